Context: an optimization exercise on an open-source flow, tuned for small area, a short achievable clock period and few clock cycles. The choices shown serve that exercise and are no tape-out recipe. At most, simulation tests tie the RTL to the original design; equivalence was not proved. The runs stand in the order in which they began. Some may have run side by side, so a run need not build on the results above it, and the first need not be the original design. Not every run is shown, and edits may drop behaviour that the tests do not exercise. Function not checked in run 1: the RTL went through the layout flow alone. No activity file was given, so power comes from the tool's default toggle rates.

## flow/run.sh

```bash
#!/bin/bash
# synth_recipe.tcl (not shown) runs the flow's synth.tcl, then flattens the netlist and writes it again
# the make line also repeats each setting of config.mk as NAME=value (left out here)
make -C /OpenROAD-flow-scripts/flow DESIGN_CONFIG=/design/flow/config.mk WORK_HOME=/design/flow/orfs CLKGATE_MAP_FILE= SYNTH_SCRIPT=/design/flow/synth_recipe.tcl finish
```

## flow/config.mk

```make
export PLATFORM = sky130hd
export DESIGN_NAME = PDU_kernel
export DESIGN_NICKNAME = PDU_kernel
export VERILOG_FILES = /design/flow/design.v
export SDC_FILE = /design/flow/constraint.sdc
export NUM_CORES = 4
export LEC_CHECK = 0
export CAP_MARGIN = 20
export CORE_MARGIN = 2
export CORE_UTILIZATION = 40
export SLEW_MARGIN = 20
```

## flow/constraint.sdc

```tcl
create_clock -name core_clock -period 12.0 [get_ports {sys_clk}]
set_input_delay 2.4000 -clock core_clock [delete_from_list [all_inputs] [get_ports {sys_clk}]]
set_output_delay 2.4000 -clock core_clock [all_outputs]
set_load 0.01 [all_outputs]
```

## flow/design.v

```verilog
module PDU_kernel (
    input                   [ 0 : 0]            sys_clk,
    input                   [ 0 : 0]            sys_rst,
    output                  [31 : 0]            imem_addr,
    input                   [31 : 0]            imem_rdata,
    output                  [31 : 0]            dmem_addr,
    output                  [31 : 0]            dmem_wdata,
    output                  [ 0 : 0]            dmem_we,
    input                   [31 : 0]            dmem_rdata
);
    reg  [ 1 : 0]           cur_state       ;
    reg  [ 1 : 0]           next_state      ;
    wire [31 : 0]           pc              ;
    wire [31 : 0]           npc             ;
    wire [31 : 0]           pc_offset       ;
    wire [31 : 0]           inst            ;
    wire [ 0 : 0]           dmem_we_raw     ;
    wire [ 4 : 0]           rf_ra0          ;
    wire [ 4 : 0]           rf_ra1          ;
    wire [ 0 : 0]           rf_we           ;
    wire [ 4 : 0]           rf_wa           ;
    wire [ 1 : 0]           wb_mux_sel      ;
    wire [ 2 : 0]           br_type         ;
    wire [ 0 : 0]           alu_src0_sel    ;
    wire [ 0 : 0]           alu_src1_sel    ;
    wire [31 : 0]           imm             ;
    wire [31 : 0]           rf_rd0          ;
    wire [31 : 0]           rf_rd1          ;
    wire [31 : 0]           rf_wd           ;
    wire [31 : 0]           alu_res         ;
    wire [ 3 : 0]           alu_op          ;
    wire [31 : 0]           alu_src0        ;
    wire [31 : 0]           alu_src1        ;
    wire [ 0 : 0]           npc_sel         ;   
    wire [31 : 0]           pc_add4     =   pc + 32'H4;
    always @(posedge sys_clk) begin
        if (sys_rst)
            cur_state <= 2'D0;
        else
            cur_state <= next_state;
    end
    always @(*) begin
        case (cur_state)
            2'D0:
                next_state = 2'D1;
            2'D1:
                next_state = 2'D2;
            2'D2:
                next_state = 2'D3;
            2'D3:
                next_state = 2'D1;
        endcase
    end
    Pkernel_MUX2 pdu_npc_mux (
        .src0           (pc_add4        ),
        .src1           (pc_offset      ),
        .sel            (npc_sel        ),
        .res            (npc            )
    );
    PKernel_PC pdu_pc (
        .sys_clk        (sys_clk        ),
        .sys_rst        (sys_rst        ),
        .set            (cur_state == 2'D0),
        .we             (cur_state == 2'D3),
        .npc            (npc            ),
        .pc             (pc             )        
    );
    assign  imem_addr   = pc;
    assign  inst        = imem_rdata;
    PKernel_Decoder pdu_decoder (
        .inst           (inst           ),
        .dmem_we        (dmem_we_raw    ),
        .rf_ra0         (rf_ra0         ),
        .rf_ra1         (rf_ra1         ),
        .rf_we          (rf_we          ),
        .rf_wa          (rf_wa          ),
        .wb_mux_sel     (wb_mux_sel     ),
        .br_type        (br_type        ),
        .alu_op         (alu_op         ),
        .alu_src0_sel   (alu_src0_sel   ),
        .alu_src1_sel   (alu_src1_sel   ),
        .imm            (imm            )
    );
    Pkernel_RegFile pdu_rf (
        .sys_clk        (sys_clk        ),
        .en             (cur_state == 2'D3),
        .rf_ra0         (rf_ra0         ),
        .rf_ra1         (rf_ra1         ),
        .rf_rd0         (rf_rd0         ),
        .rf_rd1         (rf_rd1         ),
        .rf_wa          (rf_wa          ),
        .rf_wd          (rf_wd          ),
        .rf_we          (rf_we          )
    );
    Pkernel_MUX2 pdu_alu_src0_mux (
        .src0           (rf_rd0         ),
        .src1           (pc             ),
        .sel            (alu_src0_sel   ),
        .res            (alu_src0       )
    );
    Pkernel_MUX2 pdu_alu_src1_mux (
        .src0           (rf_rd1         ),
        .src1           (imm            ),
        .sel            (alu_src1_sel   ),
        .res            (alu_src1       )
    );
    Pkernel_ALU pdu_alu (
        .src0           (alu_src0       ),
        .src1           (alu_src1       ),
        .alu_op         (alu_op         ),
        .res            (alu_res        )
    );
    assign pc_offset = alu_res;
    Pkernel_Branch pdu_branch (
        .src0           (rf_rd0         ),
        .src1           (rf_rd1         ),
        .br_type        (br_type        ),
        .npc_sel        (npc_sel        )
    );
    assign  dmem_addr   = alu_res;
    assign  dmem_wdata  = rf_rd1;
    assign  dmem_we     = dmem_we_raw && (cur_state == 2'D2);
    Pkernel_MUX4 pdu_wb_mux (
        .src0           (alu_res        ),
        .src1           (dmem_rdata     ),
        .src2           (pc_add4        ),
        .src3           (imm            ),
        .sel            (wb_mux_sel     ),
        .res            (rf_wd          )
    );
endmodule
module PKernel_PC (
    input                   [ 0 : 0]            sys_clk,
    input                   [ 0 : 0]            sys_rst,
    input                   [ 0 : 0]            set,
    input                   [ 0 : 0]            we,
    input                   [31 : 0]            npc,
    output          reg     [31 : 0]            pc
);
    always @(posedge sys_clk) begin
        if (sys_rst)
            pc <= 'B0;
        else if (set)
            pc <= 32'H00000000;
        else if (we)
            pc <= npc;
    end
endmodule
module PKernel_Decoder(
    input                   [31 : 0]            inst,
    output                  [ 0 : 0]            dmem_we,
    output                  [ 4 : 0]            rf_ra0,
    output                  [ 4 : 0]            rf_ra1,
    output                  [ 0 : 0]            rf_we,
    output                  [ 4 : 0]            rf_wa,
    output          reg     [ 1 : 0]            wb_mux_sel,
    output          reg     [ 2 : 0]            br_type,
    output          reg     [ 3 : 0]            alu_op,
    output          reg     [ 0 : 0]            alu_src0_sel,
    output          reg     [ 0 : 0]            alu_src1_sel,
    output          reg     [31 : 0]            imm 
);
    wire [ 0 : 0]  is_OP            ;
    wire [ 0 : 0]  is_OP_IMM        ;
    wire [ 0 : 0]  is_STORE         ;
    wire [ 0 : 0]  is_LOAD          ;
    wire [ 0 : 0]  is_BRANCH        ;
    wire [ 0 : 0]  is_LUI           ; 
    wire [ 0 : 0]  is_AUIPC         ; 
    wire [ 0 : 0]  is_JAL           ; 
    wire [ 0 : 0]  is_JALR          ; 
    wire [ 2 : 0]  func3            ;
    assign is_OP            = ~inst[6] &  inst[5] &  inst[4] & ~inst[3] & ~inst[2];       
    assign is_OP_IMM        = ~inst[6] & ~inst[5] &  inst[4] & ~inst[3] & ~inst[2];       
    assign is_LOAD          = ~inst[6] & ~inst[5] & ~inst[4] & ~inst[3] & ~inst[2];       
    assign is_STORE         = ~inst[6] &  inst[5] & ~inst[4] & ~inst[3] & ~inst[2];       
    assign is_BRANCH        =  inst[6] &  inst[5] & ~inst[4] & ~inst[3] & ~inst[2];       
    assign is_LUI           = ~inst[6] &  inst[5] &  inst[4] & ~inst[3] &  inst[2];       
    assign is_AUIPC         = ~inst[6] & ~inst[5] &  inst[4] & ~inst[3] &  inst[2];       
    assign is_JAL           =  inst[6] &  inst[5] & ~inst[4] &  inst[3] &  inst[2];       
    assign is_JALR          =  inst[6] &  inst[5] & ~inst[4] & ~inst[3] &  inst[2];       
    assign func3            =  inst[14:12];
    assign rf_ra0           = inst[19 : 15];
    assign rf_ra1           = inst[24 : 20];
    assign rf_wa            = inst[11 :  7];
    assign rf_we            = (|{is_OP , is_OP_IMM, is_LOAD, is_LUI, is_AUIPC, is_JAL, is_JALR});
    assign dmem_we          = is_STORE;
    always @(*) begin
        alu_op = 4'D0;
        if (is_OP || is_OP_IMM) begin
            case(func3)
                3'B000:
                    if (inst[30] && is_OP)
                        alu_op = 4'D1;
                    else
                        alu_op = 4'D0;
                3'B001:
                    alu_op = 4'D7;
                3'B010:
                    alu_op = 4'D2;
                3'B011:
                    alu_op = 4'D3;
                3'B100:
                    alu_op = 4'D6;
                3'B101:
                    if (inst[30])
                        alu_op = 4'D9;
                    else
                        alu_op = 4'D8;
                3'B110:
                    alu_op = 4'D5;
                3'B111:
                    alu_op = 4'D4;
                default:
                    alu_op = 4'D0;
            endcase
        end
    end
    always @(*) begin
        if (is_BRANCH || is_AUIPC || is_JAL)
            alu_src0_sel = 1'B1;
        else
            alu_src0_sel = 1'B0;
        if (is_OP_IMM || is_LOAD || is_STORE || is_BRANCH || is_LUI || is_AUIPC || is_JAL || is_JALR)
            alu_src1_sel = 1'B1;
        else
            alu_src1_sel = 1'B0;
    end
    always @(*) begin
        wb_mux_sel = 2'D0;
        if (is_LOAD)
            wb_mux_sel = 2'D1;
        else if (is_JAL || is_JALR)
            wb_mux_sel = 2'D2;
        else if (is_LUI)
            wb_mux_sel = 2'D3;
    end
    always @(*) begin
        if (is_BRANCH)
            case(func3)
                3'B000:
                    br_type = 3'D1;
                3'B001:
                    br_type = 3'D2;
                3'B100:
                    br_type = 3'D3;
                3'B110:
                    br_type = 3'D5;
                3'B101:
                    br_type = 3'D4;
                3'B111:
                    br_type = 3'D6;
                default:
                    br_type = 3'D0;
            endcase
        else if (is_JAL || is_JALR)
            br_type = 3'D7;
        else
            br_type = 3'D0;
    end
    always @(*) begin
        imm = 0;
        if (is_BRANCH) begin
            imm = {{20{inst[31]}}, inst[7], inst[30:25], inst[11:8], 1'B0};
        end
        if (is_LOAD || is_OP_IMM || is_JALR) begin
            imm = {{20{inst[31]}}, inst[31:20]};
        end
        if (is_STORE) begin
            imm = {{20{inst[31]}}, inst[31:25], inst[11:7]};
        end
        if (is_LUI || is_AUIPC) begin
            imm = {inst[31:12], 12'h0};
        end
        if (is_JAL) begin
            imm = {{12{inst[31]}}, inst[19:12], inst[20], inst[30:21], 1'B0};
        end
    end
endmodule
module Pkernel_ALU (
    input                   [31 : 0]            src0,
    input                   [31 : 0]            src1,
    input                   [ 3 : 0]            alu_op,
    output          reg     [31 : 0]            res
);
    always @(*) begin
        case (alu_op)
            4'D0:
                res = src0 + src1;
            4'D1:
                res = src0 - src1;
            4'D2:
                res = ($signed(src0) < $signed(src1)) ? 32'H1 : 32'H0;
            4'D3:
                res = (src0 < src1) ? 32'H1 : 32'H0;
            4'D4:
                res = src0 & src1;
            4'D5:
                res = src0 | src1;
            4'D6:
                res = src0 ^ src1;
            4'D7:
                res = src0 << src1[ 4 : 0];
            4'D8:
                res = src0 >> src1[ 4 : 0];
            4'D9:
                res = $signed(src0) >>> src1[ 4 : 0];
            default:
                res = 32'H0;
        endcase
    end
endmodule
module Pkernel_RegFile (
    input                   [ 0 : 0]            sys_clk,
    input                   [ 0 : 0]            en,
    input                   [ 4 : 0]            rf_ra0,
    input                   [ 4 : 0]            rf_ra1,
    output                  [31 : 0]            rf_rd0,
    output                  [31 : 0]            rf_rd1,
    input                   [ 4 : 0]            rf_wa,
    input                   [31 : 0]            rf_wd,
    input                   [ 0 : 0]            rf_we
);
    reg [31 : 0]    reg_file [0 : 31];
    always @(posedge sys_clk) begin
        if (en && rf_we && (|rf_wa))
            reg_file[rf_wa] <= rf_wd;
    end
    assign rf_rd0 = (|rf_ra0) ? reg_file[rf_ra0] : 32'H0;
    assign rf_rd1 = (|rf_ra1) ? reg_file[rf_ra1] : 32'H0;
endmodule
module Pkernel_Branch (
    input                   [31 : 0]            src0,
    input                   [31 : 0]            src1,
    input                   [ 2 : 0]            br_type,            
    output          reg     [ 0 : 0]            npc_sel
);
    always @(*) begin
        npc_sel = 1'B0;
        case (br_type)
            3'D0:
                npc_sel = 1'B0;
            3'D1:
                if (src0 == src1)
                    npc_sel = 1'B1;
            3'D2:
                if (src0 != src1)
                    npc_sel = 1'B1;
            3'D3:
                if ($signed(src0) < $signed(src1))
                    npc_sel = 1'B1;
            3'D5:
                if (src0 < src1)
                    npc_sel = 1'B1;
            3'D4:
                if ($signed(src0) >= $signed(src1))
                    npc_sel = 1'B1;
            3'D6:
                if (src0 >= src1)
                    npc_sel = 1'B1;
            3'D7:
                npc_sel = 1'B1;
        endcase
    end
endmodule
module Pkernel_MUX2 (
    input                   [31 : 0]            src0,
    input                   [31 : 0]            src1,
    input                   [ 0 : 0]            sel,
    output                  [31 : 0]            res
);
    assign  res = sel ? src1 : src0;
endmodule
module Pkernel_MUX4 (
    input                   [31 : 0]            src0,
    input                   [31 : 0]            src1,
    input                   [31 : 0]            src2,
    input                   [31 : 0]            src3,
    input                   [ 1 : 0]            sel,
    output                  [31 : 0]            res
);
    assign res = sel[1] ? (sel[0] ? src3 : src2) : (sel[0] ? src1 : src0);
endmodule
```

==> run notes, run 1 <==
# fillers -> 13600
global-route wire length before repair -> 382 mm
cell family with most CP delay -> compound AO/OA/AOI/OAI gates
Hold Crit Start -> cur_state[0]$_SDFF_PP0_
drt via density -> 6.75
Starting Density -> 40.2%
Yosys top cell area share -> 49.6%
antenna violations before repair -> 16
Clock Sinks -> 1058
Max Fanout on Critical Path -> 11
Max VDD drop -> 0.172 mV
Worst Hold Margin -> 613 ps
CTS root buffer -> clkbuf_16
WP buf/inv -> 9
static leakage -> 26.0 nW
Synth top cells by count -> edfxtp_1 (1024), mux4_2 (473), nand2_1 (284)
CP dominant cell by count -> buf_4
Crit Path Category -> in2out
Worst-path clk slew -> 60 ps
Post-synth EDFFs -> 1024
htree depth -> 3
violation count after the first detailed-route iteration -> 6987
total gr overflow -> 0
total power -> 11.7 mW
Worst setup EP type -> output pin
status -> timing/DRC/antenna clean
Fin. Hold Viols -> 0
Period minus WS final -> 12000 ps
RSZ-0062 raised after global routing -> no
num rows -> 144
cts bufs inserted -> 112
Max-slew headroom -> 19.2%
Synthesis Warnings -> 6
clk_skew -> 88.7 ps
drt wl/cell -> 38.5 um
Area growth syn-to-layout -> 19.2%
Final period util -> 100%
final WL -> 280 mm
Die Wd -> 398 um
setup bufs post-CTS -> 0
Reg2Reg Setup Slack -> 4280 ps
Hold Path Stages -> 2
Slowest-stage cell, CP -> a22oi_1
vias in the first global route -> 47200
worst path required time -> 9600 ps
R2R cell count -> 25
Seq cells post-synth -> 1058
most frequent cell after synthesis -> edfxtp_1
ys async rst share -> 0%
Worst R2R Start -> pdu_rf.reg_file[14][0]$_DFFE_PP_
Clock Latency Late Sink -> 790 ps
Setup violations, final -> 0
Max-Cap Viols -> 0
Die Ht -> 398 um
largest net degree at the start of global routing -> 76
Post-Syn Instances -> 4593
All-Layer GR Usage -> 34.8%
Pre-antenna DRT Iters -> 8
Hold Path Class -> reg2reg
worst reg2reg endpoint -> pdu_rf.reg_file[25][26]$_DFFE_PP_
Slew Viols, Final -> 0
maximum clock frequency -> 83.3 MHz
GPL Wtd Cong -> 1.09
CTS tree -> built
sequential-to-total area share from yosys stat -> 50.7%
ANT nets after route -> 0
port bufs -> 160
Setup crit start kind -> input port
Top Ports -> 163
dpl hpwl -> 192 mm
Die ar. -> 0.158 mm^2
Power Density -> 158 mW/mm^2
synth top area cells -> edfxtp_1 (50%), mux4_2 (17%), mux2i_1 (4.2%)
hold_buf cts -> 0
Final #Nets -> 5326
Worst EP arrival -> 9600 ps
CP peak stage delay -> 800 ps
Post-Syn Area -> 0.0620 mm^2
residual DRC count -> 0
CTS max path bufs -> 3
layout cells sized above 1 -> 27.2%
Core Area -> 0.154 mm^2
WHS Endpoint -> cur_state[0]$_SDFF_PP0_
Synth area leader -> edfxtp_1
Syn Area/Cell -> 13.5 um^2
Via Count -> 49100
actual slew at the worst max-slew pin -> 1210 ps
Cell variety after synth -> 103
Post-synth top flop -> edfxtp_1
[metrics by stage]
step	setup slack [ps]	instance area [um^2]	utilization (%)	cells	setup TNS (ps)
6_report	0.360	73800	47.9	7274	0
3_5_place_dp	-49.0	70000	45.5	7053	-49.0
2_1_floorplan	1000	62100	-	4624	0
4_1_cts	39.6	73800	47.9	7264	0
3_3_place_gp	-10.8	70000	45.4	7052	-10.8
5_1_grt	14.2	73800	47.9	7264	0
[metal layers]
layer	GRT usage [%]	part of all wire, %	vias to the layer above
met4	23.9	8.3	8
met1	43.3	36	25000
li1	-	-	19800
met5	0	0.013	-
met3	8.44	11	865
met2	53.8	45	3530
[tightest hold or removal path, stage by stage, from the launching register on]
cell and delay (ps):
dfxtp_1 360, ha_1 160, nor2_1 50
[worst max-delay path by stage]
stage | startpoint | end | slack, ps | depth (start not counted)
2_1_floorplan | imem_rdata[20] | dmem_addr[23] | 1000 | 26
3_3_place_gp | imem_rdata[18] | dmem_addr[30] | -10 | 24
3_5_place_dp | imem_rdata[18] | dmem_addr[30] | -50 | 24
4_1_cts | imem_rdata[18] | dmem_addr[30] | 40 | 28
5_1_grt | imem_rdata[15] | dmem_addr[30] | 10 | 26
6_report | imem_rdata[5] | dmem_addr[27] | 0.4 | 25
[power by group]
group | internal (mW) | switching [mW] | total [mW]
combinational | 1.26 | 2.38 | 3.64
clock | 1.98 | 1.54 | 3.52
sequential | 4.52 | 0.0165 | 4.53
total | 7.77 | 3.93 | 11.7
[registers in the layout, summed over array words and instances (netlist names)]
signal / flops
pdu_rf.reg_file: 1024
pdu_pc.pc: 32
cur_state: 2
[cell usage in the layout (no fill, tap or decap), types with 54 or more instances in the layout]
cell and n:
edfxtp_1 1024, buf_4 562, mux4_2 473, nand2_1 284, mux2i_1 260, a21oi_1 243
nor2_1 208, clkdlybuf4s50_1 150, inv_1 148, ha_1 135, o21ai_0 132, clkbuf_16 112
a211oi_1 82, a22oi_1 78, nor3_1 77, o22ai_1 67, nand3_1 58, a22o_1 54
[cells by family (layout without fill, tap and decap cells)]
family,after synthesis,in the layout,share of synthesized area (%)
AO/OA/AOI/OAI,1159,1159,13.4
XOR/XNOR,38,38,0.537
adder cells (fa/ha/maj),137,137,2.79
buffers and inverters,532,1128,3.79
flip-flops,1058,1058,50.7
multiplexers,751,751,21.7
other,1,42,0.00605
AND/OR/NAND/NOR,917,917,7.06
[cell type report]
| class | instances | area [um^2] | share of cell area [%] |
|---|---|---|---|
| sequential | 1058 | 31400 | 42.6 |
| multi-input combinational | 3034 | 28900 | 39.1 |
| timing repair buffer | 761 | 6630 | 8.98 |
| clock buffer | 129 | 2870 | 3.88 |
| tap | 2044 | 2560 | 3.46 |
| clock inverter | 82 | 868 | 1.18 |
| inverter | 156 | 586 | 0.793 |
| antenna | 10 | 25.0 | 0.0339 |
[timing repair]
action                                  CTS  global route
gates resized for setup                   1             9
endpoints found under the hold margin     0             0
endpoints found under the setup margin    1             9
==> run 2, diff against run 1 <==
==> flow/design.v (replaced) <==
module PDU_kernel (
    input                   [ 0 : 0]            sys_clk,
    input                   [ 0 : 0]            sys_rst,
    output                  [31 : 0]            imem_addr,
    input                   [31 : 0]            imem_rdata,
    output                  [31 : 0]            dmem_addr,
    output                  [31 : 0]            dmem_wdata,
    output                  [ 0 : 0]            dmem_we,
    input                   [31 : 0]            dmem_rdata
);
    reg  [31:0] f_pc;
    reg         btb_v;
    reg  [31:0] btb_pc;
    reg  [31:0] btb_tgt;
    reg         d_v;
    reg         d_pred;
    reg  [31:0] d_pc;
    reg         e_v;
    reg         e_pred;
    reg  [31:0] e_pc;
    reg  [31:0] e_rs1;
    reg  [31:0] e_rs2;
    reg  [31:0] e_imm;
    reg         e_src0_pc, e_src0_rs1, e_src1_imm, e_cmp_imm, e_sub;
    reg         e_s_add, e_s_slt, e_s_sltu, e_s_xor, e_s_or, e_s_and, e_s_sh, e_s_link;
    reg         e_sh_left, e_sh_arith;
    reg         e_br, e_jmp;
    reg  [ 2:0] e_f3;
    reg         e_ld, e_st, e_wen;
    reg  [ 4:0] e_rd;
    reg         e_f1m, e_f1w, e_f2m, e_f2w;
    reg         m_we, m_ld, m_wen;
    reg  [ 4:0] m_rd;
    reg  [31:0] m_res;
    reg  [31:0] m_sdata;
    reg         w_ld, w_wen;
    reg  [ 4:0] w_rd;
    reg  [31:0] w_res;
    wire [31:0] w_data = w_ld ? dmem_rdata : w_res;
    reg  [31:0] rf [1:31];
    genvar gi;
    generate
        for (gi = 1; gi < 32; gi = gi + 1) begin : g_rf
            always @(posedge sys_clk)
                if (w_wen && w_rd == gi)
                    rf[gi] <= w_data;
        end
    endgenerate
    wire        btb_hit = btb_v && (btb_pc == f_pc);
    assign imem_addr = f_pc;
    wire [31:0] inst = imem_rdata;
    wire [ 4:0] opc  = inst[6:2];
    wire [ 2:0] f3   = inst[14:12];
    wire [ 4:0] rs1  = inst[19:15];
    wire [ 4:0] rs2  = inst[24:20];
    wire [ 4:0] rd   = inst[11:7];
    wire is_op    = opc == 5'b01100;
    wire is_opi   = opc == 5'b00100;
    wire is_ld    = opc == 5'b00000;
    wire is_st    = opc == 5'b01000;
    wire is_br    = opc == 5'b11000;
    wire is_lui   = opc == 5'b01101;
    wire is_auipc = opc == 5'b00101;
    wire is_jal   = opc == 5'b11011;
    wire is_jalr  = opc == 5'b11001;
    wire use1 = is_op | is_opi | is_ld | is_st | is_br | is_jalr;
    wire use2 = is_op | is_st | is_br;
    wire wen  = (is_op | is_opi | is_ld | is_lui | is_auipc | is_jal | is_jalr) & (|rd);
    wire alu  = is_op | is_opi;
    reg  [31:0] imm;
    always @(*) begin
        imm = {{20{inst[31]}}, inst[31:20]};
        if (is_br)
            imm = {{20{inst[31]}}, inst[7], inst[30:25], inst[11:8], 1'b0};
        if (is_st)
            imm = {{20{inst[31]}}, inst[31:25], inst[11:7]};
        if (is_lui || is_auipc)
            imm = {inst[31:12], 12'h0};
        if (is_jal)
            imm = {{12{inst[31]}}, inst[19:12], inst[20], inst[30:21], 1'b0};
    end
    wire [31:0] rd1 = (w_wen && w_rd == rs1) ? w_data : ((|rs1) ? rf[rs1] : 32'h0);
    wire [31:0] rd2 = (w_wen && w_rd == rs2) ? w_data : ((|rs2) ? rf[rs2] : 32'h0);
    wire haz = d_v && (
        (e_v && e_ld && e_wen && ((use1 && e_rd == rs1) || (use2 && e_rd == rs2))) ||
        (m_ld && m_wen && ((use1 && m_rd == rs1) || (use2 && m_rd == rs2))));
    wire [31:0] a = e_f1m ? m_res : (e_f1w ? w_res : e_rs1);
    wire [31:0] b = e_f2m ? m_res : (e_f2w ? w_res : e_rs2);
    wire [31:0] src0 = ({32{e_src0_pc}} & e_pc) | ({32{e_src0_rs1}} & a);
    wire [31:0] src1 = e_src1_imm ? e_imm : b;
    wire [31:0] sum  = src0 + (src1 ^ {32{e_sub}}) + {31'b0, e_sub};
    wire [31:0] cmp_b = e_cmp_imm ? e_imm : b;
    wire        eq    = a == cmp_b;
    wire        ltu   = a < cmp_b;
    wire        lt    = (a[31] ^ cmp_b[31]) ? a[31] : ltu;
    reg  [31:0] sh_in, sh_res;
    integer k;
    always @(*)
        for (k = 0; k < 32; k = k + 1)
            sh_in[k] = e_sh_left ? a[31-k] : a[k];
    wire [32:0] sh_ext = {e_sh_arith & a[31], sh_in};
    wire [32:0] sh_out = $signed(sh_ext) >>> src1[4:0];
    always @(*)
        for (k = 0; k < 32; k = k + 1)
            sh_res[k] = e_sh_left ? sh_out[31-k] : sh_out[k];
    wire [31:0] link = e_pc + 32'h4;
    wire [31:0] res =
        ({32{e_s_add}}  & sum) |
        ({32{e_s_slt}}  & {31'b0, lt}) |
        ({32{e_s_sltu}} & {31'b0, ltu}) |
        ({32{e_s_xor}}  & (a ^ src1)) |
        ({32{e_s_or}}   & (a | src1)) |
        ({32{e_s_and}}  & (a & src1)) |
        ({32{e_s_sh}}   & sh_res) |
        ({32{e_s_link}} & link);
    wire cond = e_f3[2] ? ((e_f3[1] ? ltu : lt) ^ e_f3[0]) : (~e_f3[1] & (eq ^ e_f3[0]));
    wire taken = e_jmp | (e_br & cond);
    wire redirect = e_v && (taken ? !(e_br && e_pred) : e_pred);
    wire [31:0] redirect_pc = taken ? sum : link;
    wire replay = haz && !redirect;
    always @(posedge sys_clk) begin
        if (sys_rst) begin
            f_pc  <= 32'h0;
            btb_v <= 1'b0;
            d_v   <= 1'b0;
            e_v   <= 1'b0;
            e_wen <= 1'b0;
            e_ld  <= 1'b0;
            m_we  <= 1'b0;
            m_ld  <= 1'b0;
            m_wen <= 1'b0;
            w_wen <= 1'b0;
            w_ld  <= 1'b0;
        end else begin
            if (redirect)
                f_pc <= redirect_pc;
            else if (replay)
                f_pc <= d_pc;
            else if (btb_hit)
                f_pc <= btb_tgt;
            else
                f_pc <= f_pc + 32'h4;
            if (e_v && e_br && taken && !e_pred && e_imm[31]) begin
                btb_v   <= 1'b1;
                btb_pc  <= e_pc;
                btb_tgt <= sum;
            end
            d_v    <= !(redirect || replay);
            d_pred <= btb_hit;
            d_pc   <= f_pc;
            e_v        <= d_v && !redirect && !haz;
            e_wen      <= d_v && !redirect && !haz && wen;
            e_ld       <= is_ld;
            e_st       <= is_st;
            e_br       <= is_br;
            e_jmp      <= is_jal | is_jalr;
            e_pred     <= d_pred;
            e_pc       <= d_pc;
            e_rs1      <= rd1;
            e_rs2      <= rd2;
            e_imm      <= imm;
            e_rd       <= rd;
            e_f3       <= f3;
            e_src0_pc  <= is_auipc | is_jal | is_br;
            e_src0_rs1 <= is_op | is_opi | is_ld | is_st | is_jalr;
            e_src1_imm <= !is_op;
            e_cmp_imm  <= is_opi;
            e_sub      <= is_op && f3 == 3'b000 && inst[30];
            e_s_add    <= alu ? (f3 == 3'b000) : !(is_jal | is_jalr);
            e_s_slt    <= alu && f3 == 3'b010;
            e_s_sltu   <= alu && f3 == 3'b011;
            e_s_xor    <= alu && f3 == 3'b100;
            e_s_or     <= alu && f3 == 3'b110;
            e_s_and    <= alu && f3 == 3'b111;
            e_s_sh     <= alu && (f3 == 3'b001 || f3 == 3'b101);
            e_s_link   <= is_jal | is_jalr;
            e_sh_left  <= f3 == 3'b001;
            e_sh_arith <= inst[30] && !f3[1] && f3[0] && f3[2];
            e_f1m      <= e_wen && e_rd == rs1;
            e_f1w      <= m_wen && m_rd == rs1;
            e_f2m      <= e_wen && e_rd == rs2;
            e_f2w      <= m_wen && m_rd == rs2;
            m_we    <= e_v && e_st;
            m_ld    <= e_v && e_ld;
            m_wen   <= e_wen;
            m_rd    <= e_rd;
            m_res   <= res;
            m_sdata <= b;
            w_ld  <= m_ld;
            w_wen <= m_wen;
            w_rd  <= m_rd;
            w_res <= m_res;
        end
    end
    assign dmem_addr  = m_res;
    assign dmem_wdata = m_sdata;
    assign dmem_we    = m_we;
endmodule
==> run 2 against run 1 <==
  * Still clean
  * Final cell count rose by 5.0%
  * Setup slack gained 4500 ps
  * Global-route usage is 0.60 points higher
==> run notes, run 2 <==
Max VDD drop -> 0.172 mV (+0.13%)
Starting Density -> 40.3% (+0.099 points)
placed cell area -> 0.0724 mm^2 (+3.4%)
port bufs -> 160 (unchanged)
Worst EP arrival -> 7970 ps (-1630 ps)
Final #Nets -> 5517 (+3.6%)
Post-Synth XOR/XNOR Area -> 2.36% (+1.8 points)
Synth top cells by count -> edfxtp_1 (1353), a22oi_1 (336), nand2_1 (334)
worst setup margin -> 4520 ps (+4520 ps)
Power Density -> 158 mW/mm^2 (about the same)
clk_skew -> 58.8 ps (-30.0 ps)
static leakage -> 25.5 nW (-2.0%)
GPL Wtd Cong -> 0.990 (-9.4%)
Post-Syn Area -> 0.0674 mm^2 (+8.8%)
worst slack at placement -> 4790 ps (+4840 ps)
Design Area, Final -> 0.0772 mm^2 (+4.5%)
Max Fanout on Critical Path -> 39 (+28)
status -> timing/DRC/antenna clean
Die Wd -> 415 um (+4.3%)
largest family of logic cells by synthesized area -> compound AO/OA/AOI/OAI gates
TNS Setup -> 0 ps (unchanged)
total power -> 12.2 mW (+4.5%)
Max-slew headroom -> 18.5% (-0.70 points)
Final period util -> 62.3% (-38 points)
Setup crit start kind -> register
CP peak stage delay -> 730 ps (-70 ps)
Synth area leader -> edfxtp_1
# fillers -> 14700 (+8.5%)
dpl hpwl -> 187 mm (-2.5%)
Via Count -> 56400 (+15%)
Post-synth EDFFs -> 1353 (+32%)
Core Area -> 0.167 mm^2 (+8.6%)
worst path required time -> 12500 ps (+2900 ps)
Crit Path Category -> reg2reg
Clock Latency Late Sink -> 830 ps (+40 ps)
layout cells sized above 1 -> 11.3% (-16 points)
Slew Viols, Final -> 0 (unchanged)
Post-Synth Adder-Cell Area -> 2.40% (-0.39 points)
Max-Cap Viols -> 0 (unchanged)
CTS tree -> built
Die Ht -> 415 um (+4.3%)
Slowest-stage cell, CP -> o21ai_0
synth top area cells -> edfxtp_1 (60%), a22oi_1 (3.7%), a221oi_1 (3.6%)
area of the multi-input gates -> 0.0248 mm^2 (-14%)
Largest Register -> rf
Post-Syn Instances -> 5206 (+13%)
ys async rst share -> 0% (unchanged)
Compound-Gate Fraction of Synth Area -> 17.8% (+4.4 points)
actual slew at the worst max-slew pin -> 1210 ps (-4.83 ps)
number of flip-flops in the largest register -> 992 (-3.1%)
antenna violations before repair -> 11 (-5)
commonest non-fill, non-tap cell in the layout -> edfxtp_1
All-Layer GR Usage -> 35.4% (+0.60 points)
Die ar. -> 0.172 mm^2 (+8.7%)
final WL -> 316 mm (+13%)
num rows -> 150 (+4.2%)
CP dominant cell by count -> o21ai_0
ANT nets after route -> 0 (unchanged)
CTS root buffer -> clkbuf_16
Clock Sinks -> 1395 (+32%)
Resized cells post-CTS -> 0 (-1)
crit-path cells -> buf_4 -> mux2_4 -> mux2_4 -> o21ai_4 -> inv_4 -> xor2_1 -> inv_1 -> fa_1 -> nor2b_1 -> o31a_1 -> o21ai_0 -> o21ai_0 -> o21ai_0 -> o31ai_1 -> a21oi_1 -> xnor2_1 -> a221oi_1 -> o21ai_0
setup bufs post-CTS -> 0 (unchanged)
drt wl/cell -> 41.4 um (+7.7%)
utilization after layout -> 46.1% (-1.8 points)
most frequent cells in the layout -> edfxtp_1 (1353), a22oi_1 (336), nand2_1 (333), a221oi_1 (281), a22o_1 (261)
CTS max path bufs -> 3 (unchanged)
Worst Hold Margin -> 449 ps (-163 ps)
residual DRC count -> 0 (unchanged)
FF+latch area -> 0.0415 mm^2 (+32%)
drt via density -> 7.38 (+9.2%)
hold_buf cts -> 0 (unchanged)
Worst-path clk slew -> 60 ps (about the same)
Setup violations, final -> 0 (unchanged)
Worst setup EP type -> register
Period minus WS final -> 7480 ps (-4520 ps)
Pre-antenna DRT Iters -> 12 (+4)
Post-synth top flop -> edfxtp_1
Seq cells post-synth -> 1395 (+32%)
Syn Area/Cell -> 13.0 um^2 (-4.0%)
Synthesis Warnings -> 34 (+28)
Yosys top cell area share -> 60.2% (+11 points)
sequential-to-total area share from yosys stat -> 61.5% (+11 points)
most frequent cell after synthesis -> edfxtp_1
synthesized-area fraction occupied by and/or/nand/nor cells -> 7.58% (+0.52 points)
cts bufs inserted -> 147 (+31%)
htree depth -> 4 (+1)
Hold Path Class -> reg2reg
post-synthesis mux area share -> 5.57% (-16 points)
RSZ-0062 raised after global routing -> no
Cell variety after synth -> 85 (-17%)
maximum clock frequency -> 134 MHz (+61%)
Top Ports -> 163 (unchanged)
largest net degree at the start of global routing -> 119 (+57%)
final std cells w/o fill -> 7640 (+5.0%)
Area growth syn-to-layout -> 14.4%
vias in the first global route -> 52200 (+10%)
global-route wire length before repair -> 426 mm (+12%)
DP Cell Count -> 7377 (+4.6%)
Fin. Hold Viols -> 0 (unchanged)
total gr overflow -> 0 (unchanged)
violation count after the first detailed-route iteration -> 12300 (+75%)
==> run 2: logic make-up after synthesis <==
group	after synthesis
XOR/XNOR	182
AO/OA/AOI/OAI	1625
adder cells (fa/ha/maj)	129
multiplexers	322
AND/OR/NAND/NOR	1069
buffers and inverters	484
flip-flops	1395
==> run 2: cell type report <==
class / count / share of cell area [%]
clock buffers: 173 / 4.95
flip-flops and latches: 1395 / 53.8
multi-input cells: 3327 / 32.2
well taps: 2204 / 3.57
inverters: 122 / 0.610
clock inverters: 89 / 1.19
diodes: 1 / 0.00324
repair buffers: 329 / 3.72
==> run 2: worst max-delay path, delay by kind of cell (launching register included) <==
family          cells  cell delay (ps)
simple gates        1              170
buf+inv             3             1080
flops               1              330
mux                 2              650
fa+ha+maj           1              440
xor+xnor            2              500
compound gates      9             3960
==> run 2: path summary, 6_finish.rpt <==
kind / start / end / slack [ps] / cells past startpoint
worst min-delay path: d_pc[29]$_DFFE_PN_ / e_pc[29]$_DFFE_PN_ / 450 / 0
worst min register to register: d_pc[29]$_DFFE_PN_ / e_pc[29]$_DFFE_PN_ / 450 / 0
worst max-delay path: e_f2w$_DFFE_PN_ / m_res[30]$_DFFE_PN_ / 4520 / 18
worst max register to register: e_f2w$_DFFE_PN_ / m_res[30]$_DFFE_PN_ / 4520 / 18
==> run 2: where the power goes <==
part	leakage, nW	switching [mW]	internal [mW]	total [mW]
Clock	2.27	2.08	2.46	4.54
Combinational	10.5	1.35	0.638	1.99
Sequential	12.6	0.140	5.54	5.68
==> run 2: layer usage <==
layer	global-route usage [%]	routed length, um	vias to the layer above
met2	51.4	131000	5863
met5	1.36	370	-
met4	23.7	27300	14
met1	43.2	107000	27600
met3	14.3	50200	1607
li1	-	-	21300
Testbench counts for the RTL of run 2, summed over its fixed seeds: cycles 103,759.
==> run 3, diff against run 2 <==
--- a/flow/design.v
+++ b/flow/design.v
@@ -88,7 +88,8 @@
     wire [31:0] b = e_f2m ? m_res : (e_f2w ? w_res : e_rs2);
     wire [31:0] src0 = ({32{e_src0_pc}} & e_pc) | ({32{e_src0_rs1}} & a);
     wire [31:0] src1 = e_src1_imm ? e_imm : b;
-    wire [31:0] sum  = src0 + (src1 ^ {32{e_sub}}) + {31'b0, e_sub};
+    wire [32:0] sum_x = {src0, 1'b1} + {src1 ^ {32{e_sub}}, e_sub};
+    wire [31:0] sum   = sum_x[32:1];
     wire [31:0] cmp_b = e_cmp_imm ? e_imm : b;
     wire        eq    = a == cmp_b;
     wire        ltu   = a < cmp_b;
@@ -125,7 +126,6 @@
             d_v   <= 1'b0;
             e_v   <= 1'b0;
             e_wen <= 1'b0;
-            e_ld  <= 1'b0;
             m_we  <= 1'b0;
             m_ld  <= 1'b0;
             m_wen <= 1'b0;
@@ -140,16 +140,26 @@
                 f_pc <= btb_tgt;
             else
                 f_pc <= f_pc + 32'h4;
-            if (e_v && e_br && taken && !e_pred && e_imm[31]) begin
-                btb_v   <= 1'b1;
-                btb_pc  <= e_pc;
-                btb_tgt <= sum;
-            end
-            d_v    <= !(redirect || replay);
+            if (e_v && e_br && taken && !e_pred && e_imm[31])
+                btb_v <= 1'b1;
+            d_v   <= !(redirect || replay);
+            e_v   <= d_v && !redirect && !haz;
+            e_wen <= d_v && !redirect && !haz && wen;
+            m_we  <= e_v && e_st;
+            m_ld  <= e_v && e_ld;
+            m_wen <= e_wen;
+            w_ld  <= m_ld;
+            w_wen <= m_wen;
+        end
+    end
+    always @(posedge sys_clk)
+        if (e_v && e_br && taken && !e_pred && e_imm[31]) begin
+            btb_pc  <= e_pc;
+            btb_tgt <= sum;
+        end
+    always @(posedge sys_clk) begin
             d_pred <= btb_hit;
             d_pc   <= f_pc;
-            e_v        <= d_v && !redirect && !haz;
-            e_wen      <= d_v && !redirect && !haz && wen;
             e_ld       <= is_ld;
             e_st       <= is_st;
             e_br       <= is_br;
@@ -180,17 +190,11 @@
             e_f1w      <= m_wen && m_rd == rs1;
             e_f2m      <= e_wen && e_rd == rs2;
             e_f2w      <= m_wen && m_rd == rs2;
-            m_we    <= e_v && e_st;
-            m_ld    <= e_v && e_ld;
-            m_wen   <= e_wen;
             m_rd    <= e_rd;
             m_res   <= res;
             m_sdata <= b;
-            w_ld  <= m_ld;
-            w_wen <= m_wen;
             w_rd  <= m_rd;
             w_res <= m_res;
-        end
     end
     assign dmem_addr  = m_res;
     assign dmem_wdata = m_sdata;
--- a/flow/config.mk
+++ b/flow/config.mk
@@ -8,4 +8,5 @@
 export CAP_MARGIN = 20
 export CORE_MARGIN = 2
 export CORE_UTILIZATION = 40
+export SETUP_SLACK_MARGIN = 5
 export SLEW_MARGIN = 20
==> run 3 against run 2 <==
  * Clock skew decreased by 19 ps
  * Maximum frequency is 12% higher
  * Global-route usage is 0.13 points higher
  * Core utilization rose by 0.26 points
  * Critical endpoint is now btb_pc[25]$_DFFE_PP_
  * Register-to-register slack better by 790 ps
  * Clock-buffer cell count grew 5
  * Largest cell class unchanged
  * Non-clock buffer count up 2
  * Total power down 2.8%
  * Hold slack got worse by 110 ps
  * Design area shrank 3.6%
  * Sequential share of layout area shrank 2.0 points
==> run notes, run 3 <==
Die Ht -> 406 um (-2.1%)
Crit Path Category -> reg2reg
port bufs -> 160 (unchanged)
Area growth syn-to-layout -> 15.2%
most frequent cells in the layout -> edfxtp_1 (1056), a22oi_1 (361), dfxtp_1 (332), nand2_1 (310), a22o_1 (279)
Slew Viols, Final -> 0 (unchanged)
Die Wd -> 406 um (-2.1%)
Post-synth EDFFs -> 1056 (-22%)
commonest non-fill, non-tap cell in the layout -> edfxtp_1
global-route wire length before repair -> 408 mm (-4.4%)
total gr overflow -> 0 (unchanged)
Top Ports -> 163 (unchanged)
Fin. Hold Viols -> 0 (unchanged)
sequential-to-total area share from yosys stat -> 59.6% (-1.9 points)
Period minus WS final -> 6680 ps (-795 ps)
crit-path cells -> buf_4 -> mux2i_1 -> o21ai_0 -> mux2i_1 -> ha_1 -> nand4_2 -> or4_1 -> or3_1 -> a21oi_2 -> o22ai_1 -> a221oi_4 -> buf_4 -> nor4b_4 -> buf_4
Yosys top cell area share -> 49.1% (-11 points)
utilization after layout -> 46.4% (+0.26 points)
Hold Path Class -> reg2reg
RSZ-0062 raised after global routing -> no
Max VDD drop -> 0.147 mV (-14%)
Die ar. -> 0.165 mm^2 (-4.2%)
Power Density -> 160 mW/mm^2 (+0.78%)
Slowest-stage cell, CP -> o21ai_0
Worst Hold Margin -> 337 ps (-112 ps)
CTS root buffer -> clkbuf_16
Worst-path clk slew -> 60 ps (about the same)
CP peak stage delay -> 850 ps (+120 ps)
TNS Setup -> 0 ps (unchanged)
Synth top cells by count -> edfxtp_1 (1056), a22oi_1 (361), dfxtp_1 (339)
number of flip-flops in the largest register -> 992 (unchanged)
Worst setup EP type -> register
Max-slew headroom -> 12.0% (-6.4 points)
Final period util -> 55.7% (-6.6 points)
Clock Latency Late Sink -> 810 ps (-20 ps)
status -> timing/DRC/antenna clean
final WL -> 301 mm (-4.7%)
drt via density -> 7.13 (-3.4%)
Resized cells post-CTS -> 0 (unchanged)
WHS Endpoint -> e_pred$_DFF_P_
Design Area, Final -> 0.0744 mm^2 (-3.6%)
static leakage -> 24.9 nW (-2.3%)
num rows -> 147 (-2.0%)
clk_skew -> 39.5 ps (-19.3 ps)
residual DRC count -> 0 (unchanged)
violation count after the first detailed-route iteration -> 11900 (-2.7%)
DP Cell Count -> 7329 (-0.65%)
CTS max path bufs -> 3 (unchanged)
Setup crit start kind -> register
Largest Register -> rf
CP dominant cell by count -> buf_4
drt wl/cell -> 39.7 um (-4.2%)
layout cells sized above 1 -> 11.7% (+0.39 points)
Clock Sinks -> 1395 (unchanged)
synth top area cells -> edfxtp_1 (49%), dfxtp_1 (11%), a22oi_1 (4.2%)
# fillers -> 14400 (-2.4%)
actual slew at the worst max-slew pin -> 1310 ps (+98.1 ps)
Seq cells post-synth -> 1395 (unchanged)
vias in the first global route -> 50900 (-2.3%)
Hold Path Stages -> 0 (unchanged)
ys async rst share -> 0% (unchanged)
worst reg2reg endpoint -> btb_pc[25]$_DFFE_PP_
ANT nets after route -> 0 (unchanged)
GPL Wtd Cong -> 1.03 (+4.5%)
Post-Syn Instances -> 5202 (-0.077%)
Starting Density -> 40.3% (-0.061 points)
Synth area leader -> edfxtp_1
Post-synth top flop -> edfxtp_1
most frequent cell after synthesis -> edfxtp_1
Max Fanout on Critical Path -> 65 (+67%)
CTS tree -> built
placed cell area -> 0.0695 mm^2 (-4.0%)
setup bufs post-CTS -> 0 (unchanged)
Worst R2R Start -> e_f2w$_DFF_P_
Pre-antenna DRT Iters -> 10 (-2)
Core Area -> 0.160 mm^2 (-4.1%)
final std cells w/o fill -> 7601 (-0.51%)
Max-Cap Viols -> 0 (unchanged)
htree depth -> 4 (unchanged)
Post-Syn Area -> 0.0646 mm^2 (-4.2%)
Syn Area/Cell -> 12.4 um^2 (-4.2%)
Hold Crit Start -> d_pred$_DFF_P_
maximum clock frequency -> 150 MHz (+12%)
Setup violations, final -> 0 (unchanged)
worst path required time -> 12390 ps (-110 ps)
hold_buf cts -> 0 (unchanged)
cts bufs inserted -> 144 (-2.0%)
Cell variety after synth -> 89 (+4.7%)
Worst EP arrival -> 7070 ps (-900 ps)
Reg2Reg Setup Slack -> 5320 ps (+790 ps)
largest net degree at the start of global routing -> 68 (-43%)
dpl hpwl -> 179 mm (-4.4%)
All-Layer GR Usage -> 35.6% (+0.13 points)
Via Count -> 54200 (-3.9%)
cell family with most CP delay -> simple AND/OR/NAND/NOR gates
WP buf/inv -> 3 (unchanged)
Synthesis Warnings -> 34 (unchanged)
R2R cell count -> 14 (-4)
Final #Nets -> 5514 (-0.054%)
antenna violations before repair -> 14 (+3)
## run 3: final cells by class
cell class	instances	area, um^2	area share, %
tap	2160	2700	3.63
antenna	9	22.5	0.0303
sequential	1395	38500	51.8
clock inverter	81	956	1.28
multi-input combinational	3330	25000	33.7
clock buffer	178	3850	5.18
inverter	117	439	0.590
timing repair buffer	331	2880	3.87
## run 3: cells by family after synthesis
| logic type | Yosys count | synth area share [%] |
|---|---|---|
| buffers and inverters | 477 | 2.88 |
| xor gates and xnor gates | 178 | 2.45 |
| muxes | 288 | 5.28 |
| adders and majority gates | 129 | 2.50 |
| AOI/OAI and AO/OA | 1647 | 19.1 |
| DFF | 1395 | 59.6 |
| and+or+nand+nor | 1088 | 8.17 |
## run 3: worst max-delay path by stage
| stage | from | end | slack, ps | depth (start not counted) |
|---|---|---|---|---|
| after detailed placement | imem_rdata[20] | e_rs2[27]$_DFF_P_ | 5400 | 10 |
| after global placement | imem_rdata[20] | e_rs2[27]$_DFF_P_ | 5430 | 10 |
| after global routing | e_f2w$_DFF_P_ | btb_pc[26]$_DFFE_PP_ | 5200 | 14 |
| after CTS | e_f1w$_DFF_P_ | btb_pc[26]$_DFFE_PP_ | 5460 | 14 |
| after floorplan | e_f2w$_DFF_P_ | btb_pc[0]$_DFFE_PP_ | 5820 | 14 |
| final | e_f2w$_DFF_P_ | btb_pc[25]$_DFFE_PP_ | 5320 | 14 |
## run 3: per-layer routing
metal,wire [um],GRT usage (%),share of wire [%],up-vias
li1,-,-,-,21200
met1,102000,42.4,34,26100
met2,128000,52.8,42,5354
met3,45900,14.2,15,1512
met4,25700,24.0,8.5,14
met5,80,0.178,0.027,-
## run 3: per-stage QoR
| stage | worst slack, ps | power (mW) |
|---|---|---|
| 3_3_place_gp | 5430 | 7.23 |
| 3_5_place_dp | 5400 | 7.25 |
| 4_1_cts | 5460 | 11.8 |
| 6_report | 5320 | 11.9 |
| 2_1_floorplan | 5820 | 6.47 |
| 5_1_grt | 5200 | 12.1 |
## run 3: power breakdown
part	internal (mW)	total [mW]	switching, mW
Combinational	0.493	1.62	1.13
Sequential	5.48	5.62	0.140
Clock	2.60	4.63	2.03
Total	8.57	11.9	3.30
Testbench counts for the RTL of run 3, summed over its fixed seeds: cycles 103,759.
==> run 4, diff against run 3 <==
==> flow/design.v (replaced) <==
module PDU_kernel (
    input                   [ 0 : 0]            sys_clk,
    input                   [ 0 : 0]            sys_rst,
    output                  [31 : 0]            imem_addr,
    input                   [31 : 0]            imem_rdata,
    output                  [31 : 0]            dmem_addr,
    output                  [31 : 0]            dmem_wdata,
    output                  [ 0 : 0]            dmem_we,
    input                   [31 : 0]            dmem_rdata
);
    reg  [31:0] f_pc;
    reg         btb_v;
    reg  [31:0] btb_pc;
    reg  [31:0] btb_tgt;
    reg         d_v;
    reg         d_pred;
    reg  [31:0] d_pc;
    reg         e_v;
    reg         e_pred;
    reg  [31:0] e_pc;
    reg  [31:0] e_rs1;
    reg  [31:0] e_rs2;
    reg  [31:0] e_imm;
    reg         e_a_m, e_a_w, e_a_r;
    reg         e_b_m, e_b_w, e_b_r;
    reg         e_s1_m, e_s1_w, e_s1_r, e_s1_i;
    reg         e_sub;
    reg         e_s_add, e_s_slt, e_s_sltu, e_s_xor, e_s_or, e_s_and, e_s_sh;
    reg         e_s_link, e_s_tgt, e_s_imm;
    reg         e_sh_left, e_sh_arith;
    reg         e_br, e_jal, e_jalr, e_btb_new;
    reg  [ 2:0] e_f3;
    reg         e_ld, e_st, e_wen;
    reg  [ 4:0] e_rd;
    reg         m_we, m_ld, m_wen;
    reg  [ 4:0] m_rd;
    reg  [31:0] m_res;
    reg  [31:0] m_sdata;
    reg         w_ld, w_wen;
    reg  [ 4:0] w_rd;
    reg  [31:0] w_res;
    wire [31:0] w_data = w_ld ? dmem_rdata : w_res;
    reg  [31:0] rf [1:31];
    genvar gi;
    generate
        for (gi = 1; gi < 32; gi = gi + 1) begin : g_rf
            always @(posedge sys_clk)
                if (w_wen && w_rd == gi)
                    rf[gi] <= w_data;
        end
    endgenerate
    wire        btb_hit = btb_v && (btb_pc == f_pc);
    assign imem_addr = f_pc;
    wire [31:0] inst = imem_rdata;
    wire [ 4:0] opc  = inst[6:2];
    wire [ 2:0] f3   = inst[14:12];
    wire [ 4:0] rs1  = inst[19:15];
    wire [ 4:0] rs2  = inst[24:20];
    wire [ 4:0] rd   = inst[11:7];
    wire is_op    = opc == 5'b01100;
    wire is_opi   = opc == 5'b00100;
    wire is_ld    = opc == 5'b00000;
    wire is_st    = opc == 5'b01000;
    wire is_br    = opc == 5'b11000;
    wire is_lui   = opc == 5'b01101;
    wire is_auipc = opc == 5'b00101;
    wire is_jal   = opc == 5'b11011;
    wire is_jalr  = opc == 5'b11001;
    wire use1 = is_op | is_opi | is_ld | is_st | is_br | is_jalr;
    wire use2 = is_op | is_st | is_br;
    wire wen  = (is_op | is_opi | is_ld | is_lui | is_auipc | is_jal | is_jalr) & (|rd);
    wire alu  = is_op | is_opi;
    reg  [31:0] imm;
    always @(*) begin
        imm = {{20{inst[31]}}, inst[31:20]};
        if (is_br)
            imm = {{20{inst[31]}}, inst[7], inst[30:25], inst[11:8], 1'b0};
        if (is_st)
            imm = {{20{inst[31]}}, inst[31:25], inst[11:7]};
        if (is_lui || is_auipc)
            imm = {inst[31:12], 12'h0};
        if (is_jal)
            imm = {{12{inst[31]}}, inst[19:12], inst[20], inst[30:21], 1'b0};
    end
    wire [31:0] rd1 = (w_wen && w_rd == rs1) ? w_data : ((|rs1) ? rf[rs1] : 32'h0);
    wire [31:0] rd2 = (w_wen && w_rd == rs2) ? w_data : ((|rs2) ? rf[rs2] : 32'h0);
    wire f1m = e_wen && e_rd == rs1;
    wire f1w = m_wen && m_rd == rs1 && !f1m;
    wire f2m = e_wen && e_rd == rs2;
    wire f2w = m_wen && m_rd == rs2 && !f2m;
    wire haz = d_v && (
        (e_v && e_ld && e_wen && ((use1 && e_rd == rs1) || (use2 && e_rd == rs2))) ||
        (m_ld && m_wen && ((use1 && m_rd == rs1) || (use2 && m_rd == rs2))));
    wire [31:0] a  = ({32{e_a_m}} & m_res) | ({32{e_a_w}} & w_res) | ({32{e_a_r}} & e_rs1);
    wire [31:0] b  = ({32{e_b_m}} & m_res) | ({32{e_b_w}} & w_res) | ({32{e_b_r}} & e_rs2);
    wire [31:0] s1 = ({32{e_s1_m}} & m_res) | ({32{e_s1_w}} & w_res) | ({32{e_s1_r}} & e_rs2) |
                     ({32{e_s1_i}} & e_imm);
    wire [33:0] sum_x = {1'b0, a, 1'b1} + {1'b0, s1 ^ {32{e_sub}}, e_sub};
    wire [31:0] sum   = sum_x[32:1];
    wire        sltu  = !sum_x[33];
    wire        slt   = (a[31] ^ s1[31]) ? a[31] : sum[31];
    wire        eq    = a == b;
    wire        ltu   = a < b;
    wire        lt    = (a[31] ^ b[31]) ? a[31] : ltu;
    reg  [31:0] sh_in, sh_res;
    integer k;
    always @(*)
        for (k = 0; k < 32; k = k + 1)
            sh_in[k] = e_sh_left ? a[31-k] : a[k];
    wire [32:0] sh_ext = {e_sh_arith & a[31], sh_in};
    wire [32:0] sh_out = $signed(sh_ext) >>> s1[4:0];
    always @(*)
        for (k = 0; k < 32; k = k + 1)
            sh_res[k] = e_sh_left ? sh_out[31-k] : sh_out[k];
    wire [31:0] link = e_pc + 32'h4;
    wire [31:0] tgt  = e_pc + e_imm;
    wire [31:0] res =
        ({32{e_s_add}}  & sum) |
        ({32{e_s_slt}}  & {31'b0, slt}) |
        ({32{e_s_sltu}} & {31'b0, sltu}) |
        ({32{e_s_xor}}  & (a ^ s1)) |
        ({32{e_s_or}}   & (a | s1)) |
        ({32{e_s_and}}  & (a & s1)) |
        ({32{e_s_sh}}   & sh_res) |
        ({32{e_s_link}} & link) |
        ({32{e_s_tgt}}  & tgt) |
        ({32{e_s_imm}}  & e_imm);
    wire cond = e_f3[2] ? ((e_f3[1] ? ltu : lt) ^ e_f3[0]) : (~e_f3[1] & (eq ^ e_f3[0]));
    wire        redir_t  = e_v && !(e_br && e_pred);       
    wire        redir_nt = e_v && e_pred;                  
    wire        taken    = e_jal | e_jalr | (e_br & cond);
    wire        redirect = taken ? redir_t : redir_nt;
    wire [31:0] tgt_t    = e_jalr ? sum : tgt;
    wire replay = haz && !redirect;
    wire [31:0] seq_pc = haz ? d_pc : (btb_hit ? btb_tgt : f_pc + 32'h4);
    wire [31:0] pc_t   = redir_t  ? tgt_t : seq_pc;
    wire [31:0] pc_nt  = redir_nt ? link  : seq_pc;
    wire [31:0] f_next = taken ? pc_t : pc_nt;
    always @(posedge sys_clk) begin
        if (sys_rst) begin
            f_pc  <= 32'h0;
            btb_v <= 1'b0;
            d_v   <= 1'b0;
            e_v   <= 1'b0;
            e_wen <= 1'b0;
            m_we  <= 1'b0;
            m_ld  <= 1'b0;
            m_wen <= 1'b0;
            w_wen <= 1'b0;
            w_ld  <= 1'b0;
        end else begin
            f_pc  <= f_next;
            if (e_v && e_btb_new)
                btb_v <= 1'b1;
            d_v   <= !(redirect || haz);
            e_v   <= d_v && !redirect && !haz;
            e_wen <= d_v && !redirect && !haz && wen;
            m_we  <= e_v && e_st;
            m_ld  <= e_v && e_ld;
            m_wen <= e_wen;
            w_ld  <= m_ld;
            w_wen <= m_wen;
        end
    end
    always @(posedge sys_clk)
        if (e_v && e_btb_new) begin
            btb_pc  <= e_pc;
            btb_tgt <= tgt;
        end
    always @(posedge sys_clk) begin
        d_pred <= btb_hit;
        d_pc   <= f_pc;
        e_ld       <= is_ld;
        e_st       <= is_st;
        e_br       <= is_br;
        e_jal      <= is_jal;
        e_jalr     <= is_jalr;
        e_btb_new  <= is_br && inst[31] && !d_pred;
        e_pred     <= d_pred;
        e_pc       <= d_pc;
        e_rs1      <= rd1;
        e_rs2      <= rd2;
        e_imm      <= imm;
        e_rd       <= rd;
        e_f3       <= f3;
        e_a_m      <= f1m;
        e_a_w      <= f1w;
        e_a_r      <= !f1m && !f1w;
        e_b_m      <= f2m;
        e_b_w      <= f2w;
        e_b_r      <= !f2m && !f2w;
        e_s1_m     <= is_op && f2m;
        e_s1_w     <= is_op && f2w;
        e_s1_r     <= is_op && !f2m && !f2w;
        e_s1_i     <= !is_op;
        e_sub      <= alu && (f3 == 3'b010 || f3 == 3'b011 || (is_op && f3 == 3'b000 && inst[30]));
        e_s_add    <= (alu && f3 == 3'b000) || is_ld || is_st;
        e_s_slt    <= alu && f3 == 3'b010;
        e_s_sltu   <= alu && f3 == 3'b011;
        e_s_xor    <= alu && f3 == 3'b100;
        e_s_or     <= alu && f3 == 3'b110;
        e_s_and    <= alu && f3 == 3'b111;
        e_s_sh     <= alu && (f3 == 3'b001 || f3 == 3'b101);
        e_s_link   <= is_jal | is_jalr;
        e_s_tgt    <= is_auipc;
        e_s_imm    <= is_lui;
        e_sh_left  <= f3 == 3'b001;
        e_sh_arith <= inst[30] && f3 == 3'b101;
        m_rd    <= e_rd;
        m_res   <= res;
        m_sdata <= b;
        w_rd  <= m_rd;
        w_res <= m_res;
    end
    assign dmem_addr  = m_res;
    assign dmem_wdata = m_sdata;
    assign dmem_we    = m_we;
endmodule
==> run 4 against run 3 <==
  * Still clean on timing, DRC and antenna
  * Final cell count rose by 4.7%
  * Core utilization fell by 0.058 points
  * Die area rose by 2.3%
  * Global-route usage rose by 3.1 points
  * Via count rose by 7.8%
  * Clock-buffer cell count rose by 9
  * Clock power rose by 3%
  * Largest power group unchanged
  * Sequential cell count rose by 7
  * Critical path type is now in2reg
  * Wire length rose by 12%
  * First-iteration DRC count rose by 13%
==> run notes, run 4 <==
status -> timing/DRC/antenna clean
Max-slew headroom -> 9.94% (-2.1 points)
Max-Cap Viols -> 0 (unchanged)
Slowest-stage cell, CP -> nor2_4
Cell variety after synth -> 82 (-7.9%)
Post-Syn Area -> 0.0661 mm^2 (+2.3%)
port bufs -> 160 (unchanged)
setup bufs post-CTS -> 0 (unchanged)
Synth top cells by count -> edfxtp_1 (1056), a22oi_1 (417), nand2_1 (361)
Largest Register -> rf
All-Layer GR Usage -> 38.7% (+3.1 points)
final WL -> 337 mm (+12%)
drt wl/cell -> 42.4 um (+6.9%)
Fin. Hold Viols -> 0 (unchanged)
largest net degree at the start of global routing -> 66 (-2.9%)
Top Ports -> 163 (unchanged)
Die Wd -> 410 um (+1.2%)
Slew Viols, Final -> 0 (unchanged)
CP peak stage delay -> 1080 ps (+230 ps)
actual slew at the worst max-slew pin -> 1340 ps (+35.3 ps)
Area growth syn-to-layout -> 15.4%
Setup violations, final -> 0 (unchanged)
Clock Sinks -> 1402 (+0.50%)
Worst EP arrival -> 7050 ps (-20 ps)
antenna violations before repair -> 12 (-2)
Final period util -> 52.6% (-3.1 points)
residual DRC count -> 0 (unchanged)
Worst-path clk slew -> 60 ps (about the same)
ANT nets after route -> 0 (unchanged)
violation count after the first detailed-route iteration -> 13500 (+13%)
Starting Density -> 40.2% (-0.12 points)
Yosys top cell area share -> 48.0% (-1.1 points)
CTS tree -> built
Final #Nets -> 5869 (+6.4%)
dpl hpwl -> 196 mm (+9.3%)
htree depth -> 4 (unchanged)
Die ar. -> 0.169 mm^2 (+2.3%)
GPL Wtd Cong -> 1.04 (+0.57%)
TNS Setup -> 0 ps (unchanged)
Die Ht -> 410 um (+1.2%)
WP buf/inv -> 2 (-1)
Seq cells post-synth -> 1402 (+0.50%)
Resized cells post-CTS -> 0 (unchanged)
drt via density -> 7.33 (+2.9%)
most frequent cell after synthesis -> edfxtp_1
Period minus WS final -> 6310 ps (-374 ps)
Clock Latency Late Sink -> 850 ps (+40 ps)
number of flip-flops in the largest register -> 992 (unchanged)
static leakage -> 26.7 nW (+7.3%)
worst path required time -> 12740 ps (+350 ps)
crit-path cells -> clkdlybuf4s50_1 -> nand2b_1 -> nor2_4 -> buf_4 -> a22o_1 -> a221oi_1 -> nand4_1 -> nor3_1 -> a21oi_1 -> nand2_1 -> o21ai_0
Worst setup EP type -> register
sequential-to-total area share from yosys stat -> 58.5% (-1.2 points)
# fillers -> 14700 (+2.4%)
num rows -> 149 (+1.4%)
utilization after layout -> 46.3% (-0.058 points)
Worst Hold Margin -> 346 ps (+8.99 ps)
Synth area leader -> edfxtp_1
Post-Syn Instances -> 5517 (+6.1%)
vias in the first global route -> 54400 (+6.8%)
Max VDD drop -> 0.134 mV (-8.8%)
Power Density -> 158 mW/mm^2 (-1.1%)
CTS root buffer -> clkbuf_16
Post-synth EDFFs -> 1056 (unchanged)
RSZ-0062 raised after global routing -> no
hold_buf cts -> 0 (unchanged)
ys async rst share -> 0% (unchanged)
synth top area cells -> edfxtp_1 (48%), dfxtp_1 (10%), a22oi_1 (4.7%)
layout cells sized above 1 -> 10.5% (-1.2 points)
Syn Area/Cell -> 12.0 um^2 (-3.5%)
Hold Path Class -> reg2reg
CTS max path bufs -> 3 (unchanged)
Core Area -> 0.165 mm^2 (+2.6%)
commonest non-fill, non-tap cell in the layout -> edfxtp_1
most frequent cells in the layout -> edfxtp_1 (1056), a22oi_1 (417), nand2_1 (361), dfxtp_1 (342), a221oi_1 (278)
Crit Path Category -> in2reg
Via Count -> 58400 (+7.8%)
Synthesis Warnings -> 34 (unchanged)
Setup crit start kind -> input port
clk_skew -> 60.2 ps (+20.8 ps)
Max Fanout on Critical Path -> 20 (-69%)
Post-synth top flop -> edfxtp_1
cts bufs inserted -> 149 (+3.5%)
maximum clock frequency -> 159 MHz (+5.9%)
Pre-antenna DRT Iters -> 13 (+3)
global-route wire length before repair -> 451 mm (+11%)
cell family with most CP delay -> simple AND/OR/NAND/NOR gates
total gr overflow -> 0 (unchanged)
run 4: final timing paths:
check             cells past startpoint  slack (ps)                end             start
hold reg to reg                       0         350   e_pc[25]$_DFF_P_  d_pc[25]$_DFF_P_
setup / recovery                     11        5690  e_rs1[21]$_DFF_P_    imem_rdata[18]
hold / removal                        0         350   e_pc[25]$_DFF_P_  d_pc[25]$_DFF_P_
setup reg to reg                     12        6510  m_res[26]$_DFF_P_     e_a_m$_DFF_P_
run 4: through the flow:
stage	instances	cell area, um^2	setup WS (ps)	total power, mW
2_1_floorplan	5517	66100	7310	6.38
3_3_place_gp	7676	71100	5380	7.22
3_5_place_dp	7678	71200	5360	7.22
4_1_cts	7950	76200	6200	11.9
5_1_grt	7951	76200	5890	12.3
6_report	7962	76300	5690	12.0
run 4: final cells by class:
cell class,count,area [um^2],area share (%)
Antenna cell,11,27.5,0.0361
Timing Repair Buffer,351,3050,3.99
Multi-Input combinational cell,3561,26100,34.3
Tap cell,2189,2740,3.59
Sequential cell,1402,38600,50.7
Clock inverter,85,975,1.28
Inverter,176,661,0.866
Clock buffer,187,4060,5.32
run 4: cells by family (layout without fill, tap and decap cells):
logic type | Yosys count | count (layout) | synth area share [%]
XOR/XNOR | 204 | 204 | 2.70
AO/OA/AOI/OAI | 1822 | 1822 | 20.9
buffers and inverters | 554 | 799 | 3.17
adder cells (fa/ha/maj) | 162 | 162 | 3.08
AND/OR/NAND/NOR | 1211 | 1211 | 8.79
multiplexers | 162 | 162 | 2.95
flip-flops | 1402 | 1402 | 58.5
other | 0 | 11 | 0
run 4: per-layer routing:
metal  GRT usage [%]  part of all wire, %  vias up
li1                -                    -    22500
met1            45.3                   33    28300
met2            56.6                   42     5826
met3            15.8                   15     1739
met4            29.5                  9.9       31
met5           0.431                 0.11        -
run 4: where the power goes:
| group | internal [mW] | switching, mW |
|---|---|---|
| Combinational | 0.530 | 1.23 |
| Sequential | 5.35 | 0.128 |
| Clock | 2.71 | 2.08 |
Testbench counts for the RTL of run 4, summed over its fixed seeds: cycles 103,759.
==> run 5, diff against run 4 <==
--- a/flow/config.mk
+++ b/flow/config.mk
@@ -5,8 +5,8 @@
 export SDC_FILE = /design/flow/constraint.sdc
 export NUM_CORES = 4
 export LEC_CHECK = 0
-export CAP_MARGIN = 20
+export CAP_MARGIN = 50
 export CORE_MARGIN = 2
 export CORE_UTILIZATION = 40
 export SETUP_SLACK_MARGIN = 5
-export SLEW_MARGIN = 20
+export SLEW_MARGIN = 70
==> run 5 against run 4 <==
  * Synthesized area unchanged
  * Setup slack better by 450 ps
  * Hold slack got worse by 2.5 ps
  * Critical path type is now reg2reg
  * Critical endpoint is now f_pc[14]$_SDFF_PP0_
  * Largest power group unchanged
==> run notes, run 5 <==
status -> timing/DRC/antenna clean
Max VDD drop -> 0.144 mV (+7.6%)
sequential-to-total area share from yosys stat -> 58.5% (unchanged)
ys async rst share -> 0% (unchanged)
worst path required time -> 12720 ps (-20 ps)
layout cells sized above 1 -> 17.9% (+7.4 points)
setup bufs post-CTS -> 0 (unchanged)
Area growth syn-to-layout -> 24.5%
actual slew at the worst max-slew pin -> 536 ps (-805 ps)
Post-Syn Area -> 0.0661 mm^2 (unchanged)
most frequent cells in the layout -> edfxtp_1 (1056), a22oi_1 (416), nand2_1 (355), dfxtp_1 (310), a221oi_1 (269)
R2R cell count -> 16 (+4)
placed cell area -> 0.0764 mm^2 (+7.4%)
Design Area, Final -> 0.0823 mm^2 (+7.9%)
htree depth -> 4 (unchanged)
Setup violations, final -> 0 (unchanged)
drt via density -> 7.31 (-0.30%)
num rows -> 149 (unchanged)
Max-slew headroom -> 64.2% (+54 points)
met2 WL -> 143 mm (+1.9%)
Syn Area/Cell -> 12.0 um^2 (unchanged)
maximum clock frequency -> 171 MHz (+7.6%)
Die Ht -> 410 um (unchanged)
global-route wire length before repair -> 462 mm (+2.3%)
largest net degree at the start of global routing -> 65 (-1.5%)
vias in the first global route -> 56300 (+3.5%)
Max Fanout on Critical Path -> 32 (+60%)
number of flip-flops in the largest register -> 992 (unchanged)
Post-synth EDFFs -> 1056 (unchanged)
dpl hpwl -> 228 mm (+16%)
total gr overflow -> 0 (unchanged)
Die Wd -> 410 um (unchanged)
residual DRC count -> 0 (unchanged)
Worst setup EP type -> register
Worst Hold Margin -> 343 ps (-2.51 ps)
worst setup margin -> 6140 ps (+446 ps)
Clock Sinks -> 1402 (unchanged)
Hold Path Class -> reg2reg
hold_buf cts -> 0 (unchanged)
cell depth of the worst setup path -> 16 (+5)
violation count after the first detailed-route iteration -> 14100 (+4.5%)
DP Cell Count -> 7942 (+3.4%)
utilization after layout -> 50.0% (+3.6 points)
clk_skew -> 72.6 ps (+12.4 ps)
Period minus WS final -> 5860 ps (-446 ps)
Max-Cap Viols -> 0 (unchanged)
met1 wire length -> 113 mm (+0.54%)
final std cells w/o fill -> 8256 (+3.7%)
drt wl/cell -> 41.6 um (-1.7%)
crit-path cells -> buf_6 -> a222oi_1 -> clkdlybuf4s50_1 -> clkdlybuf4s50_1 -> inv_1 -> ha_1 -> nand4_1 -> nor3_1 -> and2_1 -> nand4_1 -> xnor2_1 -> a311o_1 -> or2_0 -> buf_4 -> nand2_1 -> o32ai_1
port bufs -> 160 (unchanged)
Cell variety after synth -> 82 (unchanged)
CTS max path bufs -> 3 (unchanged)
Pre-antenna DRT Iters -> 13 (unchanged)
Final #Nets -> 6159 (+4.9%)
Clock Latency Late Sink -> 860 ps (about the same)
most frequent cell after synthesis -> edfxtp_1
Worst-path clk slew -> 60 ps (about the same)
Die ar. -> 0.169 mm^2 (unchanged)
Crit Path Category -> reg2reg
Via Count -> 60400 (+3.4%)
Slowest-stage cell, CP -> clkdlybuf4s50_1
RSZ-0062 raised after global routing -> no
Hold Path Stages -> 0 (unchanged)
All-Layer GR Usage -> 39.5% (+0.83 points)
Synth area leader -> edfxtp_1
cts bufs inserted -> 149 (unchanged)
CTS tree -> built
Power Density -> 150 mW/mm^2 (-4.8%)
Core Area -> 0.165 mm^2 (unchanged)
Worst EP arrival -> 6580 ps (-470 ps)
Setup crit start kind -> register
GPL Wtd Cong -> 1.04 (unchanged)
Resized cells post-CTS -> 0 (unchanged)
CTS root buffer -> clkbuf_16
Post-Syn Instances -> 5517 (unchanged)
Post-synth top flop -> edfxtp_1
cell family with most CP delay -> buffers and inverters
WP buf/inv -> 5 (+3)
Yosys top cell area share -> 48.0% (unchanged)
ANT nets after route -> 0 (unchanged)
worst slack at placement -> 6320 ps (+966 ps)
synth top area cells -> edfxtp_1 (48%), dfxtp_1 (10%), a22oi_1 (4.7%)
met3 wire len -> 50.7 mm (-0.46%)
DR top layer -> met5
commonest non-fill, non-tap cell in the layout -> edfxtp_1
Top Ports -> 163 (unchanged)
Synthesis Warnings -> 34 (unchanged)
CP peak stage delay -> 580 ps (-500 ps)
Seq cells post-synth -> 1402 (unchanged)
final WL -> 344 mm (+1.9%)
Synth top cells by count -> edfxtp_1 (1056), a22oi_1 (417), nand2_1 (361)
Largest Register -> rf
Final period util -> 48.8% (-3.7 points)
total power -> 12.4 mW (+2.6%)
antenna violations before repair -> 7 (-5)
Starting Density -> 40.2% (unchanged)
Slew Viols, Final -> 0 (unchanged)
TNS Setup -> 0 ps (unchanged)
Fin. Hold Viols -> 0 (unchanged)
static leakage -> 28.9 nW (+8.4%)
Reg2Reg Setup Slack -> 6140 ps (-370 ps)
==> run 5: cells by family after synthesis <==
group           Yosys count  synth area share [%]
simple gates           1211                  8.79
mux                     162                  2.95
xor+xnor                204                  2.70
fa+ha+maj               162                  3.08
compound gates         1822                  20.9
buf+inv                 554                  3.17
flops                  1402                  58.5
==> run 5: layer usage <==
layer / track usage [%] / up-vias
li1: - / 23100
met1: 45.5 / 29100
met2: 57.8 / 6165
met3: 16.0 / 1954
met4: 31.8 / 12
met5: 1.49 / -
==> run 5: worst paths after layout <==
| check | from | to |
|---|---|---|
| setup reg to reg | e_a_m$_DFF_P_ | f_pc[14]$_SDFF_PP0_ |
| hold / removal | d_pc[2]$_DFF_P_ | e_pc[2]$_DFF_P_ |
| setup / recovery | e_a_m$_DFF_P_ | f_pc[14]$_SDFF_PP0_ |
| hold reg to reg | d_pc[2]$_DFF_P_ | e_pc[2]$_DFF_P_ |
==> run 5: worst register-to-register path, cell delays in order (launching register included) <==
cell and delay, ps:
dfxtp_1 300, buf_6 210, a222oi_1 430, clkdlybuf4s50_1 580
clkdlybuf4s50_1 540, inv_1 170, ha_1 340, nand4_1 140
nor3_1 420, and2_1 370, nand4_1 260, xnor2_1 310
a311o_1 440, or2_0 160, buf_4 330, nand2_1 340
o32ai_1 440
==> run 5: power breakdown <==
group / switching, mW / internal, mW
logic: 1.33 / 0.690
registers: 0.133 / 5.35
clock network: 2.09 / 2.77
total: 3.54 / 8.81
==> run 5: cell type report <==
type / instances / area [um^2]
clock buffers: 199 / 4140
diodes: 12 / 30.0
well taps: 2189 / 2740
flip-flops and latches: 1402 / 38700
multi-input cells: 3561 / 27800
clock inverters: 76 / 976
repair buffers: 641 / 7120
fillers: 14200 / 82400
inverters: 176 / 722
==> run 6, diff against run 5 <==
==> flow/config.mk (replaced) <==
export PLATFORM = sky130hd
export DESIGN_NAME = PDU_kernel
export DESIGN_NICKNAME = PDU_kernel
export VERILOG_FILES = /design/flow/design.v
export SDC_FILE = /design/flow/constraint.sdc
export NUM_CORES = 4
export LEC_CHECK = 0
export CAP_MARGIN = 20
export CORE_MARGIN = 2
export CORE_UTILIZATION = 55
export CTS_BUF_LIST = sky130_fd_sc_hd__clkbuf_8
export SETUP_SLACK_MARGIN = 5
export SLEW_MARGIN = 20
==> run 6 against run 5 <==
  * Clock power is 15% lower
  * Via count decreased by 1.5%
  * Wire length is 6.1% lower
  * Largest cell class unchanged
  * Sequential power about the same
  * Maximum frequency down 4.4%
  * Highest routed layer unchanged
  * Synthesized area unchanged
  * Hold slack better by 3.1 ps
  * Critical path depth fell by 5
  * Synthesized cell count is the same
==> run notes, run 6 <==
Post-Synth Adder-Cell Area -> 3.08% (unchanged)
Clock Latency Late Sink -> 1000 ps (+140 ps)
Post-Syn Instances -> 5517 (unchanged)
Worst setup EP type -> register
most frequent cells in the layout -> edfxtp_1 (1056), a22oi_1 (417), nand2_1 (361), dfxtp_1 (343), a221oi_1 (278)
Max-Cap Viols -> 0 (unchanged)
drt wl/cell -> 42.9 um (+2.9%)
cts bufs inserted -> 219 (+47%)
Setup crit start kind -> input port
synth top area cells -> edfxtp_1 (48%), dfxtp_1 (10%), a22oi_1 (4.7%)
antenna violations before repair -> 23 (+16)
Seq cells post-synth -> 1402 (unchanged)
vias in the first global route -> 54800 (-2.7%)
Yosys top cell area share -> 48.0% (unchanged)
largest net degree at the start of global routing -> 66 (+1.5%)
layout cells sized above 1 -> 11.3% (-6.6 points)
DP Cell Count -> 7098 (-11%)
Compound-Gate Fraction of Synth Area -> 20.9% (unchanged)
Pre-antenna DRT Iters -> 15 (+2)
final std cells w/o fill -> 7531 (-8.8%)
Final period util -> 51.1% (+2.2 points)
actual slew at the worst max-slew pin -> 1290 ps (+752 ps)
Setup violations, final -> 0 (unchanged)
CP startpoint -> imem_rdata[19]
Worst R2R Start -> e_a_m$_DFF_P_
Worst-path clk slew -> 60 ps (about the same)
All-Layer GR Usage -> 51.3% (+12 points)
ys async rst share -> 0% (unchanged)
Max-slew headroom -> 14.1% (-50 points)
Die Wd -> 351 um (-15%)
Syn Area/Cell -> 12.0 um^2 (unchanged)
# fillers -> 9451 (-33%)
Core Area -> 0.119 mm^2 (-27%)
CTS root buffer -> clkbuf_8
Cell variety after synth -> 82 (unchanged)
Synthesis Warnings -> 34 (unchanged)
Max VDD drop -> 0.119 mV (-18%)
most frequent cell after synthesis -> edfxtp_1
clk_skew -> 66.3 ps (-6.37 ps)
synthesized-area fraction occupied by and/or/nand/nor cells -> 8.79% (unchanged)
TNS Setup -> 0 ps (unchanged)
largest family of logic cells by synthesized area -> compound AO/OA/AOI/OAI gates
Hold Crit Start -> d_pc[4]$_DFF_P_
drt via density -> 7.90 (+8.0%)
num rows -> 127 (-15%)
Slew Viols, Final -> 0 (unchanged)
RSZ-0062 raised after global routing -> no
total power -> 11.4 mW (-8.0%)
CTS max path bufs -> 3 (unchanged)
Post-synth EDFFs -> 1056 (unchanged)
post-synthesis mux area share -> 2.95% (unchanged)
GPL Wtd Cong -> 1.03 (-1.1%)
Max Fanout on Critical Path -> 17 (-47%)
commonest non-fill, non-tap cell in the layout -> edfxtp_1
worst slack at placement -> 5310 ps (-1010 ps)
Largest Register -> rf
Starting Density -> 55.3% (+15 points)
sequential-to-total area share from yosys stat -> 58.5% (unchanged)
residual DRC count -> 0 (unchanged)
maximum clock frequency -> 163 MHz (-4.4%)
ANT nets after route -> 0 (unchanged)
global-route wire length before repair -> 433 mm (-6.3%)
static leakage -> 26.8 nW (-7.5%)
Resized cells post-CTS -> 0 (unchanged)
Synth area leader -> edfxtp_1
FF+latch area -> 0.0386 mm^2 (-0.11%)
final WL -> 323 mm (-6.1%)
worst path required time -> 12900 ps (+180 ps)
Worst EP arrival -> 7030 ps (+450 ps)
setup bufs post-CTS -> 0 (unchanged)
port bufs -> 160 (unchanged)
Post-Syn Area -> 0.0661 mm^2 (unchanged)
Die ar. -> 0.123 mm^2 (-27%)
status -> timing/DRC/antenna clean
Hold Path Class -> reg2reg
dpl hpwl -> 190 mm (-17%)
Area growth syn-to-layout -> 13.3%
htree depth -> 4 (unchanged)
Post-Synth XOR/XNOR Area -> 2.70% (unchanged)
Top Ports -> 163 (unchanged)
number of flip-flops in the largest register -> 992 (unchanged)
Crit Path Category -> in2reg
Fin. Hold Viols -> 0 (unchanged)
area of the multi-input gates -> 0.0261 mm^2 (-6.3%)
CTS tree -> built
Via Count -> 59500 (-1.5%)
Period minus WS final -> 6130 ps (+267 ps)
worst setup margin -> 5870 ps (-267 ps)
hold_buf cts -> 0 (unchanged)
Clock Sinks -> 1402 (unchanged)
Post-synth top flop -> edfxtp_1
total gr overflow -> 0 (unchanged)
Die Ht -> 351 um (-15%)
violation count after the first detailed-route iteration -> 14300 (+1.6%)
Power Density -> 152 mW/mm^2 (+0.98%)
Synth top cells by count -> edfxtp_1 (1056), a22oi_1 (417), nand2_1 (361)
Final #Nets -> 5936 (-3.6%)
-- run 6: cell counts after synthesis --
Identical to the previous run, type by type.
-- run 6: final timing paths --
path	endpoint	slack [ps]	cells past startpoint
setup / recovery	e_rs1[0]$_DFF_P_	5870	11
hold / removal	e_pc[4]$_DFF_P_	350	0
setup reg to reg	f_pc[27]$_SDFF_PP0_	6140	13
hold reg to reg	e_pc[4]$_DFF_P_	350	0
-- run 6: routing by layer --
layer / track usage, % / share of wire [%] / vias to the layer above
met5: 0.510 / 0.025 / -
met4: 41.8 / 11 / 4
met3: 23.1 / 17 / 2048
met2: 72.0 / 40 / 6660
met1: 60.4 / 32 / 28100
li1: - / - / 22700
-- run 6: worst max-delay path: stages --
cell and delay, ps:
clkdlybuf4s50_1 780, nand2_1 620, nor2_4 1090, buf_4 560, a22o_1 200, a221oi_1 50, nand3_1 130, nor3_1 80
a21oi_1 610, nand2_1 340, o21ai_0 140
-- run 6: per-stage QoR --
stage,hold WS (ps),area [um^2],util [%]
2_1_floorplan,326,66100,-
3_3_place_gp,333,70400,58.9
3_5_place_dp,336,70400,58.9
4_1_cts,350,74800,62.6
5_1_grt,351,74900,62.6
6_report,346,74900,62.7
-- run 6: logic make-up after synthesis --
logic type               after synthesis
adder cells (fa/ha/maj)              162
AND/OR/NAND/NOR                     1211
XOR/XNOR                             204
flip-flops                          1402
buffers and inverters                554
AO/OA/AOI/OAI                       1822
multiplexers                         162
-- run 6: final cells by class --
type,instances,area share (%)
clock buffers,237,4.35
diodes,26,0.0869
clock inverters,169,1.55
multi-input cells,3561,34.8
inverters,176,0.882
repair buffers,348,4.03
flip-flops and latches,1402,51.6
well taps,1612,2.69
-- run 6: where the power goes --
part	internal (mW)	switching [mW]	total, mW	leakage (nW)
sequential	5.36	0.136	5.49	12.6
clock	2.13	2.01	4.14	2.54
combinational	0.524	1.20	1.73	11.6
total	8.01	3.35	11.4	26.8
==> run 7, diff against run 6 <==
--- a/flow/design.v
+++ b/flow/design.v
@@ -12,9 +12,13 @@
     reg         btb_v;
     reg  [31:0] btb_pc;
     reg  [31:0] btb_tgt;
+    reg         i_v;
+    reg         i_pred;
+    reg  [31:0] i_pc;
     reg         d_v;
     reg         d_pred;
     reg  [31:0] d_pc;
+    reg  [31:0] d_inst;
     reg         e_v;
     reg         e_pred;
     reg  [31:0] e_pc;
@@ -24,6 +28,10 @@
     reg         e_a_m, e_a_w, e_a_r;
     reg         e_b_m, e_b_w, e_b_r;
     reg         e_s1_m, e_s1_w, e_s1_r, e_s1_i;
+    reg         e_ca_m, e_ca_w, e_ca_r;
+    reg         e_cb_m, e_cb_w, e_cb_r;
+    reg         e_sa_m, e_sa_w, e_sa_r;
+    reg         e_sn_m, e_sn_w, e_sn_r, e_sn_i;
     reg         e_sub;
     reg         e_s_add, e_s_slt, e_s_sltu, e_s_xor, e_s_or, e_s_and, e_s_sh;
     reg         e_s_link, e_s_tgt, e_s_imm;
@@ -51,7 +59,7 @@
     endgenerate
     wire        btb_hit = btb_v && (btb_pc == f_pc);
     assign imem_addr = f_pc;
-    wire [31:0] inst = imem_rdata;
+    wire [31:0] inst = d_inst;
     wire [ 4:0] opc  = inst[6:2];
     wire [ 2:0] f3   = inst[14:12];
     wire [ 4:0] rs1  = inst[19:15];
@@ -70,6 +78,7 @@
     wire use2 = is_op | is_st | is_br;
     wire wen  = (is_op | is_opi | is_ld | is_lui | is_auipc | is_jal | is_jalr) & (|rd);
     wire alu  = is_op | is_opi;
+    wire shift = alu && f3[1:0] == 2'b01;
     reg  [31:0] imm;
     always @(*) begin
         imm = {{20{inst[31]}}, inst[31:20]};
@@ -82,6 +91,10 @@
         if (is_jal)
             imm = {{12{inst[31]}}, inst[19:12], inst[20], inst[30:21], 1'b0};
     end
+    wire [31:0] dimm = is_jal ? {{12{inst[31]}}, inst[19:12], inst[20], inst[30:21], 1'b0}
+                              : {{20{inst[31]}}, inst[7], inst[30:25], inst[11:8], 1'b0};
+    wire [31:0] dtgt = d_pc + dimm;
+    wire        dpred = is_jal || (is_br && inst[31] && !d_pred);
     wire [31:0] rd1 = (w_wen && w_rd == rs1) ? w_data : ((|rs1) ? rf[rs1] : 32'h0);
     wire [31:0] rd2 = (w_wen && w_rd == rs2) ? w_data : ((|rs2) ? rf[rs2] : 32'h0);
     wire f1m = e_wen && e_rd == rs1;
@@ -99,16 +112,21 @@
     wire [31:0] sum   = sum_x[32:1];
     wire        sltu  = !sum_x[33];
     wire        slt   = (a[31] ^ s1[31]) ? a[31] : sum[31];
-    wire        eq    = a == b;
-    wire        ltu   = a < b;
-    wire        lt    = (a[31] ^ b[31]) ? a[31] : ltu;
+    wire [31:0] ca = ({32{e_ca_m}} & m_res) | ({32{e_ca_w}} & w_res) | ({32{e_ca_r}} & e_rs1);
+    wire [31:0] cb = ({32{e_cb_m}} & m_res) | ({32{e_cb_w}} & w_res) | ({32{e_cb_r}} & e_rs2);
+    wire        eq    = ca == cb;
+    wire        ltu   = ca < cb;
+    wire        lt    = (ca[31] ^ cb[31]) ? ca[31] : ltu;
+    wire [31:0] sa = ({32{e_sa_m}} & m_res) | ({32{e_sa_w}} & w_res) | ({32{e_sa_r}} & e_rs1);
+    wire [ 4:0] sn = ({5{e_sn_m}} & m_res[4:0]) | ({5{e_sn_w}} & w_res[4:0]) |
+                     ({5{e_sn_r}} & e_rs2[4:0]) | ({5{e_sn_i}} & e_imm[4:0]);
     reg  [31:0] sh_in, sh_res;
     integer k;
     always @(*)
         for (k = 0; k < 32; k = k + 1)
-            sh_in[k] = e_sh_left ? a[31-k] : a[k];
-    wire [32:0] sh_ext = {e_sh_arith & a[31], sh_in};
-    wire [32:0] sh_out = $signed(sh_ext) >>> s1[4:0];
+            sh_in[k] = e_sh_left ? sa[31-k] : sa[k];
+    wire [32:0] sh_ext = {e_sh_arith & sa[31], sh_in};
+    wire [32:0] sh_out = $signed(sh_ext) >>> sn;
     always @(*)
         for (k = 0; k < 32; k = k + 1)
             sh_res[k] = e_sh_left ? sh_out[31-k] : sh_out[k];
@@ -126,13 +144,15 @@
         ({32{e_s_tgt}}  & tgt) |
         ({32{e_s_imm}}  & e_imm);
     wire cond = e_f3[2] ? ((e_f3[1] ? ltu : lt) ^ e_f3[0]) : (~e_f3[1] & (eq ^ e_f3[0]));
-    wire        redir_t  = e_v && !(e_br && e_pred);       
+    wire        redir_t  = e_v && !e_pred;                 
     wire        redir_nt = e_v && e_pred;                  
+    wire        dred     = d_v && dpred;
     wire        taken    = e_jal | e_jalr | (e_br & cond);
     wire        redirect = taken ? redir_t : redir_nt;
     wire [31:0] tgt_t    = e_jalr ? sum : tgt;
-    wire replay = haz && !redirect;
-    wire [31:0] seq_pc = haz ? d_pc : (btb_hit ? btb_tgt : f_pc + 32'h4);
+    wire stall   = haz && !redirect;
+    wire refetch = haz && i_v;
+    wire [31:0] seq_pc = refetch ? i_pc : ((dred && !haz) ? dtgt : (btb_hit ? btb_tgt : f_pc + 32'h4));
     wire [31:0] pc_t   = redir_t  ? tgt_t : seq_pc;
     wire [31:0] pc_nt  = redir_nt ? link  : seq_pc;
     wire [31:0] f_next = taken ? pc_t : pc_nt;
@@ -140,6 +160,7 @@
         if (sys_rst) begin
             f_pc  <= 32'h0;
             btb_v <= 1'b0;
+            i_v   <= 1'b0;
             d_v   <= 1'b0;
             e_v   <= 1'b0;
             e_wen <= 1'b0;
@@ -152,7 +173,11 @@
             f_pc  <= f_next;
             if (e_v && e_btb_new)
                 btb_v <= 1'b1;
-            d_v   <= !(redirect || haz);
+            i_v   <= !(redirect || refetch || (dred && !haz));
+            if (!stall)
+                d_v <= i_v && !redirect && !dred;
+            if (redirect)
+                d_v <= 1'b0;
             e_v   <= d_v && !redirect && !haz;
             e_wen <= d_v && !redirect && !haz && wen;
             m_we  <= e_v && e_st;
@@ -168,15 +193,20 @@
             btb_tgt <= tgt;
         end
     always @(posedge sys_clk) begin
-        d_pred <= btb_hit;
-        d_pc   <= f_pc;
+        i_pred <= btb_hit;
+        i_pc   <= f_pc;
+        if (!haz) begin
+            d_pred <= i_pred;
+            d_pc   <= i_pc;
+            d_inst <= imem_rdata;
+        end
         e_ld       <= is_ld;
         e_st       <= is_st;
         e_br       <= is_br;
         e_jal      <= is_jal;
         e_jalr     <= is_jalr;
         e_btb_new  <= is_br && inst[31] && !d_pred;
-        e_pred     <= d_pred;
+        e_pred     <= d_pred || dpred;
         e_pc       <= d_pc;
         e_rs1      <= rd1;
         e_rs2      <= rd2;
@@ -186,13 +216,26 @@
         e_a_m      <= f1m;
         e_a_w      <= f1w;
         e_a_r      <= !f1m && !f1w;
-        e_b_m      <= f2m;
-        e_b_w      <= f2w;
-        e_b_r      <= !f2m && !f2w;
+        e_b_m      <= is_st && f2m;
+        e_b_w      <= is_st && f2w;
+        e_b_r      <= is_st && !f2m && !f2w;
         e_s1_m     <= is_op && f2m;
         e_s1_w     <= is_op && f2w;
         e_s1_r     <= is_op && !f2m && !f2w;
         e_s1_i     <= !is_op;
+        e_ca_m     <= is_br && f1m;
+        e_ca_w     <= is_br && f1w;
+        e_ca_r     <= is_br && !f1m && !f1w;
+        e_cb_m     <= is_br && f2m;
+        e_cb_w     <= is_br && f2w;
+        e_cb_r     <= is_br && !f2m && !f2w;
+        e_sa_m     <= shift && f1m;
+        e_sa_w     <= shift && f1w;
+        e_sa_r     <= shift && !f1m && !f1w;
+        e_sn_m     <= shift && is_op && f2m;
+        e_sn_w     <= shift && is_op && f2w;
+        e_sn_r     <= shift && is_op && !f2m && !f2w;
+        e_sn_i     <= shift && !is_op;
         e_sub      <= alu && (f3 == 3'b010 || f3 == 3'b011 || (is_op && f3 == 3'b000 && inst[30]));
         e_s_add    <= (alu && f3 == 3'b000) || is_ld || is_st;
         e_s_slt    <= alu && f3 == 3'b010;
@@ -200,7 +243,7 @@
         e_s_xor    <= alu && f3 == 3'b100;
         e_s_or     <= alu && f3 == 3'b110;
         e_s_and    <= alu && f3 == 3'b111;
-        e_s_sh     <= alu && (f3 == 3'b001 || f3 == 3'b101);
+        e_s_sh     <= shift;
         e_s_link   <= is_jal | is_jalr;
         e_s_tgt    <= is_auipc;
         e_s_imm    <= is_lui;
--- a/flow/config.mk
+++ b/flow/config.mk
@@ -7,7 +7,6 @@
 export LEC_CHECK = 0
 export CAP_MARGIN = 20
 export CORE_MARGIN = 2
-export CORE_UTILIZATION = 55
-export CTS_BUF_LIST = sky130_fd_sc_hd__clkbuf_8
+export CORE_UTILIZATION = 40
 export SETUP_SLACK_MARGIN = 5
 export SLEW_MARGIN = 20
==> run 7 against run 6 <==
  * Still clean
  * Design area is 8.5% higher
  * Critical path depth is 6 higher
  * Final cell count is 14% higher
  * Setup slack better by 680 ps
  * Synthesized cell count is 8.4% higher
  * Register-to-register slack better by 410 ps
  * Critical endpoint is now f_pc[29]$_SDFF_PP0_
==> run notes, run 7 <==
RSZ-0062 raised after global routing -> no
most frequent cell after synthesis -> edfxtp_1
dpl hpwl -> 219 mm (+15%)
hold_buf cts -> 0 (unchanged)
Hold Path Stages -> 0 (unchanged)
num rows -> 154 (+21%)
Clock Sinks -> 1479 (+5.5%)
Worst Hold Margin -> 373 ps (+26.4 ps)
Fin. Hold Viols -> 0 (unchanged)
Area growth syn-to-layout -> 14.5%
Pre-antenna DRT Iters -> 11 (-4)
Final period util -> 45.4% (-5.6 points)
Hold Path Class -> reg2reg
Die ar. -> 0.181 mm^2 (+47%)
cts bufs inserted -> 161 (-26%)
Max Fanout on Critical Path -> 19 (+2)
sequential-to-total area share from yosys stat -> 57.5% (-0.96 points)
Via Count -> 62600 (+5.3%)
Power Density -> 149 mW/mm^2 (-1.6%)
worst path required time -> 12720 ps (-180 ps)
port bufs -> 160 (unchanged)
CP startpoint -> d_inst[5]$_DFFE_PN_
commonest non-fill, non-tap cell in the layout -> edfxtp_1
status -> timing/DRC/antenna clean
cell depth of the worst setup path -> 17 (+6)
Max VDD drop -> 0.141 mV (+19%)
TNS Setup -> 0 ps (unchanged)
ANT nets after route -> 0 (unchanged)
R2R cell count -> 17 (+4)
GPL Wtd Cong -> 1.03 (+0.12%)
Setup violations, final -> 0 (unchanged)
WP buf/inv -> 1 (-1)
drt via density -> 7.32 (-7.3%)
Slew Viols, Final -> 0 (unchanged)
CTS max path bufs -> 3 (unchanged)
Post-synth EDFFs -> 1119 (+6.0%)
ys async rst share -> 0% (unchanged)
worst setup path end -> f_pc[29]$_SDFF_PP0_
Resized cells post-CTS -> 0 (unchanged)
CP peak stage delay -> 670 ps (-420 ps)
Worst setup EP type -> register
Clock Latency Late Sink -> 870 ps (-130 ps)
number of flip-flops in the largest register -> 992 (unchanged)
largest net degree at the start of global routing -> 66 (unchanged)
Crit Path Category -> reg2reg
Top Ports -> 163 (unchanged)
Worst EP arrival -> 6170 ps (-860 ps)
clk_skew -> 78.5 ps (+12.2 ps)
Synth top cells by count -> edfxtp_1 (1119), a22oi_1 (445), nand2_1 (411)
Syn Area/Cell -> 11.9 um^2 (-0.93%)
Largest Register -> rf
maximum clock frequency -> 183 MHz (+12%)
Post-synth top flop -> edfxtp_1
Post-Syn Instances -> 5980 (+8.4%)
Max-slew headroom -> 10.9% (-3.2 points)
Die Ht -> 425 um (+21%)
# fillers -> 15800 (+68%)
vias in the first global route -> 58100 (+6.1%)
violation count after the first detailed-route iteration -> 14000 (-2.1%)
Slowest-stage cell, CP -> and2_1
Core Area -> 0.176 mm^2 (+48%)
total gr overflow -> 0 (unchanged)
Final #Nets -> 6328 (+6.6%)
Starting Density -> 40.3% (-15 points)
Synthesis Warnings -> 34 (unchanged)
layout cells sized above 1 -> 9.74% (-1.6 points)
total power -> 12.1 mW (+6.8%)
CTS tree -> built
Worst R2R Start -> d_inst[5]$_DFFE_PN_
Period minus WS final -> 5450 ps (-677 ps)
Die Wd -> 425 um (+21%)
most frequent cells in the layout -> edfxtp_1 (1119), a22oi_1 (445), nand2_1 (410), dfxtp_1 (355), a221oi_1 (270)
residual DRC count -> 0 (unchanged)
Yosys top cell area share -> 47.3% (-0.63 points)
worst reg2reg endpoint -> f_pc[29]$_SDFF_PP0_
CTS root buffer -> clkbuf_16
Synth area leader -> edfxtp_1
cell family with most CP delay -> simple AND/OR/NAND/NOR gates
Max-Cap Viols -> 0 (unchanged)
Seq cells post-synth -> 1479 (+5.5%)
setup bufs post-CTS -> 0 (unchanged)
Reg2Reg Setup Slack -> 6550 ps (+410 ps)
actual slew at the worst max-slew pin -> 1340 ps (+48.5 ps)
Cell variety after synth -> 92 (+12%)
All-Layer GR Usage -> 37.5% (-14 points)
static leakage -> 28.8 nW (+7.8%)
synth top area cells -> edfxtp_1 (47%), dfxtp_1 (10%), a22oi_1 (4.7%)
global-route wire length before repair -> 472 mm (+9.0%)
crit-path cells -> nor2b_1 -> nand3_1 -> inv_1 -> and2_1 -> mux2_2 -> ha_1 -> fa_1 -> a211oi_1 -> nor2_1 -> o211ai_1 -> a211oi_1 -> nor2_1 -> o21ai_1 -> and4b_1 -> or4_1 -> o211ai_1 -> a31oi_1
antenna violations before repair -> 18 (-22%)
Worst-path clk slew -> 60 ps (about the same)
Post-Syn Area -> 0.0710 mm^2 (+7.4%)
Setup crit start kind -> register
drt wl/cell -> 41.1 um (-4.2%)
htree depth -> 4 (unchanged)
final WL -> 351 mm (+8.8%)
-- run 7: changes by cell type after synthesis, moves of 23 or more --
cell	previous run	this run
a222oi_1	129	229
edfxtp_1	1056	1119
nand2_1	361	411
xor2_1	82	123
inv_1	171	206
a21oi_1	213	246
a21o_1	37	69
ha_1	161	191
mux2i_1	106	135
a22oi_1	417	445
nor3_1	115	92
-- run 7: stage by stage --
step	utilization, %	worst slack [ps]	instances	instance area (um^2)
3_5_place_dp	43.1	6720	8242	75900
5_1_grt	46.1	6260	8541	81300
6_report	46.1	6550	8551	81300
2_1_floorplan	-	7900	5980	71000
3_3_place_gp	43.1	6700	8242	75900
4_1_cts	46.1	6670	8537	81200
-- run 7: area by class of cell --
cell class	count	area (um^2)	area share (%)
Antenna cell	10	25.0	0.0308
Clock buffer	202	4270	5.26
Clock inverter	93	1040	1.28
Inverter	207	777	0.956
Multi-Input combinational cell	3875	28500	35.0
Sequential cell	1479	40800	50.2
Tap cell	2340	2930	3.60
Timing Repair Buffer	345	2980	3.67
-- run 7: power by group --
group	total, mW	internal [mW]	switching [mW]
Combinational	1.23	0.373	0.858
Clock	5.06	2.80	2.25
Sequential	5.85	5.62	0.225
Total	12.1	8.80	3.34
-- run 7: cell families after synthesis --
family,after synthesis,synth area share [%]
compound gates,2026,21.9
xor+xnor,227,2.81
fa+ha+maj,193,3.42
buf+inv,626,3.43
flops,1479,57.5
mux,165,2.41
simple gates,1264,8.57
-- run 7: worst min path at each step --
stage,to,startpoint
floorplan,e_f3[1]$_DFF_P_,d_inst[13]$_DFFE_PN_
global placement,e_pc[0]$_DFF_P_,d_pc[0]$_DFFE_PN_
detailed placement,e_pc[0]$_DFF_P_,d_pc[0]$_DFFE_PN_
CTS,e_pc[7]$_DFF_P_,d_pc[7]$_DFFE_PN_
global route,e_pc[0]$_DFF_P_,d_pc[0]$_DFFE_PN_
finish,e_pc[23]$_DFF_P_,d_pc[23]$_DFFE_PN_
-- run 7: metal layers --
layer / part of all wire [%] / vias up / global-route usage (%) / routed length [um]
met5: 0.16 / - / 1.59 / 548
met4: 9.5 / 35 / 27.3 / 33300
met3: 15 / 1829 / 15.0 / 54300
met2: 42 / 6322 / 54.7 / 146000
met1: 33 / 30100 / 44.5 / 117000
li1: - / 24300 / - / -
Testbench counts for the RTL of run 7, summed over its fixed seeds: cycles 106,985.
==> run 8, diff against run 7 <==
--- a/flow/design.v
+++ b/flow/design.v
@@ -19,6 +19,8 @@
     reg         d_pred;
     reg  [31:0] d_pc;
     reg  [31:0] d_inst;
+    reg         d_jal;       
+    reg         d_bbr;       
     reg         e_v;
     reg         e_pred;
     reg  [31:0] e_pc;
@@ -37,6 +39,7 @@
     reg         e_s_link, e_s_tgt, e_s_imm;
     reg         e_sh_left, e_sh_arith;
     reg         e_br, e_jal, e_jalr, e_btb_new;
+    reg         e_br_eq, e_br_lt, e_cmp_sgn;
     reg  [ 2:0] e_f3;
     reg         e_ld, e_st, e_wen;
     reg  [ 4:0] e_rd;
@@ -91,10 +94,10 @@
         if (is_jal)
             imm = {{12{inst[31]}}, inst[19:12], inst[20], inst[30:21], 1'b0};
     end
-    wire [31:0] dimm = is_jal ? {{12{inst[31]}}, inst[19:12], inst[20], inst[30:21], 1'b0}
-                              : {{20{inst[31]}}, inst[7], inst[30:25], inst[11:8], 1'b0};
+    wire [31:0] dimm = d_jal ? {{12{inst[31]}}, inst[19:12], inst[20], inst[30:21], 1'b0}
+                             : {{20{inst[31]}}, inst[7], inst[30:25], inst[11:8], 1'b0};
     wire [31:0] dtgt = d_pc + dimm;
-    wire        dpred = is_jal || (is_br && inst[31] && !d_pred);
+    wire        dpred = d_jal || (d_bbr && !d_pred);
     wire [31:0] rd1 = (w_wen && w_rd == rs1) ? w_data : ((|rs1) ? rf[rs1] : 32'h0);
     wire [31:0] rd2 = (w_wen && w_rd == rs2) ? w_data : ((|rs2) ? rf[rs2] : 32'h0);
     wire f1m = e_wen && e_rd == rs1;
@@ -114,9 +117,35 @@
     wire        slt   = (a[31] ^ s1[31]) ? a[31] : sum[31];
     wire [31:0] ca = ({32{e_ca_m}} & m_res) | ({32{e_ca_w}} & w_res) | ({32{e_ca_r}} & e_rs1);
     wire [31:0] cb = ({32{e_cb_m}} & m_res) | ({32{e_cb_w}} & w_res) | ({32{e_cb_r}} & e_rs2);
-    wire        eq    = ca == cb;
-    wire        ltu   = ca < cb;
-    wire        lt    = (ca[31] ^ cb[31]) ? ca[31] : ltu;
+    wire [31:0] cx = {ca[31] ^ e_cmp_sgn, ca[30:0]};
+    wire [31:0] cy = {cb[31] ^ e_cmp_sgn, cb[30:0]};
+    wire [31:0] cl0 = ~cx & cy;
+    wire [31:0] ce0 = ~(cx ^ cy);
+    wire [15:0] cl1, ce1;
+    wire [ 7:0] cl2, ce2;
+    wire [ 3:0] cl3, ce3;
+    wire [ 1:0] cl4, ce4;
+    genvar ci;
+    generate
+        for (ci = 0; ci < 16; ci = ci + 1) begin : g_c1
+            assign cl1[ci] = cl0[2*ci+1] | (ce0[2*ci+1] & cl0[2*ci]);
+            assign ce1[ci] = ce0[2*ci+1] & ce0[2*ci];
+        end
+        for (ci = 0; ci < 8; ci = ci + 1) begin : g_c2
+            assign cl2[ci] = cl1[2*ci+1] | (ce1[2*ci+1] & cl1[2*ci]);
+            assign ce2[ci] = ce1[2*ci+1] & ce1[2*ci];
+        end
+        for (ci = 0; ci < 4; ci = ci + 1) begin : g_c3
+            assign cl3[ci] = cl2[2*ci+1] | (ce2[2*ci+1] & cl2[2*ci]);
+            assign ce3[ci] = ce2[2*ci+1] & ce2[2*ci];
+        end
+        for (ci = 0; ci < 2; ci = ci + 1) begin : g_c4
+            assign cl4[ci] = cl3[2*ci+1] | (ce3[2*ci+1] & cl3[2*ci]);
+            assign ce4[ci] = ce3[2*ci+1] & ce3[2*ci];
+        end
+    endgenerate
+    wire        lt    = cl4[1] | (ce4[1] & cl4[0]);
+    wire        eq    = ce4[1] & ce4[0];
     wire [31:0] sa = ({32{e_sa_m}} & m_res) | ({32{e_sa_w}} & w_res) | ({32{e_sa_r}} & e_rs1);
     wire [ 4:0] sn = ({5{e_sn_m}} & m_res[4:0]) | ({5{e_sn_w}} & w_res[4:0]) |
                      ({5{e_sn_r}} & e_rs2[4:0]) | ({5{e_sn_i}} & e_imm[4:0]);
@@ -143,16 +172,17 @@
         ({32{e_s_link}} & link) |
         ({32{e_s_tgt}}  & tgt) |
         ({32{e_s_imm}}  & e_imm);
-    wire cond = e_f3[2] ? ((e_f3[1] ? ltu : lt) ^ e_f3[0]) : (~e_f3[1] & (eq ^ e_f3[0]));
+    wire cond = (e_br_eq & (eq ^ e_f3[0])) | (e_br_lt & (lt ^ e_f3[0]));
     wire        redir_t  = e_v && !e_pred;                 
     wire        redir_nt = e_v && e_pred;                  
     wire        dred     = d_v && dpred;
-    wire        taken    = e_jal | e_jalr | (e_br & cond);
+    wire        taken    = e_jal | e_jalr | cond;
     wire        redirect = taken ? redir_t : redir_nt;
     wire [31:0] tgt_t    = e_jalr ? sum : tgt;
     wire stall   = haz && !redirect;
     wire refetch = haz && i_v;
-    wire [31:0] seq_pc = refetch ? i_pc : ((dred && !haz) ? dtgt : (btb_hit ? btb_tgt : f_pc + 32'h4));
+    wire        dsel   = dred && !haz;
+    wire [31:0] seq_pc = dsel ? dtgt : (refetch ? i_pc : (btb_hit ? btb_tgt : f_pc + 32'h4));
     wire [31:0] pc_t   = redir_t  ? tgt_t : seq_pc;
     wire [31:0] pc_nt  = redir_nt ? link  : seq_pc;
     wire [31:0] f_next = taken ? pc_t : pc_nt;
@@ -199,10 +229,15 @@
             d_pred <= i_pred;
             d_pc   <= i_pc;
             d_inst <= imem_rdata;
+            d_jal  <= imem_rdata[6:2] == 5'b11011;
+            d_bbr  <= imem_rdata[6:2] == 5'b11000 && imem_rdata[31];
         end
         e_ld       <= is_ld;
         e_st       <= is_st;
         e_br       <= is_br;
+        e_br_eq    <= is_br && f3[2:1] == 2'b00;
+        e_br_lt    <= is_br && f3[2];
+        e_cmp_sgn  <= !f3[1];
         e_jal      <= is_jal;
         e_jalr     <= is_jalr;
         e_btb_new  <= is_br && inst[31] && !d_pred;
--- a/flow/config.mk
+++ b/flow/config.mk
@@ -7,6 +7,7 @@
 export LEC_CHECK = 0
 export CAP_MARGIN = 20
 export CORE_MARGIN = 2
-export CORE_UTILIZATION = 40
+export CORE_UTILIZATION = 50
+export CTS_BUF_LIST = sky130_fd_sc_hd__clkbuf_8
 export SETUP_SLACK_MARGIN = 5
 export SLEW_MARGIN = 20
==> run 8 against run 7 <==
  * Still clean on timing, DRC and antenna
  * Final cell count decreased by 4.1%
  * Critical path depth down 4
  * Register-to-register slack got worse by 140 ps
  * Synthesized cell count fell by 0.69%
  * Core utilization up 11 points
  * Design area decreased by 1.3%
  * Clock-buffer cell count rose by 52
  * Sequential share of layout area rose by 0.76 points
  * Setup slack lost 140 ps
  * Clock skew increased by 6.4 ps
  * Critical endpoint is now f_pc[31]$_SDFF_PP0_
  * Largest power group unchanged
==> run notes, run 8 <==
total gr overflow -> 0 (unchanged)
sequential share of power -> 50.4% (+2.2 points)
Post-Synth XOR/XNOR Area -> 2.86% (+0.045 points)
R2R cell count -> 13 (-4)
Max Fanout on Critical Path -> 16 (-3)
hold_buf cts -> 0 (unchanged)
clk_skew -> 85.0 ps (+6.44 ps)
antenna violations before repair -> 20 (+2)
Die Ht -> 380 um (-11%)
Max-slew headroom -> 9.62% (-1.3 points)
Cell variety after synth -> 84 (-8.7%)
port bufs -> 160 (unchanged)
Synth top cells by count -> edfxtp_1 (1121), a22oi_1 (459), dfxtp_1 (360)
Slew Viols, Final -> 0 (unchanged)
Synthesis Warnings -> 34 (unchanged)
post-synthesis mux area share -> 2.74% (+0.33 points)
Power Density -> 145 mW/mm^2 (-2.6%)
drt via density -> 7.61 (+3.9%)
cts bufs inserted -> 237 (+47%)
synthesized-area fraction occupied by and/or/nand/nor cells -> 8.32% (-0.25 points)
residual DRC count -> 0 (unchanged)
violation count after the first detailed-route iteration -> 13200 (-5.7%)
Worst Hold Margin -> 369 ps (-4.21 ps)
Die ar. -> 0.145 mm^2 (-20%)
worst reg2reg endpoint -> f_pc[31]$_SDFF_PP0_
sequential-to-total area share from yosys stat -> 57.7% (+0.20 points)
Final period util -> 46.6% (+1.2 points)
# fillers -> 11800 (-25%)
ANT nets after route -> 0 (unchanged)
Seq cells post-synth -> 1481 (+0.14%)
Max VDD drop -> 0.109 mV (-23%)
Pre-antenna DRT Iters -> 14 (+3)
global-route wire length before repair -> 466 mm (-1.2%)
All-Layer GR Usage -> 46.2% (+8.7 points)
Psw -> 3.26 mW (-2.2%)
Clock power frac -> 39.4% (-2.3 points)
vias in the first global route -> 59300 (+2.1%)
htree depth -> 4 (unchanged)
crit-path cells -> a222oi_1 -> xor2_1 -> ha_1 -> nand2_1 -> nor4_1 -> nand4_1 -> xnor2_1 -> a221oi_1 -> a31o_2 -> nand2b_1 -> nor4_1 -> a221oi_1 -> o2bb2ai_1
synth top area cells -> edfxtp_1 (48%), dfxtp_1 (10%), a22oi_1 (4.9%)
cell depth of the worst setup path -> 13 (-4)
Hold Path Stages -> 0 (unchanged)
actual slew at the worst max-slew pin -> 1350 ps (+8.54 ps)
Post-synth top flop -> edfxtp_1
static leakage -> 28.5 nW (-1.1%)
Top Ports -> 163 (unchanged)
Hold Path Class -> reg2reg
maximum clock frequency -> 179 MHz (-2.5%)
CP peak stage delay -> 730 ps (+60 ps)
Worst EP arrival -> 6550 ps (+380 ps)
cell family with most CP delay -> simple AND/OR/NAND/NOR gates
Max-Cap Viols -> 0 (unchanged)
commonest non-fill, non-tap cell in the layout -> edfxtp_1
WHS Endpoint -> e_pc[0]$_DFF_P_
utilization after layout -> 56.9% (+11 points)
ys async rst share -> 0% (unchanged)
num rows -> 138 (-10%)
Worst-path clk slew -> 70 ps (about the same)
status -> timing/DRC/antenna clean
Worst R2R Start -> m_res[31]$_DFF_P_
setup bufs post-CTS -> 0 (unchanged)
Post-synth EDFFs -> 1121 (+0.18%)
drt wl/cell -> 42.1 um (+2.6%)
Yosys top cell area share -> 47.5% (+0.18 points)
Reg2Reg Setup Slack -> 6410 ps (-140 ps)
Period minus WS final -> 5590 ps (+140 ps)
layout cells sized above 1 -> 10.9% (+1.2 points)
switching part of the total -> 28.0% (+0.48 points)
Area growth syn-to-layout -> 13.2%
largest family of logic cells by synthesized area -> compound AO/OA/AOI/OAI gates
Syn Area/Cell -> 11.9 um^2 (+0.48%)
Post-Syn Instances -> 5939 (-0.69%)
number of flip-flops in the largest register -> 992 (unchanged)
Clock Latency Late Sink -> 1050 ps (+180 ps)
WP buf/inv -> 0 (-1)
worst path required time -> 12960 ps (+240 ps)
TNS Setup -> 0 ps (unchanged)
Setup violations, final -> 0 (unchanged)
Via Count -> 62400 (-0.42%)
Compound-Gate Fraction of Synth Area -> 21.5% (-0.36 points)
Resized cells post-CTS -> 0 (unchanged)
Comb pwr share -> 10.1% (about the same)
largest net degree at the start of global routing -> 66 (unchanged)
Worst setup EP type -> register
Slowest-stage cell, CP -> dfxtp_1
Core Area -> 0.141 mm^2 (-20%)
dpl hpwl -> 210 mm (-4.0%)
Final #Nets -> 6345 (+0.27%)
Synth area leader -> edfxtp_1
most frequent cell after synthesis -> edfxtp_1
most frequent cells in the layout -> edfxtp_1 (1121), a22oi_1 (459), nand2_1 (354), dfxtp_1 (354), inv_1 (281)
Crit Path Category -> reg2reg
CTS max path bufs -> 3 (unchanged)
CTS tree -> built
CP startpoint -> m_res[31]$_DFF_P_
GPL Wtd Cong -> 1.02 (-1.4%)
Post-Synth Adder-Cell Area -> 3.43% (+0.0071 points)
Setup crit start kind -> register
Clock Sinks -> 1481 (+0.14%)
CTS root buffer -> clkbuf_8
RSZ-0062 raised after global routing -> no
Pint -> 8.40 mW (-4.5%)
Fin. Hold Viols -> 0 (unchanged)
Post-Syn Area -> 0.0708 mm^2 (-0.21%)
final WL -> 346 mm (-1.6%)
Hold Crit Start -> d_pc[0]$_DFFE_PN_
Largest Register -> rf
Starting Density -> 50.2% (+10 points)
Die Wd -> 380 um (-11%)
run 8: changes by cell type in the layout (fill, tap and decap cells not counted), moves of 17 or more:
cell,change
clkinv_1,+24
clkbuf_1,-33
xnor2_1,+33
a22o_1,-17
nand2_1,-56
clkbuf_16,-162
a21o_1,-30
clkbuf_8,+247
buf_4,-17
inv_1,+75
o22ai_1,+30
a21oi_1,-41
xor2_1,-28
run 8: kinds of logic (layout without fill, tap and decap cells):
| kind of cell | Yosys count | in the layout |
|---|---|---|
| compound gates | 1993 | 1993 |
| other cells | 0 | 14 |
| simple gates | 1220 | 1220 |
| fa+ha+maj | 193 | 193 |
| xor+xnor | 231 | 231 |
| mux | 181 | 181 |
| buf+inv | 640 | 994 |
| flops | 1481 | 1481 |
run 8: layout make-up:
class | count | area (um^2) | area share (%)
repair buffers | 325 | 2840 | 3.54
clock inverters | 192 | 1470 | 1.83
inverters | 223 | 837 | 1.04
well taps | 1890 | 2360 | 2.95
multi-input cells | 3818 | 28300 | 35.3
flip-flops and latches | 1481 | 40900 | 51.0
clock buffers | 254 | 3500 | 4.36
diodes | 14 | 35.0 | 0.0437
run 8: how the worst max path moves through the flow:
| stage | to |
|---|---|
| after global placement | f_pc[31]$_SDFF_PP0_ |
| after floorplan | f_pc[16]$_SDFF_PP0_ |
| after global routing | f_pc[31]$_SDFF_PP0_ |
| final | f_pc[31]$_SDFF_PP0_ |
| after detailed placement | f_pc[31]$_SDFF_PP0_ |
| after CTS | f_pc[31]$_SDFF_PP0_ |
run 8: power groups by stage:
stage,logic (mW),clock network (mW),registers [mW]
4_1_cts,1.12,4.60,5.86
2_1_floorplan,0.646,0,5.81
3_3_place_gp,1.11,0,5.97
5_1_grt,1.22,4.81,5.86
6_report,1.18,4.60,5.88
3_5_place_dp,1.12,0,5.97
run 8: stage by stage:
step	power (mW)	instances	setup slack, ps	area (um^2)
after floorplan	6.45	5939	8400	70800
after global placement	7.08	7736	6730	75200
after detailed placement	7.08	7736	6640	75200
after CTS	11.6	8182	6650	80100
after global routing	11.9	8185	6340	80200
final	11.7	8197	6410	80200
run 8: per-layer routing:
layer / GRT usage (%) / up-vias / share of wire (%)
li1: - / 24400 / -
met1: 53.1 / 29900 / 32
met2: 68.7 / 6133 / 42
met3: 17.5 / 1939 / 15
met4: 37.6 / 20 / 11
met5: 0.761 / - / 0.045
Testbench counts for the RTL of run 8, summed over its fixed seeds: cycles 106,985.
==> run 9, diff against run 8 <==
--- a/flow/design.v
+++ b/flow/design.v
@@ -9,6 +9,8 @@
     input                   [31 : 0]            dmem_rdata
 );
     reg  [31:0] f_pc;
+    reg         r_v;
+    reg  [31:0] r_pc;
     reg         btb_v;
     reg  [31:0] btb_pc;
     reg  [31:0] btb_tgt;
@@ -173,22 +175,19 @@
         ({32{e_s_tgt}}  & tgt) |
         ({32{e_s_imm}}  & e_imm);
     wire cond = (e_br_eq & (eq ^ e_f3[0])) | (e_br_lt & (lt ^ e_f3[0]));
-    wire        redir_t  = e_v && !e_pred;                 
-    wire        redir_nt = e_v && e_pred;                  
+    wire        e_ok     = e_v && !r_v;
     wire        dred     = d_v && dpred;
     wire        taken    = e_jal | e_jalr | cond;
-    wire        redirect = taken ? redir_t : redir_nt;
+    wire        redirect = e_ok && (taken ? !e_pred : e_pred);
     wire [31:0] tgt_t    = e_jalr ? sum : tgt;
-    wire stall   = haz && !redirect;
     wire refetch = haz && i_v;
     wire        dsel   = dred && !haz;
     wire [31:0] seq_pc = dsel ? dtgt : (refetch ? i_pc : (btb_hit ? btb_tgt : f_pc + 32'h4));
-    wire [31:0] pc_t   = redir_t  ? tgt_t : seq_pc;
-    wire [31:0] pc_nt  = redir_nt ? link  : seq_pc;
-    wire [31:0] f_next = taken ? pc_t : pc_nt;
+    wire [31:0] f_next = r_v ? r_pc : seq_pc;
     always @(posedge sys_clk) begin
         if (sys_rst) begin
             f_pc  <= 32'h0;
+            r_v   <= 1'b0;
             btb_v <= 1'b0;
             i_v   <= 1'b0;
             d_v   <= 1'b0;
@@ -201,28 +200,30 @@
             w_ld  <= 1'b0;
         end else begin
             f_pc  <= f_next;
-            if (e_v && e_btb_new)
+            r_v   <= redirect;
+            if (e_ok && e_btb_new)
                 btb_v <= 1'b1;
-            i_v   <= !(redirect || refetch || (dred && !haz));
-            if (!stall)
-                d_v <= i_v && !redirect && !dred;
-            if (redirect)
+            i_v   <= !(r_v || refetch || dsel);
+            if (!haz)
+                d_v <= i_v && !dred;
+            if (r_v)
                 d_v <= 1'b0;
-            e_v   <= d_v && !redirect && !haz;
-            e_wen <= d_v && !redirect && !haz && wen;
-            m_we  <= e_v && e_st;
-            m_ld  <= e_v && e_ld;
-            m_wen <= e_wen;
+            e_v   <= d_v && !r_v && !haz;
+            e_wen <= d_v && !r_v && !haz && wen;
+            m_we  <= e_ok && e_st;
+            m_ld  <= e_ok && e_ld;
+            m_wen <= e_wen && !r_v;
             w_ld  <= m_ld;
             w_wen <= m_wen;
         end
     end
     always @(posedge sys_clk)
-        if (e_v && e_btb_new) begin
+        if (e_ok && e_btb_new) begin
             btb_pc  <= e_pc;
             btb_tgt <= tgt;
         end
     always @(posedge sys_clk) begin
+        r_pc   <= e_pred ? link : tgt_t;      
         i_pred <= btb_hit;
         i_pc   <= f_pc;
         if (!haz) begin
--- a/flow/config.mk
+++ b/flow/config.mk
@@ -8,6 +8,7 @@
 export CAP_MARGIN = 20
 export CORE_MARGIN = 2
 export CORE_UTILIZATION = 50
-export CTS_BUF_LIST = sky130_fd_sc_hd__clkbuf_8
+export CTS_CLUSTER_DIAMETER = 80
+export CTS_CLUSTER_SIZE = 22
 export SETUP_SLACK_MARGIN = 5
 export SLEW_MARGIN = 20
==> run 9 against run 8 <==
  * Still clean on timing, DRC and antenna
  * Design area is 1.1% lower
  * Core utilization down 1.4 points
  * Clock power fell by 26%
  * Clock-buffer cell count shrank 138
  * Via count is 0.89% lower
  * First-iteration DRC count increased by 4.2%
  * Synthesized cell count up 0.71%
  * Die area up 1.5%
  * Hold slack gained 16 ps
  * Non-clock buffer count increased by 17
  * Final cell count shrank 2.7%
  * Critical path type unchanged
  * Largest cell class unchanged
==> run notes, run 9 <==
status -> timing/DRC/antenna clean
setup bufs post-CTS -> 0 (unchanged)
Post-Syn Area -> 0.0719 mm^2 (+1.5%)
Worst EP arrival -> 5530 ps (-1020 ps)
Core Area -> 0.143 mm^2 (+1.5%)
Post-synth EDFFs -> 1121 (unchanged)
Die Ht -> 383 um (+0.73%)
antenna violations before repair -> 13 (-35%)
Power Density -> 134 mW/mm^2 (-8.2%)
GPL Wtd Cong -> 1.00 (-1.6%)
final WL -> 341 mm (-1.3%)
Largest Register -> rf
port bufs -> 160 (unchanged)
Max-Cap Viols -> 0 (unchanged)
CTS root buffer -> clkbuf_16
DP Cell Count -> 7814 (+1.0%)
Worst Hold Margin -> 385 ps (+15.9 ps)
crit-path cells -> buf_4 -> a222oi_1 -> inv_1 -> ha_1 -> a211oi_1 -> o211ai_1 -> a221oi_1 -> buf_4 -> o31ai_1 -> a31oi_1 -> o21ai_0 -> xor2_1 -> nand2_1 -> o211ai_1
num rows -> 139 (+0.72%)
most frequent cell after synthesis -> edfxtp_1
Worst setup EP type -> register
Syn Area/Cell -> 12.0 um^2 (+0.76%)
dpl hpwl -> 209 mm (-0.42%)
Hold Path Stages -> 0 (unchanged)
Area growth syn-to-layout -> 10.4%
static leakage -> 27.9 nW (-2.2%)
most frequent cells in the layout -> edfxtp_1 (1121), a22oi_1 (440), dfxtp_1 (387), nand2_1 (335), a221oi_1 (276)
Die Wd -> 383 um (+0.73%)
Setup crit start kind -> register
drt via density -> 7.75 (+1.8%)
placed cell area -> 0.0764 mm^2 (+1.6%)
All-Layer GR Usage -> 45.1% (-1.1 points)
Slew Viols, Final -> 0 (unchanged)
CTS max path bufs -> 3 (unchanged)
Max VDD drop -> 0.136 mV (+25%)
Pre-antenna DRT Iters -> 15 (+1)
CP startpoint -> e_a_m$_DFF_P_
drt wl/cell -> 42.7 um (+1.4%)
Hold Path Class -> reg2reg
clk_skew -> 52.6 ps (-32.4 ps)
ys async rst share -> 0% (unchanged)
Via Count -> 61800 (-0.89%)
commonest non-fill, non-tap cell in the layout -> edfxtp_1
Worst-path clk slew -> 90 ps (+20 ps)
Setup violations, final -> 0 (unchanged)
R2R cell count -> 14 (+1)
Slowest-stage cell, CP -> a222oi_1
Post-synth top flop -> edfxtp_1
maximum clock frequency -> 204 MHz (+14%)
Final #Nets -> 6267 (-1.2%)
Synth top cells by count -> edfxtp_1 (1121), a22oi_1 (440), dfxtp_1 (393)
ANT nets after route -> 0 (unchanged)
hold_buf cts -> 0 (unchanged)
Synth area leader -> edfxtp_1
synth top area cells -> edfxtp_1 (47%), dfxtp_1 (11%), a22oi_1 (4.6%)
Die ar. -> 0.147 mm^2 (+1.5%)
Max Fanout on Critical Path -> 32 (+16)
Resized cells post-CTS -> 0 (unchanged)
Clock Latency Late Sink -> 780 ps (-270 ps)
Starting Density -> 50.2% (about the same)
Reg2Reg Setup Slack -> 7110 ps (+700 ps)
CTS tree -> built
Final period util -> 40.8% (-5.8 points)
vias in the first global route -> 57500 (-3.1%)
Cell variety after synth -> 88 (+4.8%)
number of flip-flops in the largest register -> 992 (unchanged)
utilization after layout -> 55.4% (-1.4 points)
Fin. Hold Viols -> 0 (unchanged)
RSZ-0062 raised after global routing -> no
WP buf/inv -> 3 (+3)
largest net degree at the start of global routing -> 67 (+1.5%)
Crit Path Category -> reg2reg
Synthesis Warnings -> 34 (unchanged)
Seq cells post-synth -> 1514 (+2.2%)
global-route wire length before repair -> 461 mm (-1.2%)
TNS Setup -> 0 ps (unchanged)
layout cells sized above 1 -> 8.09% (-2.8 points)
Period minus WS final -> 4890 ps (-699 ps)
actual slew at the worst max-slew pin -> 1300 ps (-44.8 ps)
Worst R2R Start -> e_a_m$_DFF_P_
worst path required time -> 12640 ps (-320 ps)
Max-slew headroom -> 12.4% (+2.8 points)
Design Area, Final -> 0.0793 mm^2 (-1.1%)
final std cells w/o fill -> 7979 (-2.7%)
residual DRC count -> 0 (unchanged)
CP peak stage delay -> 850 ps (+120 ps)
total gr overflow -> 0 (unchanged)
Clock Sinks -> 1514 (+2.2%)
Top Ports -> 163 (unchanged)
htree depth -> 3 (-1)
sequential-to-total area share from yosys stat -> 57.8% (+0.079 points)
Hold Crit Start -> d_pc[8]$_DFFE_PN_
cts bufs inserted -> 90 (-62%)
WHS Endpoint -> e_pc[8]$_DFF_P_
worst reg2reg endpoint -> m_res[24]$_DFF_P_
Yosys top cell area share -> 46.8% (-0.69 points)
violation count after the first detailed-route iteration -> 13800 (+4.2%)
cell family with most CP delay -> compound AO/OA/AOI/OAI gates
Post-Syn Instances -> 5981 (+0.71%)
## run 9: layer usage
metal / up-vias / track usage, % / part of all wire, %
met5: - / 0 / 0.050
met3: 1675 / 15.8 / 15
met4: 22 / 33.1 / 9.4
li1: 24200 / - / -
met2: 5870 / 66.6 / 42
met1: 30100 / 54.5 / 34
## run 9: how the worst max path moves through the flow
stage | cells past startpoint | end
floorplan | 13 | m_res[30]$_DFF_P_
global placement | 14 | m_res[24]$_DFF_P_
detailed placement | 14 | m_res[24]$_DFF_P_
CTS | 14 | m_res[24]$_DFF_P_
global route | 14 | m_res[24]$_DFF_P_
finish | 14 | m_res[24]$_DFF_P_
## run 9: logic make-up (layout without fill, tap and decap cells)
logic type / Yosys count / in the layout / synth area share, %
xor gates and xnor gates: 236 / 236 / 2.88
and+or+nand+nor: 1204 / 1204 / 8.13
buffers and inverters: 625 / 711 / 3.32
AOI/OAI and AO/OA: 2006 / 2006 / 21.4
other: 0 / 9 / 0
DFF: 1514 / 1514 / 57.8
adders and majority gates: 193 / 193 / 3.38
muxes: 203 / 203 / 3.13
## run 9: worst register-to-register path: cells and delay by family (launching register included)
family | cells | cell delay (ps)
flops | 1 | 310
compound gates | 8 | 2960
simple gates | 1 | 100
xor+xnor | 1 | 430
buf+inv | 3 | 600
fa+ha+maj | 1 | 370
## run 9: where the power goes
| group | switching [mW] | internal (mW) | total [mW] |
|---|---|---|---|
| logic | 0.841 | 0.373 | 1.21 |
| registers | 0.228 | 5.75 | 5.98 |
| clock network | 1.91 | 1.50 | 3.41 |
| total | 2.97 | 7.62 | 10.6 |
## run 9: cell type report
cell class | count | area [um^2]
timing repair buffer | 342 | 2980
multi-input combinational | 3842 | 28700
inverter | 218 | 818
clock buffer | 116 | 2400
fill | 12000 | 63800
antenna | 9 | 22.5
sequential | 1514 | 41500
clock inverter | 35 | 449
tap | 1903 | 2380
## run 9: through the flow
step,worst slack (ps),power (mW)
finish,7110,10.6
global route,6910,10.8
CTS,7210,10.5
global placement,7200,7.21
floorplan,8570,6.60
detailed placement,7280,7.22
Testbench counts for the RTL of run 9, summed over its fixed seeds: cycles 109,990.
==> run 10, diff against run 9 <==
--- a/flow/design.v
+++ b/flow/design.v
@@ -36,6 +36,7 @@
     reg         e_cb_m, e_cb_w, e_cb_r;
     reg         e_sa_m, e_sa_w, e_sa_r;
     reg         e_sn_m, e_sn_w, e_sn_r, e_sn_i;
+    reg         e_sb_m, e_sb_w, e_sb_r, e_sb_i;
     reg         e_sub;
     reg         e_s_add, e_s_slt, e_s_sltu, e_s_xor, e_s_or, e_s_and, e_s_sh;
     reg         e_s_link, e_s_tgt, e_s_imm;
@@ -84,6 +85,7 @@
     wire wen  = (is_op | is_opi | is_ld | is_lui | is_auipc | is_jal | is_jalr) & (|rd);
     wire alu  = is_op | is_opi;
     wire shift = alu && f3[1:0] == 2'b01;
+    wire logic_op = alu && (f3 == 3'b100 || f3 == 3'b110 || f3 == 3'b111);
     reg  [31:0] imm;
     always @(*) begin
         imm = {{20{inst[31]}}, inst[31:20]};
@@ -149,6 +151,8 @@
     wire        lt    = cl4[1] | (ce4[1] & cl4[0]);
     wire        eq    = ce4[1] & ce4[0];
     wire [31:0] sa = ({32{e_sa_m}} & m_res) | ({32{e_sa_w}} & w_res) | ({32{e_sa_r}} & e_rs1);
+    wire [31:0] sb = ({32{e_sb_m}} & m_res) | ({32{e_sb_w}} & w_res) |
+                     ({32{e_sb_r}} & e_rs2) | ({32{e_sb_i}} & e_imm);
     wire [ 4:0] sn = ({5{e_sn_m}} & m_res[4:0]) | ({5{e_sn_w}} & w_res[4:0]) |
                      ({5{e_sn_r}} & e_rs2[4:0]) | ({5{e_sn_i}} & e_imm[4:0]);
     reg  [31:0] sh_in, sh_res;
@@ -167,9 +171,9 @@
         ({32{e_s_add}}  & sum) |
         ({32{e_s_slt}}  & {31'b0, slt}) |
         ({32{e_s_sltu}} & {31'b0, sltu}) |
-        ({32{e_s_xor}}  & (a ^ s1)) |
-        ({32{e_s_or}}   & (a | s1)) |
-        ({32{e_s_and}}  & (a & s1)) |
+        ({32{e_s_xor}}  & (sa ^ sb)) |
+        ({32{e_s_or}}   & (sa | sb)) |
+        ({32{e_s_and}}  & (sa & sb)) |
         ({32{e_s_sh}}   & sh_res) |
         ({32{e_s_link}} & link) |
         ({32{e_s_tgt}}  & tgt) |
@@ -265,9 +269,13 @@
         e_cb_m     <= is_br && f2m;
         e_cb_w     <= is_br && f2w;
         e_cb_r     <= is_br && !f2m && !f2w;
-        e_sa_m     <= shift && f1m;
-        e_sa_w     <= shift && f1w;
-        e_sa_r     <= shift && !f1m && !f1w;
+        e_sa_m     <= (shift || logic_op) && f1m;
+        e_sa_w     <= (shift || logic_op) && f1w;
+        e_sa_r     <= (shift || logic_op) && !f1m && !f1w;
+        e_sb_m     <= logic_op && is_op && f2m;
+        e_sb_w     <= logic_op && is_op && f2w;
+        e_sb_r     <= logic_op && is_op && !f2m && !f2w;
+        e_sb_i     <= logic_op && !is_op;
         e_sn_m     <= shift && is_op && f2m;
         e_sn_w     <= shift && is_op && f2w;
         e_sn_r     <= shift && is_op && !f2m && !f2w;
==> run 10 against run 9 <==
  * Critical endpoint is now r_pc[30]$_DFF_P_
  * Clock skew is 0.59 ps lower
  * Critical path type unchanged
  * Register-to-register slack gained 110 ps
  * Highest routed layer unchanged
  * Critical path depth stayed put
  * Final cell count rose by 2.4%
==> run notes, run 10 <==
WHS Endpoint -> e_pc[0]$_DFF_P_
All-Layer GR Usage -> 46.2% (+1.2 points)
Final period util -> 39.8% (-0.92 points)
antenna violations before repair -> 25 (+12)
Hold Path Stages -> 0 (unchanged)
Setup violations, final -> 0 (unchanged)
num rows -> 140 (+0.72%)
DP Cell Count -> 8006 (+2.5%)
status -> timing/DRC/antenna clean
Synthesis Warnings -> 34 (unchanged)
Seq cells post-synth -> 1518 (+0.26%)
Worst EP arrival -> 5430 ps (-100 ps)
Slew Viols, Final -> 0 (unchanged)
maximum clock frequency -> 209 MHz (+2.3%)
CTS max path bufs -> 3 (unchanged)
Via Count -> 63600 (+2.9%)
Max Fanout on Critical Path -> 32 (unchanged)
dpl hpwl -> 217 mm (+3.8%)
Worst R2R Start -> e_s1_r$_DFF_P_
Syn Area/Cell -> 11.7 um^2 (-2.3%)
GPL Wtd Cong -> 1.03 (+3.5%)
Hold Path Class -> reg2reg
synth top area cells -> edfxtp_1 (46%), dfxtp_1 (11%), a22oi_1 (4.9%)
drt wl/cell -> 43.3 um (+1.4%)
Final #Nets -> 6440 (+2.8%)
Starting Density -> 50.2% (about the same)
R2R cell count -> 14 (unchanged)
vias in the first global route -> 58500 (+1.9%)
Worst setup EP type -> register
CTS tree -> built
Hold Crit Start -> d_pc[0]$_DFFE_PN_
global-route wire length before repair -> 475 mm (+3.2%)
Clock Sinks -> 1518 (+0.26%)
static leakage -> 28.1 nW (+0.74%)
clk_skew -> 52.0 ps (-0.591 ps)
violation count after the first detailed-route iteration -> 14300 (+4.1%)
most frequent cell after synthesis -> edfxtp_1
Max-Cap Viols -> 0 (unchanged)
layout cells sized above 1 -> 8.06% (-0.031 points)
RSZ-0062 raised after global routing -> no
Reg2Reg Setup Slack -> 7220 ps (+110 ps)
actual slew at the worst max-slew pin -> 1330 ps (+29.4 ps)
final std cells w/o fill -> 8167 (+2.4%)
setup bufs post-CTS -> 0 (unchanged)
Worst-path clk slew -> 90 ps (about the same)
Top Ports -> 163 (unchanged)
Die Wd -> 386 um (+0.68%)
Core Area -> 0.145 mm^2 (+1.5%)
Clock Latency Late Sink -> 780 ps (about the same)
Fin. Hold Viols -> 0 (unchanged)
TNS Setup -> 0 ps (unchanged)
Die Ht -> 386 um (+0.68%)
Setup crit start kind -> register
residual DRC count -> 0 (unchanged)
Post-synth EDFFs -> 1121 (unchanged)
Area growth syn-to-layout -> 9.92%
CTS root buffer -> clkbuf_16
Post-Syn Instances -> 6208 (+3.8%)
Pre-antenna DRT Iters -> 13 (-2)
Max-slew headroom -> 10.7% (-1.7 points)
Yosys top cell area share -> 46.2% (-0.63 points)
# fillers -> 12300 (+2.1%)
Power Density -> 132 mW/mm^2 (-1.4%)
final WL -> 354 mm (+3.8%)
htree depth -> 3 (unchanged)
drt via density -> 7.79 (+0.57%)
worst reg2reg endpoint -> r_pc[30]$_DFF_P_
port bufs -> 160 (unchanged)
Synth top cells by count -> edfxtp_1 (1121), a22oi_1 (479), clkbuf_1 (411)
Post-Syn Area -> 0.0729 mm^2 (+1.4%)
Resized cells post-CTS -> 0 (unchanged)
Post-synth top flop -> edfxtp_1
Largest Register -> rf
most frequent cells in the layout -> edfxtp_1 (1121), a22oi_1 (479), dfxtp_1 (392), nand2_1 (386), a221oi_1 (285)
sequential-to-total area share from yosys stat -> 57.1% (-0.67 points)
Die ar. -> 0.149 mm^2 (+1.4%)
worst path required time -> 12650 ps (about the same)
Period minus WS final -> 4780 ps (-111 ps)
largest net degree at the start of global routing -> 67 (unchanged)
CP startpoint -> e_s1_r$_DFF_P_
total gr overflow -> 0 (unchanged)
ys async rst share -> 0% (unchanged)
Synth area leader -> edfxtp_1
Crit Path Category -> reg2reg
hold_buf cts -> 0 (unchanged)
number of flip-flops in the largest register -> 992 (unchanged)
cts bufs inserted -> 89 (-1.1%)
ANT nets after route -> 0 (unchanged)
Max VDD drop -> 0.143 mV (+4.6%)
commonest non-fill, non-tap cell in the layout -> edfxtp_1
Cell variety after synth -> 79 (-10%)
[run 10: cell count changes after synthesis, sizes merged, moves of 16 or more]
cell,delta
a211o,-16
nand2,+52
nor4,+16
buf,-16
nor2,+20
a22oi,+39
a21o,-17
clkbuf,+76
nand3,+18
o21ai,+46
inv,+24
mux2i,-55
[run 10: worst max path at each step]
stage | to | slack [ps] | cells past startpoint
after floorplan | r_pc[30]$_DFF_P_ | 8330 | 14
after global placement | rf[15][3]$_DFFE_PP_ | 7280 | 3
after detailed placement | rf[5][0]$_DFFE_PP_ | 7270 | 3
after CTS | dmem_addr[26] | 7360 | 1
after global routing | r_pc[30]$_DFF_P_ | 7090 | 14
final | r_pc[30]$_DFF_P_ | 7220 | 14
[run 10: area by class of cell]
| class | count | area (um^2) | area share (%) |
|---|---|---|---|
| multi-input cells | 3981 | 29300 | 36.6 |
| inverters | 242 | 908 | 1.13 |
| diodes | 11 | 27.5 | 0.0344 |
| repair buffers | 349 | 3020 | 3.77 |
| flip-flops and latches | 1518 | 41600 | 52.0 |
| well taps | 1917 | 2400 | 2.99 |
| clock inverters | 33 | 457 | 0.570 |
| clock buffers | 116 | 2350 | 2.93 |
[run 10: metal layers]
metal | vias up | global-route usage [%] | part of all wire (%)
met4 | 32 | 34.9 | 9.7
met2 | 6248 | 68.5 | 42
met5 | - | 0 | 0.077
met1 | 30700 | 55.0 | 33
li1 | 24800 | - | -
met3 | 1792 | 16.7 | 15
[run 10: where the power goes]
group | internal, mW | switching [mW] | leakage, nW
logic | 0.363 | 0.807 | 13.0
clock network | 1.48 | 1.91 | 1.35
registers | 5.75 | 0.236 | 13.7
total | 7.59 | 2.96 | 28.1
[run 10: critical path: stages, from the launching register on]
cell      delay [ps]
dfxtp_1          310
buf_4            260
a22o_1           280
a221oi_1         270
xnor2_1          120
ha_1             480
nand3_1          190
nor4_1           510
nand3_1          210
and3_1           310
o31ai_1          320
a21oi_1          200
o21ai_0          530
mux2_2           410
a211o_1          260
[run 10: cell families (layout without fill, tap and decap cells)]
group / Yosys count / count (layout) / share of synthesized area, %
AO/OA/AOI/OAI: 2088 / 2088 / 21.8
XOR/XNOR: 231 / 231 / 2.78
adder cells (fa/ha/maj): 193 / 193 / 3.33
buffers and inverters: 709 / 740 / 3.69
flip-flops: 1518 / 1518 / 57.1
multiplexers: 161 / 161 / 2.64
other: 0 / 11 / 0
AND/OR/NAND/NOR: 1308 / 1308 / 8.60
[run 10: metrics by stage]
stage / power (mW) / cell area, um^2 / utilization [%] / worst slack [ps] / hold WS, ps
floorplan: 6.58 / 72900 / - / 8330 / 349
global placement: 7.19 / 77200 / 53.2 / 7280 / 352
detailed placement: 7.19 / 77200 / 53.2 / 7270 / 360
CTS: 10.4 / 80000 / 55.1 / 7360 / 382
global route: 10.7 / 80100 / 55.1 / 7090 / 390
finish: 10.5 / 80100 / 55.1 / 7220 / 381
Testbench counts for the RTL of run 10, summed over its fixed seeds: cycles 109,990.
==> run 11, diff against run 10 <==
--- a/flow/config.mk
+++ b/flow/config.mk
@@ -7,8 +7,9 @@
 export LEC_CHECK = 0
 export CAP_MARGIN = 20
 export CORE_MARGIN = 2
-export CORE_UTILIZATION = 50
+export CORE_UTILIZATION = 55
 export CTS_CLUSTER_DIAMETER = 80
 export CTS_CLUSTER_SIZE = 22
+export PLACE_DENSITY = 0.68
 export SETUP_SLACK_MARGIN = 5
 export SLEW_MARGIN = 20
==> run 11 against run 10 <==
  * Largest power group unchanged
  * Sequential cell count stayed put
  * Final cell count is 1.9% lower
  * Highest routed layer unchanged
  * Die area is 9.0% lower
  * Clock skew is 8.7 ps lower
  * Synthesized cell count stayed put
  * Combinational power hardly changed
  * Design area is 0.17% lower
  * Wire length is 4.0% lower
  * Largest cell class unchanged
  * Via count is 1.2% higher
  * Global-route usage is 2.3 points higher
==> run notes, run 11 <==
CP dominant cell by count -> o21ai_0
antenna violations before repair -> 24 (-4.0%)
Period minus WS final -> 4800 ps (+17.6 ps)
cts bufs inserted -> 89 (unchanged)
status -> timing/DRC/antenna clean
Worst R2R Start -> e_s1_r$_DFF_P_
Pre-antenna DRT Iters -> 14 (+1)
final std cells w/o fill -> 8013 (-1.9%)
port bufs -> 160 (unchanged)
Die Wd -> 368 um (-4.6%)
Clock Latency Late Sink -> 750 ps (-30 ps)
Synth top cells by count -> edfxtp_1 (1121), a22oi_1 (479), clkbuf_1 (411)
actual slew at the worst max-slew pin -> 1390 ps (+61.4 ps)
CTS root buffer -> clkbuf_16
vias in the first global route -> 59400 (+1.5%)
largest net degree at the start of global routing -> 67 (unchanged)
Yosys top cell area share -> 46.2% (unchanged)
residual DRC count -> 0 (unchanged)
number of flip-flops in the largest register -> 992 (unchanged)
Slowest-stage cell, CP -> a211oi_1
Hold Crit Start -> d_pc[11]$_DFFE_PN_
Hold Path Stages -> 0 (unchanged)
commonest non-fill, non-tap cell in the layout -> edfxtp_1
global-route wire length before repair -> 461 mm (-3.0%)
layout cells sized above 1 -> 8.17% (+0.11 points)
Slew Viols, Final -> 0 (unchanged)
Area growth syn-to-layout -> 9.74%
final WL -> 340 mm (-4.0%)
ys async rst share -> 0% (unchanged)
CTS max path bufs -> 3 (unchanged)
Final #Nets -> 6448 (+0.12%)
Setup crit start kind -> register
Syn Area/Cell -> 11.7 um^2 (unchanged)
Post-Syn Area -> 0.0729 mm^2 (unchanged)
hold_buf cts -> 0 (unchanged)
TNS Setup -> 0 ps (unchanged)
drt wl/cell -> 42.4 um (-2.1%)
synth top area cells -> edfxtp_1 (46%), dfxtp_1 (11%), a22oi_1 (4.9%)
ANT nets after route -> 0 (unchanged)
Max Fanout on Critical Path -> 32 (unchanged)
DP Cell Count -> 7852 (-1.9%)
Max VDD drop -> 0.168 mV (+18%)
All-Layer GR Usage -> 48.5% (+2.3 points)
Final period util -> 40.0% (+0.15 points)
Cell variety after synth -> 79 (unchanged)
Setup violations, final -> 0 (unchanged)
Max-slew headroom -> 6.53% (-4.1 points)
worst reg2reg endpoint -> r_pc[31]$_DFF_P_
drt via density -> 8.04 (+3.2%)
clk_skew -> 43.3 ps (-8.70 ps)
sequential-to-total area share from yosys stat -> 57.1% (unchanged)
most frequent cell after synthesis -> edfxtp_1
dpl hpwl -> 207 mm (-4.4%)
Post-Syn Instances -> 6208 (unchanged)
Die Ht -> 368 um (-4.6%)
WHS Endpoint -> e_pc[11]$_DFF_P_
static leakage -> 28.1 nW (+0.14%)
Hold Path Class -> reg2reg
Power Density -> 132 mW/mm^2 (+0.12%)
CTS tree -> built
setup bufs post-CTS -> 0 (unchanged)
maximum clock frequency -> 208 MHz (-0.37%)
GPL Wtd Cong -> 1.06 (+2.4%)
Core Area -> 0.131 mm^2 (-9.5%)
htree depth -> 3 (unchanged)
Worst-path clk slew -> 100 ps (about the same)
Crit Path Category -> reg2reg
crit-path cells -> buf_4 -> a22o_1 -> a221oi_1 -> xnor2_1 -> ha_1 -> nand3_1 -> nor4_1 -> o21ai_0 -> a211oi_1 -> o21ai_0 -> a21boi_0 -> o31ai_1 -> mux2_2
num rows -> 133 (-5.0%)
total gr overflow -> 0 (unchanged)
Starting Density -> 55.4% (+5.2 points)
worst path required time -> 12620 ps (-30 ps)
Largest Register -> rf
Die ar. -> 0.135 mm^2 (-9.0%)
Via Count -> 64400 (+1.2%)
RSZ-0062 raised after global routing -> no
Synthesis Warnings -> 34 (unchanged)
Worst EP arrival -> 5420 ps (about the same)
CP peak stage delay -> 710 ps (+180 ps)
most frequent cells in the layout -> edfxtp_1 (1121), a22oi_1 (479), dfxtp_1 (393), nand2_1 (387), a221oi_1 (285)
Resized cells post-CTS -> 0 (unchanged)
violation count after the first detailed-route iteration -> 14700 (+2.6%)
Top Ports -> 163 (unchanged)
R2R cell count -> 13 (-1)
Seq cells post-synth -> 1518 (unchanged)
Reg2Reg Setup Slack -> 7200 ps (-20 ps)
Worst setup EP type -> register
Post-synth top flop -> edfxtp_1
Post-synth EDFFs -> 1121 (unchanged)
Fin. Hold Viols -> 0 (unchanged)
Clock Sinks -> 1518 (unchanged)
Max-Cap Viols -> 0 (unchanged)
Synth area leader -> edfxtp_1
==> run 11: cell counts after synthesis <==
Identical to the previous run, type by type.
==> run 11: layout make-up <==
class                      count  area, um^2
multi-input combinational   3981       29300
antenna                       14        35.0
clock inverter                28         367
inverter                     242         908
timing repair buffer         357        3080
sequential                  1518       41600
clock buffer                 118        2440
tap                         1755        2200
fill                       10600       51500
==> run 11: power breakdown <==
group          internal, mW  switching, mW  total [mW]  leakage (nW)
Sequential             5.75          0.226        5.97          13.7
Clock                  1.52           1.86        3.38          1.36
Combinational         0.364          0.825        1.19          13.0
==> run 11: cells by family after synthesis <==
kind of cell / after synthesis / share of synthesized area, %
compound gates: 2088 / 21.8
flops: 1518 / 57.1
simple gates: 1308 / 8.60
buf+inv: 709 / 3.69
xor+xnor: 231 / 2.78
fa+ha+maj: 193 / 3.33
mux: 161 / 2.64
==> run 11: through the flow <==
stage	hold WS (ps)	cell area [um^2]	util [%]	setup WS [ps]	total power, mW
finish	387	80000	60.8	7200	10.5
floorplan	349	72900	-	8330	6.58
detailed placement	362	77100	58.6	7340	7.19
global route	394	79900	60.8	7220	10.7
CTS	377	79900	60.8	7340	10.4
global placement	353	77100	58.6	7370	7.18
==> run 11: layer usage <==
metal | part of all wire [%] | track usage [%] | vias to the layer above
met5 | 0.10 | 0.107 | -
met4 | 9.7 | 36.3 | 32
met3 | 16 | 18.7 | 1914
met2 | 42 | 71.1 | 6793
met1 | 32 | 57.8 | 30800
li1 | - | - | 24800
==> run 11: how the worst max path moves through the flow <==
stage | slack, ps | startpoint | to | depth (start not counted)
2_1_floorplan | 8330 | e_sub$_DFF_P_ | r_pc[30]$_DFF_P_ | 14
3_3_place_gp | 7370 | e_s1_r$_DFF_P_ | r_pc[31]$_DFF_P_ | 13
3_5_place_dp | 7340 | dmem_rdata[0] | rf[23][0]$_DFFE_PP_ | 3
4_1_cts | 7340 | e_s1_r$_DFF_P_ | r_pc[31]$_DFF_P_ | 13
5_1_grt | 7220 | e_s1_i$_DFF_P_ | r_pc[23]$_DFF_P_ | 13
6_report | 7200 | e_s1_r$_DFF_P_ | r_pc[31]$_DFF_P_ | 13
==> run 11: critical path: cells and delay by family (launching register included) <==
kind,cells,cell delay (ps)
AOI/OAI and AO/OA,7,2420
and+or+nand+nor,2,760
adders and majority gates,1,480
DFF,1,310
muxes,1,300
buffers and inverters,1,270
xor gates and xnor gates,1,120
==> run 12, diff against run 11 <==
--- a/flow/design.v
+++ b/flow/design.v
@@ -29,14 +29,14 @@
     reg  [31:0] e_rs1;
     reg  [31:0] e_rs2;
     reg  [31:0] e_imm;
-    reg         e_a_m, e_a_w, e_a_r;
-    reg         e_b_m, e_b_w, e_b_r;
-    reg         e_s1_m, e_s1_w, e_s1_r, e_s1_i;
-    reg         e_ca_m, e_ca_w, e_ca_r;
-    reg         e_cb_m, e_cb_w, e_cb_r;
-    reg         e_sa_m, e_sa_w, e_sa_r;
-    reg         e_sn_m, e_sn_w, e_sn_r, e_sn_i;
-    reg         e_sb_m, e_sb_w, e_sb_r, e_sb_i;
+    reg         e_a_m, e_a_r;
+    reg         e_b_m, e_b_r;
+    reg         e_s1_m, e_s1_r, e_s1_i;
+    reg         e_ca_m, e_ca_r;
+    reg         e_cb_m, e_cb_r;
+    reg         e_sa_m, e_sa_r;
+    reg         e_sn_m, e_sn_r, e_sn_i;
+    reg         e_sb_m, e_sb_r, e_sb_i;
     reg         e_sub;
     reg         e_s_add, e_s_slt, e_s_sltu, e_s_xor, e_s_or, e_s_and, e_s_sh;
     reg         e_s_link, e_s_tgt, e_s_imm;
@@ -102,25 +102,25 @@
                              : {{20{inst[31]}}, inst[7], inst[30:25], inst[11:8], 1'b0};
     wire [31:0] dtgt = d_pc + dimm;
     wire        dpred = d_jal || (d_bbr && !d_pred);
-    wire [31:0] rd1 = (w_wen && w_rd == rs1) ? w_data : ((|rs1) ? rf[rs1] : 32'h0);
-    wire [31:0] rd2 = (w_wen && w_rd == rs2) ? w_data : ((|rs2) ? rf[rs2] : 32'h0);
+    wire [31:0] rd1 = (m_wen && m_rd == rs1) ? m_res :
+                      (w_wen && w_rd == rs1) ? w_data : ((|rs1) ? rf[rs1] : 32'h0);
+    wire [31:0] rd2 = (m_wen && m_rd == rs2) ? m_res :
+                      (w_wen && w_rd == rs2) ? w_data : ((|rs2) ? rf[rs2] : 32'h0);
     wire f1m = e_wen && e_rd == rs1;
-    wire f1w = m_wen && m_rd == rs1 && !f1m;
     wire f2m = e_wen && e_rd == rs2;
-    wire f2w = m_wen && m_rd == rs2 && !f2m;
     wire haz = d_v && (
         (e_v && e_ld && e_wen && ((use1 && e_rd == rs1) || (use2 && e_rd == rs2))) ||
         (m_ld && m_wen && ((use1 && m_rd == rs1) || (use2 && m_rd == rs2))));
-    wire [31:0] a  = ({32{e_a_m}} & m_res) | ({32{e_a_w}} & w_res) | ({32{e_a_r}} & e_rs1);
-    wire [31:0] b  = ({32{e_b_m}} & m_res) | ({32{e_b_w}} & w_res) | ({32{e_b_r}} & e_rs2);
-    wire [31:0] s1 = ({32{e_s1_m}} & m_res) | ({32{e_s1_w}} & w_res) | ({32{e_s1_r}} & e_rs2) |
+    wire [31:0] a  = ({32{e_a_m}} & m_res) | ({32{e_a_r}} & e_rs1);
+    wire [31:0] b  = ({32{e_b_m}} & m_res) | ({32{e_b_r}} & e_rs2);
+    wire [31:0] s1 = ({32{e_s1_m}} & m_res) | ({32{e_s1_r}} & e_rs2) |
                      ({32{e_s1_i}} & e_imm);
     wire [33:0] sum_x = {1'b0, a, 1'b1} + {1'b0, s1 ^ {32{e_sub}}, e_sub};
     wire [31:0] sum   = sum_x[32:1];
     wire        sltu  = !sum_x[33];
     wire        slt   = (a[31] ^ s1[31]) ? a[31] : sum[31];
-    wire [31:0] ca = ({32{e_ca_m}} & m_res) | ({32{e_ca_w}} & w_res) | ({32{e_ca_r}} & e_rs1);
-    wire [31:0] cb = ({32{e_cb_m}} & m_res) | ({32{e_cb_w}} & w_res) | ({32{e_cb_r}} & e_rs2);
+    wire [31:0] ca = ({32{e_ca_m}} & m_res) | ({32{e_ca_r}} & e_rs1);
+    wire [31:0] cb = ({32{e_cb_m}} & m_res) | ({32{e_cb_r}} & e_rs2);
     wire [31:0] cx = {ca[31] ^ e_cmp_sgn, ca[30:0]};
     wire [31:0] cy = {cb[31] ^ e_cmp_sgn, cb[30:0]};
     wire [31:0] cl0 = ~cx & cy;
@@ -150,11 +150,10 @@
     endgenerate
     wire        lt    = cl4[1] | (ce4[1] & cl4[0]);
     wire        eq    = ce4[1] & ce4[0];
-    wire [31:0] sa = ({32{e_sa_m}} & m_res) | ({32{e_sa_w}} & w_res) | ({32{e_sa_r}} & e_rs1);
-    wire [31:0] sb = ({32{e_sb_m}} & m_res) | ({32{e_sb_w}} & w_res) |
+    wire [31:0] sa = ({32{e_sa_m}} & m_res) | ({32{e_sa_r}} & e_rs1);
+    wire [31:0] sb = ({32{e_sb_m}} & m_res) |
                      ({32{e_sb_r}} & e_rs2) | ({32{e_sb_i}} & e_imm);
-    wire [ 4:0] sn = ({5{e_sn_m}} & m_res[4:0]) | ({5{e_sn_w}} & w_res[4:0]) |
-                     ({5{e_sn_r}} & e_rs2[4:0]) | ({5{e_sn_i}} & e_imm[4:0]);
+    wire [ 4:0] sn = ({5{e_sn_m}} & m_res[4:0]) | ({5{e_sn_r}} & e_rs2[4:0]) | ({5{e_sn_i}} & e_imm[4:0]);
     reg  [31:0] sh_in, sh_res;
     integer k;
     always @(*)
@@ -254,31 +253,23 @@
         e_rd       <= rd;
         e_f3       <= f3;
         e_a_m      <= f1m;
-        e_a_w      <= f1w;
-        e_a_r      <= !f1m && !f1w;
+        e_a_r      <= !f1m;
         e_b_m      <= is_st && f2m;
-        e_b_w      <= is_st && f2w;
-        e_b_r      <= is_st && !f2m && !f2w;
+        e_b_r      <= is_st && !f2m;
         e_s1_m     <= is_op && f2m;
-        e_s1_w     <= is_op && f2w;
-        e_s1_r     <= is_op && !f2m && !f2w;
+        e_s1_r     <= is_op && !f2m;
         e_s1_i     <= !is_op;
         e_ca_m     <= is_br && f1m;
-        e_ca_w     <= is_br && f1w;
-        e_ca_r     <= is_br && !f1m && !f1w;
+        e_ca_r     <= is_br && !f1m;
         e_cb_m     <= is_br && f2m;
-        e_cb_w     <= is_br && f2w;
-        e_cb_r     <= is_br && !f2m && !f2w;
+        e_cb_r     <= is_br && !f2m;
         e_sa_m     <= (shift || logic_op) && f1m;
-        e_sa_w     <= (shift || logic_op) && f1w;
-        e_sa_r     <= (shift || logic_op) && !f1m && !f1w;
+        e_sa_r     <= (shift || logic_op) && !f1m;
         e_sb_m     <= logic_op && is_op && f2m;
-        e_sb_w     <= logic_op && is_op && f2w;
-        e_sb_r     <= logic_op && is_op && !f2m && !f2w;
+        e_sb_r     <= logic_op && is_op && !f2m;
         e_sb_i     <= logic_op && !is_op;
         e_sn_m     <= shift && is_op && f2m;
-        e_sn_w     <= shift && is_op && f2w;
-        e_sn_r     <= shift && is_op && !f2m && !f2w;
+        e_sn_r     <= shift && is_op && !f2m;
         e_sn_i     <= shift && !is_op;
         e_sub      <= alu && (f3 == 3'b010 || f3 == 3'b011 || (is_op && f3 == 3'b000 && inst[30]));
         e_s_add    <= (alu && f3 == 3'b000) || is_ld || is_st;
--- a/flow/config.mk
+++ b/flow/config.mk
@@ -7,9 +7,8 @@
 export LEC_CHECK = 0
 export CAP_MARGIN = 20
 export CORE_MARGIN = 2
-export CORE_UTILIZATION = 55
+export CORE_UTILIZATION = 50
 export CTS_CLUSTER_DIAMETER = 80
 export CTS_CLUSTER_SIZE = 22
-export PLACE_DENSITY = 0.68
 export SETUP_SLACK_MARGIN = 5
 export SLEW_MARGIN = 20
==> run 12 against run 11 <==
  * Clock-buffer cell count is 3 lower
  * Still clean on timing, DRC and antenna
  * Sequential share of layout area is 0.53 points higher
  * Largest cell class unchanged
  * First-iteration DRC count is 10% lower
  * Maximum frequency is 1.7% lower
  * Critical path type is now reg2out
  * Combinational power hardly changed
  * Highest routed layer unchanged
  * Synthesized cell count is 4.7% lower
  * Register-to-register slack better by 180 ps
  * Critical path depth is 12 lower
  * Hold slack worse by 12 ps
  * Core utilization is 5.7 points lower
==> run notes, run 12 <==
Cell variety after synth -> 98 (+24%)
commonest non-fill, non-tap cell in the layout -> edfxtp_1
residual DRC count -> 0 (unchanged)
Setup violations, final -> 0 (unchanged)
Area growth syn-to-layout -> 9.60%
vias in the first global route -> 57600 (-3.0%)
most frequent cells in the layout -> edfxtp_1 (1121), a22o_1 (444), nand2_1 (411), dfxtp_1 (384), a221oi_1 (368)
violation count after the first detailed-route iteration -> 13200 (-10%)
Die Ht -> 383 um (+4.2%)
Synth area leader -> edfxtp_1
met3 wire len -> 54.4 mm (-0.25%)
Slowest-stage cell, CP -> dfxtp_1
worst reg2reg endpoint -> r_pc[19]$_DFF_P_
Max-slew headroom -> 9.28% (+2.8 points)
DP Cell Count -> 7693 (-2.0%)
synth top area cells -> edfxtp_1 (47%), dfxtp_1 (11%), a22o_1 (5.4%)
Setup crit start kind -> register
Synthesis Warnings -> 34 (unchanged)
cts bufs inserted -> 88 (-1.1%)
Worst R2R Start -> m_res[10]$_DFF_P_
ANT nets after route -> 0 (unchanged)
total gr overflow -> 0 (unchanged)
CP peak stage delay -> 1010 ps (+300 ps)
Seq cells post-synth -> 1510 (-0.53%)
RSZ-0062 raised after global routing -> no
Post-synth EDFFs -> 1121 (unchanged)
Slew Viols, Final -> 0 (unchanged)
static leakage -> 27.2 nW (-3.5%)
CTS max path bufs -> 3 (unchanged)
most frequent cell after synthesis -> edfxtp_1
Die Wd -> 383 um (+4.2%)
num rows -> 139 (+4.5%)
DR top layer -> met5
All-Layer GR Usage -> 46.0% (-2.5 points)
worst slack at placement -> 7610 ps (+273 ps)
Final period util -> 40.7% (+0.71 points)
Post-Syn Area -> 0.0719 mm^2 (-1.3%)
Max-Cap Viols -> 0 (unchanged)
met1 wire length -> 114 mm (+4.0%)
Worst-path clk slew -> 100 ps (about the same)
Power Density -> 133 mW/mm^2 (+1.1%)
Max Fanout on Critical Path -> 13 (-59%)
crit-path cells -> clkdlybuf4s50_1
drt via density -> 7.93 (-1.3%)
final std cells w/o fill -> 7846 (-2.1%)
Worst EP arrival -> 2480 ps (-2940 ps)
Crit Path Category -> reg2out
port bufs -> 160 (unchanged)
WHS Endpoint -> e_pc[0]$_DFF_P_
Final #Nets -> 6139 (-4.8%)
maximum clock frequency -> 205 MHz (-1.7%)
Pre-antenna DRT Iters -> 11 (-3)
Clock Sinks -> 1510 (-0.53%)
largest net degree at the start of global routing -> 67 (unchanged)
worst path required time -> 9600 ps (-3020 ps)
Design Area, Final -> 0.0788 mm^2 (-1.4%)
status -> timing/DRC/antenna clean
layout cells sized above 1 -> 8.29% (+0.12 points)
drt wl/cell -> 44.3 um (+4.5%)
Starting Density -> 50.3% (-5.2 points)
global-route wire length before repair -> 469 mm (+1.6%)
TNS Setup -> 0 ps (unchanged)
hold_buf cts -> 0 (unchanged)
htree depth -> 3 (unchanged)
Hold Path Stages -> 0 (unchanged)
met2 WL -> 145 mm (+1.7%)
Resized cells post-CTS -> 0 (unchanged)
Post-synth top flop -> edfxtp_1
Core Area -> 0.143 mm^2 (+8.9%)
Max VDD drop -> 0.130 mV (-23%)
worst setup margin -> 7120 ps (-84.6 ps)
Clock Latency Late Sink -> 770 ps (+20 ps)
CTS tree -> built
Via Count -> 62200 (-3.4%)
Reg2Reg Setup Slack -> 7380 ps (+180 ps)
Largest Register -> rf
clk_skew -> 69.0 ps (+25.7 ps)
R2R cell count -> 11 (-2)
Fin. Hold Viols -> 0 (unchanged)
Yosys top cell area share -> 46.8% (+0.59 points)
Die ar. -> 0.147 mm^2 (+8.5%)
final WL -> 348 mm (+2.4%)
antenna violations before repair -> 27 (+13%)
sequential-to-total area share from yosys stat -> 57.6% (+0.51 points)
setup bufs post-CTS -> 0 (unchanged)
Top Ports -> 163 (unchanged)
WP buf/inv -> 1 (unchanged)
cell family with most CP delay -> flip-flops
Syn Area/Cell -> 12.2 um^2 (+3.6%)
Hold Path Class -> reg2reg
Hold Crit Start -> d_pc[0]$_DFFE_PN_
GPL Wtd Cong -> 1.05 (-0.64%)
Post-Syn Instances -> 5918 (-4.7%)
Period minus WS final -> 4880 ps (+84.6 ps)
Synth top cells by count -> edfxtp_1 (1121), a22o_1 (444), nand2_1 (414)
placed cell area -> 0.0761 mm^2 (-1.3%)
number of flip-flops in the largest register -> 992 (unchanged)
actual slew at the worst max-slew pin -> 1360 ps (-30.6 ps)
ys async rst share -> 0% (unchanged)
Worst setup EP type -> output pin
dpl hpwl -> 206 mm (-0.85%)
CP startpoint -> m_res[1]$_DFF_P_
CTS root buffer -> clkbuf_16
==> run 12: cell count changes in the layout (fill, tap and decap cells not counted), moves of 62 or more <==
cell      delta
a222oi_1    -92
inv_1      -121
o21ai_0    -106
o221ai_1    +65
nor3_1      -62
a22oi_1    -233
a22o_1     +173
a31oi_1     +64
nand3_1     -98
a221oi_1    +83
==> run 12: worst max path at each step <==
stage,slack (ps),cells past startpoint,end
floorplan,8440,12,m_res[29]$_DFF_P_
global placement,7610,12,r_pc[20]$_DFF_P_
detailed placement,7610,12,r_pc[24]$_DFF_P_
CTS,7190,1,dmem_addr[1]
global route,7200,1,dmem_addr[1]
finish,7120,1,dmem_addr[1]
==> run 12: layout make-up <==
class	count	area (um^2)
tap	1903	2380
clock buffer	115	2380
clock inverter	29	369
sequential	1510	41500
inverter	119	447
timing repair buffer	316	2770
multi-input combinational	3845	29000
antenna	9	22.5
fill	11900	64300
==> run 12: per-stage QoR <==
stage	hold WS [ps]	power (mW)	util (%)
4_1_cts	373	10.4	55.1
3_5_place_dp	363	7.18	53.1
3_3_place_gp	361	7.17	53.1
5_1_grt	389	10.7	55.1
2_1_floorplan	349	6.57	-
6_report	375	10.5	55.1
==> run 12: power breakdown <==
group	internal [mW]	switching [mW]	total, mW
logic	0.380	0.821	1.20
registers	5.72	0.237	5.96
clock network	1.47	1.88	3.35
==> run 12: cell families after synthesis <==
group | after synthesis | synth area share, %
flip-flops | 1510 | 57.6
XOR/XNOR | 232 | 2.82
AND/OR/NAND/NOR | 1253 | 8.30
multiplexers | 142 | 2.64
buffers and inverters | 563 | 3.11
AO/OA/AOI/OAI | 2025 | 22.1
adder cells (fa/ha/maj) | 193 | 3.38
==> run 12: per-layer routing <==
metal,track usage (%),up-vias
met2,67.0,6221
met5,0.162,-
met1,54.8,30200
met4,34.8,42
li1,-,23900
met3,18.2,1888
Testbench counts for the RTL of run 12, summed over its fixed seeds: cycles 109,990.
==> run 13, diff against run 12 <==
--- a/flow/design.v
+++ b/flow/design.v
@@ -49,6 +49,8 @@
     reg         m_we, m_ld, m_wen;
     reg  [ 4:0] m_rd;
     reg  [31:0] m_res;
+    reg  [31:0] m_addr;      
+    reg         e_mem;
     reg  [31:0] m_sdata;
     reg         w_ld, w_wen;
     reg  [ 4:0] w_rd;
@@ -237,6 +239,7 @@
             d_bbr  <= imem_rdata[6:2] == 5'b11000 && imem_rdata[31];
         end
         e_ld       <= is_ld;
+        e_mem      <= is_ld || is_st;
         e_st       <= is_st;
         e_br       <= is_br;
         e_br_eq    <= is_br && f3[2:1] == 2'b00;
@@ -286,11 +289,12 @@
         e_sh_arith <= inst[30] && f3 == 3'b101;
         m_rd    <= e_rd;
         m_res   <= res;
+        m_addr  <= {32{e_mem}} & sum;
         m_sdata <= b;
         w_rd  <= m_rd;
         w_res <= m_res;
     end
-    assign dmem_addr  = m_res;
+    assign dmem_addr  = m_addr;
     assign dmem_wdata = m_sdata;
     assign dmem_we    = m_we;
 endmodule
==> run 13 against run 12 <==
  * Critical endpoint is now r_pc[16]$_DFF_P_
  * Sequential power is 2% higher
  * Synthesized area is 0.73% higher
  * Sequential share of layout area is 0.31 points higher
  * Sequential cell count is 33 higher
  * Wire length is 0.58% higher
  * Combinational power is 8% higher
  * Non-clock buffer count is 2 higher
  * Largest power group unchanged
  * Via count hardly changed
  * Maximum frequency is 6.1% lower
  * Still clean on timing, DRC and antenna
  * Global-route usage is 0.070 points higher
  * Core utilization is 0.36 points higher
  * Critical path depth is 12 higher
==> run notes, run 13 <==
status -> timing/DRC/antenna clean
sequential-to-total area share from yosys stat -> 58.1% (+0.49 points)
hold_buf cts -> 0 (unchanged)
Setup violations, final -> 0 (unchanged)
ys async rst share -> 0% (unchanged)
Clock Latency Late Sink -> 790 ps (+20 ps)
Hold Path Class -> reg2reg
Max-Cap Viols -> 0 (unchanged)
drt via density -> 7.87 (-0.72%)
Post-synth EDFFs -> 1121 (unchanged)
Period minus WS final -> 5200 ps (+315 ps)
CTS tree -> built
global-route wire length before repair -> 471 mm (+0.40%)
Synthesis Warnings -> 34 (unchanged)
residual DRC count -> 0 (unchanged)
Post-Syn Instances -> 5969 (+0.86%)
Post-synth top flop -> edfxtp_1
DR top layer -> met5
synth top area cells -> edfxtp_1 (46%), dfxtp_1 (12%), a22o_1 (5.6%)
total gr overflow -> 0 (unchanged)
static leakage -> 27.6 nW (+1.6%)
commonest non-fill, non-tap cell in the layout -> edfxtp_1
most frequent cell after synthesis -> edfxtp_1
cts bufs inserted -> 94 (+6.8%)
Synth top cells by count -> edfxtp_1 (1121), a22o_1 (465), nand2_1 (464)
Setup crit start kind -> register
All-Layer GR Usage -> 46.1% (+0.070 points)
Power Density -> 137 mW/mm^2 (+2.5%)
maximum clock frequency -> 192 MHz (-6.1%)
num rows -> 139 (unchanged)
area of the multi-input gates -> 0.0289 mm^2 (-0.25%)
Seq cells post-synth -> 1543 (+2.2%)
TNS Setup -> 0 ps (unchanged)
Clock Sinks -> 1543 (+2.2%)
Cell variety after synth -> 87 (-11%)
most frequent cells in the layout -> edfxtp_1 (1121), a22o_1 (465), nand2_1 (463), dfxtp_1 (415), a221oi_1 (408)
Max-slew headroom -> 12.4% (+3.2 points)
RSZ-0062 raised after global routing -> no
Die ar. -> 0.148 mm^2 (+0.72%)
number of flip-flops in the largest register -> 992 (unchanged)
met1 wire length -> 116 mm (+1.9%)
met2 WL -> 147 mm (+1.8%)
Core Area -> 0.144 mm^2 (+0.36%)
clk_skew -> 49.4 ps (-19.6 ps)
Final period util -> 43.3% (+2.6 points)
R2R cell count -> 13 (+2)
actual slew at the worst max-slew pin -> 1300 ps (-61.3 ps)
FF+latch area -> 0.0421 mm^2 (+1.6%)
Crit Path Category -> reg2reg
Fin. Hold Viols -> 0 (unchanged)
total power -> 10.9 mW (+3.5%)
Largest Register -> rf
Top Ports -> 163 (unchanged)
largest net degree at the start of global routing -> 67 (unchanged)
Post-Syn Area -> 0.0725 mm^2 (+0.73%)
Hold Path Stages -> 0 (unchanged)
htree depth -> 3 (unchanged)
Via Count -> 62200 (-0.0016%)
Synth area leader -> edfxtp_1
Worst EP arrival -> 5730 ps (+3250 ps)
antenna violations before repair -> 27 (unchanged)
violation count after the first detailed-route iteration -> 13300 (+0.71%)
Max Fanout on Critical Path -> 32 (+19)
Die Ht -> 385 um (+0.36%)
Syn Area/Cell -> 12.1 um^2 (-0.13%)
vias in the first global route -> 57600 (-0.036%)
Resized cells post-CTS -> 0 (unchanged)
Worst-path clk slew -> 90 ps (about the same)
Area growth syn-to-layout -> 9.91%
layout cells sized above 1 -> 8.60% (+0.31 points)
CTS root buffer -> clkbuf_16
setup bufs post-CTS -> 0 (unchanged)
ANT nets after route -> 0 (unchanged)
Starting Density -> 50.4% (+0.18 points)
Max VDD drop -> 0.143 mV (+10%)
Slew Viols, Final -> 0 (unchanged)
met3 wire len -> 51.2 mm (-5.8%)
GPL Wtd Cong -> 1.01 (-3.9%)
Final #Nets -> 6191 (+0.85%)
Pre-antenna DRT Iters -> 13 (+2)
worst path required time -> 12530 ps (+2930 ps)
Worst setup EP type -> register
CTS max path bufs -> 3 (unchanged)
port bufs -> 160 (unchanged)
Die Wd -> 385 um (+0.36%)
# fillers -> 12200 (+2.4%)
Yosys top cell area share -> 46.5% (-0.34 points)
drt wl/cell -> 44.3 um (-0.15%)
dpl hpwl -> 206 mm (about the same)
final WL -> 350 mm (+0.58%)
-- run 13: changes by cell type in the layout (fill, tap and decap cells not counted), sizes merged, moves of 17 or more --
cell | before | now
nor2 | 330 | 347
a22o | 448 | 469
a22oi | 246 | 181
and2 | 23 | 55
xnor2 | 133 | 160
a221oi | 369 | 409
dfxtp | 389 | 422
nand4b | 35 | 12
nand2 | 414 | 464
xor2 | 99 | 71
o211ai | 60 | 38
-- run 13: cells by family after synthesis --
family	Yosys count	share of synthesized area (%)
AO/OA/AOI/OAI	1990	21.7
flip-flops	1543	58.1
AND/OR/NAND/NOR	1327	8.60
buffers and inverters	553	2.97
XOR/XNOR	231	2.79
adder cells (fa/ha/maj)	194	3.37
multiplexers	131	2.45
-- run 13: routing by layer --
layer / vias up / global-route usage [%]
li1: 24000 / -
met1: 30300 / 55.5
met2: 6040 / 67.5
met3: 1821 / 16.6
met4: 28 / 35.2
met5: - / 0.0975
-- run 13: final cells by class --
cell class                      count  area share, %
Timing Repair Buffer              318           3.50
Tap cell                         1903           2.99
Clock inverter                     40          0.701
Multi-Input combinational cell   3873           36.3
Clock buffer                      111           3.06
Inverter                          102          0.481
Antenna cell                       13         0.0408
Sequential cell                  1543           52.9
-- run 13: path summary, 6_finish.rpt --
kind	startpoint	to	slack, ps
worst min register to register	d_pc[22]$_DFFE_PN_	e_pc[22]$_DFF_P_	380
worst min-delay path	d_pc[22]$_DFFE_PN_	e_pc[22]$_DFF_P_	380
worst max-delay path	e_s1_m$_DFF_P_	r_pc[16]$_DFF_P_	6800
worst max register to register	e_s1_m$_DFF_P_	r_pc[16]$_DFF_P_	6800
-- run 13: through the flow --
stage | hold WS (ps) | utilization (%) | setup slack, ps | area [um^2] | instances
final | 383 | 55.4 | 6800 | 79600 | 7903
after global routing | 392 | 55.4 | 6820 | 79600 | 7891
after CTS | 382 | 55.4 | 7010 | 79600 | 7890
after detailed placement | 355 | 53.3 | 7030 | 76600 | 7739
after global placement | 353 | 53.3 | 7050 | 76600 | 7739
after floorplan | 326 | - | 8370 | 72500 | 5969
-- run 13: critical path, stage by stage (launching register included) --
cell      delay, ps
dfxtp_1         300
buf_4           270
a222oi_1        550
xnor2_1         150
ha_1            380
a211oi_1        270
o21ai_1         170
o31ai_2         540
o21ai_1         380
a21o_1          270
a21oi_1         180
xnor2_1         330
mux2i_1         150
o21ai_0        1030
-- run 13: power breakdown --
part           internal (mW)  switching [mW]  leakage (nW)
clock                   1.56            1.98          1.44
sequential              5.84           0.213          13.9
combinational          0.376           0.911          12.2
Testbench counts for the RTL of run 13, summed over its fixed seeds: cycles 109,990.
==> run 14, diff against run 13 <==
--- a/flow/config.mk
+++ b/flow/config.mk
@@ -11,4 +11,4 @@
 export CTS_CLUSTER_DIAMETER = 80
 export CTS_CLUSTER_SIZE = 22
 export SETUP_SLACK_MARGIN = 5
-export SLEW_MARGIN = 20
+export SLEW_MARGIN = 40
==> run 14 against run 13 <==
  * Sequential cell count did not move
  * Critical path type unchanged
  * Synthesized cell count did not move
  * Critical path depth rose by 1
==> run notes, run 14 <==
status -> timing/DRC/antenna clean
actual slew at the worst max-slew pin -> 1100 ps (-204 ps)
ANT nets after route -> 0 (unchanged)
final WL -> 349 mm (-0.27%)
setup bufs post-CTS -> 0 (unchanged)
htree depth -> 3 (unchanged)
Max-Cap Viols -> 0 (unchanged)
Period minus WS final -> 5060 ps (-133 ps)
worst setup margin -> 6940 ps (+133 ps)
Clock Latency Late Sink -> 790 ps (about the same)
placed cell area -> 0.0769 mm^2 (+0.43%)
violation count after the first detailed-route iteration -> 13600 (+2.3%)
Top Ports -> 163 (unchanged)
Resized cells post-CTS -> 0 (unchanged)
Final period util -> 42.2% (-1.1 points)
Power Density -> 136 mW/mm^2 (-0.23%)
cts bufs inserted -> 92 (-2.1%)
Die Ht -> 385 um (unchanged)
largest net degree at the start of global routing -> 67 (unchanged)
Design Area, Final -> 0.0801 mm^2 (+0.63%)
Yosys top cell area share -> 46.5% (unchanged)
layout cells sized above 1 -> 9.05% (+0.45 points)
commonest non-fill, non-tap cell in the layout -> edfxtp_1
Seq cells post-synth -> 1543 (unchanged)
Post-Syn Area -> 0.0725 mm^2 (unchanged)
number of flip-flops in the largest register -> 992 (unchanged)
Largest Register -> rf
Post-synth top flop -> edfxtp_1
residual DRC count -> 0 (unchanged)
Post-Syn Instances -> 5969 (unchanged)
Synthesis Warnings -> 34 (unchanged)
drt via density -> 7.84 (-0.36%)
port bufs -> 160 (unchanged)
Synth area leader -> edfxtp_1
ys async rst share -> 0% (unchanged)
sequential-to-total area share from yosys stat -> 58.1% (unchanged)
Worst Hold Margin -> 382 ps (-1.06 ps)
Worst-path clk slew -> 90 ps (about the same)
Area growth syn-to-layout -> 10.6%
Via Count -> 62000 (-0.28%)
global-route wire length before repair -> 469 mm (-0.37%)
Die ar. -> 0.148 mm^2 (unchanged)
RSZ-0062 raised after global routing -> no
GPL Wtd Cong -> 1.01 (unchanged)
dpl hpwl -> 206 mm (+0.10%)
CTS tree -> built
hold_buf cts -> 0 (unchanged)
maximum clock frequency -> 197 MHz (+2.6%)
Starting Density -> 50.4% (unchanged)
Slew Viols, Final -> 0 (unchanged)
Final #Nets -> 6204 (+0.21%)
Synth top cells by count -> edfxtp_1 (1121), a22o_1 (465), nand2_1 (464)
Syn Area/Cell -> 12.1 um^2 (unchanged)
Fin. Hold Viols -> 0 (unchanged)
All-Layer GR Usage -> 46.0% (-0.092 points)
CTS root buffer -> clkbuf_16
most frequent cell after synthesis -> edfxtp_1
Hold Path Class -> reg2reg
Max-slew headroom -> 26.9% (+14 points)
Worst EP arrival -> 5710 ps (-20 ps)
antenna violations before repair -> 22 (-19%)
Worst setup EP type -> register
num rows -> 139 (unchanged)
clk_skew -> 46.7 ps (-2.67 ps)
Post-synth EDFFs -> 1121 (unchanged)
worst slack at placement -> 7150 ps (+122 ps)
Die Wd -> 385 um (unchanged)
most frequent cells in the layout -> edfxtp_1 (1121), a22o_1 (465), nand2_1 (463), dfxtp_1 (415), a221oi_1 (408)
CTS max path bufs -> 3 (unchanged)
Max VDD drop -> 0.142 mV (-0.74%)
Setup violations, final -> 0 (unchanged)
Cell variety after synth -> 87 (unchanged)
drt wl/cell -> 44.1 um (-0.35%)
worst path required time -> 12650 ps (+120 ps)
vias in the first global route -> 57500 (-0.26%)
Core Area -> 0.144 mm^2 (unchanged)
Clock Sinks -> 1543 (unchanged)
synth top area cells -> edfxtp_1 (46%), dfxtp_1 (12%), a22o_1 (5.6%)
static leakage -> 27.8 nW (+0.67%)
Crit Path Category -> reg2reg
TNS Setup -> 0 ps (unchanged)
Setup crit start kind -> register
Max Fanout on Critical Path -> 32 (unchanged)
Pre-antenna DRT Iters -> 10 (-3)
total gr overflow -> 0 (unchanged)
## run 14: cell count changes in the layout (fill, tap and decap cells not counted), sizes merged
cell | previous run | this run
diode | 13 | 8
buf | 158 | 170
clkinvlp | 4 | 1
clkbuf | 111 | 117
bufinv | 2 | 4
inv | 123 | 117
## run 14: worst max-delay path, cell delays in order, from the launching register on
cell and delay, ps:
dfxtp_1 310, buf_4 250, a222oi_1 550, xnor2_1 140
ha_1 380, a211oi_1 270, o21ai_1 180, o31ai_2 580
o21ai_1 380, a211oi_1 600, o21ai_1 210, a41o_1 350
o21ai_1 120, xnor2_1 260, a221o_1 360
## run 14: per-stage QoR
stage	cells	total power [mW]	util, %
floorplan	5969	6.68	-
global placement	7739	7.35	53.3
detailed placement	7745	7.37	53.6
CTS	7892	10.8	55.6
global route	7901	11.1	55.8
finish	7909	10.9	55.8
## run 14: final timing paths
kind	slack, ps	from	endpoint	cells past startpoint
worst max-delay path	6940	e_s1_m$_DFF_P_	m_res[30]$_DFF_P_	14
worst min-delay path	380	d_pc[0]$_DFFE_PN_	e_pc[0]$_DFF_P_	0
worst max register to register	6940	e_s1_m$_DFF_P_	m_res[30]$_DFF_P_	14
worst min register to register	380	d_pc[0]$_DFFE_PN_	e_pc[0]$_DFF_P_	0
## run 14: metal layers
metal / global-route usage, % / vias to the layer above / wire, um
li1: - / 24000 / -
met1: 55.4 / 29900 / 115000
met2: 66.8 / 6275 / 146000
met3: 17.0 / 1840 / 52700
met4: 35.7 / 20 / 35300
met5: 0.195 / - / 131
## run 14: cell families after synthesis
kind of cell	synth area share, %
AOI/OAI and AO/OA	21.7
DFF	58.1
and+or+nand+nor	8.60
buffers and inverters	2.97
xor gates and xnor gates	2.79
adders and majority gates	3.37
muxes	2.45
## run 14: area by class of cell
cell class	count	area, um^2
diodes	8	20.0
clock buffers	114	2460
clock inverters	33	529
fillers	12200	63500
inverters	102	383
multi-input cells	3873	29100
flip-flops and latches	1543	42100
well taps	1903	2380
repair buffers	333	3170
## run 14: power by group
| group | internal [mW] | switching (mW) |
|---|---|---|
| sequential | 5.83 | 0.215 |
| clock | 1.60 | 1.96 |
| combinational | 0.388 | 0.915 |
| total | 7.82 | 3.09 |
==> run 15, diff against run 14 <==
--- a/flow/design.v
+++ b/flow/design.v
@@ -49,8 +49,6 @@
     reg         m_we, m_ld, m_wen;
     reg  [ 4:0] m_rd;
     reg  [31:0] m_res;
-    reg  [31:0] m_addr;      
-    reg         e_mem;
     reg  [31:0] m_sdata;
     reg         w_ld, w_wen;
     reg  [ 4:0] w_rd;
@@ -239,7 +237,6 @@
             d_bbr  <= imem_rdata[6:2] == 5'b11000 && imem_rdata[31];
         end
         e_ld       <= is_ld;
-        e_mem      <= is_ld || is_st;
         e_st       <= is_st;
         e_br       <= is_br;
         e_br_eq    <= is_br && f3[2:1] == 2'b00;
@@ -289,12 +286,11 @@
         e_sh_arith <= inst[30] && f3 == 3'b101;
         m_rd    <= e_rd;
         m_res   <= res;
-        m_addr  <= {32{e_mem}} & sum;
         m_sdata <= b;
         w_rd  <= m_rd;
         w_res <= m_res;
     end
-    assign dmem_addr  = m_addr;
+    assign dmem_addr  = m_res;
     assign dmem_wdata = m_sdata;
     assign dmem_we    = m_we;
 endmodule
==> run 15 against run 14 <==
  * Still clean
  * Register-to-register slack improved by 580 ps
  * Maximum frequency increased by 7.0%
  * First-iteration DRC count decreased by 1.7%
  * Clock power decreased by 6%
  * Synthesized area decreased by 0.73%
  * Wire length decreased by 0.28%
  * Sequential share of layout area decreased by 0.38 points
  * Combinational power decreased by 7%
  * Hold slack got worse by 11 ps
  * Clock skew increased by 5.7 ps
  * Synthesized cell count decreased by 0.85%
  * Critical path type is now reg2out
  * Largest cell class unchanged
==> run notes, run 15 <==
met2 Resource Use GR -> 67.4% (+0.59 points)
GPL Wtd Cong -> 1.05 (+4.0%)
CTS root buffer -> clkbuf_16
Seq cells post-synth -> 1510 (-2.1%)
TNS Setup -> 0 ps (unchanged)
drt via density -> 7.92 (+1.0%)
Final #Nets -> 6156 (-0.77%)
actual slew at the worst max-slew pin -> 1080 ps (-17.3 ps)
Max VDD drop -> 0.154 mV (+8.5%)
CTS max path bufs -> 3 (unchanged)
CP peak stage delay -> 910 ps (+310 ps)
Syn Area/Cell -> 12.2 um^2 (+0.13%)
status -> timing/DRC/antenna clean
setup bufs post-CTS -> 0 (unchanged)
Hold Path Class -> reg2reg
Clock Sinks -> 1510 (-2.1%)
Post-synth top flop -> edfxtp_1
Crit Path Category -> reg2out
final WL -> 348 mm (-0.28%)
Die Ht -> 383 um (-0.36%)
Die ar. -> 0.147 mm^2 (-0.72%)
most frequent cell after synthesis -> edfxtp_1
dpl hpwl -> 206 mm (+0.34%)
Slew Viols, Final -> 0 (unchanged)
ys async rst share -> 0% (unchanged)
commonest non-fill, non-tap cell in the layout -> edfxtp_1
Pre-antenna DRT Iters -> 13 (+3)
antenna violations before repair -> 24 (+9.1%)
area of the multi-input gates -> 0.0292 mm^2 (+0.31%)
worst path required time -> 9600 ps (-3050 ps)
Setup crit start kind -> register
Area growth syn-to-layout -> 10.4%
port bufs -> 160 (unchanged)
num rows -> 139 (unchanged)
Post-Syn Area -> 0.0719 mm^2 (-0.73%)
Synth top cells by count -> edfxtp_1 (1121), a22o_1 (444), nand2_1 (414)
# fillers -> 11800 (-2.7%)
Slowest-stage cell, CP -> dfxtp_1
cts bufs inserted -> 88 (-4.3%)
cell family with most CP delay -> flip-flops
Setup violations, final -> 0 (unchanged)
Core Area -> 0.143 mm^2 (-0.36%)
Fin. Hold Viols -> 0 (unchanged)
Worst-path clk slew -> 90 ps (about the same)
hold_buf cts -> 0 (unchanged)
maximum clock frequency -> 211 MHz (+7.0%)
Clock Latency Late Sink -> 770 ps (-20 ps)
total gr overflow -> 0 (unchanged)
violation count after the first detailed-route iteration -> 13400 (-1.7%)
Via Count -> 62400 (+0.62%)
sequential-to-total area share from yosys stat -> 57.6% (-0.49 points)
CTS tree -> built
Final period util -> 39.5% (-2.7 points)
Largest Register -> rf
htree depth -> 3 (unchanged)
Period minus WS final -> 4730 ps (-330 ps)
Max-slew headroom -> 28.1% (+1.2 points)
Max Fanout on Critical Path -> 11 (-66%)
Power Density -> 133 mW/mm^2 (-2.7%)
Worst EP arrival -> 2330 ps (-3380 ps)
synth top area cells -> edfxtp_1 (47%), dfxtp_1 (11%), a22o_1 (5.4%)
crit-path cells -> clkdlybuf4s50_1
met3 usage -> 18.7% (+1.7 points)
RSZ-0062 raised after global routing -> no
gr busiest metal -> met2
Die Wd -> 383 um (-0.36%)
Max-Cap Viols -> 0 (unchanged)
drt wl/cell -> 44.2 um (+0.12%)
Synth area leader -> edfxtp_1
Post-Syn Instances -> 5918 (-0.85%)
Resized cells post-CTS -> 0 (unchanged)
Cell variety after synth -> 98 (+13%)
vias in the first global route -> 57700 (+0.50%)
Post-synth EDFFs -> 1121 (unchanged)
global-route wire length before repair -> 469 mm (about the same)
Worst Hold Margin -> 371 ps (-10.9 ps)
Starting Density -> 50.3% (-0.18 points)
met1 GRT Util -> 54.3% (-1.0 points)
FF+latch area -> 0.0415 mm^2 (-1.6%)
layout cells sized above 1 -> 8.96% (-0.092 points)
Top Ports -> 163 (unchanged)
number of flip-flops in the largest register -> 992 (unchanged)
All-Layer GR Usage -> 46.1% (+0.069 points)
most frequent cells in the layout -> edfxtp_1 (1121), a22o_1 (444), nand2_1 (411), dfxtp_1 (383), a221oi_1 (368)
static leakage -> 27.4 nW (-1.5%)
clk_skew -> 52.4 ps (+5.75 ps)
WP buf/inv -> 1 (unchanged)
largest net degree at the start of global routing -> 66 (-1.5%)
Worst setup EP type -> output pin
ANT nets after route -> 0 (unchanged)
residual DRC count -> 0 (unchanged)
Synthesis Warnings -> 34 (unchanged)
Yosys top cell area share -> 46.8% (+0.34 points)
## run 15: cell count changes in the layout (fill, tap and decap cells not counted), moves of 23 or more
cell / delta
xnor2_1: -25
a221oi_1: -40
dfxtp_1: -32
nand4b_1: +23
o21ai_0: +38
o21ai_1: -23
xor2_1: +30
a22oi_1: +64
and2_1: -31
nand2_1: -52
## run 15: cell type report
cell class | count | share of cell area [%]
sequential | 1510 | 52.2
multi-input combinational | 3845 | 36.7
timing repair buffer | 333 | 3.98
clock buffer | 123 | 3.00
tap | 1903 | 3.00
inverter | 119 | 0.562
clock inverter | 29 | 0.517
antenna | 15 | 0.0472
## run 15: path summary, 6_finish.rpt
check,from,depth (start not counted),slack [ps],to
worst max-delay path,m_res[25]$_DFF_P_,1,7270,dmem_addr[25]
worst min-delay path,d_pc[12]$_DFFE_PN_,0,370,e_pc[12]$_DFF_P_
worst max register to register,m_res[10]$_DFF_P_,12,7520,m_res[29]$_DFF_P_
worst min register to register,d_pc[12]$_DFFE_PN_,0,370,e_pc[12]$_DFF_P_
## run 15: per-stage QoR
step	instances	util, %	area, um^2	total power, mW	setup slack [ps]
2_1_floorplan	5918	-	71900	6.57	8440
5_1_grt	7863	55.5	79400	10.7	7290
3_3_place_gp	7693	53.1	76100	7.17	7610
3_5_place_dp	7700	53.3	76300	7.18	7600
4_1_cts	7852	55.3	79100	10.4	7240
6_report	7877	55.5	79500	10.5	7270
## run 15: power by group
part           internal, mW  leakage [nW]  switching [mW]
clock network          1.51          1.34            1.86
registers              5.72          13.7           0.235
logic                 0.386          12.4           0.822
## run 15: layer usage
layer	wire [um]	share of wire [%]	up-vias
met1	113000	33	30100
met3	54200	16	1928
met4	34500	9.9	30
li1	-	-	23900
met2	146000	42	6392
met5	285	0.082	-
## run 15: logic make-up after synthesis
| group | after synthesis | synth area share (%) |
|---|---|---|
| AO/OA/AOI/OAI | 2025 | 22.1 |
| flip-flops | 1510 | 57.6 |
| AND/OR/NAND/NOR | 1253 | 8.30 |
| buffers and inverters | 563 | 3.11 |
| XOR/XNOR | 232 | 2.82 |
| adder cells (fa/ha/maj) | 193 | 3.38 |
| multiplexers | 142 | 2.64 |
Testbench counts for the RTL of run 15, summed over its fixed seeds: cycles 109,990.
